Context: an optimization exercise on an open-source flow, tuned for small area and a short achievable clock period. The choices shown serve that exercise and are no tape-out recipe. The RTL was checked by simulation tests, not by an equivalence proof against the original design. Order is by start time. A run may have started before the one above it ended, and the first run may already hold edits. The series may have gaps, and a smaller design here may also do less where the tests do not look. Power figures rest on the tool's default switching activity, not on a simulated workload.

<file path="design.v">
module alu(
    input [15:0] a, b,
    input [2:0] ALUCtrl,
    output zero,
    output reg [15:0] out
);
    always @(*) begin
        case (ALUCtrl)
            3'b000: out = a & b;
            3'b001: out = a | b;
            3'b010: out = a + b;
            3'b011: out = a ^ b;
            3'b100: out = ~(a | b);
            3'b110: out = a - b;
            3'b111: out = ($signed(a) < $signed(b)) ? 16'b1 : 16'b0;
            default: out = 0;
        endcase
    end
    assign zero = (out == 16'b0);
endmodule
module ctrl_unit(
    input [3:0] opcode,
    input [2:0] funct,
    output reg [2:0] ALUCtrl,
    output reg reg_dst, branch, mem_to_reg, mem_write, alu_src, reg_write
);
    always @(*) begin
        case (opcode)
            4'b0000: begin
                reg_dst = 1;
                branch = 0;
                mem_to_reg = 0;
                mem_write = 0;
                alu_src = 0;
                reg_write = 1;
                ALUCtrl = funct;
            end
            4'b0001: begin
                reg_dst = 0;
                branch = 0;
                mem_to_reg = 0;
                mem_write = 0;
                alu_src = 1;
                reg_write = 1;
                ALUCtrl = 3'b010;
            end
            4'b0010: begin
                reg_dst = 0;
                branch = 0;
                mem_to_reg = 0;
                mem_write = 0;
                alu_src = 1;
                reg_write = 1;
                ALUCtrl = 3'b110;
            end
            4'b1000: begin
                reg_dst = 0;
                branch = 0;
                mem_to_reg = 1;
                mem_write = 0;
                alu_src = 1;
                reg_write = 1;
                ALUCtrl = 3'b010;
            end
            4'b1010: begin
                reg_dst = 1'b0;
                branch = 0;
                mem_to_reg = 1'b0;
                mem_write = 1;
                alu_src = 1;
                reg_write = 0;
                ALUCtrl = 3'b010;
            end
            4'b1100: begin
                reg_dst = 1'b0;
                branch = 1;
                mem_to_reg = 1'b0;
                mem_write = 0;
                alu_src = 0;
                reg_write = 0;
                ALUCtrl = 3'b110;
            end
            default: begin
                reg_dst = 0;
                branch = 0;
                mem_to_reg = 0;
                mem_write = 0;
                alu_src = 0;
                reg_write = 0;
                ALUCtrl = 3'b010;  
            end
        endcase
    end
endmodule
module sign_extend(
    input [5:0] in,
    output [15:0] out
);
    assign out = {{10{in[5]}}, in};
endmodule
module rf(
    input clk, reg_write,
    input [2:0] rs, rt, rd,
    input [15:0] write_data,
    output reg [15:0] read_rs, read_rt
);
    reg [15:0] v0;
    reg [15:0] a0;
    reg [15:0] a1;
    reg [15:0] t0;
    reg [15:0] t1;
    reg [15:0] s0;
    reg [15:0] s1;
    always @(posedge clk) begin
        if (reg_write) begin
            case (rd)
                3'b000: ;  
                3'b001: v0 <= write_data;
                3'b010: a0 <= write_data;
                3'b011: a1 <= write_data;
                3'b100: t0 <= write_data;
                3'b101: t1 <= write_data;
                3'b110: s0 <= write_data;
                3'b111: s1 <= write_data;
            endcase
        end
    end
    always @(*) begin
        case (rs)
            3'b001: read_rs = v0;
            3'b010: read_rs = a0;
            3'b011: read_rs = a1;
            3'b100: read_rs = t0;
            3'b101: read_rs = t1;
            3'b110: read_rs = s0;
            3'b111: read_rs = s1;
            default: read_rs = 16'h0000;
        endcase
        case (rt)
            3'b001: read_rt = v0;
            3'b010: read_rt = a0;
            3'b011: read_rt = a1;
            3'b100: read_rt = t0;
            3'b101: read_rt = t1;
            3'b110: read_rt = s0;
            3'b111: read_rt = s1;
            default: read_rt = 16'h0000;
        endcase
    end
endmodule
module dm(
    input clk, we,  
    input [15:0] addr,
    input [15:0] d_in,
    output [15:0] d_out
);
    reg [7:0] mem [5:63];
    wire [7:0] rbyte [0:63];
    assign rbyte[0] = 8'h12;
    assign rbyte[1] = 8'h02;
    assign rbyte[2] = 8'h22;
    assign rbyte[3] = 8'h20;
    assign rbyte[4] = 8'h01;
    genvar g;
    generate
        for (g = 5; g < 64; g = g + 1) begin : rd_bytes
            assign rbyte[g] = mem[g];
        end
    endgenerate
    wire [15:0] addr_p1 = addr + 16'd1;
    always @(posedge clk) begin
        if (we) begin
            if (addr > 16'h4 && addr < 16'h003F) begin
                mem[addr[5:0]] <= d_in[7:0];
                mem[addr_p1[5:0]] <= d_in[15:8];
            end
        end
    end
    assign d_out = (addr < 16'h003F) ? {rbyte[addr_p1[5:0]], rbyte[addr[5:0]]} : 16'h0;
endmodule
module pc (
    input clk, reset,
    input [15:0] pc_in,
    output reg [15:0] pc_out
);
    always @(posedge clk or posedge reset) begin
        if (reset)
            pc_out <= 16'b0;
        else
            pc_out <= pc_in;
    end
endmodule
module pc_adder (
    input [15:0] pc_out,
    output [15:0] pc_in
);
    assign pc_in = ((pc_out + 16'd2) % 16'd64);  
endmodule
module if_id(
    input clk,
    input [15:0] i_out_f,
    output reg [15:0] i_out_d
);
    always @(posedge clk)
        i_out_d <= i_out_f;
endmodule
module id_ex(
    input clk,
    input [2:0] ALUCtrl_d,
    input reg_dst_d, mem_to_reg_d, mem_write_d, alu_src_d, reg_write_d,
    input [15:0] rdata1_d, rdata2_d, sign_ext_imm_d,
    input [2:0] rt_d, rd_d,
    output reg [2:0] ALUCtrl_x,
    output reg reg_dst_x, mem_to_reg_x, mem_write_x, alu_src_x, reg_write_x,
    output reg [15:0] rdata1_x, rdata2_x, sign_ext_imm_x,
    output reg [2:0] rt_x, rd_x
);
    always @(posedge clk) begin
        ALUCtrl_x <= ALUCtrl_d;
        reg_dst_x <= reg_dst_d;
        mem_to_reg_x <= mem_to_reg_d;
        mem_write_x <= mem_write_d;
        alu_src_x <= alu_src_d;
        reg_write_x <= reg_write_d;
        rdata1_x <= rdata1_d;
        rdata2_x <= rdata2_d;
        sign_ext_imm_x <= sign_ext_imm_d;
        rt_x <= rt_d;
        rd_x <= rd_d;
    end
endmodule
module ex_mem(
    input clk,
    input mem_to_reg_x, mem_write_x, reg_write_x,
    input [15:0] alu_result_x, rdata2_x,
    input [2:0] rd_x,
    output reg mem_to_reg_m, mem_write_m, reg_write_m,
    output reg [15:0] alu_result_m, rdata2_m,
    output reg [2:0] rd_m
);
    always @(posedge clk) begin
        mem_to_reg_m <= mem_to_reg_x;
        mem_write_m <= mem_write_x;
        reg_write_m <= reg_write_x;
        alu_result_m <= alu_result_x;
        rdata2_m <= rdata2_x;
        rd_m <= rd_x;
    end
endmodule
module mem_wb(
    input clk,
    input mem_to_reg_m, reg_write_m,
    input [15:0] alu_result_m, mem_data_m,
    input [2:0] rd_m,
    output reg mem_to_reg_w, reg_write_w,
    output reg [15:0] alu_result_w, mem_data_w,
    output reg [2:0] rd_w
);
    always @(posedge clk) begin
        mem_to_reg_w <= mem_to_reg_m;
        reg_write_w <= reg_write_m;
        alu_result_w <= alu_result_m;
        mem_data_w <= mem_data_m;
        rd_w <= rd_m;
    end
endmodule
module processorPipe(
    input clk,
    input rst,
    input [15:0] instr_in,
    output [15:0] pc_out,
    output [15:0] alu_res,
    output memWrite,
    output regWrite,
    output [15:0] rf_WD,
    output [15:0] alu_b,
    output [15:0] read_rs,
    output [15:0] data_out,
    output [15:0] data_in
);
    wire [15:0] pc_in;
    wire [15:0] i_out_d;
    pc inst8 (.clk(clk), .reset(rst), .pc_in(pc_in), .pc_out(pc_out));
    pc_adder inst9 (.pc_out(pc_out), .pc_in(pc_in));
    if_id inst1 (.clk(clk), .i_out_f(instr_in), .i_out_d(i_out_d));
    wire [2:0] ALUCtrl_d;
    wire reg_dst_d, branch_d, mem_to_reg_d, mem_write_d, alu_src_d, reg_write_d;
    wire [15:0] rdata1_d, rdata2_d, sign_ext_imm_d;
    wire [2:0] rd_w;
    ctrl_unit inst4 (
        .opcode(i_out_d[15:12]), .funct(i_out_d[2:0]),
        .ALUCtrl(ALUCtrl_d),
        .reg_dst(reg_dst_d), .branch(branch_d), .mem_to_reg(mem_to_reg_d),
        .mem_write(mem_write_d), .alu_src(alu_src_d), .reg_write(reg_write_d)
    );
    rf inst10 (
        .clk(clk), .reg_write(regWrite),
        .rs(i_out_d[11:9]), .rt(i_out_d[8:6]), .rd(rd_w),
        .write_data(rf_WD),
        .read_rs(rdata1_d), .read_rt(rdata2_d)
    );
    sign_extend inst11 (.in(i_out_d[5:0]), .out(sign_ext_imm_d));
    wire [2:0] ALUCtrl_x;
    wire reg_dst_x, mem_to_reg_x, mem_write_x, alu_src_x, reg_write_x;
    wire [15:0] rdata2_x, sign_ext_imm_x;
    wire [2:0] rt_x, rd_x;
    wire [15:0] alu_out_x;
    wire alu_zero_x;
    id_ex inst2 (
        .clk(clk),
        .ALUCtrl_d(ALUCtrl_d),
        .reg_dst_d(reg_dst_d), .mem_to_reg_d(mem_to_reg_d), .mem_write_d(mem_write_d),
        .alu_src_d(alu_src_d), .reg_write_d(reg_write_d),
        .rdata1_d(rdata1_d), .rdata2_d(rdata2_d), .sign_ext_imm_d(sign_ext_imm_d),
        .rt_d(i_out_d[8:6]), .rd_d(i_out_d[5:3]),
        .ALUCtrl_x(ALUCtrl_x),
        .reg_dst_x(reg_dst_x), .mem_to_reg_x(mem_to_reg_x), .mem_write_x(mem_write_x),
        .alu_src_x(alu_src_x), .reg_write_x(reg_write_x),
        .rdata1_x(read_rs), .rdata2_x(rdata2_x), .sign_ext_imm_x(sign_ext_imm_x),
        .rt_x(rt_x), .rd_x(rd_x)
    );
    wire [2:0] wreg_x = reg_dst_x ? rd_x : rt_x;         
    assign alu_b = alu_src_x ? sign_ext_imm_x : rdata2_x;   
    alu inst (.a(read_rs), .b(alu_b), .ALUCtrl(ALUCtrl_x), .zero(alu_zero_x), .out(alu_out_x));
    wire mem_to_reg_m, reg_write_m;
    wire [2:0] rd_m;
    wire [15:0] mem_data_m;
    ex_mem inst6 (
        .clk(clk),
        .mem_to_reg_x(mem_to_reg_x), .mem_write_x(mem_write_x), .reg_write_x(reg_write_x),
        .alu_result_x(alu_out_x), .rdata2_x(rdata2_x), .rd_x(wreg_x),
        .mem_to_reg_m(mem_to_reg_m), .mem_write_m(memWrite), .reg_write_m(reg_write_m),
        .alu_result_m(alu_res), .rdata2_m(data_in), .rd_m(rd_m)
    );
    dm inst5 (.clk(clk), .we(memWrite), .addr(alu_res), .d_in(data_in), .d_out(mem_data_m));
    wire mem_to_reg_w;
    wire [15:0] alu_result_w;
    mem_wb inst7 (
        .clk(clk),
        .mem_to_reg_m(mem_to_reg_m), .reg_write_m(reg_write_m),
        .alu_result_m(alu_res), .mem_data_m(mem_data_m), .rd_m(rd_m),
        .mem_to_reg_w(mem_to_reg_w), .reg_write_w(regWrite),
        .alu_result_w(alu_result_w), .mem_data_w(data_out), .rd_w(rd_w)
    );
    assign rf_WD = mem_to_reg_w ? data_out : alu_result_w;   
endmodule
</file>
<file path="run.sh">
#!/bin/bash
# synth_recipe.tcl (not shown) runs the flow's synth.tcl, then flattens the netlist and writes it again
# the make line also repeats each setting of config.mk as NAME=value (left out here)
make -C /OpenROAD-flow-scripts/flow DESIGN_CONFIG=/design/flow/config.mk WORK_HOME=/design/flow/orfs CLKGATE_MAP_FILE= SYNTH_SCRIPT=/design/flow/synth_recipe.tcl finish
</file>
<file path="config.mk">
export PLATFORM = sky130hd
export DESIGN_NAME = processorPipe
export DESIGN_NICKNAME = processorPipe
export VERILOG_FILES = /design/flow/design.v
export SDC_FILE = /design/flow/constraint.sdc
export NUM_CORES = 4
export LEC_CHECK = 0
export CAP_MARGIN = 20
export CORE_MARGIN = 2
export CORE_UTILIZATION = 25
export PLACE_DENSITY = 0.35
export SLEW_MARGIN = 20
</file>
<file path="constraint.sdc">
create_clock -name core_clock -period 5.5 [get_ports {clk}]
set_input_delay 1.1000 -clock core_clock [delete_from_list [all_inputs] [get_ports {clk}]]
set_output_delay 1.1000 -clock core_clock [all_outputs]
set_load 0.01 [all_outputs]
</file>
==> results of run 1 <==
-- stage by stage --
step / setup slack, ps / hold slack [ps]
final: 490 / 316
after global routing: 592 / 333
after detailed placement: 724 / 312
after floorplan: 2000 / 310
after CTS: 728 / 321
after global placement: 98.1 / 316
-- worst max-delay path: stages, from the launching register on --
cell and delay [ps]:
dfxtp_1 670, ha_1 620, buf_4 330, nor3_1 160, o21a_1 430, buf_12 250
a22oi_1 670, o211ai_1 240, a2111oi_0 910, and4_1 460, a31oi_1 130
-- cell families (layout without fill, tap and decap cells) --
logic type / Yosys count / count (layout) / share of synthesized area (%)
compound gates: 888 / 888 / 16.6
mux: 598 / 598 / 17.2
simple gates: 669 / 669 / 8.62
flops: 729 / 729 / 51.6
xor+xnor: 11 / 11 / 0.281
buf+inv: 345 / 664 / 3.71
fa+ha+maj: 62 / 62 / 1.99
other cells: 1 / 35 / 0.00946
-- worst paths after layout --
| check | start | end |
|---|---|---|
| setup / recovery | inst6.alu_result_m[0] | inst7.mem_data_w[15] |
| hold / removal | inst2.mem_write_x | inst6.mem_write_m |
| max in group asynchronous | rst | inst8.pc_out[2] |
| min in group asynchronous | rst | inst8.pc_out[5] |
| setup reg to reg | inst6.alu_result_m[0] | inst7.mem_data_w[15] |
| hold reg to reg | inst2.mem_write_x | inst6.mem_write_m |
-- area by class of cell --
class | instances | share of cell area (%)
tap | 2072 | 5.40
clock buffer | 117 | 4.99
multi-input combinational | 2239 | 37.5
antenna | 24 | 0.125
timing repair buffer | 436 | 7.66
sequential | 729 | 42.7
clock inverter | 43 | 1.11
inverter | 68 | 0.532
-- routing by layer --
layer | track usage [%] | wire, µm | vias to the layer above
met5 | 0 | 262 | -
met1 | 55.4 | 143000 | 19400
met3 | 11.3 | 33200 | 567
li1 | - | - | 13600
met4 | 20.4 | 19900 | 36
met2 | 54.2 | 131000 | 2769
-- Yosys cell counts (68+ instances only) --
| cell type | n |
|---|---|
| clkbuf_1 | 175 |
| a22o_1 | 81 |
| a221oi_1 | 83 |
| nor2_1 | 150 |
| dfxtp_1 | 140 |
| inv_1 | 68 |
| mux2_2 | 521 |
| nand2_1 | 156 |
| a21oi_1 | 108 |
| a22oi_1 | 200 |
| nand3_1 | 89 |
| edfxtp_1 | 584 |
| o21ai_0 | 118 |
-- report_power, final --
part / leakage (µW) / total (µW) / internal, µW / switching, µW
sequential: 0.00651 / 6680 / 6240 / 438
clock: 0.00140 / 5970 / 3340 / 2620
combinational: 0.00855 / 6550 / 1930 / 4620
==> run summary, run 1 <==
placed cells=5542; Area growth, synth to finish=21.2%; setup TNS=0 ps; worst hold path class=reg2reg; top_reg_cell synth=edfxtp_1; Highest Clock Rate=0.200 GHz; Routed Antenna Nets=0; first-pass GRT wire length=about 400 mm; Overall Global Routing Usage=between 30% and 40%; CP arrival=about 5600 ps; sequential share of the synthesized area=51.6%; Synth Warn #=9; Yosys cell types=101; CTS root buffer=clkbuf_16; crit path time final=5010 ps; Setup violations, final=0; # Max-Cap Violations=0; CORE AREA=0.158 mm²; Post-CTS Hold Fix Bufs=0; via count=36.4k; fillers=between 15k and 20k; post-DP HPWL=roughly 260 mm; CP Class=reg2reg; synthesized area per cell=around 12 µm²; total CTS buffers=88; element type at the critical path end=register; storage element area=0.0205 mm²; WL final=327 mm; Via density=6.36; Final Non-Filler Cells=5728; worst skew pair latency=790 ps; post-route cell area=0.0480 mm²; commonest non-fill, non-tap cell in the layout=edfxtp_1; routability cong.=1.11; RSZ-0062 raised after global routing=false; largest cells by area after synthesis=edfxtp_1 (44%), mux2_2 (15%), dfxtp_1 (7.1%); worst-path maximum fanout=15; Slew @ Worst Pin=1340 ps; post-synthesis cell area=a little under 0.04 mm²; pwr/cell area=between 300 and 400 mW/mm²; commonest non-fill, non-tap cells in the layout=edfxtp_1 (584), mux2_2 (521), buf_4 (303); H-tree depth=3; VDD IR max=0.000273 V; area of the multi-input gates=~0.018 mm²; Synth area leader=edfxtp_1; full die area=0.162 mm²; TritonCTS clock tree=built; Final Max Tran Viols=0; # IOs=132; relative slew slack=a little over a tenth; Power, Total=19200 µW; vias in the first global route=33.8k; starting density of the core=25.1%; routed length per instance=57.2 µm; Layout Nets=between 3k and 4k; leakage power=approximately 0.016 µW; number of flops mapped to enable cells by yosys=584; max FFs per register=roughly 470; Setup Skew=roughly 100 ps; PortBufs=120; setup slack, reg-to-reg=490 ps; Chip Width=402 µm; # rows=146; status=timing/DRC/antenna clean; Initial DRC Count=6588; largest net degree at the start of global routing=just over 60; Placed Area=0.0450 mm²; CP required=6080 ps; worst reg-to-reg path cell count=10; DR pass1 iterations=8; total grt overflow=0; Post-Syn Instances=roughly 3.3k; Synth top area share=44.3%; layout cell share with drive strength beyond 1=30.5%; Die Ht=just over 400 µm; final core occ=between 30 and 40%; Clock Pin Slew Worst Setup and Hold Paths=60 ps; clock buffer depth=3; Remaining DRCs=0; cts repair resizes=0; post-CTS setup buffer count=0; startpoint types=register; period utilization=slightly above 90%; WHS Path Cells=0; fraction of registers with async set/reset=0.686%; #FFs+latches synth=729; antenna violations before repair=74; number of hold violations in the final report=0; Clock Sinks=729
==> inputs of run 2 (changes only) <==
==> design.v (replaced) <==
module processorPipe(
    input clk,
    input rst,
    input [15:0] instr_in,
    output [15:0] pc_out,
    output [15:0] alu_res,
    output memWrite,
    output regWrite,
    output [15:0] rf_WD,
    output [15:0] alu_b,
    output [15:0] read_rs,
    output [15:0] data_out,
    output [15:0] data_in
);
    reg [4:0] pc_q;    
    always @(posedge clk or posedge rst) begin
        if (rst)
            pc_q <= 5'd0;
        else
            pc_q <= pc_q + 5'd1;
    end
    assign pc_out = {10'd0, pc_q, 1'b0};
    reg [15:0] ir;
    always @(posedge clk)
        ir <= instr_in;
    wire [3:0] op = ir[15:12];
    wire [2:0] rs = ir[11:9];
    wire [2:0] rt = ir[8:6];
    wire [2:0] rd = ir[5:3];
    wire [2:0] fn = ir[2:0];
    reg [2:0] alu_ctrl_d;
    reg       reg_dst_d, mem_to_reg_d, mem_write_d, alu_src_d, reg_write_d;
    always @(*) begin
        reg_dst_d = 1'b0;
        mem_to_reg_d = 1'b0;
        mem_write_d = 1'b0;
        alu_src_d = 1'b0;
        reg_write_d = 1'b0;
        alu_ctrl_d = 3'b010;
        case (op)
            4'b0000: begin reg_dst_d = 1'b1; reg_write_d = 1'b1; alu_ctrl_d = fn; end
            4'b0001: begin alu_src_d = 1'b1; reg_write_d = 1'b1; end
            4'b0010: begin alu_src_d = 1'b1; reg_write_d = 1'b1; alu_ctrl_d = 3'b110; end
            4'b1000: begin alu_src_d = 1'b1; reg_write_d = 1'b1; mem_to_reg_d = 1'b1; end
            4'b1010: begin alu_src_d = 1'b1; mem_write_d = 1'b1; end
            4'b1100: begin alu_ctrl_d = 3'b110; end
            default: ;
        endcase
    end
    reg [16*8-1:0] rf;    
    reg [15:0] rs_val, rt_val;
    integer i;
    always @(*) begin
        rs_val = 16'd0;
        rt_val = 16'd0;
        for (i = 1; i < 8; i = i + 1) begin
            rs_val = rs_val | (rf[16*i +: 16] & {16{rs == i[2:0]}});
            rt_val = rt_val | (rf[16*i +: 16] & {16{rt == i[2:0]}});
        end
    end
    wire [15:0] imm_ext = {{10{ir[5]}}, ir[5:0]};
    reg [15:0] ex_a, ex_b, ex_s;
    reg [2:0]  ex_ctrl;
    reg        ex_sub, ex_mem_write, ex_reg_write, ex_mem_to_reg;
    reg [2:0]  ex_wreg;
    always @(posedge clk) begin
        ex_a <= rs_val;
        ex_b <= alu_src_d ? imm_ext : rt_val;
        ex_s <= rt_val;
        ex_ctrl <= alu_ctrl_d;
        ex_sub <= alu_ctrl_d[2] & alu_ctrl_d[1];
        ex_mem_write <= mem_write_d;
        ex_reg_write <= reg_write_d;
        ex_mem_to_reg <= mem_to_reg_d;
        ex_wreg <= reg_dst_d ? rd : rt;
    end
    assign read_rs = ex_a;
    assign alu_b = ex_b;
    wire [15:0] bx = ex_b ^ {16{ex_sub}};
    wire [15:0] sum = ex_a + bx + {15'd0, ex_sub};
    wire slt = (ex_a[15] ^ ex_b[15]) ? ex_a[15] : sum[15];
    reg [15:0] alu_out;
    always @(*) begin
        case (ex_ctrl)
            3'b000: alu_out = ex_a & ex_b;
            3'b001: alu_out = ex_a | ex_b;
            3'b010: alu_out = sum;
            3'b011: alu_out = ex_a ^ ex_b;
            3'b100: alu_out = ~(ex_a | ex_b);
            3'b110: alu_out = sum;
            3'b111: alu_out = {15'd0, slt};
            default: alu_out = 16'd0;
        endcase
    end
    reg [15:0] m_res, m_s;
    reg        m_mem_write, m_reg_write, m_mem_to_reg;
    reg [2:0]  m_wreg;
    always @(posedge clk) begin
        m_res <= alu_out;
        m_s <= ex_s;
        m_mem_write <= ex_mem_write;
        m_reg_write <= ex_reg_write;
        m_mem_to_reg <= ex_mem_to_reg;
        m_wreg <= ex_wreg;
    end
    assign alu_res = m_res;
    assign memWrite = m_mem_write;
    assign data_in = m_s;
    reg [8*32-1:0] mem_e;    
    reg [8*32-1:0] mem_o;    
    wire [5:0] a = m_res[5:0];
    wire hi_zero = (m_res[15:6] == 10'd0);
    wire rd_ok = hi_zero & (a != 6'd63);
    wire wr_ok = m_mem_write & hi_zero & (a >= 6'd5) & (a <= 6'd62);
    reg [31:0] sel_o, sel_e;
    integer j;
    always @(*) begin
        for (j = 0; j < 32; j = j + 1) begin
            sel_o[j] = (a[5:1] == j[4:0]);
            sel_e[j] = (a == 2 * j) | (a == 2 * j - 1);
        end
    end
    reg [7:0] rd_e, rd_o;
    always @(*) begin
        rd_e = (8'h12 & {8{sel_e[0]}}) | (8'h22 & {8{sel_e[1]}}) | (8'h01 & {8{sel_e[2]}});
        rd_o = (8'h02 & {8{sel_o[0]}}) | (8'h20 & {8{sel_o[1]}});
        for (j = 3; j < 32; j = j + 1)
            rd_e = rd_e | (mem_e[8*j +: 8] & {8{sel_e[j]}});
        for (j = 2; j < 32; j = j + 1)
            rd_o = rd_o | (mem_o[8*j +: 8] & {8{sel_o[j]}});
    end
    wire [7:0] rd_lo = a[0] ? rd_o : rd_e;
    wire [7:0] rd_hi = a[0] ? rd_e : rd_o;
    wire [15:0] mem_rd = {rd_hi, rd_lo} & {16{rd_ok}};
    wire [7:0] wd_e = a[0] ? m_s[15:8] : m_s[7:0];
    wire [7:0] wd_o = a[0] ? m_s[7:0] : m_s[15:8];
    always @(posedge clk) begin
        for (j = 3; j < 32; j = j + 1)
            if (wr_ok & sel_e[j])
                mem_e[8*j +: 8] <= wd_e;
        for (j = 2; j < 32; j = j + 1)
            if (wr_ok & sel_o[j])
                mem_o[8*j +: 8] <= wd_o;
    end
    reg [15:0] w_data, w_wd;
    reg        w_reg_write;
    reg [2:0]  w_wreg;
    always @(posedge clk) begin
        w_data <= mem_rd;
        w_wd <= m_mem_to_reg ? mem_rd : m_res;
        w_reg_write <= m_reg_write;
        w_wreg <= m_wreg;
    end
    assign data_out = w_data;
    assign rf_WD = w_wd;
    assign regWrite = w_reg_write;
    always @(posedge clk) begin
        for (i = 1; i < 8; i = i + 1)
            if (w_reg_write & (w_wreg == i[2:0]))
                rf[16*i +: 16] <= w_wd;
    end
endmodule
--- a/config.mk
+++ b/config.mk
@@ -8,5 +8,5 @@
 export CAP_MARGIN = 20
 export CORE_MARGIN = 2
-export CORE_UTILIZATION = 25
-export PLACE_DENSITY = 0.35
+export CORE_UTILIZATION = 50
+export PLACE_DENSITY = 0.6
 export SLEW_MARGIN = 20
==> run 2 against run 1 <==
Compared with the run above:
- still clean
- global-route usage fell by 8.3 points
- die area is 62% lower
- routed wire length shrank 71%
- final cell count fell by 47%
- largest cell class unchanged
==> run summary, run 2 <==
starting density of the core=50.5%; element type at the critical path end=register; Initial DRC Count=2459; post-synthesis cell area=0.0297 mm²; number of hold violations in the final report=0; NetSw=4920 µW; RR Endpoint=w_wd[10]; WHS Path Cells=0; Synth top area share=59.1%; Overall Global Routing Usage=31.1%; Synth area leader=edfxtp_1; Final Non-Filler Cells=3023; Chip Width=248 µm; #FFs+latches synth=737; Die Ht=between 200 and 250 µm; logic gate share of total power=22.4%; first-pass GRT wire length=~130 mm; Remaining DRCs=0; commonest cells in the netlist=edfxtp_1 (584), dfxtp_1 (148), a22oi_1 (119); worst skew pair latency=640 ps; Flop pwr share=44.7%; Routed Antenna Nets=0; setup TNS=0 ps; Int Power=between 10000 and 15000 µW; Clock power frac=approximately a third; leakage power=0.0121 µW; relative slew slack=17.0%; commonest non-fill, non-tap cell in the layout=edfxtp_1; cts repair resizes=0; Synth Warn #=1; # rows=89; Post-Syn Instances=2031; CP Class=reg2reg; full die area=0.0613 mm²; # IOs=132; clock buffer depth=3; vias in the first global route=18.5k; sw frac=31.7%; Clock Pin Slew Worst Setup and Hold Paths=60 ps; commonest non-fill, non-tap cells in the layout=edfxtp_1 (584), dfxtp_1 (142), clkdlybuf4s50_1 (120); WL met1=about 39 mm; CP required=6010 ps; largest net degree at the start of global routing=47; post-DP HPWL=64.0 mm; Placed Area=roughly 0.032 mm²; Setup violations, final=0; Setup Skew=approximately 28 ps; Layout Nets=2259; RSZ-0062 raised after global routing=false; Top Registers=mem_o (240), mem_e (232), rf (112); total CTS buffers=77; Setup WS post-layout=1160 ps; antenna violations before repair=4; Area growth, synth to finish=16.7%; synthesized area per cell=14.6 µm²; Routed met3 length=10.1 mm; WL final=95.1 mm; placed cells=roughly 2.9k; via count=19.4k; fraction of registers with async set/reset=0.678%; CP arrival=4850 ps; largest cells by area after synthesis=edfxtp_1 (59%), dfxtp_1 (10%), a22oi_1 (3.0%); Clock Sinks=737; PortBufs=120; # Max-Cap Violations=0; hold endpoint=m_s[3]; Yosys cell types=85; number of flops mapped to enable cells by yosys=roughly 580; routed length per instance=31.5 µm; crit path time final=4340 ps; VDD IR max=0.000265 V; max FFs per register=240; Post-CTS Hold Fix Bufs=0; routability cong.=0.991; most common cell in the netlist=edfxtp_1; period utilization=79.0%; post-CTS setup buffer count=0; pwr/cell area=roughly 450 mW/mm²; post-route cell area=0.0346 mm²; CTS root buffer=clkbuf_16; Final Max Tran Viols=0; Slew @ Worst Pin=1240 ps; sequential share of the synthesized area=a little over two thirds; CORE AREA=0.0588 mm²; worst hold start=ex_s[3]; worst-path maximum fanout=33; status=timing/DRC/antenna clean; Highest Clock Rate=between 0.2 and 0.25 GHz; worst reg-to-reg path cell count=8; total grt overflow=0; post-place setup slack=1320 ps; startpoint types=register; H-tree depth=3; setup slack, reg-to-reg=between 1000 and 1500 ps; DR WL met2=42.1 mm; Top Metal Used=met5; Via density=6.43; top_reg_cell synth=edfxtp_1; worst hold path class=reg2reg; layout cell share with drive strength beyond 1=approximately 16%; DR pass1 iterations=6; TritonCTS clock tree=built; worst r2r src=m_res[5]
-- run 2: changes by cell type in the layout (fill, tap and decap cells not counted), moves of 36 or more --
cell | previous run | this run
a221oi_1 | 82 | 24
buf_4 | 303 | 81
nand2_1 | 156 | 86
a22o_1 | 81 | 26
a21oi_1 | 108 | 50
o21ai_0 | 104 | 45
a22oi_1 | 200 | 119
nor2_2 | 40 | 4
mux2_2 | 521 | 71
-- run 2: area by class of cell --
class / instances / area, µm²
fillers: 4577 / 24200
flip-flops and latches: 737 / 20600
multi-input cells: 1113 / 8480
clock buffers: 109 / 2240
repair buffers: 203 / 1840
well taps: 773 / 967
clock inverters: 26 / 231
inverters: 61 / 229
diodes: 1 / 2.50
-- run 2: metrics by stage --
| stage | power [µW] | utilization (%) | hold WS, ps |
|---|---|---|---|
| after floorplan | 8670 | - | 310 |
| after global placement | 10400 | 54.6 | 310 |
| after detailed placement | 10400 | 54.6 | 312 |
| after CTS | 15400 | 58.8 | 320 |
| after global routing | 15900 | 58.9 | 332 |
| final | 15500 | 58.9 | 316 |
-- run 2: power by group through the flow --
stage	registers (µW)	logic, µW	clock network, µW
final	6920	3470	5100
after detailed placement	7020	3360	0
after floorplan	6840	1830	0
after global placement	7020	3340	0
after global routing	6950	3600	5370
after CTS	6910	3380	5150
-- run 2: worst max-delay path: stages (launching register included) --
cell	delay, ps
dfxtp_2	830
and3b_1	540
and3_1	340
a2111oi_1	1070
nand3_1	140
or4_1	560
nand2b_1	190
o211a_1	230
mux2_2	290
-- run 2: worst max-delay path by stage --
stage / startpoint / end / slack [ps] / depth (start not counted)
after floorplan: ex_sub / m_res[12] / 2530 / 12
after global placement: m_res[5] / w_wd[10] / 1270 / 8
after detailed placement: m_res[1] / w_wd[10] / 1320 / 9
after CTS: m_res[1] / w_wd[10] / 1320 / 9
after global routing: m_res[2] / mem_o[231] / 1120 / 7
final: m_res[5] / w_wd[10] / 1160 / 8
-- run 2: logic make-up after synthesis --
| group | after synthesis | synth area share [%] |
|---|---|---|
| other cells | 1 | 0.0126 |
| xor+xnor | 32 | 0.945 |
| fa+ha+maj | 49 | 2.08 |
| simple gates | 502 | 9.10 |
| mux | 124 | 5.43 |
| buf+inv | 191 | 2.91 |
| flops | 737 | 69.5 |
| compound gates | 395 | 10.0 |
-- run 2: per-layer routing --
layer	global-route usage [%]	vias up
met3	6.55	184
li1	-	8283
met5	0	-
met1	45.9	9761
met2	46.1	1208
met4	10.4	4
==> inputs of run 3 (changes only) <==
==> design.v (replaced) <==
module processorPipe(
    input clk,
    input rst,
    input [15:0] instr_in,
    output [15:0] pc_out,
    output [15:0] alu_res,
    output memWrite,
    output regWrite,
    output [15:0] rf_WD,
    output [15:0] alu_b,
    output [15:0] read_rs,
    output [15:0] data_out,
    output [15:0] data_in
);
    integer i, k;
    reg [4:0] pc_q;    
    always @(posedge clk or posedge rst) begin
        if (rst)
            pc_q <= 5'd0;
        else
            pc_q <= pc_q + 5'd1;
    end
    assign pc_out = {10'd0, pc_q, 1'b0};
    wire [3:0] op_f = instr_in[15:12];
    wire alu_src_f = (op_f == 4'b0001) | (op_f == 4'b0010) | (op_f == 4'b1000) | (op_f == 4'b1010);
    wire sub_f = (op_f == 4'b0010) | (op_f == 4'b1100) |
                 ((op_f == 4'b0000) & (instr_in[2:1] == 2'b11));
    reg [15:0] ir;
    reg [7:1]  rs_oh, rt_oh;    
    reg        alu_src_d, sub_d;
    always @(posedge clk) begin
        ir <= instr_in;
        for (i = 1; i < 8; i = i + 1) begin
            rs_oh[i] <= (instr_in[11:9] == i[2:0]);
            rt_oh[i] <= (instr_in[8:6] == i[2:0]);
        end
        alu_src_d <= alu_src_f;
        sub_d <= sub_f;
    end
    wire [3:0] op = ir[15:12];
    wire [2:0] rt = ir[8:6];
    wire [2:0] rd = ir[5:3];
    wire [2:0] fn = ir[2:0];
    reg [2:0] alu_ctrl_d;
    reg       reg_dst_d, mem_to_reg_d, mem_write_d, reg_write_d;
    always @(*) begin
        reg_dst_d = 1'b0;
        mem_to_reg_d = 1'b0;
        mem_write_d = 1'b0;
        reg_write_d = 1'b0;
        alu_ctrl_d = 3'b010;
        case (op)
            4'b0000: begin reg_dst_d = 1'b1; reg_write_d = 1'b1; alu_ctrl_d = fn; end
            4'b0001: begin reg_write_d = 1'b1; end
            4'b0010: begin reg_write_d = 1'b1; alu_ctrl_d = 3'b110; end
            4'b1000: begin reg_write_d = 1'b1; mem_to_reg_d = 1'b1; end
            4'b1010: begin mem_write_d = 1'b1; end
            4'b1100: begin alu_ctrl_d = 3'b110; end
            default: ;
        endcase
    end
    reg [16*8-1:0] rf;    
    reg [15:0] rs_val, rt_val;
    always @(*) begin
        rs_val = 16'd0;
        rt_val = 16'd0;
        for (i = 1; i < 8; i = i + 1) begin
            rs_val = rs_val | (rf[16*i +: 16] & {16{rs_oh[i]}});
            rt_val = rt_val | (rf[16*i +: 16] & {16{rt_oh[i]}});
        end
    end
    wire [15:0] imm_ext = {{10{ir[5]}}, ir[5:0]};
    wire [15:0] b_d = alu_src_d ? imm_ext : rt_val;
    wire [15:0] bx_d = b_d ^ {16{sub_d}};    
    reg [15:0] ex_a, ex_b, ex_s, ex_p, ex_g;
    reg [2:0]  ex_ctrl;
    reg        ex_sub, ex_mem_write, ex_reg_write, ex_mem_to_reg;
    reg [2:0]  ex_wreg;
    always @(posedge clk) begin
        ex_a <= rs_val;
        ex_b <= b_d;
        ex_s <= rt_val;
        ex_p <= rs_val ^ bx_d;
        ex_g <= rs_val & bx_d;
        ex_ctrl <= alu_ctrl_d;
        ex_sub <= sub_d;
        ex_mem_write <= mem_write_d;
        ex_reg_write <= reg_write_d;
        ex_mem_to_reg <= mem_to_reg_d;
        ex_wreg <= reg_dst_d ? rd : rt;
    end
    assign read_rs = ex_a;
    assign alu_b = ex_b;
    reg [15:0] gg, pp, ng, np;
    reg [16:0] cy;
    always @(*) begin
        gg = ex_g;
        pp = ex_p;
        gg[0] = ex_g[0] | (ex_p[0] & ex_sub);
        for (k = 1; k < 16; k = 2 * k) begin
            ng = gg;
            np = pp;
            for (i = k; i < 16; i = i + 1) begin
                ng[i] = gg[i] | (pp[i] & gg[i - k]);
                np[i] = pp[i] & pp[i - k];
            end
            gg = ng;
            pp = np;
        end
        cy = {gg, ex_sub};
    end
    wire [15:0] sum = ex_p ^ cy[15:0];
    wire slt = ex_p[15] ? sum[15] : ex_a[15];
    wire [15:0] lor = ex_g | ex_p;
    reg [15:0] alu_out;
    always @(*) begin
        case (ex_ctrl)
            3'b000: alu_out = ex_g;
            3'b001: alu_out = lor;
            3'b010: alu_out = sum;
            3'b011: alu_out = ex_p;
            3'b100: alu_out = ~lor;
            3'b110: alu_out = sum;
            3'b111: alu_out = {15'd0, slt};
            default: alu_out = 16'd0;
        endcase
    end
    reg [31:0] sel_o_x, sel_e_x;
    always @(*) begin
        for (k = 0; k < 32; k = k + 1)
            sel_o_x[k] = (alu_out[5:1] == k[4:0]);
        sel_e_x = alu_out[0] ? {sel_o_x[30:0], 1'b0} : sel_o_x;
    end
    reg [15:0] m_res, m_s;
    reg        m_mem_write, m_reg_write, m_mem_to_reg;
    reg [2:0]  m_wreg;
    reg [31:0] sel_o, sel_e;
    reg        m_a0n;    
    always @(posedge clk) begin
        m_res <= alu_out;
        sel_o <= sel_o_x;
        sel_e <= sel_e_x;
        m_a0n <= ~alu_out[0];
        m_s <= ex_s;
        m_mem_write <= ex_mem_write;
        m_reg_write <= ex_reg_write;
        m_mem_to_reg <= ex_mem_to_reg;
        m_wreg <= ex_wreg;
    end
    assign alu_res = m_res;
    assign memWrite = m_mem_write;
    assign data_in = m_s;
    reg [8*32-1:0] mem_e;    
    reg [8*32-1:0] mem_o;    
    wire [5:0] a = m_res[5:0];
    wire a0 = ~m_a0n;
    wire hi_zero = (m_res[15:6] == 10'd0);
    wire rd_ok = hi_zero & (a != 6'd63);
    wire wr_ok = m_mem_write & hi_zero & (a >= 6'd5) & (a <= 6'd62);
    reg [7:0] rd_e, rd_o;
    integer j;
    always @(*) begin
        rd_e = (8'h12 & {8{sel_e[0]}}) | (8'h22 & {8{sel_e[1]}}) | (8'h01 & {8{sel_e[2]}});
        rd_o = (8'h02 & {8{sel_o[0]}}) | (8'h20 & {8{sel_o[1]}});
        for (j = 3; j < 32; j = j + 1)
            rd_e = rd_e | (mem_e[8*j +: 8] & {8{sel_e[j]}});
        for (j = 2; j < 32; j = j + 1)
            rd_o = rd_o | (mem_o[8*j +: 8] & {8{sel_o[j]}});
    end
    wire [7:0] rd_lo = a0 ? rd_o : rd_e;
    wire [7:0] rd_hi = a0 ? rd_e : rd_o;
    wire [15:0] mem_rd = {rd_hi, rd_lo} & {16{rd_ok}};
    wire [7:0] wd_e = a0 ? m_s[15:8] : m_s[7:0];
    wire [7:0] wd_o = a0 ? m_s[7:0] : m_s[15:8];
    always @(posedge clk) begin
        for (j = 3; j < 32; j = j + 1)
            if (wr_ok & sel_e[j])
                mem_e[8*j +: 8] <= wd_e;
        for (j = 2; j < 32; j = j + 1)
            if (wr_ok & sel_o[j])
                mem_o[8*j +: 8] <= wd_o;
    end
    reg [15:0] w_data, w_wd;
    reg        w_reg_write;
    reg [2:0]  w_wreg;
    always @(posedge clk) begin
        w_data <= mem_rd;
        w_wd <= m_mem_to_reg ? mem_rd : m_res;
        w_reg_write <= m_reg_write;
        w_wreg <= m_wreg;
    end
    assign data_out = w_data;
    assign rf_WD = w_wd;
    assign regWrite = w_reg_write;
    always @(posedge clk) begin
        for (i = 1; i < 8; i = i + 1)
            if (w_reg_write & (w_wreg == i[2:0]))
                rf[16*i +: 16] <= w_wd;
    end
endmodule
--- a/config.mk
+++ b/config.mk
@@ -9,4 +9,7 @@
 export CORE_MARGIN = 2
 export CORE_UTILIZATION = 50
+export CTS_CLUSTER_DIAMETER = 60
+export CTS_CLUSTER_SIZE = 30
 export PLACE_DENSITY = 0.6
+export SETUP_SLACK_MARGIN = 3.2
 export SLEW_MARGIN = 20
==> run 3 against run 2 <==
Compared with the run above:
- still clean
- core utilization grew 0.31 points
- synthesized cell count decreased by 3.4%
- clock-buffer cell count decreased by 58
- area after synthesis up 1.4%
- power rose by 1.8%
- register-to-register slack better by 2000 ps
- die area is 1.4% higher
- flip-flop and latch count is 110 higher
- clock power shrank 15%
- final area increased by 1.3%
- clock skew is 12 ps higher
- critical path type unchanged
- critical endpoint is now w_wd[3]
- largest cell class unchanged
- highest routed layer is now met4
==> run summary, run 3 <==
biggest cell delay along the critical path=about 470 ps; GR peak layer=met2; full die area=just over 0.06 mm²; NetSw=5080 µW; Setup WS post-layout=roughly 3100 ps; #FFs+latches synth=847; commonest cells in the netlist=edfxtp_1 (584), a22oi_1 (258), dfxtp_1 (258); sw frac=32.2%; largest net degree at the start of global routing=35; commonest non-fill, non-tap cells in the layout=edfxtp_1 (584), a22oi_1 (241), dfxtp_1 (152); most common cell in the netlist=edfxtp_1; synthesized area per cell=15.3 µm²; routing usage on met1=42.0%; Chip Width=249 µm; TritonCTS clock tree=built; pwr/cell area=450 mW/mm²; Initial DRC Count=2772; Synth area leader=edfxtp_1; Synth Area in Simple Gates=7.13%; H-tree depth=2; Final Max Tran Viols=0; antenna violations before repair=0; largest family of logic cells by synthesized area=compound AO/OA/AOI/OAI gates; Remaining DRCs=0; worst r2r src=sel_o[20]; Clock power frac=between 20 and 30%; Via density=6.55; CP arrival=2860 ps; post-place setup slack=2470 ps; worst hold path class=reg2reg; number of hold violations in the final report=0; number of flops mapped to enable cells by yosys=between 500 and 600; Synth top area share=58.3%; Highest Clock Rate=0.425 GHz; RSZ-0062 raised after global routing=true; adder-cell share of the synthesized area=0.823%; VDD IR max=0.000361 V; largest cells by area after synthesis=edfxtp_1 (58%), dfxtp_1 (17%), a22oi_1 (6.4%); fraction of registers with async set/reset=0.590%; met3 usage=6.12%; Post-Syn Instances=1961; XOR/XNOR Fraction of Synth Area=0.640%; Flop pwr share=around 51%; worst-path maximum fanout=9; # IOs=132; # Max-Cap Violations=0; Int Power=10700 µW; setup TNS=0 ps; total CTS buffers=slightly below 50; logic gate share of total power=a little over a fifth; sequential share of the synthesized area=75.9%; routability cong.=roughly 1; Area growth, synth to finish=16.5%; status=timing/DRC/antenna clean; clock buffer depth=3; Slew @ Worst Pin=~1100 ps; PortBufs=120; CORE AREA=between 0.05 and 0.06 mm²; worst reg-to-reg path cell count=7; Setup violations, final=0; critical path's slowest cell=dfxtp_1; Clock Pin Slew Worst Setup and Hold Paths=110 ps; grt met2 use=48.9%; CP Class=reg2reg; Overall Global Routing Usage=30.5%; via count=19.2k; Setup Skew=just over 40 ps; crit path time final=2350 ps; period utilization=42.7%; WL final=95.8 mm; Die Ht=249 µm; post-DP HPWL=62.5 mm; max FFs per register=240; Routed Antenna Nets=0; WHS Path Cells=0; element type at the critical path end=register; RR Endpoint=w_wd[3]; CP startpoint=sel_o[20]; layout cell share with drive strength beyond 1=27.8%; Layout Nets=2153; Clock Sinks=847; Synth Warn #=1; mux cell area share after synthesis=1.57%; relative slew slack=around a quarter; starting density of the core=50.8%; Cell Chain, Critical Path=a22oi_1 -> nand4_1 -> nor4_4 -> buf_4 -> nand2_1 -> and3_1 -> mux2_2; setup slack, reg-to-reg=3150 ps; routed length per instance=between 30 and 40 µm; commonest non-fill, non-tap cell in the layout=edfxtp_1; worst skew pair latency=660 ps; # rows=89; DR pass1 iterations=8; startpoint types=register; total grt overflow=0; post-synthesis cell area=around 0.03 mm²; top_reg_cell synth=edfxtp_1; vias in the first global route=18.4k; complex-gate fraction of the synthesized area=12.0%; Top Registers=mem_o (240), mem_e (232), rf (112); leakage power=0.0121 µW; CTS root buffer=clkbuf_16; Yosys cell types=71; Post-CTS Hold Fix Bufs=0; first-pass GRT wire length=~140 mm; Setup crit end=w_wd[3]; CP required=6010 ps
## run 3: metrics by stage
stage	util (%)	instances	cell area, µm²	hold WS [ps]	power, µW
after floorplan	-	1971	30200	310	9300
after global placement	53.8	2745	31900	310	10900
after detailed placement	53.8	2745	31900	312	10900
after CTS	58.8	2923	34800	330	15600
after global routing	59.2	2929	35100	325	16200
final	59.2	2930	35100	330	15800
## run 3: what timing repair did
item                       in CTS  in global routing
buffers inserted               83                  5
pin swaps                      25                 27
cloned                          4                  1
setup endpoints to repair     687                289
resized for setup             647                 87
## run 3: power by group through the flow
stage               logic (µW)  clock network [µW]  registers [µW]
floorplan                 1430                   0            7870
global placement          2650                   0            8220
detailed placement        2640                   0            8220
CTS                       3140                4410            8060
global route              3490                4640            8110
finish                    3330                4360            8090
## run 3: worst max-delay path, delay by kind of cell, from the launching register on
| kind | cells | cell delay [ps] |
|---|---|---|
| and+or+nand+nor | 4 | 970 |
| DFF | 1 | 470 |
| muxes | 1 | 330 |
| AOI/OAI and AO/OA | 1 | 230 |
| buffers and inverters | 1 | 210 |
## run 3: cell families (layout without fill, tap and decap cells)
family,count (synthesis),in the layout
other cells,1,12
compound gates,472,472
flops,847,847
fa+ha+maj,20,20
mux,41,41
buf+inv,146,326
simple gates,412,417
xor+xnor,22,22
## run 3: routing by layer
layer	wire length, µm	vias up
met4	3630	0
met2	44900	1303
met1	36900	9638
met3	10400	208
met5	0	-
li1	-	8038
## run 3: worst min path at each step
stage,from,endpoint,slack (ps)
floorplan,ex_mem_to_reg,m_mem_to_reg,310
global placement,ex_s[5],m_s[5],310
detailed placement,ex_s[8],m_s[8],310
CTS,ex_mem_write,m_mem_write,330
global route,ex_s[12],m_s[12],330
finish,ex_s[9],m_s[9],330
## run 3: area by class of cell
class                   count  area, µm²
flip-flops and latches    847      23000
diodes                      1       2.50
inverters                  14       63.8
repair buffers            221       1700
well taps                 773        967
clock inverters            40        583
multi-input cells         983       7460
fillers                  4506      24200
clock buffers              51       1240
==> inputs of run 4 (changes only) <==
--- a/config.mk
+++ b/config.mk
@@ -6,4 +6,5 @@
 export NUM_CORES = 4
 export LEC_CHECK = 0
+export ABC_AREA = 1
 export CAP_MARGIN = 20
 export CORE_MARGIN = 2
==> run 4 against run 3 <==
Compared with the run above:
- core utilization decreased by 1.1 points
- flip-flop and latch count unchanged
- die area increased by 6.0%
- clock-buffer cell count increased by 3
- routed wire length increased by 1.9%
- critical endpoint unchanged
- largest cell class unchanged
==> run summary, run 4 <==
CORE AREA=approximately 0.063 mm²; Remaining DRCs=0; starting density of the core=50.6%; status=timing/DRC/antenna clean; sequential share of the synthesized area=a little under three quarters; startpoint types=register; CTS root buffer=clkbuf_16; critical path's slowest cell=dfxtp_2; Clock Sinks=approximately 850; sw frac=33.4%; #FFs+latches synth=847; Final Max Tran Viols=0; NetSw=5110 µW; worst-path maximum fanout=9; total grt overflow=0; leakage power=0.0139 µW; Flop pwr share=between 50% and 60%; worst hold path class=reg2reg; Slew @ Worst Pin=1110 ps; logic gate share of total power=20.1%; element type at the critical path end=register; Synth top area share=54.9%; # rows=92; most common cell in the netlist=nand2_1; commonest non-fill, non-tap cell in the layout=nand2_1; routability cong.=0.997; relative slew slack=25.7%; Setup Skew=36.8 ps; Via density=5.62; PortBufs=120; setup TNS=0 ps; worst reg-to-reg path cell count=8; worst skew pair latency=650 ps; commonest non-fill, non-tap cells in the layout=nand2_1 (1054), edfxtp_1 (584), dfxtp_1 (192); clock buffer depth=3; number of flops mapped to enable cells by yosys=584; biggest cell delay along the critical path=~420 ps; Setup WS post-layout=3140 ps; TritonCTS clock tree=built; via count=22.1k; H-tree depth=2; Synth Warn #=1; Int Power=10200 µW; worst hold slack=between 300 and 400 ps; # Max-Cap Violations=0; crit path time final=2360 ps; RR Endpoint=w_wd[3]; total CTS buffers=between 40 and 50; final core occ=58.1%; Top Family by Delay on Critical Path=simple AND/OR/NAND/NOR gates; routed length per instance=24.8 µm; Chip Width=257 µm; CP startpoint=sel_e[24]; DR pass1 iterations=6; vias in the first global route=20.8k; CP Depth=8; Routed Antenna Nets=0; number of hold violations in the final report=0; Synth area leader=edfxtp_1; max FFs per register=240; Layout Nets=just over 3k; synthesized area per cell=10.9 µm²; VDD IR max=0.000331 V; Initial DRC Count=2502; Setup violations, final=0; CP bufs+invs=0; Overall Global Routing Usage=29.1%; first-pass GRT wire length=roughly 140 mm; CP Class=reg2reg; Setup crit end=w_wd[3]; Die Ht=257 µm; post-DP HPWL=67.6 mm; post-place setup slack=around 2600 ps; Clock power frac=27.8%; Top Registers=mem_o (240), mem_e (232), rf (112); pwr/cell area=418 mW/mm²; RSZ-0062 raised after global routing=true; Post-Syn Instances=a little under 3k; largest cells by area after synthesis=edfxtp_1 (55%), dfxtp_1 (16%), nand2_1 (12%); Yosys cell types=46; worst r2r src=sel_e[24]; CP required=5920 ps; largest net degree at the start of global routing=34; commonest cells in the netlist=nand2_1 (1060), edfxtp_1 (584), dfxtp_1 (258); antenna violations before repair=1; setup slack, reg-to-reg=3140 ps; Cell Chain, Critical Path=nand2_1 -> nand2_1 -> nor2_1 -> nand4_1 -> nor2_1 -> nand3_1 -> nand4_1 -> o21ai_0; full die area=0.0659 mm²; WL final=97.6 mm; Area growth, synth to finish=14.8%; Highest Clock Rate=0.424 GHz; placed cells=3789; layout cell share with drive strength beyond 1=15.6%; fraction of registers with async set/reset=0.590%; Clock Pin Slew Worst Setup and Hold Paths=100 ps; period utilization=42.8%; # IOs=between 100 and 150; CP arrival=2780 ps; top_reg_cell synth=edfxtp_1; Final Non-Filler Cells=around 3.9k; post-synthesis cell area=0.0319 mm²
==> run 4: changes by cell type after synthesis, moves of 13 or more <==
cell	previous run	this run
xor2_1	20	7
mux2_2	33	2
nor3_1	15	30
and2_1	63	2
o21ai_0	17	54
nor2_1	108	220
a22oi_1	258	1
nand2_1	45	1060
nand4_1	46	95
o21a_1	15	2
nand3_1	68	114
a222oi_1	38	0
inv_1	9	176
==> run 4: worst min path at each step <==
stage / start / end / slack, ps / cells past startpoint
after floorplan: ex_mem_to_reg / m_mem_to_reg / 310 / 0
after global placement: m_wreg[1] / w_wreg[1] / 310 / 0
after detailed placement: ex_reg_write / m_reg_write / 310 / 0
after CTS: ex_s[1] / m_s[1] / 320 / 0
after global routing: m_reg_write / w_reg_write / 330 / 0
final: ex_s[1] / m_s[1] / 320 / 0
==> run 4: per-layer routing <==
| layer | track usage, % | wire, µm | part of all wire (%) |
|---|---|---|---|
| met4 | 7.45 | 2480 | 2.5 |
| met2 | 47.6 | 46600 | 48 |
| met5 | 0 | 0 | 0 |
| met3 | 4.32 | 7860 | 8.1 |
| met1 | 41.0 | 40600 | 42 |
==> run 4: kinds of logic after synthesis <==
family                   after synthesis  synth area share, %
other                                  1               0.0117
buffers and inverters                323                 4.08
AND/OR/NAND/NOR                     1565                 20.2
XOR/XNOR                               9                0.247
adder cells (fa/ha/maj)               19                0.745
flip-flops                           847                 71.5
multiplexers                           2               0.0706
AO/OA/AOI/OAI                        157                 3.16
==> run 4: area by class of cell <==
| class | count | area (µm²) |
|---|---|---|
| fillers | 5371 | 26400 |
| flip-flops and latches | 847 | 23000 |
| multi-input cells | 1764 | 8630 |
| repair buffers | 195 | 1510 |
| clock buffers | 54 | 1310 |
| well taps | 846 | 1060 |
| inverters | 186 | 701 |
| clock inverters | 38 | 468 |
| diodes | 2 | 5.00 |
==> run 4: metrics by stage <==
step	power, µW	area (µm²)
CTS	15200	36300
global placement	11000	33900
detailed placement	11000	33900
finish	15300	36700
floorplan	9350	32000
global route	15800	36700
==> run 4: power groups by stage <==
stage | clock network [µW] | logic, µW | registers (µW)
4_1_cts | 4300 | 2930 | 7970
5_1_grt | 4530 | 3270 | 8020
6_report | 4250 | 3080 | 7980
3_5_place_dp | 0 | 2820 | 8140
3_3_place_gp | 0 | 2830 | 8140
2_1_floorplan | 0 | 1490 | 7870
==> run 4: what timing repair did <==
action | 4_1_cts | 5_1_grt
endpoints found under the setup margin | 620 | 492
gates resized for setup | 632 | 76
setup buffers | 34 | 8
hold buffers | 0 | 0
pin swaps | 4 | 15
endpoints found under the hold margin | 0 | 0
cloned | 1 | 5
==> inputs of run 5 (changes only) <==
==> flow/run.sh (new file) <==
#!/bin/bash
# Layout flow: the standard ORFS flow (standard.sh, standard synthesis
# unchanged), with clock tree synthesis told not to insert dummy loads.
set -euo pipefail
export CTS_ARGS="-sink_clustering_enable -repair_clock_nets -dont_use_dummy_load -sink_clustering_size 30 -sink_clustering_max_diameter 60"
bash standard.sh > standard_flow.log 2>&1
==> standard.sh (new file) <==
#!/bin/bash
# synth_recipe.tcl (not shown) runs the flow's synth.tcl, then flattens the netlist and writes it again
# the make line also repeats each setting of config.mk as NAME=value (left out here)
make -C /OpenROAD-flow-scripts/flow DESIGN_CONFIG=/design/flow/config.mk WORK_HOME=/design/flow/orfs CLKGATE_MAP_FILE= SYNTH_SCRIPT=/design/flow/synth_recipe.tcl "${@:-finish}"
--- a/config.mk
+++ b/config.mk
@@ -6,5 +6,4 @@
 export NUM_CORES = 4
 export LEC_CHECK = 0
-export ABC_AREA = 1
 export CAP_MARGIN = 20
 export CORE_MARGIN = 2
removed: run.sh
==> run 5 against run 4 <==
Compared with the run above:
- still clean
- die area fell by 5.6%
- area after synthesis fell by 5.7%
- clock power fell by 18%
- first-iteration DRC count rose by 5.5%
- final area fell by 5.8%
- register-to-register slack got worse by 60 ps
- synthesized cell count fell by 33%
- non-clock buffer count rose by 25
- power fell by 2.6%
- sequential power rose by 2%
- critical endpoint is now sel_e[6]
- highest routed layer is now met5
==> run summary, run 5 <==
via count=19.0k; # IOs=132; final core occ=58.3%; layout cell share with drive strength beyond 1=25.0%; most frequent cell on the critical path=ha_4; element type at the critical path end=register; Setup violations, final=0; Placed Area=0.0319 mm²; most common cell in the netlist=edfxtp_1; DR pass1 iterations=9; Setup WS post-layout=approximately 3000 ps; # Max-Cap Violations=0; post-synthesis cell area=0.0301 mm²; top_reg_cell synth=edfxtp_1; Highest Clock Rate=0.414 GHz; commonest cells in the netlist=edfxtp_1 (584), a22oi_1 (258), dfxtp_1 (258); H-tree depth=2; #FFs+latches synth=847; total grt overflow=0; max FFs per register=240; commonest non-fill, non-tap cells in the layout=edfxtp_1 (584), a22oi_1 (241), dfxtp_1 (164); biggest cell delay along the critical path=just over 400 ps; pwr/cell area=roughly 430 mW/mm²; CP arrival=2980 ps; Overall Global Routing Usage=30.4%; commonest non-fill, non-tap cell in the layout=edfxtp_1; RSZ-0062 raised after global routing=true; Clock Sinks=847; clock buffer depth=3; number of flops mapped to enable cells by yosys=584; TritonCTS clock tree=built; first-pass GRT wire length=about 140 mm; Area growth, synth to finish=14.8%; period utilization=43.9%; Setup Skew=73.7 ps; setup TNS=0 ps; PortBufs=120; Layout Nets=2151; Synth Warn #=1; Routed Antenna Nets=0; CP Class=reg2reg; largest net degree at the start of global routing=35; Die Ht=between 200 and 250 µm; Remaining DRCs=0; post-place setup slack=2470 ps; starting density of the core=50.8%; Synth area leader=edfxtp_1; Via density=6.59; leakage power=0.0118 µW; CORE AREA=between 0.05 and 0.06 mm²; WL final=95.9 mm; status=timing/DRC/antenna clean; Cell Chain, Critical Path=ha_4 -> or2_4 -> ha_4 -> o211ai_1 -> a2111oi_2 -> or3_4 -> nor2_4 -> buf_4 -> buf_6 -> nand2_8 -> nor3_1; routed length per instance=33.2 µm; Final Max Tran Viols=0; relative slew slack=about 26%; vias in the first global route=about 18k; startpoint types=register; Initial DRC Count=2639; total CTS buffers=49; VDD IR max=~0.00036 V; sequential share of the synthesized area=75.9%; Slew @ Worst Pin=1110 ps; Top Registers=mem_o (240), mem_e (232), rf (112); CP required=6070 ps; post-route cell area=0.0345 mm²; fillers=about 4.6k; Top Family by Delay on Critical Path=simple AND/OR/NAND/NOR gates; routability cong.=0.997; post-DP HPWL=about 63 mm; CTS root buffer=clkbuf_16; antenna violations before repair=3; fraction of registers with async set/reset=0.590%; worst-path maximum fanout=7; Chip Width=249 µm; synthesized area per cell=15.3 µm²; Yosys cell types=71; largest cells by area after synthesis=edfxtp_1 (58%), dfxtp_1 (17%), a22oi_1 (6.4%); Synth top area share=approximately 58%; critical path's slowest cell=or3_4; worst skew pair latency=650 ps; worst hold path class=reg2reg; crit path time final=2420 ps; Post-Syn Instances=between 1.5k and 2k; CP bufs+invs=2; # rows=slightly below 90; Clock Pin Slew Worst Setup and Hold Paths=about 90 ps; number of hold violations in the final report=0; full die area=0.0622 mm²
==> run 5: path summary, 6_finish.rpt <==
kind | end | slack [ps] | cells past startpoint | start
setup / recovery | sel_e[6] | 3080 | 11 | ex_p[0]
hold / removal | m_s[12] | 310 | 0 | ex_s[12]
setup reg to reg | sel_e[6] | 3080 | 11 | ex_p[0]
hold reg to reg | m_s[12] | 310 | 0 | ex_s[12]
max in group asynchronous | pc_q[3] | 4640 | 2 | rst
min in group asynchronous | pc_q[1] | 680 | 2 | rst
==> run 5: routing by layer <==
metal	global-route usage (%)	up-vias	part of all wire, %
li1	-	7959	-
met1	41.7	9602	38
met2	49.1	1280	47
met3	6.55	194	11
met4	8.57	4	3.3
met5	0	-	0.028
==> run 5: power breakdown <==
group	total, µW	switching (µW)	internal (µW)
Sequential	8110	582	7530
Clock	3490	1910	1580
Combinational	3300	2100	1200
Total	14900	4600	10300
==> run 5: cells by family (layout without fill, tap and decap cells) <==
group,count (synthesis),count (layout),share of synthesized area [%]
AO/OA/AOI/OAI,472,472,12.0
XOR/XNOR,22,22,0.640
adder cells (fa/ha/maj),20,20,0.823
buffers and inverters,146,283,2.01
flip-flops,847,847,75.9
multiplexers,41,41,1.57
other,1,13,0.0125
AND/OR/NAND/NOR,412,416,7.13
==> run 5: timing repair <==
item                       CTS  global route
buffers inserted            80             7
pin swaps                   23            31
cloned                       4             0
hold buffers                 0             0
setup endpoints to repair  689           489
resized for setup          577           113
==> run 5: final cells by class <==
cell class                 count  area [µm²]  share of cell area (%)
clock buffer                  49        1230                    3.55
antenna                        2        5.00                  0.0145
timing repair buffer         220        1770                    5.14
inverter                      14        72.6                   0.210
sequential                   847       23000                    66.7
tap                          773         967                    2.80
multi-input combinational    982        7450                    21.6
==> run 5: per-stage QoR <==
step | hold slack (ps) | std cells | power [µW]
after floorplan | 310 | 1971 | 9300
after global placement | 310 | 2745 | 10900
after detailed placement | 312 | 2745 | 10900
after CTS | 310 | 2878 | 14700
after global routing | 302 | 2885 | 15400
final | 308 | 2887 | 14900
==> inputs of run 6 (changes only) <==
--- a/design.v
+++ b/design.v
@@ -92,10 +92,11 @@
     assign read_rs = ex_a;
     assign alu_b = ex_b;
+    wire [15:0] ex_t = ex_g | ex_p;
     reg [15:0] gg, pp, ng, np;
     reg [16:0] cy;
     always @(*) begin
         gg = ex_g;
-        pp = ex_p;
-        gg[0] = ex_g[0] | (ex_p[0] & ex_sub);
+        pp = ex_t;
+        gg[0] = ex_g[0] | (ex_t[0] & ex_sub);
         for (k = 1; k < 16; k = 2 * k) begin
             ng = gg;
@@ -112,5 +113,5 @@
     wire [15:0] sum = ex_p ^ cy[15:0];
     wire slt = ex_p[15] ? sum[15] : ex_a[15];
-    wire [15:0] lor = ex_g | ex_p;
+    wire [15:0] lor = ex_t;
     reg [15:0] alu_out;
     always @(*) begin
==> run.sh (new file) <==
#!/bin/bash
# synth_recipe.tcl (not shown) runs the flow's synth.tcl, then flattens the netlist and writes it again
# the make line also repeats each setting of config.mk as NAME=value (left out here)
make -C /OpenROAD-flow-scripts/flow DESIGN_CONFIG=/design/flow/config.mk WORK_HOME=/design/flow/orfs CLKGATE_MAP_FILE= SYNTH_SCRIPT=/design/flow/synth_recipe.tcl finish
removed: flow/run.sh
removed: standard.sh
==> run 6 against run 5 <==
Compared with the run above:
- clock power increased by 26%
- core utilization up 0.84 points
- maximum frequency is 2.0% higher
- highest routed layer is now met4
==> run summary, run 6 <==
Clock Pin Slew Worst Setup and Hold Paths=between 100 and 150 ps; most common cell in the netlist=edfxtp_1; worst reg-to-reg path cell count=6; first-pass GRT wire length=136 mm; PortBufs=120; Synth Warn #=1; worst-path maximum fanout=8; Final Max Tran Viols=0; clock buffer depth=3; DR pass1 iterations=8; fillers=about 4.6k; H-tree depth=2; via count=between 15k and 20k; worst hold path class=reg2reg; Synth top area share=58.3%; VDD IR max=0.000415 V; starting density of the core=50.7%; commonest non-fill, non-tap cells in the layout=edfxtp_1 (584), a22oi_1 (244), dfxtp_1 (135); status=timing/DRC/antenna clean; Highest Clock Rate=0.422 GHz; setup slack, reg-to-reg=3130 ps; CORE AREA=0.0592 mm²; RR Endpoint=w_wd[8]; post-place setup slack=2240 ps; post-synthesis cell area=0.0301 mm²; critical path's slowest cell=or4_4; Overall Global Routing Usage=30.9%; Layout Nets=2113; max FFs per register=240; Yosys cell types=a little under 80; Clock Sinks=~850; vias in the first global route=18.0k; element type at the critical path end=register; Remaining DRCs=0; CTS root buffer=clkbuf_16; largest net degree at the start of global routing=40; Initial DRC Count=3161; WHS Path Cells=0; Die Ht=around 250 µm; Synth area leader=edfxtp_1; Setup violations, final=0; CP arrival=2880 ps; Area growth, synth to finish=16.6%; worst r2r src=sel_e[7]; crit path time final=2370 ps; Post-Syn Instances=around 1.9k; period utilization=about 43%; sequential share of the synthesized area=75.9%; Setup WS post-layout=around 3100 ps; number of hold violations in the final report=0; antenna cells=0; Top Registers=mem_o (240), mem_e (232), rf (112); TritonCTS clock tree=built; startpoint types=register; # rows=89; CP required=6020 ps; # Max-Cap Violations=0; Setup Skew=between 40 and 50 ps; largest cells by area after synthesis=edfxtp_1 (58%), dfxtp_1 (17%), a22oi_1 (6.4%); Via density=6.55; routability cong.=0.970; biggest cell delay along the critical path=590 ps; hold endpoint=m_s[0]; #FFs+latches synth=847; worst hold start=ex_s[0]; Cell Chain, Critical Path=a22o_4 -> a221oi_2 -> nand3_1 -> or4_4 -> o211a_4 -> mux2_2; pwr/cell area=441 mW/mm²; layout cell share with drive strength beyond 1=30.1%; final core occ=59.1%; worst skew pair latency=650 ps; total CTS buffers=48; CP Class=reg2reg; number of flops mapped to enable cells by yosys=584; fraction of registers with async set/reset=0.590%; Post-CTS Hold Fix Bufs=0; Slew @ Worst Pin=1020 ps; # IOs=132; post-DP HPWL=between 60 and 70 mm; Chip Width=249 µm; routed length per instance=33.7 µm; full die area=between 0.06 and 0.07 mm²; antenna violations before repair=2; relative slew slack=between 30% and 40%; synthesized area per cell=15.7 µm²; top_reg_cell synth=edfxtp_1; commonest cells in the netlist=edfxtp_1 (584), dfxtp_1 (258), a22oi_1 (256); leakage power=0.0122 µW; RSZ-0062 raised after global routing=true; commonest non-fill, non-tap cell in the layout=edfxtp_1; setup TNS=0 ps; total grt overflow=0; Routed Antenna Nets=0; WL final=97.3 mm
[run 6: cell count changes after synthesis, sizes merged, moves of 5 or more]
cell	delta
o211ai	-8
mux2	+12
nand2	-17
nor3	-6
a21oi	-21
nand3	+7
nand4	-9
nor2	-11
o21ai	+5
o32a	+5
o211a	+8
[run 6: timing repair]
action                                  4_1_cts  5_1_grt
endpoints found under the setup margin      699      577
resized for setup                           630      152
setup buffers                                63       33
endpoints found under the hold margin         0        0
pin swaps                                    29       31
gates cloned                                  8        0
[run 6: cell families (layout without fill, tap and decap cells)]
kind of cell	after synthesis	in the layout	share of synthesized area (%)
AO/OA/AOI/OAI	457	461	11.9
XOR/XNOR	24	24	0.699
adder cells (fa/ha/maj)	18	18	0.741
buffers and inverters	144	329	2.04
flip-flops	847	847	75.9
multiplexers	52	52	1.94
other	1	11	0.0125
AND/OR/NAND/NOR	373	376	6.75
[run 6: worst max-delay path by stage]
| stage | startpoint | end | depth (start not counted) |
|---|---|---|---|
| 2_1_floorplan | m_res[6] | mem_e[100] | 7 |
| 6_report | sel_e[7] | w_wd[8] | 6 |
| 5_1_grt | ex_sub | sel_e[25] | 11 |
| 3_5_place_dp | ex_ctrl[0] | sel_e[11] | 7 |
| 4_1_cts | sel_e[7] | w_wd[8] | 6 |
| 3_3_place_gp | ex_ctrl[0] | sel_e[1] | 7 |
[run 6: worst max-delay path: cells and delay by family, from the launching register on]
kind             cells  cell delay [ps]
AO/OA/AOI/OAI        3              740
flip-flops           1              420
multiplexers         1              310
AND/OR/NAND/NOR      2              740
[run 6: layer usage]
layer  routed length [µm]  vias to the layer above  part of all wire [%]  GRT usage, %
met5                    0                        -                     0             0
met4                 4890                        0                   5.0          12.9
met3                10300                      229                    11          6.85
met2                44700                     1233                    46          48.1
met1                37400                     9566                    38          42.3
li1                     -                     7899                     -             -
[run 6: power breakdown]
group	internal, µW	switching, µW	total (µW)
clock	1970	2410	4380
sequential	7510	554	8070
combinational	1060	1960	3020
total	10500	4920	15500
[run 6: final cells by class]
class,instances,area [µm²],share of cell area (%)
timing repair inverter,1,7.51,0.0214
multi-input combinational,942,7360,21.0
clock inverter,40,603,1.72
tap,773,967,2.76
timing repair buffer,224,1720,4.90
clock buffer,50,1230,3.51
inverter,14,65.1,0.186
sequential,847,23100,65.9
[run 6: stage by stage]
stage	std cells	hold WS, ps	power, µW	area [µm²]
floorplan	1926	310	9170	30100
global placement	2696	310	10700	31800
detailed placement	2697	312	10700	31800
CTS	2858	319	15300	34600
global route	2891	319	15900	35000
finish	2891	312	15500	35000
==> inputs of run 7 (changes only) <==
--- a/design.v
+++ b/design.v
@@ -127,4 +127,19 @@
         endcase
     end
+    reg hz_arith, hz_x;
+    always @(*) begin
+        hz_arith = (ex_p[6] == cy[6]);
+        for (i = 7; i < 16; i = i + 1)
+            hz_arith = hz_arith & (ex_p[i] == ex_t[i - 1]);
+        case (ex_ctrl)
+            3'b000: hz_x = ~|ex_g[15:6];
+            3'b001: hz_x = ~|ex_t[15:6];
+            3'b011: hz_x = ~|ex_p[15:6];
+            3'b100: hz_x = &ex_t[15:6];
+            3'b010, 3'b110: hz_x = hz_arith;
+            default: hz_x = 1'b1;
+        endcase
+    end
+    wire wr_ok_x = ex_mem_write & hz_arith & (sum[5:0] >= 6'd5) & (sum[5:0] <= 6'd62);
     reg [31:0] sel_o_x, sel_e_x;
     always @(*) begin
@@ -138,5 +153,9 @@
     reg [31:0] sel_o, sel_e;
     reg        m_a0n;    
-    always @(posedge clk) begin
+    reg        m_hz;     
+    reg        m_wr_ok;  
+    always @(posedge clk) begin
+        m_hz <= hz_x;
+        m_wr_ok <= wr_ok_x;
         m_res <= alu_out;
         sel_o <= sel_o_x;
@@ -156,7 +175,6 @@
     wire [5:0] a = m_res[5:0];
     wire a0 = ~m_a0n;
-    wire hi_zero = (m_res[15:6] == 10'd0);
-    wire rd_ok = hi_zero & (a != 6'd63);
-    wire wr_ok = m_mem_write & hi_zero & (a >= 6'd5) & (a <= 6'd62);
+    wire rd_ok = m_hz & (a != 6'd63);
+    wire wr_ok = m_wr_ok;
     reg [7:0] rd_e, rd_o;
     integer j;
@@ -169,7 +187,13 @@
             rd_o = rd_o | (mem_o[8*j +: 8] & {8{sel_o[j]}});
     end
-    wire [7:0] rd_lo = a0 ? rd_o : rd_e;
-    wire [7:0] rd_hi = a0 ? rd_e : rd_o;
-    wire [15:0] mem_rd = {rd_hi, rd_lo} & {16{rd_ok}};
+    wire s_o_lo = rd_ok & a0;      
+    wire s_e_lo = rd_ok & ~a0;     
+    wire [15:0] mem_rd = {({8{s_e_lo}} & rd_o) | ({8{s_o_lo}} & rd_e),
+                          ({8{s_o_lo}} & rd_o) | ({8{s_e_lo}} & rd_e)};
+    wire w_o_lo = m_mem_to_reg & s_o_lo;
+    wire w_e_lo = m_mem_to_reg & s_e_lo;
+    wire [15:0] wd_m = {16{~m_mem_to_reg}} & m_res;
+    wire [15:0] wd_x = {({8{w_e_lo}} & rd_o) | ({8{w_o_lo}} & rd_e) | wd_m[15:8],
+                        ({8{w_o_lo}} & rd_o) | ({8{w_e_lo}} & rd_e) | wd_m[7:0]};
     wire [7:0] wd_e = a0 ? m_s[15:8] : m_s[7:0];
     wire [7:0] wd_o = a0 ? m_s[7:0] : m_s[15:8];
@@ -187,5 +211,5 @@
     always @(posedge clk) begin
         w_data <= mem_rd;
-        w_wd <= m_mem_to_reg ? mem_rd : m_res;
+        w_wd <= wd_x;
         w_reg_write <= m_reg_write;
         w_wreg <= m_wreg;
==> run 7 against run 6 <==
Compared with the run above:
- still clean
- non-clock buffer count is 8 lower
- critical path depth is 1 lower
- area after synthesis is 1.0% higher
- synthesized cell count increased by 3.0%
- flip-flop and latch count rose by 2
- largest cell class unchanged
- largest power group unchanged
==> run summary, run 7 <==
CP arrival=2870 ps; number of hold violations in the final report=0; Chip Width=250 µm; synthesized area per cell=15.4 µm²; Post-Syn Instances=1974; CP bufs+invs=0; most common cell in the netlist=edfxtp_1; Clock Sinks=849; Clock power frac=27.7%; CORE AREA=0.0602 mm²; Highest Clock Rate=about 0.43 GHz; final core occ=57.9%; worst r2r src=rt_oh[6]; setup slack, reg-to-reg=3160 ps; Power, Total=approximately 15000 µW; relative slew slack=between 20% and 30%; Synth top area share=between 50% and 60%; NetSw=around 4900 µW; total CTS buffers=48; critical path's slowest cell=dfxtp_2; #FFs+latches synth=849; Clock Pin Slew Worst Setup and Hold Paths=110 ps; Via density=6.44; vias in the first global route=18.0k; starting density of the core=50.4%; Yosys cell types=76; Die Ht=~250 µm; setup TNS=0 ps; status=timing/DRC/antenna clean; largest cells by area after synthesis=edfxtp_1 (58%), dfxtp_1 (17%), a22oi_1 (5.5%); # IOs=132; antenna cells=0; total grt overflow=0; post-place setup slack=1930 ps; commonest cells in the netlist=edfxtp_1 (584), dfxtp_1 (260), a22oi_1 (222); Slew @ Worst Pin=approximately 1100 ps; Initial DRC Count=2605; post-DP HPWL=60.1 mm; VDD IR max=0.000281 V; via count=about 19k; CP required=6030 ps; Final Max Tran Viols=0; crit path time final=2340 ps; Int Power=10600 µW; sequential share of the synthesized area=between 70 and 80%; worst hold path class=reg2reg; biggest cell delay along the critical path=490 ps; routed length per instance=between 30 and 40 µm; Routed Antenna Nets=0; Setup WS post-layout=3160 ps; clock buffer depth=3; commonest non-fill, non-tap cells in the layout=edfxtp_1 (584), a22oi_1 (218), dfxtp_1 (129); routability cong.=between 0.9 and 1; layout cell share with drive strength beyond 1=between 20% and 30%; startpoint types=register; RSZ-0062 raised after global routing=true; Final Non-Filler Cells=roughly 2.9k; Synth area leader=edfxtp_1; period utilization=42.5%; logic gate share of total power=19.1%; element type at the critical path end=register; Post-CTS Hold Fix Bufs=0; Cell Chain, Critical Path=a222oi_1 -> nand3_1 -> mux2_2 -> xor2_1 -> ha_1; post-synthesis cell area=roughly 0.030 mm²; worst hold start=ex_s[15]; worst-path maximum fanout=16; PortBufs=120; Remaining DRCs=0; Overall Global Routing Usage=slightly below 30%; commonest non-fill, non-tap cell in the layout=edfxtp_1; top_reg_cell synth=edfxtp_1; Flop pwr share=53.2%; Top Registers=mem_o (240), mem_e (232), rf (112); max FFs per register=240; sw frac=approximately a third; worst skew pair latency=640 ps; CTS root buffer=clkbuf_16; pwr/cell area=443 mW/mm²; # Max-Cap Violations=0; Setup Skew=38.1 ps; H-tree depth=2; antenna violations before repair=5; placed cells=2755; largest net degree at the start of global routing=60; DR pass1 iterations=8; Setup violations, final=0; full die area=0.0627 mm²; Top Family by Delay on Critical Path=flip-flops; leakage power=0.0120 µW; number of flops mapped to enable cells by yosys=584; Area growth, synth to finish=14.8%; WL final=about 92 mm; TritonCTS clock tree=built; Synth Warn #=1; first-pass GRT wire length=~130 mm; fraction of registers with async set/reset=less than 1%; # rows=90; CP startpoint=rt_oh[6]; CP Class=reg2reg; Layout Nets=approximately 2.1k
run 7: changes by cell type after synthesis, moves of 9 or more:
cell / change
nor2_1: +9
a221oi_1: +13
nor3_2: +9
o211a_1: -13
a22o_1: +21
nor3_1: +10
nand2_1: +27
a22oi_1: -34
run 7: cell families (layout without fill, tap and decap cells):
logic type | count (synthesis) | count (layout) | synth area share [%]
AOI/OAI and AO/OA | 467 | 467 | 12.2
DFF | 849 | 849 | 75.3
adders and majority gates | 18 | 18 | 0.733
buffers and inverters | 155 | 318 | 2.18
xor gates and xnor gates | 30 | 30 | 0.927
muxes | 41 | 41 | 1.52
and+or+nand+nor | 413 | 413 | 7.16
other | 1 | 11 | 0.0123
run 7: layer usage:
metal	share of wire (%)	wire length (µm)	global-route usage, %
met5	0	0	0
met4	3.0	2750	8.23
met3	10	9220	5.95
met2	45	41800	44.6
met1	41	38100	41.8
run 7: path summary, 6_finish.rpt:
path	endpoint	cells after the start
worst max-delay path	ex_p[0]	5
worst min-delay path	m_s[15]	0
worst max register to register	ex_p[0]	5
worst min register to register	m_s[15]	0
max in group asynchronous	pc_q[4]	2
min in group asynchronous	pc_q[1]	2
run 7: cell type report:
class | instances | area [µm²]
clock inverter | 37 | 523
sequential | 849 | 23200
multi-input combinational | 980 | 7250
tap | 782 | 978
fill | 4693 | 25400
clock buffer | 52 | 1270
timing repair buffer | 216 | 1610
inverter | 13 | 55.1
run 7: power groups by stage:
stage / clock network [µW] / registers [µW] / logic (µW)
finish: 4280 / 8220 / 2960
global placement: 0 / 8330 / 2360
CTS: 4330 / 8180 / 2720
global route: 4560 / 8240 / 3120
detailed placement: 0 / 8330 / 2380
floorplan: 0 / 7830 / 1450
run 7: stage by stage:
stage                     hold WS [ps]  cell area (µm²)
after floorplan                    310            30400
after global placement             311            32100
after detailed placement           312            32100
after CTS                          304            34400
after global routing               302            34900
final                              304            34900
run 7: timing repair:
item | 4_1_cts | 5_1_grt
endpoints found under the setup margin | 207 | 86
gates resized for setup | 616 | 92
buffers inserted | 62 | 23
pin swaps | 18 | 28
==> inputs of run 8 (changes only) <==
--- a/design.v
+++ b/design.v
@@ -142,14 +142,45 @@
     end
     wire wr_ok_x = ex_mem_write & hz_arith & (sum[5:0] >= 6'd5) & (sum[5:0] <= 6'd62);
-    reg [31:0] sel_o_x, sel_e_x;
-    always @(*) begin
-        for (k = 0; k < 32; k = k + 1)
-            sel_o_x[k] = (alu_out[5:1] == k[4:0]);
-        sel_e_x = alu_out[0] ? {sel_o_x[30:0], 1'b0} : sel_o_x;
-    end
+    wire is_arith = (ex_ctrl == 3'b010) | (ex_ctrl == 3'b110);
+    reg [5:1] lres;    
+    always @(*) begin
+        case (ex_ctrl)
+            3'b000: lres = ex_g[5:1];
+            3'b001: lres = ex_t[5:1];
+            3'b011: lres = ex_p[5:1];
+            3'b100: lres = ~ex_t[5:1];
+            default: lres = 5'd0;
+        endcase
+    end
+    function match;
+        input integer bb;
+        input v, w;
+        match = ((ex_p[bb] ^ v) == (w ? ex_g[bb - 1] : ex_t[bb - 1]));
+    endfunction
+    reg [3:0] o_lo_x;
+    reg [7:0] o_hi_x;
+    reg [2:0] kk;
+    always @(*) begin
+        for (k = 0; k < 4; k = k + 1) begin
+            kk = k[2:0];
+            o_lo_x[k] = is_arith ? (((ex_p[1] ^ kk[0]) == cy[1]) & match(2, kk[1], kk[0]))
+                                 : (lres[2:1] == kk[1:0]);
+        end
+        for (k = 0; k < 8; k = k + 1) begin
+            kk = k[2:0];
+            o_hi_x[k] = is_arith ? (((ex_p[3] ^ kk[0]) == cy[3]) & match(4, kk[1], kk[0])
+                                    & match(5, kk[2], kk[1]))
+                                 : (lres[5:3] == kk);
+        end
+    end
+    wire cy_lo = alu_out[0];
+    wire cy_hi = alu_out[0] & alu_out[1] & alu_out[2];
+    wire [3:0] e_lo_x = cy_lo ? {o_lo_x[2:0], o_lo_x[3]} : o_lo_x;
+    wire [7:0] e_hi_x = cy_hi ? {o_hi_x[6:0], o_hi_x[7]} : o_hi_x;
     reg [15:0] m_res, m_s;
     reg        m_mem_write, m_reg_write, m_mem_to_reg;
     reg [2:0]  m_wreg;
-    reg [31:0] sel_o, sel_e;
+    reg [3:0]  o_lo, e_lo;
+    reg [7:0]  o_hi, e_hi;
     reg        m_a0n;    
     reg        m_hz;     
@@ -159,6 +190,8 @@
         m_wr_ok <= wr_ok_x;
         m_res <= alu_out;
-        sel_o <= sel_o_x;
-        sel_e <= sel_e_x;
+        o_lo <= o_lo_x;
+        e_lo <= e_lo_x;
+        o_hi <= o_hi_x;
+        e_hi <= e_hi_x;
         m_a0n <= ~alu_out[0];
         m_s <= ex_s;
@@ -177,13 +210,21 @@
     wire rd_ok = m_hz & (a != 6'd63);
     wire wr_ok = m_wr_ok;
-    reg [7:0] rd_e, rd_o;
-    integer j;
-    always @(*) begin
-        rd_e = (8'h12 & {8{sel_e[0]}}) | (8'h22 & {8{sel_e[1]}}) | (8'h01 & {8{sel_e[2]}});
-        rd_o = (8'h02 & {8{sel_o[0]}}) | (8'h20 & {8{sel_o[1]}});
-        for (j = 3; j < 32; j = j + 1)
-            rd_e = rd_e | (mem_e[8*j +: 8] & {8{sel_e[j]}});
-        for (j = 2; j < 32; j = j + 1)
-            rd_o = rd_o | (mem_o[8*j +: 8] & {8{sel_o[j]}});
+    wire [8*32-1:0] bank_e = {mem_e[8*32-1:8*3], 8'h01, 8'h22, 8'h12};
+    wire [8*32-1:0] bank_o = {mem_o[8*32-1:8*2], 8'h20, 8'h02};
+    reg [7:0] rd_e, rd_o, grp_e, grp_o;
+    integer j, h;
+    always @(*) begin
+        rd_e = 8'd0;
+        rd_o = 8'd0;
+        for (h = 0; h < 8; h = h + 1) begin
+            grp_e = 8'd0;
+            grp_o = 8'd0;
+            for (j = 0; j < 4; j = j + 1) begin
+                grp_e = grp_e | (bank_e[8*(4*h+j) +: 8] & {8{e_lo[j]}});
+                grp_o = grp_o | (bank_o[8*(4*h+j) +: 8] & {8{o_lo[j]}});
+            end
+            rd_e = rd_e | (grp_e & {8{e_hi[h]}});
+            rd_o = rd_o | (grp_o & {8{o_hi[h]}});
+        end
     end
     wire s_o_lo = rd_ok & a0;      
@@ -196,12 +237,14 @@
     wire [15:0] wd_x = {({8{w_e_lo}} & rd_o) | ({8{w_o_lo}} & rd_e) | wd_m[15:8],
                         ({8{w_o_lo}} & rd_o) | ({8{w_e_lo}} & rd_e) | wd_m[7:0]};
+    wire [7:0] wen_e = e_hi & {8{wr_ok}};
+    wire [7:0] wen_o = o_hi & {8{wr_ok}};
     wire [7:0] wd_e = a0 ? m_s[15:8] : m_s[7:0];
     wire [7:0] wd_o = a0 ? m_s[7:0] : m_s[15:8];
     always @(posedge clk) begin
         for (j = 3; j < 32; j = j + 1)
-            if (wr_ok & sel_e[j])
+            if (wen_e[j / 4] & e_lo[j % 4])
                 mem_e[8*j +: 8] <= wd_e;
         for (j = 2; j < 32; j = j + 1)
-            if (wr_ok & sel_o[j])
+            if (wen_o[j / 4] & o_lo[j % 4])
                 mem_o[8*j +: 8] <= wd_o;
     end
==> run 8 against run 7 <==
Compared with the run above:
- critical path depth fell by 4
- hold slack improved by 25 ps
- core utilization fell by 0.93 points
- sequential power fell by 1%
- largest cell class unchanged
- largest power group unchanged
- worst setup slack improved by 54 ps
- sequential share of layout area fell by 1.3 points
- final cell count rose by 2.4%
- first-iteration DRC count fell by 21%
- combinational power rose by 29%
- clock power fell by 4%
==> run summary, run 8 <==
Die Ht=250 µm; DR WL met2=39.9 mm; routed length per instance=about 28 µm; antenna violations before repair=1; CP Depth=1; setup TNS=0 ps; status=timing/DRC/antenna clean; Synth top area share=57.8%; H-tree depth=2; Setup violations, final=0; vias in the first global route=18.2k; largest net degree at the start of global routing=65; Clock Sinks=slightly above 800; Top Registers=mem_o (240), mem_e (232), rf (112); Final Max Tran Viols=0; critical path's slowest cell=dfxtp_4; TritonCTS clock tree=built; Final Non-Filler Cells=2998; element type at the critical path end=output pin; Chip Width=250 µm; worst skew pair latency=640 ps; commonest non-fill, non-tap cells in the layout=edfxtp_1 (584), a22oi_1 (352), nand2_1 (146); VDD IR max=0.000257 V; leakage power=0.0121 µW; Post-Syn Instances=2086; worst reg-to-reg path cell count=7; placed cells=2855; CP bufs+invs=1; Remaining DRCs=0; starting density of the core=approximately half; number of hold violations in the final report=0; startpoint types=register; CP required=4400 ps; commonest non-fill, non-tap cell in the layout=edfxtp_1; routability cong.=roughly 0.88; fillers=4774; # IOs=132; #FFs+latches synth=809; post-place setup slack=2570 ps; worst-path maximum fanout=8; Initial DRC Count=2054; top_reg_cell synth=edfxtp_1; # rows=90; Synth Warn #=1; synthesized area per cell=14.5 µm²; period utilization=41.5%; CP arrival=1180 ps; full die area=0.0626 mm²; biggest cell delay along the critical path=between 400 and 500 ps; commonest cells in the netlist=edfxtp_1 (584), a22oi_1 (355), dfxtp_1 (220); CORE AREA=0.0601 mm²; Routed Antenna Nets=0; layout cell share with drive strength beyond 1=between 10% and 20%; CTS root buffer=clkbuf_16; first-pass GRT wire length=123 mm; WL final=83.9 mm; area of the multi-input gates=0.00764 mm²; Routed met3 length=6.88 mm; crit path time final=2280 ps; Setup Skew=49.1 ps; total grt overflow=0; fraction of registers with async set/reset=0.618%; CP Class=reg2out; Layout Nets=around 2.2k; Top Family by Delay on Critical Path=flip-flops; Highest Clock Rate=0.438 GHz; post-synthesis cell area=0.0303 mm²; Synth area leader=edfxtp_1; Yosys cell types=between 70 and 80; number of flops mapped to enable cells by yosys=584; sequential share of the synthesized area=72.8%; Via density=6.28; storage element area=0.0223 mm²; Cell Chain, Critical Path=buf_6; max FFs per register=between 200 and 250; relative slew slack=31.4%; PortBufs=120; DR pass1 iterations=7; # Max-Cap Violations=0; Slew @ Worst Pin=1030 ps; Setup WS post-layout=3220 ps; total CTS buffers=46; post-DP HPWL=between 50 and 60 mm; WHS Path Cells=0; final core occ=56.9%; Overall Global Routing Usage=a little over a quarter; Power, Total=16000 µW; worst hold path class=reg2reg; Area growth, synth to finish=12.9%; Clock Pin Slew Worst Setup and Hold Paths=90 ps; pwr/cell area=468 mW/mm²; via count=18.8k; clock buffer depth=3; RSZ-0062 raised after global routing=true; WL met1=roughly 34 mm; largest cells by area after synthesis=edfxtp_1 (58%), dfxtp_1 (15%), a22oi_1 (8.8%); Top Metal Used=met4; most common cell in the netlist=edfxtp_1
## run 8: cell count changes after synthesis, moves of 34 or more
cell,before,now
nor2_1,97,53
a221oi_1,38,1
and3_1,5,62
a22oi_1,222,355
dfxtp_1,260,220
nand4_1,37,3
nand2_1,55,146
a22o_1,41,6
and2_1,64,3
## run 8: per-stage QoR
stage	instance area, µm²	hold slack [ps]
after floorplan	30400	310
after global placement	32000	310
after global routing	34200	335
final	34200	329
after CTS	34100	329
after detailed placement	32000	312
## run 8: cells by family (layout without fill, tap and decap cells)
kind of cell / Yosys count / count (layout) / synth area share, %
other: 1 / 12 / 0.0124
XOR/XNOR: 39 / 39 / 1.13
AO/OA/AOI/OAI: 571 / 571 / 14.3
AND/OR/NAND/NOR: 426 / 426 / 7.22
multiplexers: 37 / 37 / 1.33
flip-flops: 809 / 809 / 72.8
buffers and inverters: 185 / 304 / 2.52
adder cells (fa/ha/maj): 18 / 18 / 0.734
## run 8: worst paths after layout
check	from	end	slack, ps
max in group asynchronous	rst	pc_q[3]	4630
min in group asynchronous	rst	pc_q[4]	700
worst min-delay path	ex_s[1]	m_s[1]	330
worst min register to register	ex_s[1]	m_s[1]	330
worst max register to register	o_lo[0]	w_data[0]	3250
worst max-delay path	w_wd[8]	rf_WD[8]	3220
## run 8: repair_timing
item | CTS | global route
hold buffers | 0 | 0
setup endpoints to repair | 169 | 67
buffers inserted | 49 | 8
resized for setup | 529 | 70
pin swaps | 1 | 0
## run 8: final cells by class
type,instances,share of cell area [%]
clock buffer,51,3.62
clock inverter,34,1.48
inverter,20,0.219
timing repair buffer,199,4.25
tap,782,2.86
antenna,1,0.00731
sequential,809,65.2
multi-input combinational,1102,22.3
## run 8: power breakdown
group          switching (µW)  internal (µW)  total, µW
combinational            2410           1400       3810
clock                    2220           1880       4100
sequential                826           7280       8100
## run 8: per-layer routing
metal / track usage, % / vias to the layer above
met5: 0 / -
met4: 9.68 / 0
met3: 4.67 / 153
met2: 42.5 / 887
met1: 36.6 / 9428
li1: - / 8352
==> inputs of run 9 (changes only) <==
==> design.v: back to that of run 7 <==
==> flow/run.sh (new file) <==
#!/bin/bash
# Layout flow: the standard ORFS flow (standard.sh, standard synthesis
# unchanged), with clock tree synthesis told not to insert dummy loads.
set -euo pipefail
export CTS_ARGS="-sink_clustering_enable -repair_clock_nets -dont_use_dummy_load -sink_clustering_size 30 -sink_clustering_max_diameter 60"
bash standard.sh > standard_flow.log 2>&1
==> standard.sh (new file) <==
#!/bin/bash
# synth_recipe.tcl (not shown) runs the flow's synth.tcl, then flattens the netlist and writes it again
# the make line also repeats each setting of config.mk as NAME=value (left out here)
make -C /OpenROAD-flow-scripts/flow DESIGN_CONFIG=/design/flow/config.mk WORK_HOME=/design/flow/orfs CLKGATE_MAP_FILE= SYNTH_SCRIPT=/design/flow/synth_recipe.tcl "${@:-finish}"
removed: run.sh
==> run 9 against run 8 <==
Compared with the run above:
- sequential share of layout area grew 2.3 points
- routed wire length grew 9.3%
- first-iteration DRC count increased by 36%
- register-to-register slack lost 80 ps
- sequential power grew 1%
- largest cell class unchanged
- critical endpoint is now ex_p[0]
==> run summary, run 9 <==
element type at the critical path end=register; worst r2r src=rt_oh[3]; via count=18.8k; Synth top area share=57.7%; placed cells=2755; routed length per instance=31.8 µm; worst hold start=ex_s[15]; antenna violations before repair=4; total grt overflow=0; sequential share of the synthesized area=around three quarters; layout cell share with drive strength beyond 1=22.8%; Final Non-Filler Cells=2885; worst reg-to-reg path cell count=5; VDD IR max=between 0.0002 and 0.00025 V; relative slew slack=24.4%; starting density of the core=50.4%; number of flops mapped to enable cells by yosys=between 500 and 600; post-synthesis cell area=0.0304 mm²; worst-path maximum fanout=16; total CTS buffers=48; H-tree depth=2; commonest non-fill, non-tap cells in the layout=edfxtp_1 (584), a22oi_1 (219), dfxtp_1 (141); CP Class=reg2reg; most common cell in the netlist=edfxtp_1; worst hold path class=reg2reg; antenna cells=0; Layout Nets=2140; Setup Skew=approximately 68 ps; Chip Width=250 µm; # rows=90; setup slack, reg-to-reg=3170 ps; WHS Path Cells=0; Routed Antenna Nets=0; # IOs=around 130; Power, Total=about 15000 µW; Area growth, synth to finish=12.8%; commonest cells in the netlist=edfxtp_1 (584), dfxtp_1 (260), a22oi_1 (222); fraction of registers with async set/reset=0.589%; Slew @ Worst Pin=between 1000 and 1500 ps; synthesized area per cell=15.4 µm²; Highest Clock Rate=about 0.43 GHz; routability cong.=0.912; number of hold violations in the final report=0; hold endpoint=m_s[15]; crit path time final=approximately 2300 ps; fillers=4735; RSZ-0062 raised after global routing=true; max FFs per register=240; post-DP HPWL=roughly 60 mm; WL final=between 90 and 100 mm; full die area=0.0627 mm²; storage element area=0.0232 mm²; first-pass GRT wire length=~130 mm; Setup violations, final=0; PortBufs=120; Initial DRC Count=between 2k and 3k; Remaining DRCs=0; # Max-Cap Violations=0; leakage power=0.0117 µW; RR Endpoint=ex_p[0]; Clock Pin Slew Worst Setup and Hold Paths=110 ps; worst skew pair latency=640 ps; status=timing/DRC/antenna clean; commonest non-fill, non-tap cell in the layout=edfxtp_1; Synth Warn #=1; TritonCTS clock tree=built; vias in the first global route=17.9k; Post-Syn Instances=1974; DR pass1 iterations=8; #FFs+latches synth=849; clock buffer depth=3; largest net degree at the start of global routing=60; Clock Sinks=849; top_reg_cell synth=edfxtp_1; startpoint types=register; CTS root buffer=clkbuf_16; Yosys cell types=76; Final Max Tran Viols=0; Overall Global Routing Usage=28.7%; Synth area leader=edfxtp_1; period utilization=42.5%; Die Ht=250 µm; CP arrival=2850 ps; CORE AREA=roughly 0.06 mm²; Via density=6.50; Top Registers=mem_o (240), mem_e (232), rf (112); pwr/cell area=428 mW/mm²; area of the multi-input gates=0.00724 mm²; setup TNS=0 ps; largest cells by area after synthesis=edfxtp_1 (58%), dfxtp_1 (17%), a22oi_1 (5.5%); CP required=6010 ps
run 9: area by class of cell:
type / count / share of cell area [%]
timing repair buffer: 213 / 4.79
tap: 782 / 2.85
inverter: 13 / 0.153
multi-input combinational: 980 / 21.1
sequential: 849 / 67.6
clock buffer: 48 / 3.50
run 9: worst max-delay path by stage:
stage | from | to | slack (ps) | depth (start not counted)
CTS | ex_g[1] | sel_e[26] | 3110 | 8
floorplan | ex_g[0] | m_res[15] | 3410 | 8
detailed placement | ex_ctrl[1] | sel_e[26] | 1930 | 7
global route | ex_g[1] | sel_e[16] | 3100 | 8
global placement | ex_ctrl[0] | sel_e[14] | 2010 | 7
finish | rt_oh[3] | ex_p[0] | 3170 | 5
run 9: metal layers:
metal / share of wire, % / track usage [%] / wire (µm) / vias up
met5: 0 / 0 / 0 / -
met4: 3.2 / 8.28 / 2930 / 0
met3: 9.8 / 5.90 / 8940 / 158
met2: 45 / 44.6 / 41600 / 1101
met1: 42 / 41.3 / 38200 / 9546
li1: - / - / - / 7951
run 9: where the power goes:
part	internal, µW	leakage (µW)	switching [µW]
logic	1140	0.00359	1810
clock network	1550	0.000592	1930
registers	7540	0.00756	687
total	10200	0.0117	4430
run 9: logic make-up (layout without fill, tap and decap cells):
family / after synthesis / count (layout) / share of synthesized area, %
XOR/XNOR: 30 / 30 / 0.927
AND/OR/NAND/NOR: 413 / 413 / 7.16
adder cells (fa/ha/maj): 18 / 18 / 0.733
AO/OA/AOI/OAI: 467 / 467 / 12.2
other: 1 / 11 / 0.0123
buffers and inverters: 155 / 274 / 2.18
multiplexers: 41 / 41 / 1.52
flip-flops: 849 / 849 / 75.3
run 9: per-stage QoR:
stage | utilization, % | setup WS (ps) | hold slack, ps | cell area (µm²)
finish | 56.9 | 3170 | 256 | 34300
global route | 56.9 | 3100 | 252 | 34300
CTS | 56.2 | 3110 | 252 | 33800
detailed placement | 53.2 | 1930 | 312 | 32100
global placement | 53.2 | 2010 | 311 | 32100
floorplan | - | 3410 | 310 | 30400
run 9: timing repair:
| action | 4_1_cts | 5_1_grt |
|---|---|---|
| endpoints found under the setup margin | 207 | 105 |
| cloned | 0 | 1 |
| buffers inserted | 60 | 21 |
| pin swaps | 18 | 32 |
| hold buffers | 0 | 0 |
| gates resized for setup | 556 | 105 |
run 9: worst max-delay path, stage by stage, from the launching register on:
cell and delay (ps):
dfxtp_1 900, a22oi_1 150, nand3_1 340, mux2_2 250, xor2_1 280, ha_1 290
==> inputs of run 10 (changes only) <==
==> design.v: back to that of run 8 <==
==> run 10 against run 9 <==
Compared with the run above:
- final area down 2.0%
- critical endpoint is now rf_WD[9]
- maximum frequency grew 1.6%
- critical path type is now reg2out
- clock skew grew 14 ps
- still clean on timing, DRC and antenna
- highest routed layer unchanged
- power grew 3.5%
- largest power group unchanged
==> run summary, run 10 <==
setup TNS=0 ps; critical path's slowest cell=dfxtp_4; TritonCTS clock tree=built; Die Ht=250 µm; antenna cells=0; worst skew pair latency=630 ps; Flop pwr share=about 54%; synthesized area per cell=14.5 µm²; WL final=83.9 mm; Post-Syn Instances=2086; Setup Skew=82.4 ps; CTS root buffer=clkbuf_16; PortBufs=120; post-place setup slack=2570 ps; Synth top area share=57.8%; Clock Sinks=809; routed length per instance=28.5 µm; CP Class=reg2out; #FFs+latches synth=around 810; startpoint types=register; antenna violations before repair=1; vias in the first global route=about 18k; worst-path maximum fanout=2; fraction of registers with async set/reset=0.618%; Slew @ Worst Pin=1050 ps; WHS Path Cells=0; area of the multi-input gates=0.00765 mm²; RSZ-0062 raised after global routing=true; RR Endpoint=w_data[0]; NetSw=5060 µW; Setup violations, final=0; element type at the critical path end=output pin; Layout Nets=between 2k and 2.5k; post-synthesis cell area=0.0303 mm²; fillers=4827; CP bufs+invs=1; Clock Pin Slew Worst Setup and Hold Paths=110 ps; hold endpoint=m_s[1]; CORE AREA=approximately 0.060 mm²; Area growth, synth to finish=10.8%; CP arrival=between 1000 and 1500 ps; CP startpoint=w_wd[9]; Initial DRC Count=2071; Int Power=10100 µW; routability cong.=about 0.9; logic gate share of total power=24.6%; Clock power frac=between 20% and 30%; largest cells by area after synthesis=edfxtp_1 (58%), dfxtp_1 (15%), a22oi_1 (8.8%); total CTS buffers=between 40 and 50; storage element area=0.0223 mm²; Setup WS post-layout=3200 ps; VDD IR max=0.000248 V; status=timing/DRC/antenna clean; worst hold path class=reg2reg; relative slew slack=a little under a third; # rows=90; commonest non-fill, non-tap cells in the layout=edfxtp_1 (584), a22oi_1 (353), nand2_1 (146); max FFs per register=240; via count=18.7k; leakage power=0.0118 µW; clock buffer depth=3; Yosys cell types=around 70; layout cell share with drive strength beyond 1=between 15 and 20%; full die area=between 0.06 and 0.07 mm²; Highest Clock Rate=roughly 0.44 GHz; period utilization=a little over two fifths; Top Registers=mem_o (240), mem_e (232), rf (112); Top Family by Delay on Critical Path=flip-flops; first-pass GRT wire length=123 mm; setup slack, reg-to-reg=3260 ps; starting density of the core=50.4%; final core occ=55.9%; Chip Width=250 µm; Routed Antenna Nets=0; worst reg-to-reg path cell count=7; Final Max Tran Viols=0; largest net degree at the start of global routing=between 60 and 70; CP required=4400 ps; worst r2r src=o_lo[0]; H-tree depth=2; Via density=6.34; Cell Chain, Critical Path=clkbuf_2; commonest cells in the netlist=edfxtp_1 (584), a22oi_1 (355), dfxtp_1 (220); Synth area leader=edfxtp_1; post-DP HPWL=53.9 mm; Remaining DRCs=0; total grt overflow=0; number of hold violations in the final report=0; biggest cell delay along the critical path=430 ps; worst hold start=ex_s[1]; sw frac=33.3%; DR pass1 iterations=6; pwr/cell area=452 mW/mm²; Overall Global Routing Usage=26.4%; # IOs=around 130; # Max-Cap Violations=0; crit path time final=about 2300 ps; top_reg_cell synth=edfxtp_1; most common cell in the netlist=edfxtp_1; sequential share of the synthesized area=72.8%; Synth Warn #=1; commonest non-fill, non-tap cell in the layout=edfxtp_1; number of flops mapped to enable cells by yosys=584
[run 10: cell types whose count changed after synthesis, sizes merged, moves of 40 or more]
cell   change
and2      -61
nor2      -43
dfxtp     -40
nand2     +91
a22oi    +133
and3      +57
[run 10: worst max-delay path by stage]
stage / end / slack (ps) / cells past startpoint
floorplan: rf[64] / 3460 / 2
global placement: e_lo[1] / 2610 / 5
detailed placement: e_hi[3] / 2570 / 6
CTS: rf_WD[9] / 3040 / 1
global route: rf_WD[9] / 3170 / 1
finish: rf_WD[9] / 3200 / 1
[run 10: repair_timing]
item                       in CTS  in global routing
hold buffers                    0                  0
setup endpoints to repair     169                 64
pin swaps                       1                  0
resized for setup             506                 56
setup buffers                  38                  8
[run 10: cell type report]
type / count / area share, %
Tap cell: 782 / 2.91
Clock buffer: 46 / 3.43
Timing Repair Buffer: 188 / 4.23
Sequential cell: 809 / 66.4
Multi-Input combinational cell: 1102 / 22.8
Inverter: 20 / 0.223
[run 10: power groups by stage]
stage          clock network (µW)  registers (µW)  logic [µW]
2_1_floorplan                   0            7580        2310
3_3_place_gp                    0            8310        3360
3_5_place_dp                    0            8320        3380
4_1_cts                      3360            8170        3570
5_1_grt                      3560            8180        4010
6_report                     3310            8130        3730
[run 10: metrics by stage]
step                      hold WS (ps)  area [µm²]  total power [µW]  instances
final                              326       33600             15200       2947
after global routing               332       33600             15800       2947
after CTS                          326       33500             15100       2939
after detailed placement           312       32000             11700       2855
after global placement             310       32000             11700       2855
after floorplan                    310       30400              9890       2096
[run 10: routing by layer]
metal  wire length (µm)  global-route usage [%]  vias up
met5                  0                       0        -
met4               2890                    9.27        0
met3               6440                    4.77      134
met2              40200                    42.4      824
met1              34400                    36.3     9450
li1                   -                       -     8281
[run 10: logic make-up (layout without fill, tap and decap cells)]
kind of cell / Yosys count / in the layout / synth area share, %
AOI/OAI and AO/OA: 571 / 571 / 14.3
xor gates and xnor gates: 39 / 39 / 1.13
adders and majority gates: 18 / 18 / 0.734
buffers and inverters: 185 / 254 / 2.52
DFF: 809 / 809 / 72.8
muxes: 37 / 37 / 1.33
other: 1 / 11 / 0.0124
and+or+nand+nor: 426 / 426 / 7.22
==> inputs of run 11 (changes only) <==
--- a/config.mk
+++ b/config.mk
@@ -6,10 +6,10 @@
 export NUM_CORES = 4
 export LEC_CHECK = 0
-export CAP_MARGIN = 20
+export CAP_MARGIN = 10
 export CORE_MARGIN = 2
-export CORE_UTILIZATION = 50
+export CORE_UTILIZATION = 60
 export CTS_CLUSTER_DIAMETER = 60
 export CTS_CLUSTER_SIZE = 30
-export PLACE_DENSITY = 0.6
+export PLACE_DENSITY = 0.7
 export SETUP_SLACK_MARGIN = 3.2
-export SLEW_MARGIN = 20
+export SLEW_MARGIN = 10
==> run 11 against run 10 <==
Compared with the run above:
- power rose by 0.11%
- clock skew fell by 6.8 ps
- flip-flop and latch count did not move
- area after synthesis did not move
- sequential share of layout area rose by 0.055 points
==> run summary, run 11 <==
biggest cell delay along the critical path=between 400 and 500 ps; Chip Width=229 µm; # rows=82; Final Max Tran Viols=0; WL final=just over 80 mm; Cell Chain, Critical Path=buf_6; Top Registers=mem_o (240), mem_e (232), rf (112); vias in the first global route=18.5k; CP arrival=1180 ps; CP required=4400 ps; DR pass1 iterations=10; full die area=0.0524 mm²; Top Family by Delay on Critical Path=flip-flops; Synth top area share=between 50% and 60%; total grt overflow=0; Clock Sinks=809; via count=roughly 19k; PortBufs=120; synthesized area per cell=14.5 µm²; Post-Syn Instances=between 2k and 2.5k; NetSw=5070 µW; Placed Area=~0.032 mm²; worst skew pair latency=630 ps; worst-path maximum fanout=2; fraction of registers with async set/reset=0.618%; logic gate share of total power=25.7%; commonest cells in the netlist=edfxtp_1 (584), a22oi_1 (355), dfxtp_1 (220); relative slew slack=22.6%; crit path time final=2280 ps; Routed Antenna Nets=0; most common cell in the netlist=edfxtp_1; antenna violations before repair=0; Power, Total=15200 µW; clock buffer depth=3; Int Power=10100 µW; leakage power=0.0118 µW; top_reg_cell synth=edfxtp_1; post-DP HPWL=50.6 mm; Setup Skew=roughly 76 ps; startpoint types=register; CORE AREA=0.0501 mm²; Die Ht=229 µm; #FFs+latches synth=809; RSZ-0062 raised after global routing=true; largest cells by area after synthesis=edfxtp_1 (58%), dfxtp_1 (15%), a22oi_1 (8.8%); Synth Warn #=1; worst hold slack=about 310 ps; sequential share of the synthesized area=72.8%; # IOs=about 130; Via density=6.74; total CTS buffers=44; Clock Pin Slew Worst Setup and Hold Paths=110 ps; TritonCTS clock tree=built; period utilization=41.5%; Clock power frac=21.1%; worst r2r src=rt_oh[2]; Remaining DRCs=0; post-synthesis cell area=0.0303 mm²; post-route cell area=~0.034 mm²; Setup WS post-layout=between 3000 and 4000 ps; routability cong.=0.909; VDD IR max=0.000332 V; number of flops mapped to enable cells by yosys=roughly 580; Setup violations, final=0; setup TNS=0 ps; # Max-Cap Violations=0; number of hold violations in the final report=0; sw frac=33.4%; Slew @ Worst Pin=~1200 ps; max FFs per register=240; Yosys cell types=72; H-tree depth=2; layout cell share with drive strength beyond 1=16.3%; Highest Clock Rate=0.438 GHz; Synth area leader=edfxtp_1; commonest non-fill, non-tap cells in the layout=edfxtp_1 (584), a22oi_1 (352), nand2_1 (146); CTS root buffer=clkbuf_16; Layout Nets=2203; Area growth, synth to finish=10.5%; worst hold start=m_wreg[2]; status=timing/DRC/antenna clean; Post-CTS Hold Fix Bufs=0; Overall Global Routing Usage=30.8%; worst hold path class=reg2reg; CP startpoint=w_wd[9]; first-pass GRT wire length=121 mm; pwr/cell area=453 mW/mm²; CP bufs+invs=1; starting density of the core=60.6%; largest net degree at the start of global routing=60; critical path's slowest cell=dfxtp_4; post-place setup slack=2420 ps; routed length per instance=around 29 µm; element type at the critical path end=output pin; commonest non-fill, non-tap cell in the layout=edfxtp_1; Flop pwr share=53.2%; Initial DRC Count=between 2k and 3k; CP Class=reg2out; fillers=3579
## run 11: cell counts after synthesis
No cell type changed its count.
## run 11: per-stage QoR
| stage | instances | utilization, % |
|---|---|---|
| detailed placement | 2740 | 63.6 |
| finish | 2839 | 66.9 |
| CTS | 2832 | 66.8 |
| floorplan | 2096 | - |
| global route | 2838 | 66.9 |
| global placement | 2740 | 63.6 |
## run 11: final timing paths
path                        endpoint  slack [ps]  cells after the start
min in group asynchronous    pc_q[2]         690                      2
max in group asynchronous    pc_q[0]        4610                      2
setup / recovery            rf_WD[9]        3220                      1
hold reg to reg            w_wreg[2]         310                      0
hold / removal             w_wreg[2]         310                      0
setup reg to reg             ex_p[0]        3220                      5
## run 11: what timing repair did
item	4_1_cts	5_1_grt
endpoints found under the setup margin	169	75
pin swaps	1	1
buffers inserted	48	6
gates resized for setup	462	64
## run 11: kinds of logic after synthesis
group | synth area share [%]
flip-flops | 72.8
AND/OR/NAND/NOR | 7.22
XOR/XNOR | 1.13
multiplexers | 1.33
adder cells (fa/ha/maj) | 0.734
AO/OA/AOI/OAI | 14.3
buffers and inverters | 2.52
other | 0.0124
## run 11: power by group through the flow
stage | Clock [µW] | Combinational (µW) | Sequential [µW]
after floorplan | 0 | 2310 | 7580
after global placement | 0 | 3200 | 8320
after detailed placement | 0 | 3260 | 8330
after CTS | 3240 | 3730 | 8080
after global routing | 3440 | 4170 | 8130
final | 3210 | 3900 | 8080
## run 11: final cells by class
| type | instances | area [µm²] | area share (%) |
|---|---|---|---|
| Inverter | 20 | 75.1 | 0.224 |
| Timing Repair Buffer | 191 | 1550 | 4.63 |
| Multi-Input combinational cell | 1102 | 7660 | 22.9 |
| Clock buffer | 44 | 1100 | 3.29 |
| Antenna cell | 1 | 2.50 | 0.00747 |
| Sequential cell | 809 | 22300 | 66.5 |
| Tap cell | 672 | 841 | 2.51 |
## run 11: layer usage
metal	vias to the layer above	part of all wire [%]	GRT usage, %
li1	8281	-	-
met5	-	0	0
met3	155	9.7	5.79
met1	9569	39	43.1
met2	1136	48	49.6
met4	0	3.6	9.58
==> inputs of run 12 (changes only) <==
--- a/design.v
+++ b/design.v
@@ -158,29 +158,29 @@
         match = ((ex_p[bb] ^ v) == (w ? ex_g[bb - 1] : ex_t[bb - 1]));
     endfunction
-    reg [3:0] o_lo_x;
-    reg [7:0] o_hi_x;
+    reg [7:0] o_lo_x;
+    reg [3:0] o_hi_x;
     reg [2:0] kk;
     always @(*) begin
+        for (k = 0; k < 8; k = k + 1) begin
+            kk = k[2:0];
+            o_lo_x[k] = is_arith ? (((ex_p[1] ^ kk[0]) == cy[1]) & match(2, kk[1], kk[0])
+                                    & match(3, kk[2], kk[1]))
+                                 : (lres[3:1] == kk);
+        end
         for (k = 0; k < 4; k = k + 1) begin
             kk = k[2:0];
-            o_lo_x[k] = is_arith ? (((ex_p[1] ^ kk[0]) == cy[1]) & match(2, kk[1], kk[0]))
-                                 : (lres[2:1] == kk[1:0]);
-        end
-        for (k = 0; k < 8; k = k + 1) begin
-            kk = k[2:0];
-            o_hi_x[k] = is_arith ? (((ex_p[3] ^ kk[0]) == cy[3]) & match(4, kk[1], kk[0])
-                                    & match(5, kk[2], kk[1]))
-                                 : (lres[5:3] == kk);
+            o_hi_x[k] = is_arith ? (((ex_p[4] ^ kk[0]) == cy[4]) & match(5, kk[1], kk[0]))
+                                 : (lres[5:4] == kk[1:0]);
         end
     end
     wire cy_lo = alu_out[0];
-    wire cy_hi = alu_out[0] & alu_out[1] & alu_out[2];
-    wire [3:0] e_lo_x = cy_lo ? {o_lo_x[2:0], o_lo_x[3]} : o_lo_x;
-    wire [7:0] e_hi_x = cy_hi ? {o_hi_x[6:0], o_hi_x[7]} : o_hi_x;
+    wire cy_hi = alu_out[0] & alu_out[1] & alu_out[2] & alu_out[3];
+    wire [7:0] e_lo_x = cy_lo ? {o_lo_x[6:0], o_lo_x[7]} : o_lo_x;
+    wire [3:0] e_hi_x = cy_hi ? {o_hi_x[2:0], o_hi_x[3]} : o_hi_x;
     reg [15:0] m_res, m_s;
     reg        m_mem_write, m_reg_write, m_mem_to_reg;
     reg [2:0]  m_wreg;
-    reg [3:0]  o_lo, e_lo;
-    reg [7:0]  o_hi, e_hi;
+    reg [7:0]  o_lo, e_lo;
+    reg [3:0]  o_hi, e_hi;
     reg        m_a0n;    
     reg        m_hz;     
@@ -217,10 +217,10 @@
         rd_e = 8'd0;
         rd_o = 8'd0;
-        for (h = 0; h < 8; h = h + 1) begin
+        for (h = 0; h < 4; h = h + 1) begin
             grp_e = 8'd0;
             grp_o = 8'd0;
-            for (j = 0; j < 4; j = j + 1) begin
-                grp_e = grp_e | (bank_e[8*(4*h+j) +: 8] & {8{e_lo[j]}});
-                grp_o = grp_o | (bank_o[8*(4*h+j) +: 8] & {8{o_lo[j]}});
+            for (j = 0; j < 8; j = j + 1) begin
+                grp_e = grp_e | (bank_e[8*(8*h+j) +: 8] & {8{e_lo[j]}});
+                grp_o = grp_o | (bank_o[8*(8*h+j) +: 8] & {8{o_lo[j]}});
             end
             rd_e = rd_e | (grp_e & {8{e_hi[h]}});
@@ -237,14 +237,14 @@
     wire [15:0] wd_x = {({8{w_e_lo}} & rd_o) | ({8{w_o_lo}} & rd_e) | wd_m[15:8],
                         ({8{w_o_lo}} & rd_o) | ({8{w_e_lo}} & rd_e) | wd_m[7:0]};
-    wire [7:0] wen_e = e_hi & {8{wr_ok}};
-    wire [7:0] wen_o = o_hi & {8{wr_ok}};
+    wire [3:0] wen_e = e_hi & {4{wr_ok}};
+    wire [3:0] wen_o = o_hi & {4{wr_ok}};
     wire [7:0] wd_e = a0 ? m_s[15:8] : m_s[7:0];
     wire [7:0] wd_o = a0 ? m_s[7:0] : m_s[15:8];
     always @(posedge clk) begin
         for (j = 3; j < 32; j = j + 1)
-            if (wen_e[j / 4] & e_lo[j % 4])
+            if (wen_e[j / 8] & e_lo[j % 8])
                 mem_e[8*j +: 8] <= wd_e;
         for (j = 2; j < 32; j = j + 1)
-            if (wen_o[j / 4] & o_lo[j % 4])
+            if (wen_o[j / 8] & o_lo[j % 8])
                 mem_o[8*j +: 8] <= wd_o;
     end
--- a/config.mk
+++ b/config.mk
@@ -6,10 +6,10 @@
 export NUM_CORES = 4
 export LEC_CHECK = 0
-export CAP_MARGIN = 10
+export CAP_MARGIN = 20
 export CORE_MARGIN = 2
-export CORE_UTILIZATION = 60
+export CORE_UTILIZATION = 50
 export CTS_CLUSTER_DIAMETER = 60
 export CTS_CLUSTER_SIZE = 30
-export PLACE_DENSITY = 0.7
+export PLACE_DENSITY = 0.6
 export SETUP_SLACK_MARGIN = 3.2
-export SLEW_MARGIN = 10
+export SLEW_MARGIN = 20
==> run 12 against run 11 <==
Compared with the run above:
- hold slack lost 18 ps
- global-route usage fell by 5.3 points
- critical path depth is 4 higher
- clock skew up 7.6 ps
- flip-flop and latch count unchanged
- critical endpoint is now ex_p[1]
- highest routed layer unchanged
==> run summary, run 12 <==
antenna cells=0; synthesized area per cell=15.3 µm²; CP required=5990 ps; status=timing/DRC/antenna clean; met3 usage=4.20%; CP arrival=roughly 2800 ps; CORE AREA=a little under 0.06 mm²; Remaining DRCs=0; PortBufs=120; total CTS buffers=44; crit path time final=2270 ps; starting density of the core=50.4%; WL final=78.6 mm; sequential share of the synthesized area=74.5%; Setup violations, final=0; Synth Warn #=1; # Max-Cap Violations=0; worst-path maximum fanout=16; commonest non-fill, non-tap cells in the layout=edfxtp_1 (584), a22oi_1 (298), dfxtp_1 (138); Via density=~6.4; routed length per instance=28.2 µm; GR peak layer=met2; Placed Area=0.0313 mm²; Initial DRC Count=about 2k; most common cell in the netlist=edfxtp_1; number of hold violations in the final report=0; antenna violations before repair=2; Highest Clock Rate=0.441 GHz; Routed Antenna Nets=0; RSZ-0062 raised after global routing=true; routability cong.=around 0.9; commonest non-fill, non-tap cell in the layout=edfxtp_1; commonest cells in the netlist=edfxtp_1 (584), a22oi_1 (301), dfxtp_1 (220); first-pass GRT wire length=about 110 mm; largest cells by area after synthesis=edfxtp_1 (59%), dfxtp_1 (15%), a22oi_1 (7.6%); worst hold path class=reg2reg; vias in the first global route=17.3k; layout cell share with drive strength beyond 1=18.5%; via count=17.8k; worst skew pair latency=620 ps; Post-CTS Hold Fix Bufs=0; largest net degree at the start of global routing=60; full die area=0.0612 mm²; Die Ht=between 200 and 250 µm; biggest cell delay along the critical path=940 ps; clock buffer depth=3; Chip Width=about 250 µm; Clock Sinks=809; fraction of registers with async set/reset=0.618%; grt met2 use=41.7%; #FFs+latches synth=about 810; CP bufs+invs=0; Synth Area in Simple Gates=5.96%; Cell Chain, Critical Path=a22oi_1 -> nand3_1 -> mux2_2 -> xor2_1 -> ha_1; startpoint types=register; top_reg_cell synth=edfxtp_1; mux cell area share after synthesis=1.99%; complex-gate fraction of the synthesized area=between 10% and 20%; post-synthesis cell area=0.0296 mm²; relative slew slack=31.8%; VDD IR max=between 0.0002 and 0.0003 V; Final Max Tran Viols=0; fillers=4660; Layout Nets=2052; Yosys cell types=72; # IOs=132; pwr/cell area=448 mW/mm²; H-tree depth=2; CP Class=reg2reg; Area growth, synth to finish=11.4%; Synth area leader=edfxtp_1; post-route cell area=0.0330 mm²; Synth top area share=59.2%; setup TNS=0 ps; element type at the critical path end=register; Post-Syn Instances=1933; Overall Global Routing Usage=25.5%; max FFs per register=240; period utilization=between 40% and 50%; critical path's slowest cell=dfxtp_1; Clock Pin Slew Worst Setup and Hold Paths=~100 ps; number of flops mapped to enable cells by yosys=between 500 and 600; adder-cell share of the synthesized area=0.752%; TritonCTS clock tree=built; Top Family by Delay on Critical Path=flip-flops; routing usage on met1=35.5%; Top Registers=mem_o (240), mem_e (232), rf (112); DR pass1 iterations=6; Setup Skew=83.2 ps; largest family of logic cells by synthesized area=compound AO/OA/AOI/OAI gates; post-DP HPWL=50.3 mm; # rows=89; CTS root buffer=clkbuf_16; total grt overflow=0; XOR/XNOR Fraction of Synth Area=under 10%; Slew @ Worst Pin=1020 ps; leakage power=approximately 0.011 µW
[run 12: cell count changes after synthesis, sizes merged, moves of 13 or more]
cell and delta:
and4 -16, o22ai +21, o221ai -16, nand2b -15
mux2 +20, nand2 -102, a221oi +14, a22oi -54
a211oi -17, nor2b -20, nand4 +46, nand3 +13
[run 12: cells by family (layout without fill, tap and decap cells)]
kind of cell    count (synthesis)  in the layout
compound gates                514            514
other cells                     1             11
buf+inv                       174            246
xor+xnor                       38             38
fa+ha+maj                      18             18
simple gates                  326            326
flops                         809            809
mux                            53             53
[run 12: metrics by stage]
step | hold slack (ps) | worst slack (ps) | cells | power (µW) | util [%]
global route | 287 | 3160 | 2788 | 15300 | 56.1
finish | 293 | 3230 | 2788 | 14800 | 56.1
CTS | 291 | 3200 | 2784 | 14700 | 55.8
detailed placement | 313 | 2410 | 2705 | 11300 | 53.3
global placement | 310 | 2560 | 2705 | 11300 | 53.3
floorplan | 310 | 3460 | 1943 | 9610 | -
[run 12: power by group]
part	total [µW]	internal [µW]	switching, µW
registers	7950	7270	675
logic	3630	1330	2300
clock network	3190	1420	1770
[run 12: what timing repair did]
item,4_1_cts,5_1_grt
gates resized for setup,479,70
endpoints found under the setup margin,166,61
buffers inserted,35,4
cloned,0,0
pin swaps,2,5
[run 12: path summary, 6_finish.rpt]
check	from	endpoint	slack (ps)	depth (start not counted)
hold reg to reg	ex_s[3]	m_s[3]	290	0
setup reg to reg	rt_oh[2]	ex_p[1]	3230	5
hold / removal	ex_s[3]	m_s[3]	290	0
min in group asynchronous	rst	pc_q[2]	700	2
setup / recovery	rt_oh[2]	ex_p[1]	3230	5
max in group asynchronous	rst	pc_q[0]	4620	2
[run 12: cell type report]
cell class                      instances  area (µm²)  area share, %
Clock buffer                           44        1100           3.34
Inverter                               19        75.1          0.228
Multi-Input combinational cell        960        7180           21.8
Sequential cell                       809       22300           67.6
Tap cell                              773         967           2.93
Timing Repair Buffer                  183        1380           4.19
[run 12: layer usage]
layer	vias up	routed length (µm)	part of all wire [%]
met3	159	6170	7.8
met1	8964	32600	41
met4	0	2560	3.3
met5	-	0	0
met2	843	37300	47
li1	7824	-	-
==> inputs of run 13 (changes only) <==
--- a/design.v
+++ b/design.v
@@ -102,7 +102,9 @@
             ng = gg;
             np = pp;
-            for (i = k; i < 16; i = i + 1) begin
-                ng[i] = gg[i] | (pp[i] & gg[i - k]);
-                np[i] = pp[i] & pp[i - k];
+            for (i = 0; i < 16; i = i + 1) begin
+                if ((i / k) % 2 == 1) begin
+                    ng[i] = gg[i] | (pp[i] & gg[(i / k) * k - 1]);
+                    np[i] = pp[i] & pp[(i / k) * k - 1];
+                end
             end
             gg = ng;
==> run 13 against run 12 <==
Compared with the run above:
- final cell count is 0.79% lower
- routed wire length is 3.1% higher
- combinational power hardly changed
- via count is 0.35% lower
- clock skew is 14 ps lower
- first-iteration DRC count is 5.6% higher
- power is 0.93% higher
- final area is 0.30% higher
- register-to-register slack worse by 60 ps
- critical path type unchanged
- highest routed layer unchanged
==> run summary, run 13 <==
period utilization=42.3%; CP required=5990 ps; Slew @ Worst Pin=1040 ps; worst hold path class=reg2reg; Top Family by Delay on Critical Path=compound AO/OA/AOI/OAI gates; TritonCTS clock tree=built; Initial DRC Count=2103; Synth Area in Simple Gates=5.79%; leakage power=between 0.01 and 0.015 µW; top_reg_cell synth=edfxtp_1; Setup Skew=69.4 ps; CTS root buffer=clkbuf_16; setup TNS=0 ps; # rows=89; Die Ht=247 µm; sequential share of the synthesized area=about 75%; clock buffer depth=3; routability cong.=0.851; Setup WS post-layout=3180 ps; post-route cell area=~0.033 mm²; starting density of the core=between 50% and 60%; XOR/XNOR Fraction of Synth Area=1.16%; CORE AREA=0.0587 mm²; relative slew slack=between 30% and 40%; largest family of logic cells by synthesized area=compound AO/OA/AOI/OAI gates; Setup violations, final=0; Synth Warn #=1; Via density=between 6 and 7; total CTS buffers=45; largest net degree at the start of global routing=60; Placed Area=between 0.03 and 0.04 mm²; layout cell share with drive strength beyond 1=20.8%; Top Registers=mem_o (240), mem_e (232), rf (112); startpoint types=register; antenna cells=0; complex-gate fraction of the synthesized area=13.2%; Clock Pin Slew Worst Setup and Hold Paths=110 ps; Chip Width=~250 µm; number of flops mapped to enable cells by yosys=roughly 600; Layout Nets=between 2k and 2.5k; Remaining DRCs=0; Synth area leader=edfxtp_1; worst skew pair latency=630 ps; storage element area=0.0223 mm²; Final Max Tran Viols=0; total grt overflow=0; fraction of registers with async set/reset=0.618%; critical path's slowest cell=dfxtp_4; VDD IR max=0.000309 V; Overall Global Routing Usage=roughly a quarter; # Max-Cap Violations=0; vias in the first global route=17.5k; Cell Chain, Critical Path=buf_4 -> a22oi_1 -> nand4_1 -> a22o_1 -> a221oi_4 -> o22ai_2 -> mux2_2; RSZ-0062 raised after global routing=true; # IOs=132; Routed Antenna Nets=0; Synth top area share=59.5%; CP Class=reg2reg; commonest cells in the netlist=edfxtp_1 (584), a22oi_1 (300), dfxtp_1 (220); most common cell in the netlist=edfxtp_1; PortBufs=120; routed length per instance=about 29 µm; DR pass1 iterations=9; Clock Sinks=809; pwr/cell area=451 mW/mm²; fillers=4613; max FFs per register=240; crit path time final=2320 ps; commonest non-fill, non-tap cells in the layout=edfxtp_1 (584), a22oi_1 (297), dfxtp_1 (129); adder-cell share of the synthesized area=less than 1%; via count=17.7k; H-tree depth=2; Post-Syn Instances=1894; commonest non-fill, non-tap cell in the layout=edfxtp_1; CP arrival=2820 ps; Yosys cell types=72; synthesized area per cell=about 16 µm²; post-place setup slack=2410 ps; final core occ=a little under three fifths; largest cells by area after synthesis=edfxtp_1 (59%), dfxtp_1 (15%), a22oi_1 (7.6%); Area growth, synth to finish=12.2%; antenna violations before repair=0; #FFs+latches synth=809; worst-path maximum fanout=15; area of the multi-input gates=0.00721 mm²; number of hold violations in the final report=0; WL final=81.0 mm; mux cell area share after synthesis=2.02%; Highest Clock Rate=0.430 GHz; post-DP HPWL=between 50 and 60 mm; element type at the critical path end=register; CP bufs+invs=1; post-synthesis cell area=0.0295 mm²; full die area=0.0609 mm²; first-pass GRT wire length=roughly 120 mm; status=timing/DRC/antenna clean; biggest cell delay along the critical path=approximately 420 ps
==> run 13: cell count changes in the layout (fill, tap and decap cells not counted), sizes merged, moves of 5 or more <==
cell / before / now
a21oi: 32 / 25
buf: 125 / 141
dlygate4sd2: 8 / 1
inv: 18 / 13
nand2: 44 / 30
nor2: 55 / 39
==> run 13: final timing paths <==
kind                            startpoint  endpoint  slack [ps]  cells after the start
worst min register to register    ex_s[15]   m_s[15]         300                      0
min in group asynchronous              rst   pc_q[3]         710                      2
worst min-delay path              ex_s[15]   m_s[15]         300                      0
max in group asynchronous              rst   pc_q[4]        4600                      2
worst max register to register     e_lo[2]   w_wd[9]        3180                      7
worst max-delay path               e_lo[2]   w_wd[9]        3180                      7
==> run 13: metal layers <==
metal	GRT usage, %	routed length (µm)	part of all wire (%)
met1	36.9	33500	41
met2	43.1	38800	48
met3	4.12	5940	7.3
met4	8.50	2790	3.4
met5	0	0	0
==> run 13: cells by family (layout without fill, tap and decap cells) <==
kind of cell,after synthesis,count (layout)
AO/OA/AOI/OAI,509,509
AND/OR/NAND/NOR,305,305
adder cells (fa/ha/maj),18,18
other,1,11
multiplexers,53,53
buffers and inverters,160,249
flip-flops,809,809
XOR/XNOR,39,39
==> run 13: report_power, final <==
part	total, µW	internal, µW	switching, µW
sequential	7980	7270	710
combinational	3660	1390	2270
clock	3270	1460	1820
total	14900	10100	4800
==> run 13: what timing repair did <==
item                       in CTS  in global routing
setup endpoints to repair     169                 65
hold buffers                    0                  0
buffers inserted               33                  8
pin swaps                       3                  7
gates resized for setup       518                 66
==> run 13: layout make-up <==
cell class                      count  area share (%)
Multi-Input combinational cell    935            21.8
Tap cell                          773            2.92
Sequential cell                   809            67.4
Timing Repair Buffer              191            4.38
Clock buffer                       45            3.40
Inverter                           13           0.155
==> run 13: metrics by stage <==
stage / hold WS [ps] / power [µW] / cells
finish: 302 / 14900 / 2766
global route: 314 / 15400 / 2766
CTS: 309 / 14800 / 2758
detailed placement: 312 / 11200 / 2680
global placement: 310 / 11200 / 2680
floorplan: 310 / 9510 / 1904
==> inputs of run 14 (changes only) <==
--- a/design.v
+++ b/design.v
@@ -102,9 +102,7 @@
             ng = gg;
             np = pp;
-            for (i = 0; i < 16; i = i + 1) begin
-                if ((i / k) % 2 == 1) begin
-                    ng[i] = gg[i] | (pp[i] & gg[(i / k) * k - 1]);
-                    np[i] = pp[i] & pp[(i / k) * k - 1];
-                end
+            for (i = k; i < 16; i = i + 1) begin
+                ng[i] = gg[i] | (pp[i] & gg[i - k]);
+                np[i] = pp[i] & pp[i - k];
             end
             gg = ng;
--- a/config.mk
+++ b/config.mk
@@ -12,4 +12,4 @@
 export CTS_CLUSTER_SIZE = 30
 export PLACE_DENSITY = 0.6
-export SETUP_SLACK_MARGIN = 3.2
+export SETUP_SLACK_MARGIN = 3.3
 export SLEW_MARGIN = 20
==> run 14 against run 13 <==
Compared with the run above:
- still clean
- area after synthesis up 0.41%
- non-clock buffer count up 13
- sequential power about the same
- routed wire length down 0.93%
- combinational power up 14%
- critical path type is now reg2out
- critical endpoint is now rf_WD[11]
- largest power group unchanged
==> run summary, run 14 <==
status=timing/DRC/antenna clean; Slew @ Worst Pin=~1100 ps; starting density of the core=50.4%; Top Metal Used=met4; number of hold violations in the final report=0; # Max-Cap Violations=0; #FFs+latches synth=809; largest cells by area after synthesis=edfxtp_1 (59%), dfxtp_1 (15%), a22oi_1 (7.6%); TritonCTS clock tree=built; Overall Global Routing Usage=25.8%; Setup violations, final=0; WL met1=about 33 mm; worst hold path class=reg2reg; Top Family by Delay on Critical Path=flip-flops; complex-gate fraction of the synthesized area=between 10% and 20%; CP Class=reg2out; PortBufs=120; # rows=89; Yosys cell types=72; Die Ht=247 µm; Final Max Tran Viols=0; largest family of logic cells by synthesized area=compound AO/OA/AOI/OAI gates; post-synthesis cell area=0.0296 mm²; CTS root buffer=clkbuf_16; RR Endpoint=w_wd[15]; top_reg_cell synth=edfxtp_1; Post-Syn Instances=between 1.5k and 2k; Cell Chain, Critical Path=buf_6; worst r2r src=o_lo[3]; commonest cells in the netlist=edfxtp_1 (584), a22oi_1 (301), dfxtp_1 (220); hold endpoint=m_s[3]; Clock Pin Slew Worst Setup and Hold Paths=110 ps; setup slack, reg-to-reg=3330 ps; synthesized area per cell=15.3 µm²; routed length per instance=28.6 µm; Highest Clock Rate=0.441 GHz; commonest non-fill, non-tap cell in the layout=edfxtp_1; Post-CTS Hold Fix Bufs=0; VDD IR max=around 0.00028 V; Synth Area in Simple Gates=5.96%; layout cell share with drive strength beyond 1=23.1%; Synth Warn #=1; critical path's slowest cell=dfxtp_4; Layout Nets=2073; element type at the critical path end=output pin; crit path time final=2270 ps; CP arrival=around 1200 ps; Placed Area=between 0.03 and 0.04 mm²; CORE AREA=0.0588 mm²; Clock Sinks=809; worst hold start=ex_s[3]; antenna violations before repair=0; Area growth, synth to finish=14.4%; Top Registers=mem_o (240), mem_e (232), rf (112); number of flops mapped to enable cells by yosys=584; Synth area leader=edfxtp_1; Routed Antenna Nets=0; Synth top area share=59.2%; vias in the first global route=17.4k; startpoint types=register; total grt overflow=0; DR pass1 iterations=6; biggest cell delay along the critical path=440 ps; Via density=6.42; mux cell area share after synthesis=under 10%; Remaining DRCs=0; clock buffer depth=3; worst reg-to-reg path cell count=7; total CTS buffers=44; WHS Path Cells=0; full die area=0.0612 mm²; Routed met3 length=between 6 and 7 mm; CP required=4400 ps; largest net degree at the start of global routing=60; post-route cell area=0.0339 mm²; Chip Width=around 250 µm; max FFs per register=240; fillers=4524; RSZ-0062 raised after global routing=true; worst skew pair latency=620 ps; XOR/XNOR Fraction of Synth Area=1.12%; leakage power=0.0115 µW; routability cong.=0.903; CP bufs+invs=1; # IOs=132; most common cell in the netlist=edfxtp_1; commonest non-fill, non-tap cells in the layout=edfxtp_1 (584), a22oi_1 (286), dfxtp_1 (109); DR WL met2=38.4 mm; period utilization=between 40% and 50%; sequential share of the synthesized area=74.5%; relative slew slack=~25%; first-pass GRT wire length=about 120 mm; Setup Skew=roughly 84 ps; WL final=80.2 mm; Initial DRC Count=2026; adder-cell share of the synthesized area=0.752%; via count=18.0k; worst-path maximum fanout=8; H-tree depth=2; pwr/cell area=454 mW/mm²; fraction of registers with async set/reset=0.618%; setup TNS=0 ps; post-DP HPWL=50.3 mm
==> run 14: how the worst max path moves through the flow <==
| stage | startpoint | cells after the start | endpoint |
|---|---|---|---|
| after floorplan | ex_sub | 9 | e_lo[4] |
| after global placement | ex_ctrl[1] | 7 | e_hi[2] |
| after detailed placement | ex_ctrl[1] | 7 | e_hi[1] |
| after CTS | w_wd[11] | 1 | rf_WD[11] |
| after global routing | w_wd[11] | 1 | rf_WD[11] |
| final | w_wd[11] | 1 | rf_WD[11] |
==> run 14: metrics by stage <==
stage / total power (µW) / hold WS [ps] / util (%) / std cells / setup slack [ps]
CTS: 15100 / 291 / 56.7 / 2798 / 3200
global placement: 11300 / 310 / 53.3 / 2705 / 2560
finish: 15400 / 293 / 57.6 / 2810 / 3230
floorplan: 9610 / 310 / - / 1943 / 3460
global route: 15900 / 288 / 57.6 / 2809 / 3190
detailed placement: 11300 / 313 / 53.3 / 2705 / 2410
==> run 14: repair_timing <==
item | in CTS | in global routing
pin swaps | 6 | 24
cloned | 3 | 2
gates resized for setup | 698 | 99
endpoints found under the setup margin | 195 | 103
setup buffers | 46 | 9
==> run 14: final cells by class <==
class	count	area, µm²	area share, %
clock buffer	44	1100	3.25
antenna	1	2.50	0.00739
tap	773	967	2.85
timing repair buffer	204	1970	5.81
multi-input combinational	960	7410	21.9
inverter	19	77.6	0.229
sequential	809	22400	66.0
==> run 14: kinds of logic (layout without fill, tap and decap cells) <==
family / count (synthesis) / in the layout
xor gates and xnor gates: 38 / 38
DFF: 809 / 809
muxes: 53 / 53
adders and majority gates: 18 / 18
AOI/OAI and AO/OA: 514 / 514
and+or+nand+nor: 326 / 326
buffers and inverters: 174 / 267
other: 1 / 12
==> run 14: routing by layer <==
metal  GRT usage, %  vias to the layer above
li1               -                     7874
met1           36.0                     9177
met2           41.9                      859
met3           4.54                      136
met4           7.61                        0
met5              0                        -
==> run 14: power by group <==
group	total (µW)	internal, µW	switching, µW
Clock	3220	1420	1790
Combinational	4160	1700	2460
Sequential	8000	7290	712
==> inputs of run 15 (changes only) <==
--- a/config.mk
+++ b/config.mk
@@ -11,5 +11,5 @@
 export CTS_CLUSTER_DIAMETER = 60
 export CTS_CLUSTER_SIZE = 30
-export PLACE_DENSITY = 0.6
-export SETUP_SLACK_MARGIN = 3.3
+export PLACE_DENSITY = 0.65
+export SETUP_SLACK_MARGIN = 3.2
 export SLEW_MARGIN = 20
==> run 15 against run 14 <==
Compared with the run above:
- sequential share of layout area is 1.3 points higher
- clock skew is 5.9 ps higher
- largest cell class unchanged
- register-to-register slack worse by 130 ps
- area after synthesis stayed put
- flip-flop and latch count stayed put
- routed wire length is 2.4% lower
- hold slack worse by 1.8 ps
- final cell count is 0.21% lower
- clock power is 2% higher
- first-iteration DRC count is 16% higher
- highest routed layer unchanged
- synthesized cell count stayed put
- critical path type is now reg2reg
==> run summary, run 15 <==
status=timing/DRC/antenna clean; Chip Width=247 µm; RR Endpoint=w_wd[11]; largest net degree at the start of global routing=60; VDD IR max=around 0.00036 V; # Max-Cap Violations=0; setup slack, reg-to-reg=3200 ps; adder-cell share of the synthesized area=0.752%; WL final=78.3 mm; setup TNS=0 ps; sequential share of the synthesized area=74.5%; RSZ-0062 raised after global routing=true; vias in the first global route=about 17k; worst hold path class=reg2reg; number of flops mapped to enable cells by yosys=about 600; period utilization=41.8%; number of hold violations in the final report=0; startpoint types=register; post-DP HPWL=49.8 mm; Setup violations, final=0; Setup Skew=89.5 ps; complex-gate fraction of the synthesized area=roughly an eighth; PortBufs=120; routed length per instance=27.9 µm; element type at the critical path end=register; Overall Global Routing Usage=25.3%; CORE AREA=0.0588 mm²; # rows=89; CP arrival=2780 ps; Area growth, synth to finish=12.1%; worst skew pair latency=640 ps; routability cong.=about 0.9; post-synthesis cell area=0.0296 mm²; XOR/XNOR Fraction of Synth Area=1.12%; Top Registers=mem_o (240), mem_e (232), rf (112); Routed Antenna Nets=0; top_reg_cell synth=edfxtp_1; antenna violations before repair=1; largest family of logic cells by synthesized area=compound AO/OA/AOI/OAI gates; full die area=around 0.061 mm²; max FFs per register=240; crit path time final=2300 ps; commonest cells in the netlist=edfxtp_1 (584), a22oi_1 (301), dfxtp_1 (220); #FFs+latches synth=around 800; DR pass1 iterations=12; synthesized area per cell=15.3 µm²; Via density=6.42; worst reg-to-reg path cell count=7; via count=18.0k; total grt overflow=0; total CTS buffers=46; Final Non-Filler Cells=2804; Synth Warn #=1; H-tree depth=2; clock buffer depth=3; TritonCTS clock tree=built; first-pass GRT wire length=roughly 110 mm; Initial DRC Count=roughly 2.4k; Yosys cell types=72; WHS Path Cells=0; Synth Area in Simple Gates=under 10%; CP Class=reg2reg; commonest non-fill, non-tap cells in the layout=edfxtp_1 (584), a22oi_1 (298), dfxtp_1 (126); CP startpoint=o_lo[0]; most common cell in the netlist=edfxtp_1; CP required=5980 ps; fraction of registers with async set/reset=0.618%; antenna cells=0; Remaining DRCs=0; # IOs=132; Synth top area share=59.2%; worst hold slack=291 ps; Layout Nets=2068; Post-CTS Hold Fix Bufs=0; layout cell share with drive strength beyond 1=approximately 20%; starting density of the core=50.4%; Setup crit end=w_wd[11]; placed cells=2704; Post-Syn Instances=1933; largest cells by area after synthesis=edfxtp_1 (59%), dfxtp_1 (15%), a22oi_1 (7.6%); Highest Clock Rate=0.435 GHz; Final Max Tran Viols=0; CTS root buffer=clkbuf_16; Synth area leader=edfxtp_1; worst-path maximum fanout=28; pwr/cell area=450 mW/mm²; worst r2r src=o_lo[0]; relative slew slack=about 28%; Die Ht=247 µm; Clock Pin Slew Worst Setup and Hold Paths=110 ps; commonest non-fill, non-tap cell in the layout=edfxtp_1; Clock Sinks=809; leakage power=0.0113 µW; Slew @ Worst Pin=1080 ps; mux cell area share after synthesis=1.99%
[run 15: cell counts after synthesis]
Identical to the previous run, type by type.
[run 15: repair_timing]
item                                   CTS  global route
buffers inserted                        40            11
cloned                                   0             2
setup endpoints to repair              183            61
pin swaps                                3             8
endpoints found under the hold margin    0             0
resized for setup                      519            77
[run 15: kinds of logic (layout without fill, tap and decap cells)]
family / after synthesis / after routing
DFF: 809 / 809
AOI/OAI and AO/OA: 514 / 514
and+or+nand+nor: 326 / 326
buffers and inverters: 174 / 262
muxes: 53 / 53
xor gates and xnor gates: 38 / 38
adders and majority gates: 18 / 18
other: 1 / 11
[run 15: worst min path at each step]
stage | from | endpoint | slack [ps]
CTS | ex_s[3] | m_s[3] | 290
finish | ex_s[3] | m_s[3] | 290
global route | ex_s[3] | m_s[3] | 290
detailed placement | ex_s[11] | m_s[11] | 310
floorplan | ex_mem_to_reg | m_mem_to_reg | 310
global placement | ex_wreg[2] | m_wreg[2] | 310
[run 15: area by class of cell]
| cell class | count | area, µm² |
|---|---|---|
| fillers | 4641 | 25600 |
| flip-flops and latches | 809 | 22300 |
| multi-input cells | 960 | 7190 |
| repair buffers | 196 | 1490 |
| clock buffers | 46 | 1150 |
| well taps | 773 | 967 |
| inverters | 19 | 75.1 |
| repair inverters | 1 | 5.00 |
[run 15: per-stage QoR]
| stage | total power (µW) | util, % | worst slack, ps | area (µm²) |
|---|---|---|---|---|
| after floorplan | 9610 | - | 3460 | 29700 |
| after global placement | 11200 | 53.3 | 2600 | 31300 |
| after global routing | 15500 | 56.5 | 3170 | 33200 |
| final | 14900 | 56.5 | 3200 | 33200 |
| after CTS | 14800 | 56.0 | 3190 | 32900 |
| after detailed placement | 11300 | 53.3 | 2440 | 31300 |
[run 15: routing by layer]
| metal | share of wire [%] | vias up | GRT usage (%) |
|---|---|---|---|
| met3 | 9.5 | 160 | 4.96 |
| met5 | 0 | - | 0 |
| met4 | 3.9 | 0 | 8.86 |
| met1 | 40 | 9031 | 35.5 |
| met2 | 46 | 960 | 39.7 |
| li1 | - | 7856 | - |
[run 15: where the power goes]
part / switching, µW / internal (µW) / total [µW]
clock network: 1790 / 1480 / 3280
logic: 2290 / 1370 / 3660
registers: 713 / 7270 / 7990
[run 15: critical path, cell delays in order, from the launching register on]
cell and delay [ps]:
dfxtp_1 310, buf_4 240, a22oi_1 220, nand4_1 210, a22o_2 330, a221oi_4 290, o22ai_1 200, mux2_2 310
==> inputs of run 16 (changes only) <==
==> flow/run.sh (replaced) <==
#!/bin/bash
# Layout flow: the standard ORFS flow (standard.sh, standard synthesis
# unchanged), with clock tree synthesis told not to insert dummy loads and
# the port buffers made plain buf_2 cells instead of delay buffers.
set -euo pipefail
export CTS_ARGS="-sink_clustering_enable -repair_clock_nets -dont_use_dummy_load -sink_clustering_size 30 -sink_clustering_max_diameter 60"
export BUFFER_PORTS_ARGS="-buffer_cell sky130_fd_sc_hd__buf_2"
bash standard.sh > standard_flow.log 2>&1
--- a/config.mk
+++ b/config.mk
@@ -11,5 +11,5 @@
 export CTS_CLUSTER_DIAMETER = 60
 export CTS_CLUSTER_SIZE = 30
-export PLACE_DENSITY = 0.65
+export PLACE_DENSITY = 0.6
 export SETUP_SLACK_MARGIN = 3.2
 export SLEW_MARGIN = 20
==> run 16 against run 15 <==
Compared with the run above:
- worst setup slack worse by 38 ps
- final cell count shrank 0.96%
- die area unchanged
- synthesized cell count unchanged
==> run summary, run 16 <==
Clock Pin Slew Worst Setup and Hold Paths=110 ps; starting density of the core=50.4%; antenna cells=0; total CTS buffers=45; worst hold start=ex_s[2]; worst reg-to-reg path cell count=7; first-pass GRT wire length=116 mm; CORE AREA=0.0588 mm²; Synth Area in Simple Gates=5.96%; vias in the first global route=17.3k; synthesized area per cell=15.3 µm²; period utilization=42.5%; Power, Total=14900 µW; largest net degree at the start of global routing=60; CP bufs+invs=1; Layout Nets=roughly 2k; relative slew slack=30.0%; DR pass1 iterations=8; worst skew pair latency=630 ps; full die area=0.0612 mm²; Synth Warn #=1; Setup WS post-layout=between 3000 and 4000 ps; H-tree depth=2; most common cell in the netlist=edfxtp_1; Final Max Tran Viols=0; routed length per instance=28.8 µm; Int Power=10000 µW; Setup Skew=a little under 90 ps; sw frac=32.4%; complex-gate fraction of the synthesized area=between 10% and 20%; Top Family by Delay on Critical Path=compound AO/OA/AOI/OAI gates; post-place setup slack=2420 ps; worst-path maximum fanout=13; setup slack, reg-to-reg=3160 ps; worst hold path class=reg2reg; CP arrival=2850 ps; Slew @ Worst Pin=approximately 1000 ps; total grt overflow=0; setup TNS=0 ps; post-route cell area=0.0327 mm²; # IOs=132; number of hold violations in the final report=0; # rows=89; hold endpoint=m_s[2]; Routed Antenna Nets=0; biggest cell delay along the critical path=430 ps; commonest cells in the netlist=edfxtp_1 (584), a22oi_1 (301), dfxtp_1 (220); #FFs+latches synth=809; RSZ-0062 raised after global routing=true; Initial DRC Count=1861; antenna violations before repair=2; sequential share of the synthesized area=74.5%; commonest non-fill, non-tap cell in the layout=edfxtp_1; worst hold slack=a little over 300 ps; Yosys cell types=between 70 and 80; RR Endpoint=w_wd[10]; largest family of logic cells by synthesized area=compound AO/OA/AOI/OAI gates; CP required=~6000 ps; CP Class=reg2reg; logic gate share of total power=24.1%; # Max-Cap Violations=0; WHS Path Cells=0; commonest non-fill, non-tap cells in the layout=edfxtp_1 (584), a22oi_1 (294), dfxtp_1 (133); pwr/cell area=455 mW/mm²; TritonCTS clock tree=built; Chip Width=247 µm; mux cell area share after synthesis=1.99%; Synth area leader=edfxtp_1; Area growth, synth to finish=10.3%; XOR/XNOR Fraction of Synth Area=1.12%; Post-CTS Hold Fix Bufs=0; layout cell share with drive strength beyond 1=20.1%; fraction of registers with async set/reset=0.618%; Post-Syn Instances=1933; element type at the critical path end=register; Overall Global Routing Usage=25.9%; Clock Sinks=809; largest cells by area after synthesis=edfxtp_1 (59%), dfxtp_1 (15%), a22oi_1 (7.6%); Die Ht=247 µm; post-DP HPWL=51.5 mm; Setup violations, final=0; startpoint types=register; crit path time final=2340 ps; Remaining DRCs=0; Top Registers=mem_o (240), mem_e (232), rf (112); adder-cell share of the synthesized area=less than 1%; CTS root buffer=clkbuf_16; Synth top area share=59.2%; Highest Clock Rate=~0.43 GHz; clock buffer depth=3; critical path's slowest cell=dfxtp_4; Cell Chain, Critical Path=buf_4 -> a22oi_1 -> nand4_1 -> a22o_1 -> a221oi_2 -> o22ai_1 -> mux2_2; VDD IR max=0.000318 V; leakage power=0.0112 µW; number of flops mapped to enable cells by yosys=584; routability cong.=0.917; Clock power frac=22.0%; Placed Area=0.0307 mm²; NetSw=4820 µW; PortBufs=120; WL final=~80 mm; status=timing/DRC/antenna clean; max FFs per register=240; top_reg_cell synth=edfxtp_1; Via density=roughly 6.4; post-synthesis cell area=0.0296 mm²; Flop pwr share=53.9%; worst r2r src=e_lo[6]; CP startpoint=e_lo[6]; via count=17.9k
run 16: cell counts after synthesis:
Identical to the previous run, type by type.
run 16: worst max path at each step:
stage / cells past startpoint / to / slack, ps
after floorplan: 9 / e_lo[4] / 3460
after global placement: 7 / e_hi[1] / 2600
after detailed placement: 7 / e_hi[2] / 2420
after CTS: 1 / rf_WD[10] / 3170
after global routing: 7 / w_wd[13] / 3080
final: 7 / w_wd[10] / 3160
run 16: cell type report:
cell class                 instances  area, µm²
multi-input combinational        960       7160
inverter                          19       75.1
sequential                       809      22300
fill                            4692      26100
tap                              773        967
clock buffer                      45       1130
timing repair buffer             171       1090
run 16: power by group through the flow:
| stage | registers [µW] | logic [µW] | clock network, µW |
|---|---|---|---|
| after CTS | 8000 | 3430 | 3320 |
| after detailed placement | 8090 | 3080 | 0 |
| after global placement | 8090 | 3050 | 0 |
| after floorplan | 7600 | 2010 | 0 |
| final | 8010 | 3580 | 3260 |
| after global routing | 8040 | 3830 | 3520 |
run 16: logic make-up (layout without fill, tap and decap cells):
family | count (synthesis) | count (layout)
DFF | 809 | 809
AOI/OAI and AO/OA | 514 | 514
and+or+nand+nor | 326 | 326
buffers and inverters | 174 | 235
muxes | 53 | 53
xor gates and xnor gates | 38 | 38
adders and majority gates | 18 | 18
other | 1 | 11
run 16: metrics by stage:
step | cells | util [%]
after floorplan | 1943 | -
after global placement | 2706 | 52.3
final | 2777 | 55.6
after global routing | 2777 | 55.6
after detailed placement | 2706 | 52.3
after CTS | 2769 | 55.1
run 16: repair_timing:
action	4_1_cts	5_1_grt
gates resized for setup	151	44
endpoints found under the setup margin	139	45
endpoints found under the hold margin	0	0
buffers inserted	18	8
pin swaps	1	4
run 16: metal layers:
| layer | global-route usage [%] | wire, µm |
|---|---|---|
| met4 | 8.35 | 2520 |
| met2 | 41.7 | 38000 |
| met3 | 4.18 | 6880 |
| met5 | 0 | 13 |
| met1 | 36.4 | 32600 |
==> inputs of run 17 (changes only) <==
--- a/design.v
+++ b/design.v
@@ -74,5 +74,5 @@
     wire [15:0] bx_d = b_d ^ {16{sub_d}};    
     reg [15:0] ex_a, ex_b, ex_s, ex_p, ex_g;
-    reg [2:0]  ex_ctrl;
+    reg        ex_op_sum, ex_op_slt, ex_lp, ex_lg, ex_ln;
     reg        ex_sub, ex_mem_write, ex_reg_write, ex_mem_to_reg;
     reg [2:0]  ex_wreg;
@@ -83,5 +83,9 @@
         ex_p <= rs_val ^ bx_d;
         ex_g <= rs_val & bx_d;
-        ex_ctrl <= alu_ctrl_d;
+        ex_op_sum <= (alu_ctrl_d == 3'b010) | (alu_ctrl_d == 3'b110);
+        ex_op_slt <= (alu_ctrl_d == 3'b111);
+        ex_lp <= (alu_ctrl_d == 3'b001) | (alu_ctrl_d == 3'b011);
+        ex_lg <= (alu_ctrl_d == 3'b000) | (alu_ctrl_d == 3'b001);
+        ex_ln <= (alu_ctrl_d == 3'b100);
         ex_sub <= sub_d;
         ex_mem_write <= mem_write_d;
@@ -113,18 +117,6 @@
     wire [15:0] sum = ex_p ^ cy[15:0];
     wire slt = ex_p[15] ? sum[15] : ex_a[15];
-    wire [15:0] lor = ex_t;
-    reg [15:0] alu_out;
-    always @(*) begin
-        case (ex_ctrl)
-            3'b000: alu_out = ex_g;
-            3'b001: alu_out = lor;
-            3'b010: alu_out = sum;
-            3'b011: alu_out = ex_p;
-            3'b100: alu_out = ~lor;
-            3'b110: alu_out = sum;
-            3'b111: alu_out = {15'd0, slt};
-            default: alu_out = 16'd0;
-        endcase
-    end
+    wire [15:0] lres_all = ({16{ex_lp}} & ex_p) | ({16{ex_lg}} & ex_g) | ({16{ex_ln}} & ~ex_t);
+    wire [15:0] alu_out = ({16{ex_op_sum}} & sum) | lres_all | {15'd0, ex_op_slt & slt};
     reg hz_arith, hz_x;
     always @(*) begin
@@ -132,25 +124,9 @@
         for (i = 7; i < 16; i = i + 1)
             hz_arith = hz_arith & (ex_p[i] == ex_t[i - 1]);
-        case (ex_ctrl)
-            3'b000: hz_x = ~|ex_g[15:6];
-            3'b001: hz_x = ~|ex_t[15:6];
-            3'b011: hz_x = ~|ex_p[15:6];
-            3'b100: hz_x = &ex_t[15:6];
-            3'b010, 3'b110: hz_x = hz_arith;
-            default: hz_x = 1'b1;
-        endcase
+        hz_x = ex_op_sum ? hz_arith : ~|lres_all[15:6];
     end
     wire wr_ok_x = ex_mem_write & hz_arith & (sum[5:0] >= 6'd5) & (sum[5:0] <= 6'd62);
-    wire is_arith = (ex_ctrl == 3'b010) | (ex_ctrl == 3'b110);
-    reg [5:1] lres;    
-    always @(*) begin
-        case (ex_ctrl)
-            3'b000: lres = ex_g[5:1];
-            3'b001: lres = ex_t[5:1];
-            3'b011: lres = ex_p[5:1];
-            3'b100: lres = ~ex_t[5:1];
-            default: lres = 5'd0;
-        endcase
-    end
+    wire is_arith = ex_op_sum;
+    wire [5:1] lres = lres_all[5:1];    
     function match;
         input integer bb;
==> run 17 against run 16 <==
Compared with the run above:
- register-to-register slack improved by 50 ps
- via count shrank 0.47%
- largest power group unchanged
- power barely moved
==> run summary, run 17 <==
status=timing/DRC/antenna clean; Setup Skew=90.9 ps; Clock Sinks=811; leakage power=0.0111 µW; worst reg-to-reg path cell count=7; CTS root buffer=clkbuf_16; Post-CTS Hold Fix Bufs=0; vias in the first global route=17.1k; top_reg_cell synth=edfxtp_1; Cell Chain, Critical Path=buf_6; TritonCTS clock tree=built; Top Registers=mem_o (240), mem_e (232), rf (112); Post-Syn Instances=1897; worst r2r src=e_lo[4]; antenna cells=0; RR Endpoint=w_wd[11]; Highest Clock Rate=0.434 GHz; routability cong.=between 0.8 and 0.9; layout cell share with drive strength beyond 1=18.9%; commonest non-fill, non-tap cells in the layout=edfxtp_1 (584), a22oi_1 (295), dfxtp_1 (144); routed length per instance=29.9 µm; Synth Warn #=1; synthesized area per cell=15.6 µm²; sw frac=32.6%; logic gate share of total power=23.5%; via count=17.8k; largest net degree at the start of global routing=60; # IOs=about 130; largest cells by area after synthesis=edfxtp_1 (59%), dfxtp_1 (15%), a22oi_1 (7.6%); Clock power frac=between 20% and 30%; Synth area leader=edfxtp_1; Setup violations, final=0; crit path time final=2300 ps; # rows=between 80 and 90; Overall Global Routing Usage=a little over a quarter; number of flops mapped to enable cells by yosys=584; commonest cells in the netlist=edfxtp_1 (584), a22oi_1 (299), dfxtp_1 (222); worst skew pair latency=630 ps; VDD IR max=0.000332 V; Top Family by Delay on Critical Path=flip-flops; period utilization=41.9%; pwr/cell area=458 mW/mm²; fraction of registers with async set/reset=0.617%; CORE AREA=0.0587 mm²; worst hold path class=reg2reg; first-pass GRT wire length=119 mm; starting density of the core=roughly half; Remaining DRCs=0; element type at the critical path end=output pin; total grt overflow=0; Final Max Tran Viols=0; CP arrival=1200 ps; worst-path maximum fanout=3; max FFs per register=240; Final Non-Filler Cells=2735; CP required=4400 ps; startpoint types=register; number of hold violations in the final report=0; #FFs+latches synth=811; CP Class=reg2out; Chip Width=247 µm; post-DP HPWL=52.0 mm; Die Ht=247 µm; post-synthesis cell area=0.0295 mm²; Layout Nets=1999; critical path's slowest cell=dfxtp_4; PortBufs=120; CP startpoint=w_wd[14]; setup slack, reg-to-reg=3210 ps; Clock Pin Slew Worst Setup and Hold Paths=100 ps; NetSw=4850 µW; Synth top area share=59.4%; Flop pwr share=54.8%; sequential share of the synthesized area=about three quarters; Routed Antenna Nets=0; Area growth, synth to finish=9.75%; CP bufs+invs=1; fillers=4590; most common cell in the netlist=edfxtp_1; commonest non-fill, non-tap cell in the layout=edfxtp_1; placed cells=2673; Slew @ Worst Pin=between 1000 and 1500 ps; biggest cell delay along the critical path=440 ps; H-tree depth=2; antenna violations before repair=2; RSZ-0062 raised after global routing=true; Setup crit end=rf_WD[14]; Yosys cell types=76; Via density=6.51; total CTS buffers=44; clock buffer depth=3; setup TNS=0 ps; CP Depth=1; DR pass1 iterations=8; full die area=between 0.06 and 0.07 mm²; relative slew slack=24.3%; Initial DRC Count=2118; # Max-Cap Violations=0; Int Power=10000 µW; WL final=approximately 82 mm
-- run 17: stage by stage --
| step | cell area (µm²) | power [µW] | hold slack [ps] | worst slack [ps] | utilization (%) |
|---|---|---|---|---|---|
| finish | 32400 | 14900 | 304 | 3200 | 55.3 |
| global route | 32400 | 15400 | 304 | 3150 | 55.3 |
| CTS | 32300 | 14800 | 302 | 3130 | 55.0 |
| detailed placement | 30700 | 11200 | 312 | 2600 | 52.3 |
| global placement | 30700 | 11200 | 310 | 2610 | 52.3 |
| floorplan | 29600 | 9640 | 310 | 3460 | - |
-- run 17: worst min path at each step --
stage	start	to	depth (start not counted)
floorplan	ex_mem_to_reg	m_mem_to_reg	0
global placement	ex_s[5]	m_s[5]	0
CTS	ex_s[3]	m_s[3]	0
finish	ex_s[3]	m_s[3]	0
global route	ex_s[3]	m_s[3]	0
detailed placement	m_wreg[0]	w_wreg[0]	0
-- run 17: cell families after synthesis --
| kind of cell | count (synthesis) | synth area share, % |
|---|---|---|
| flops | 811 | 74.8 |
| compound gates | 516 | 13.3 |
| simple gates | 292 | 5.47 |
| buf+inv | 166 | 2.43 |
| mux | 51 | 1.93 |
| xor+xnor | 42 | 1.30 |
| fa+ha+maj | 18 | 0.754 |
| other cells | 1 | 0.0127 |
-- run 17: repair_timing --
action,in CTS,in global routing
endpoints found under the setup margin,110,45
pin swaps,1,5
buffers inserted,15,3
gates resized for setup,132,32
-- run 17: layer usage --
| metal | vias up | track usage, % | wire, µm |
|---|---|---|---|
| met5 | - | 0 | 0 |
| met4 | 0 | 8.58 | 2970 |
| met3 | 146 | 4.57 | 6650 |
| met2 | 897 | 43.0 | 38900 |
| met1 | 9085 | 37.1 | 33200 |
| li1 | 7680 | - | - |
-- run 17: layout make-up --
class                      instances  area (µm²)  area share (%)
clock buffer                      44        1100            3.40
inverter                          15        58.8           0.181
multi-input combinational        930        7000            21.6
sequential                       811       22300            68.7
tap                              773         967            2.98
timing repair buffer             162        1020            3.14
-- run 17: power groups by stage --
stage	Sequential (µW)	Clock (µW)	Combinational (µW)
CTS	8110	3280	3360
global placement	8210	0	3010
global route	8170	3470	3720
detailed placement	8210	0	3020
floorplan	7650	0	1990
finish	8140	3220	3490
==> inputs of run 18 (changes only) <==
--- a/config.mk
+++ b/config.mk
@@ -6,5 +6,5 @@
 export NUM_CORES = 4
 export LEC_CHECK = 0
-export CAP_MARGIN = 20
+export CAP_MARGIN = 10
 export CORE_MARGIN = 2
 export CORE_UTILIZATION = 50
@@ -13,3 +13,3 @@
 export PLACE_DENSITY = 0.6
 export SETUP_SLACK_MARGIN = 3.2
-export SLEW_MARGIN = 20
+export SLEW_MARGIN = 10
==> run 18 against run 17 <==
Compared with the run above:
- final cell count did not move
- clock-buffer cell count did not move
- power did not move
- global-route usage did not move
- flip-flop and latch count did not move
- combinational power barely moved
- sequential power barely moved
- first-iteration DRC count did not move
- clock skew did not move
- synthesized cell count did not move
- largest power group unchanged
==> run summary, run 18 <==
Top Family by Delay on Critical Path=flip-flops; #FFs+latches synth=811; commonest non-fill, non-tap cells in the layout=edfxtp_1 (584), a22oi_1 (295), dfxtp_1 (144); placed cells=2673; Remaining DRCs=0; full die area=0.0611 mm²; Layout Nets=1999; Synth Warn #=1; Yosys cell types=76; number of hold violations in the final report=0; DR pass1 iterations=8; Clock Sinks=811; most common cell in the netlist=edfxtp_1; Routed met3 length=between 6 and 7 mm; post-DP HPWL=52.0 mm; VDD IR max=roughly 0.00033 V; largest net degree at the start of global routing=60; pwr/cell area=458 mW/mm²; Setup violations, final=0; setup TNS=0 ps; period utilization=41.9%; Overall Global Routing Usage=around a quarter; post-route cell area=about 0.032 mm²; sw frac=32.6%; leakage power=around 0.011 µW; first-pass GRT wire length=119 mm; routability cong.=0.878; NetSw=4850 µW; Slew @ Worst Pin=1130 ps; via count=17.8k; Chip Width=247 µm; Post-Syn Instances=1897; Top Registers=mem_o (240), mem_e (232), rf (112); # Max-Cap Violations=0; CP required=4400 ps; critical path's slowest cell=dfxtp_4; DR WL met2=38.9 mm; commonest cells in the netlist=edfxtp_1 (584), a22oi_1 (299), dfxtp_1 (222); CP bufs+invs=1; Highest Clock Rate=0.434 GHz; startpoint types=register; antenna violations before repair=2; CP Class=reg2out; H-tree depth=2; top_reg_cell synth=edfxtp_1; Int Power=approximately 10000 µW; layout cell share with drive strength beyond 1=18.9%; Die Ht=roughly 250 µm; PortBufs=120; Post-CTS Hold Fix Bufs=0; Synth area leader=edfxtp_1; RSZ-0062 raised after global routing=true; Final Non-Filler Cells=2735; antenna cells=0; Top Metal Used=met4; commonest non-fill, non-tap cell in the layout=edfxtp_1; status=timing/DRC/antenna clean; element type at the critical path end=output pin; worst-path maximum fanout=3; Cell Chain, Critical Path=buf_6; worst hold slack=~300 ps; # IOs=132; sequential share of the synthesized area=approximately 75%; relative slew slack=24.3%; Routed Antenna Nets=0; starting density of the core=about 50%; biggest cell delay along the critical path=440 ps; largest cells by area after synthesis=edfxtp_1 (59%), dfxtp_1 (15%), a22oi_1 (7.6%); Final Max Tran Viols=0; TritonCTS clock tree=built; Synth top area share=between 50% and 60%; total CTS buffers=44; worst hold path class=reg2reg; Clock power frac=between 20 and 25%; WL final=81.7 mm; Placed Area=0.0307 mm²; fraction of registers with async set/reset=less than 1%; logic gate share of total power=23.5%; crit path time final=2300 ps; clock buffer depth=3; synthesized area per cell=15.6 µm²; CTS root buffer=clkbuf_16; Initial DRC Count=2118; worst skew pair latency=630 ps; Flop pwr share=approximately 55%; vias in the first global route=17.1k; Setup Skew=90.9 ps; # rows=89; Clock Pin Slew Worst Setup and Hold Paths=100 ps; CORE AREA=0.0587 mm²; total grt overflow=0; WL met1=roughly 33 mm; routed length per instance=29.9 µm; CP arrival=around 1200 ps; post-synthesis cell area=0.0295 mm²; Area growth, synth to finish=9.75%; max FFs per register=240; Via density=6.51; number of flops mapped to enable cells by yosys=584
-- run 18: cell counts after synthesis --
No cell type changed its count.
-- run 18: repair_timing --
action	4_1_cts	5_1_grt
gates resized for setup	132	32
pin swaps	1	5
endpoints found under the setup margin	110	45
buffers inserted	15	3
-- run 18: power groups by stage --
stage | combinational, µW | clock, µW | sequential (µW)
floorplan | 1990 | 0 | 7650
global placement | 3010 | 0 | 8210
detailed placement | 3020 | 0 | 8210
CTS | 3360 | 3280 | 8110
global route | 3720 | 3470 | 8170
finish | 3490 | 3220 | 8140
-- run 18: routing by layer --
metal  vias up  global-route usage (%)
li1       7680                       -
met3       146                    4.57
met1      9085                    37.1
met5         -                       0
met2       897                    43.0
met4         0                    8.58
-- run 18: layout make-up --
type / instances / area, µm²
clock buffer: 44 / 1100
multi-input combinational: 930 / 7000
sequential: 811 / 22300
timing repair buffer: 162 / 1020
tap: 773 / 967
fill: 4590 / 26300
inverter: 15 / 58.8
-- run 18: metrics by stage --
step                      utilization, %  setup slack (ps)  power, µW
after global routing                55.3              3150      15400
after global placement              52.3              2610      11200
after floorplan                        -              3460       9640
final                               55.3              3200      14900
after detailed placement            52.3              2600      11200
after CTS                           55.0              3130      14800
-- run 18: kinds of logic (layout without fill, tap and decap cells) --
group,count (synthesis),in the layout,synth area share (%)
adder cells (fa/ha/maj),18,18,0.754
other,1,11,0.0127
AO/OA/AOI/OAI,516,516,13.3
AND/OR/NAND/NOR,292,292,5.47
flip-flops,811,811,74.8
XOR/XNOR,42,42,1.30
buffers and inverters,166,221,2.43
multiplexers,51,51,1.93
-- run 18: final timing paths --
path                          start         to  slack, ps  depth (start not counted)
setup / recovery           w_wd[14]  rf_WD[14]       3200                          1
hold / removal              ex_s[3]     m_s[3]        300                          0
setup reg to reg            e_lo[4]   w_wd[11]       3210                          7
hold reg to reg             ex_s[3]     m_s[3]        300                          0
max in group asynchronous       rst    pc_q[2]       4940                          2
min in group asynchronous       rst    pc_q[1]        390                          2
-- run 18: worst reg2reg max path: cells and delay by family, from the launching register on --
kind / cells / cell delay (ps)
buffers and inverters: 1 / 280
AO/OA/AOI/OAI: 4 / 1120
multiplexers: 1 / 320
flip-flops: 1 / 310
AND/OR/NAND/NOR: 1 / 120
==> inputs of run 19 (changes only) <==
==> flow/run.sh (replaced) <==
#!/bin/bash
# Layout flow: the standard ORFS flow (standard.sh, standard synthesis
# unchanged), with clock tree synthesis told not to insert dummy loads and
# the port buffers made plain buf_1 cells instead of delay buffers.
set -euo pipefail
export CTS_ARGS="-sink_clustering_enable -repair_clock_nets -dont_use_dummy_load -sink_clustering_size 30 -sink_clustering_max_diameter 60"
export BUFFER_PORTS_ARGS="-buffer_cell sky130_fd_sc_hd__buf_1"
bash standard.sh > standard_flow.log 2>&1
--- a/config.mk
+++ b/config.mk
@@ -6,5 +6,5 @@
 export NUM_CORES = 4
 export LEC_CHECK = 0
-export CAP_MARGIN = 10
+export CAP_MARGIN = 20
 export CORE_MARGIN = 2
 export CORE_UTILIZATION = 50
@@ -13,3 +13,3 @@
 export PLACE_DENSITY = 0.6
 export SETUP_SLACK_MARGIN = 3.2
-export SLEW_MARGIN = 10
+export SLEW_MARGIN = 20
==> run 19 against run 18 <==
Compared with the run above:
- sequential power fell by 1%
- critical path depth did not move
- power fell by 0.27%
==> run summary, run 19 <==
vias in the first global route=16.9k; worst skew pair latency=630 ps; CP bufs+invs=1; WL met1=roughly 33 mm; Setup violations, final=0; CP required=4400 ps; Slew @ Worst Pin=987 ps; pwr/cell area=459 mW/mm²; Routed Antenna Nets=0; layout cell share with drive strength beyond 1=between 10 and 15%; status=timing/DRC/antenna clean; Final Max Tran Viols=0; worst-path maximum fanout=8; Initial DRC Count=roughly 2.3k; max FFs per register=240; # Max-Cap Violations=0; first-pass GRT wire length=118 mm; VDD IR max=approximately 0.0003 V; setup TNS=0 ps; Int Power=roughly 10000 µW; fraction of registers with async set/reset=0.617%; startpoint types=register; largest net degree at the start of global routing=60; commonest non-fill, non-tap cell in the layout=edfxtp_1; element type at the critical path end=output pin; commonest non-fill, non-tap cells in the layout=edfxtp_1 (584), a22oi_1 (298), dfxtp_1 (146); NetSw=4840 µW; PortBufs=120; Remaining DRCs=0; top_reg_cell synth=edfxtp_1; post-synthesis cell area=0.0295 mm²; leakage power=0.0108 µW; Via density=6.51; sw frac=32.7%; post-place setup slack=2900 ps; clock buffer depth=3; Overall Global Routing Usage=26.4%; routed length per instance=29.8 µm; number of hold violations in the final report=0; Top Registers=mem_o (240), mem_e (232), rf (112); Layout Nets=2003; Yosys cell types=76; routability cong.=~0.88; Top Metal Used=met5; most common cell in the netlist=edfxtp_1; #FFs+latches synth=811; via count=17.8k; final core occ=55.0%; Setup WS post-layout=3200 ps; Post-Syn Instances=~1.9k; critical path's slowest cell=dfxtp_4; H-tree depth=2; CORE AREA=0.0587 mm²; Cell Chain, Critical Path=buf_6; Clock Sinks=between 800 and 900; TritonCTS clock tree=built; post-DP HPWL=51.0 mm; # IOs=between 100 and 150; starting density of the core=50.3%; Chip Width=247 µm; Area growth, synth to finish=9.30%; Synth top area share=59.4%; worst hold slack=between 300 and 400 ps; Flop pwr share=around 54%; Clock power frac=22.1%; Highest Clock Rate=0.435 GHz; largest cells by area after synthesis=edfxtp_1 (59%), dfxtp_1 (15%), a22oi_1 (7.6%); Synth Warn #=1; Setup Skew=90.3 ps; Routed met3 length=7.04 mm; Clock Pin Slew Worst Setup and Hold Paths=100 ps; Synth area leader=edfxtp_1; worst hold path class=reg2reg; number of flops mapped to enable cells by yosys=584; placed cells=2675; total grt overflow=0; biggest cell delay along the critical path=440 ps; CP arrival=around 1200 ps; sequential share of the synthesized area=between 70% and 80%; period utilization=41.8%; fillers=4624; antenna cells=0; WL final=81.6 mm; commonest cells in the netlist=edfxtp_1 (584), a22oi_1 (299), dfxtp_1 (222); CTS root buffer=clkbuf_16; CP Class=reg2out; logic gate share of total power=a little under a quarter; synthesized area per cell=15.6 µm²; crit path time final=2300 ps; Die Ht=approximately 250 µm; Top Family by Delay on Critical Path=flip-flops; Final Non-Filler Cells=2739; setup slack, reg-to-reg=between 3000 and 4000 ps; relative slew slack=~34%; DR WL met2=38.9 mm; # rows=slightly below 90; RSZ-0062 raised after global routing=true; full die area=0.0611 mm²; worst hold start=ex_s[15]; DR pass1 iterations=9; worst r2r src=e_lo[4]; CP startpoint=w_wd[14]; antenna violations before repair=1; total CTS buffers=45
==> run 19: final timing paths <==
check / to / depth (start not counted)
hold reg to reg: m_s[15] / 0
setup / recovery: rf_WD[14] / 1
min in group asynchronous: pc_q[1] / 2
hold / removal: m_s[15] / 0
setup reg to reg: w_wd[13] / 7
max in group asynchronous: pc_q[4] / 2
==> run 19: logic make-up (layout without fill, tap and decap cells) <==
logic type | after synthesis | in the layout | share of synthesized area (%)
buffers and inverters | 166 | 225 | 2.43
AOI/OAI and AO/OA | 516 | 516 | 13.3
muxes | 51 | 51 | 1.93
adders and majority gates | 18 | 18 | 0.754
DFF | 811 | 811 | 74.8
and+or+nand+nor | 292 | 292 | 5.47
xor gates and xnor gates | 42 | 42 | 1.30
other | 1 | 11 | 0.0127
==> run 19: metrics by stage <==
step | cell area (µm²) | power (µW)
floorplan | 29600 | 9640
CTS | 32100 | 14700
global route | 32300 | 15300
finish | 32300 | 14800
detailed placement | 30500 | 11200
global placement | 30500 | 11200
==> run 19: layer usage <==
metal	track usage (%)	up-vias
li1	-	7674
met1	36.9	9088
met2	42.8	939
met3	4.12	136
met4	8.19	2
met5	0	-
==> run 19: timing repair <==
| item | in CTS | in global routing |
|---|---|---|
| setup buffers | 12 | 7 |
| pin swaps | 0 | 2 |
| setup endpoints to repair | 95 | 57 |
| resized for setup | 137 | 57 |
| gates cloned | 0 | 0 |
| hold buffers | 0 | 0 |
==> run 19: power groups by stage <==
stage	Sequential, µW	Combinational [µW]	Clock (µW)
5_1_grt	8050	3730	3500
3_5_place_dp	8090	3100	0
4_1_cts	7990	3370	3310
6_report	8020	3510	3280
3_3_place_gp	8090	3080	0
2_1_floorplan	7650	1990	0
==> run 19: final cells by class <==
cell class / count / area [µm²] / share of cell area, %
repair buffers: 165 / 946 / 2.93
well taps: 773 / 967 / 2.99
clock buffers: 45 / 1130 / 3.49
multi-input cells: 930 / 6940 / 21.5
inverters: 15 / 58.8 / 0.182
flip-flops and latches: 811 / 22300 / 68.9
==> run 19: worst reg2reg max path: stages, from the launching register on <==
cell	delay [ps]
dfxtp_1	320
buf_4	280
a22oi_1	280
nand4_1	180
a22o_1	310
a221oi_4	280
o22ai_1	160
mux2_2	310

[afterwards: timing with drivers on the ports]
No port has a modelled driver above. Below, the same layouts with a new extraction and two added sets of constraints. Step 1 sets driving cells, clkbuf_16 on the clock port and buf_2 on the other inputs (assumed; they add their load-dependent delay and slew). Step 2 times the ports against the registers' clock, not the clock port: input delays grow and output delays shrink by t, the midpoint of the rising clock arrivals with the driver on. Three values: ideal, step 1, step 2; two values: the first two.
run | t (ns) | setup WS [ns] | hold slack, ns | pins driven straight from the clock port
run 1 | 0.822 | 0.490 / 0.490 / 0.490 | 0.316 / 0.316 / 0.316 | 1
run 2 | 0.683 | 1.156 / 1.156 / 1.156 | 0.316 / 0.316 / 0.316 | 1
run 3 | 0.698 | 3.149 / 3.149 / 3.149 | 0.330 / 0.330 / 0.330 | 1
run 4 | 0.695 | 3.144 / 3.144 / 3.144 | 0.317 / 0.317 / 0.317 | 1
run 5 | 0.672 | 3.084 / 3.084 / 3.084 | 0.308 / 0.308 / 0.308 | 1
run 6 | 0.697 | 3.132 / 3.132 / 3.132 | 0.312 / 0.312 / 0.312 | 1
run 7 | 0.686 | 3.162 / 3.128 / 3.162 | 0.304 / 0.304 / 0.304 | 1
run 8 | 0.676 | 3.217 / 3.154 / 3.251 | 0.329 / 0.329 / 0.329 | 1
run 9 | 0.669 | 3.165 / 3.128 / 3.165 | 0.256 / 0.256 / 0.256 | 1
run 10 | 0.652 | 3.203 / 3.143 / 3.264 | 0.326 / 0.326 / 0.326 | 1
run 11 | 0.651 | 3.217 / 3.157 / 3.222 | 0.311 / 0.311 / 0.311 | 1
run 12 | 0.637 | 3.234 / 3.173 / 3.234 | 0.293 / 0.293 / 0.293 | 1
run 13 | 0.653 | 3.176 / 3.148 / 3.176 | 0.302 / 0.302 / 0.302 | 1
run 14 | 0.637 | 3.234 / 3.174 / 3.327 | 0.293 / 0.293 / 0.293 | 1
run 15 | 0.655 | 3.201 / 3.159 / 3.201 | 0.291 / 0.291 / 0.291 | 1
run 16 | 0.650 | 3.163 / 3.147 / 3.163 | 0.306 / 0.306 / 0.306 | 1
run 17 | 0.647 | 3.198 / 3.137 / 3.209 | 0.304 / 0.304 / 0.304 | 1
run 18 | 0.647 | 3.198 / 3.137 / 3.209 | 0.304 / 0.304 / 0.304 | 1
run 19 | 0.644 | 3.201 / 3.140 / 3.251 | 0.309 / 0.304 / 0.309 | 1
After both steps setup and hold are still met in every run listed.
